From an optimization exercise on the open Yosys and OpenROAD flow, aimed at small area; shortcuts taken in it are not production practice.
Where RTL was checked, it was by simulation tests only, not by an equivalence proof against the original.
The runs stand in the order in which they began. Some may have run side by side, so a run need not build on the results above it, and the first need not be the original design.
Some runs may be left out. An edit can pass the tests and still lose a function that they never use.
Only the layout flow was run in run 3; the RTL was not checked for function there.
The clock cells of runs 19 and 20 come from the design's own scripts or RTL, not from TritonCTS.
The clock input has no modelled driver; a real chip could not lean on it and would need a root buffer or a full tree.
No activity file was given, so power comes from the tool's default toggle rates.

==> config.mk <==
export PLATFORM = sky130hd
export DESIGN_NAME = pll_d
export DESIGN_NICKNAME = pll_d
export VERILOG_FILES = /design/flow/design.v
export SDC_FILE = /design/flow/constraint.sdc
export NUM_CORES = 4
export LEC_CHECK = 0
export CAP_MARGIN = 20
export CORE_MARGIN = 2
export CORE_UTILIZATION = 40
export SLEW_MARGIN = 20
==> constraint.sdc <==
create_clock -name core_clock -period 6.0 [get_ports {Clock}]
set_input_delay 1.2000 -clock core_clock [delete_from_list [all_inputs] [get_ports {Clock}]]
set_output_delay 1.2000 -clock core_clock [all_outputs]
set_load 0.01 [all_outputs]
==> design.v <==
module pfd (
	output logic first_second, timeout, ready,
	output logic [16-1:0] diff_1, diff_2, f_out,
	input f_1, f_2,
	input Clock, nReset
);
logic [16-1:0] counter_1, counter_2, f_count;
logic [1:0] state, state2;
logic [16:0] timeout_counter;
always_ff @(posedge Clock, negedge nReset)
	if(~nReset)
	begin
		first_second <= 0;
		counter_1 <= 0;
		counter_2 <= 0;
		f_out <= 0;
		f_count <= 0;
		ready <= 0;
		diff_1 <= 0;
		diff_2 <= 0;
		state <= 0;
		state2 <= 0;
		timeout_counter <= 0;
	end
	else
	begin
		case(state2)
		0: if(f_1)
			begin
			f_count <= 0;
			state2 <= 1;
			end
		1: if(f_1 == 0) begin
			f_out <= f_count;
			state2 <= 0;
			end
			else
			if(f_count < 2**16-2)
				f_count <= f_count + 1;
		default: state2 <= 0;
		endcase
		case(state)
		0: begin
			if(f_1 ^ f_2)
				begin
				if(f_1)
					first_second <= 0;
				else
					first_second <= 1;
				ready <= 0;
				state <= 1;
				counter_1 <= 0;
				counter_2 <= 0;
				timeout_counter <= 0;
				end
			end
		1: begin
			timeout_counter <= timeout_counter + 1;
			if(f_1 & ~f_2)
				if(counter_1 < 2**16-2)
					counter_1 <= counter_1 + 1;
			if(f_2 & ~f_1)
				if(counter_2 < 2**16-2)
					counter_2 <= counter_2 + 1;
			if(f_1 == 0 & f_2 == 0)
				begin
				diff_1 <= counter_1;
				diff_2 <= counter_2;
				ready <= 1;
				state <= 0;
				end
			if(timeout_counter >= (2**16-2))
				state <= 2;
			end
		2: begin
			if(f_1 == 0 & f_2 == 0)
				begin
				diff_1 <= counter_1;
				diff_2 <= counter_2;
				ready <= 0;
				state <= 0;
				end
			end
		default: state <= 0;
		endcase
	end
assign timeout = (state == 2);
endmodule
module freq_gen(
	output logic f_out,
	input first_second, timeout, ready,
	input [16-1:0] diff_1, diff_2, f_in,
	input Clock, nReset
	);
logic [1:0] state;
logic skip;
logic [16:0] counter, difference;
always_ff @(posedge Clock, negedge nReset)
	if(~nReset)
	begin
		counter <= 0;
		difference <= 0;
		skip <= 0;
		state <= 0;
	end
	else
	begin
		if(timeout) begin
			difference <= 0;
			counter <= 0;
		end
		if(ready)
			skip <= !skip;
		if(ready) begin
			if(diff_1 + diff_2 > 0)
				if(skip)
					if(first_second)
						difference <= diff_1+1;
					else
						difference <= -diff_1-1;
				else
					if(first_second)
						difference <= diff_1;
					else
						difference <= -diff_1;
			else
				difference <= 0;
			end
		case(state)
		0: begin
				if(counter >= f_in)
					begin
					counter <= 0;
					state <= 1;
					end
				else
					counter <= counter + 1;
			end
		1: begin
				if(counter >= f_in + difference)
					begin
					counter <= 0;
					state <= 0;
					end
				else
					counter <= counter + 1;
			end
		default: state <= 0;
		endcase
	end
always_comb
begin
f_out = (state == 0);
end
endmodule
module pll_d(
	output logic freq_synced,
	input freq_in,
	input Clock, nReset
	);
wire first_second, timeout, ready;
wire [16-1:0] diff_1, diff_2, f_out;
pfd p0(
	.first_second, .timeout, .ready,
	.diff_1, .diff_2, .f_out,
	.f_1(freq_in), .f_2(freq_synced),
	.Clock, .nReset
);
freq_gen f0(.f_out(freq_synced),
	.first_second, .timeout, .ready,
	.diff_1, .diff_2, .f_in(f_out),
	.Clock, .nReset
	);
endmodule
==> run.sh <==
#!/bin/bash
# synth_recipe.tcl (not shown) runs the flow's synth.tcl, then flattens the netlist and writes it again
# the make line also repeats each setting of config.mk as NAME=value (left out here)
make -C /OpenROAD-flow-scripts/flow DESIGN_CONFIG=/design/flow/config.mk WORK_HOME=/design/flow/orfs CLKGATE_MAP_FILE= SYNTH_SCRIPT=/design/flow/synth_recipe.tcl finish
==> results of run 1 <==
==> flip-flops by register name (all words and copies together), names as in the netlist, 2 cells and up <==
register,flops
p0.counter_2,16
p0.counter_1,16
f0.counter,17
p0.f_count,16
p0.f_out,16
p0.diff_2,16
p0.timeout_counter,17
p0.state,2
p0.diff_1,16
f0.difference,17
==> area by class of cell <==
class | count | area, sq um | share of cell area (%)
multi-input combinational | 860 | 5810 | 52.9
clock buffer | 17 | 425 | 3.88
inverter | 54 | 203 | 1.85
timing repair buffer | 13 | 106 | 0.969
tap | 330 | 413 | 3.76
sequential | 154 | 3850 | 35.1
clock inverter | 15 | 168 | 1.53
==> layout by cell type (no fill, tap or decap), types with 19 or more instances in the layout <==
cell type | synthesis | layout
inv_1 | 54 | 54
mux2_2 | 32 | 32
nand2_1 | 137 | 137
a21oi_1 | 63 | 63
nand4_1 | 26 | 26
o21ai_0 | 77 | 77
dfrtp_1 | 154 | 154
xor2_1 | 42 | 42
o22ai_1 | 19 | 19
nor3_1 | 19 | 19
nand3_1 | 42 | 42
ha_1 | 82 | 82
nor2_1 | 73 | 71
and3_1 | 19 | 19
xnor2_1 | 41 | 41
==> routing by layer <==
layer	wire length [um]	part of all wire, %
met2	11300	49
met4	441	1.9
met1	11000	47
met3	510	2.2
met5	0	0
==> cell families after synthesis <==
logic type / after synthesis
flip-flops: 154
buffers and inverters: 96
AND/OR/NAND/NOR: 392
XOR/XNOR: 83
AO/OA/AOI/OAI: 268
adder cells (fa/ha/maj): 84
multiplexers: 33
==> power groups by stage <==
stage	sequential [mW]	clock [mW]	combinational (mW)
6_report	1.40	1.07	1.45
5_1_grt	1.43	1.13	1.66
4_1_cts	1.40	1.10	1.45
3_5_place_dp	1.42	0	1.45
3_3_place_gp	1.42	0	1.43
2_1_floorplan	1.31	0	1.21
==> worst max path at each step <==
stage,to,slack (ns)
global placement,p0.counter_2[13],1.91
detailed placement,p0.counter_2[13],1.80
floorplan,f0.counter[1],2.21
global route,f0.counter[0],1.58
finish,f0.counter[0],1.97
CTS,f0.counter[0],1.98
==> tightest hold or removal path, stage by stage, from the launching register on <==
cell and delay (ns):
dfrtp_1 0.35, nand2_1 0.05, o31ai_1 0.05
==> stage by stage <==
step	util, %	hold WS (ns)	power (mW)
CTS	43.9	0.496	3.95
global route	44.0	0.523	4.23
finish	44.0	0.490	3.92
floorplan	-	0.455	2.52
global placement	41.5	0.477	2.84
detailed placement	41.5	0.477	2.86
==> reports/metrics.csv, run 1 <==
stage;metric;value;unit
grt;M2 GR Usage;31.3;%
grt;met3 usage;2.93;%
job;max-cap check violation count;0;
clock_network;Clk Latency, worst-skew pair;0.43;ns
synth;Synth Cell Area;10100;sq um
hold_path;worst min path class;reg -> reg;
worst_setup_path;CP Depth;16;
cells_and_area;final std cells w/o fill;1443;
synth;area fraction of the dominant cell type after synthesis;38.3;%
timing;Max Fclk;248;MHz
synth;Post-synth top flop;dfrtp_1;
placed_design;placed insts;1410;
worst_setup_path;CP Cell Sequence;ha_1 > inv_1 > fa_1 > nor2b_1 > o21ai_0 > a21boi_0 > o211ai_1 > a31oi_1 > nor4b_1 > nor4_1 > ha_1 > a2111o_1 > nor3_1 > a31oi_1 > buf_4 > o32ai_1;
grt;first-pass GRT wire length;39700;um
worst_setup_path;slowest stage delay, CP;0.40;ns
power_and_ir_drop;pwr dens;357;nW/um^2
synth;register area share after synthesis;38.3;%
synth;mux cell area share after synthesis;3.68;%
worst_setup_path;WS Path Type;reg -> reg;
hold_path;Worst Hold Path Cells;2;
worst_setup_path;worst r2r path cells;16;
synth;Simple-Gate Fraction of Synth Area;19.1;%
synth;Synth Warn #;2;
clock_network;CTS tree;built;
clock_network;CTS resizes;0;
synth;Post-Syn Nets;1197;
synth;number of synthesized flops with an enable pin;0;
floorplan;Core Area;25000;sq um
power_and_ir_drop;P_sw;1.56;mW
synth;Synth top cells by count;dfrtp_1 (154), nand2_1 (137), ha_1 (82);
synth;post-synthesis average cell area;9.07;sq um
power_and_ir_drop;VDD IR max;211;uV
floorplan;Die Footprint;26500;sq um
drt;average wire per standard cell;16.1;um
clock_network;Setup Buffers After CTS;0;
placed_design;Area after DPL;10400;sq um
timing;Final Max Slew Viols;0;
hold_path;Hold Crit Start;f0.difference[0];
power_and_ir_drop;Clock power frac;27.3;%
grt;GR Util All Layers;18.5;%
clock_network;clock transition at the registers of the reported paths;0.07;ns
grt;initial antenna violation count;0;
synth;Compound-Gate Fraction of Synth Area;17.1;%
clock_network;cts hold-fix bufs;0;
power_and_ir_drop;Leakage;4.87;nW
hold_path;hold path endpoint;f0.difference[0];
grt;largest net degree at the start of global routing;100;
worst_setup_path;Worst path top cell family by delay;compound AO/OA/AOI/OAI gates;
clock_network;CTS Buffer Depth;2;
timing;Final min period;4.03;ns
placed_design;Detail Placement HPWL;17000;um
worst_setup_path;CP bufs+invs;2;
cells_and_area;Filler cells;2452;
floorplan;width of the die;163;um
power_and_ir_drop;part of the power in registers;35.8;%
power_and_ir_drop;Internal;2.36;mW
timing;Worst Tran Pin Value;1.00;ns
synth;cell taking the most area after synthesis;dfrtp_1;
worst_setup_path;CP Max Fanout;18;
timing;Worst slew margin;33.2;%
placed_design;Placer Congestion;0.844;
timing;TNS Setup;0;ns
synth;register bit total from synthesis;154;
worst_setup_path;reg2reg setup slack;1.97;ns
worst_setup_path;CP Launch Type;flip-flop;
timing;RSZ-0062 raised after global routing;no;
synth;count leader, synth;dfrtp_1;
timing;Tcrit/Tclk final;67.2;%
worst_setup_path;Req. time, crit path;6.33;ns
grt;overflow left after global routing;0;
placed_design;port bufs;3;
timing;final number of setup-violating endpoints;0;
drt;vias per cell;5.53;
floorplan;I/O pins;4;
clock_network;H-tree Lvls;4;
timing;post-route worst setup slack;1.97;ns
drt;total number of vias;7982;
synth;synth top area cells;dfrtp_1 (38%), ha_1 (10%), nand2_1 (5.1%);
clock_network;clk sinks;154;
cells_and_area;layout cells sized above 1;8.36;%
worst_setup_path;CP arrival;4.36;ns
floorplan;Initial Utilization;40.3;%
cells_and_area;Non-Filler Cell Area, Final;11000;sq um
timing;Clock Skew;0.0150;ns
synth;Adder-Cell Fraction of Synth Area;10.6;%
floorplan;Site Rows;58;
clock_network;root buffer cell;clkbuf_16;
worst_setup_path;Worst R2R Start;p0.f_out[0];
worst_setup_path;Crit. End Element;flip-flop;
worst_setup_path;Crit. Startpoint;p0.f_out[0];
synth;Netlist cell types;70;
cells_and_area;final net count;1187;
status;run status;complete, no violations;
cells_and_area;Antenna diodes;0;
floorplan;Die Ht;163;um
worst_setup_path;Worst path slowest cell;fa_1;
clock_network;clock buffer count from CTS;17;
drt;detailed-route DRC error count;0;
synth;Gate Count Post-Synth;1110;
synth;async set-reset flop share out of synthesis;100;%
drt;Post-DRT Antenna Nets;0;
timing;Fin. Hold Viols;0;
cells_and_area;synthesis-to-layout area growth;9.02;%
worst_setup_path;R2R Path End;f0.counter[0];
power_and_ir_drop;combinational fraction of design power;36.9;%
grt;gr busiest metal;met2;
grt;M1 GR Usage;24.6;%
drt;final WL;23300;um
drt;Iteration-0 DRC Markers;456;
synth;combinational family with the most area after synthesis;simple AND/OR/NAND/NOR gates;
placed_design;post-placement setup slack;1.80;ns
drt;First-pass DRT Iterations;5;
grt;vias in the first global route;7911;
synth;XOR/XNOR share of the synthesized area;7.22;%
power_and_ir_drop;Sw Ratio;39.7;%
==> run 2, diff against run 1 <==
==> design.v (replaced) <==
module pfd (
	output logic first_second, timeout, ready, nz, measuring,
	output logic [16-1:0] counter_1, f_out,
	input f_1, f_2,
	input Clock, nReset
);
logic [16-1:0] f_count, tc;
logic state2, st1, st2;
wire both_low = ~f_1 & ~f_2;
wire entry    = ~st1 & ~st2 & (f_1 ^ f_2);
wire hit      = (tc == 16'h0001);
always_ff @(posedge Clock, negedge nReset)
	if(~nReset)
	begin
		state2 <= 0;
		f_out <= 0;
		st1 <= 0;
		st2 <= 0;
		ready <= 0;
	end
	else
	begin
		if(~state2)
		begin
			if(f_1)
				state2 <= 1;
		end
		else if(~f_1)
		begin
			f_out <= f_count;
			state2 <= 0;
		end
		if(st1)
		begin
			st1 <= ~hit & ~both_low;
			st2 <= hit;
			ready <= both_low;
		end
		else if(st2)
		begin
			if(both_low)
			begin
				st2 <= 0;
				ready <= 0;
			end
		end
		else if(f_1 ^ f_2)
		begin
			st1 <= 1;
			ready <= 0;
		end
	end
always_ff @(posedge Clock)
begin
	if(~state2)
		f_count <= 0;
	else if(~&f_count[16-1:1])
		f_count <= f_count + 1;
	if(entry)
	begin
		first_second <= f_2;
		counter_1 <= 0;
		nz <= 0;
	end
	else if(st1)
	begin
		if(f_1 & ~f_2)
			counter_1 <= counter_1 + 1;
		if(f_1 ^ f_2)
			nz <= 1;
	end
	if(st1)
		tc <= {~tc[0], tc[15], tc[14] ^ ~tc[0], tc[13] ^ ~tc[0], tc[12], tc[11] ^ ~tc[0], tc[10:1]};
	else
		tc <= 0;
end
assign timeout = st2;
assign measuring = st1;
endmodule
module freq_gen(
	output logic f_out,
	input first_second, timeout, ready, nz, measuring,
	input [16-1:0] diff_1, f_in,
	input Clock, nReset
	);
logic state, skip, dzero, fsd;
logic [16-1:0] dcopy;
logic [16:0] counter;
wire use_d = state & ~dzero;
wire [16:0] x = {~fsd, dcopy ^ {16{~fsd}}} & {(16+1){use_d}};
wire cin = use_d & (skip ^ fsd);
wire [16:0] threshold = {1'b0, f_in} + x + cin;
wire ge = counter >= threshold;
always_ff @(posedge Clock, negedge nReset)
	if(~nReset)
	begin
		counter <= 0;
		skip <= 0;
		dzero <= 1;
		state <= 0;
	end
	else
	begin
		if(ready)
		begin
			skip <= ~skip;
			dzero <= ~nz;
		end
		else if(timeout)
			dzero <= 1;
		if(ge)
		begin
			counter <= 0;
			state <= ~state;
		end
		else
			counter <= counter + 1;
	end
always_ff @(posedge Clock)
	if(~measuring)
	begin
		dcopy <= diff_1;
		fsd <= first_second;
	end
assign f_out = ~state;
endmodule
module pll_d(
	output logic freq_synced,
	input freq_in,
	input Clock, nReset
	);
wire first_second, timeout, ready, nz, measuring;
wire [16-1:0] counter_1, f_out;
pfd p0(
	.first_second, .timeout, .ready, .nz, .measuring,
	.counter_1, .f_out,
	.f_1(freq_in), .f_2(freq_synced),
	.Clock, .nReset
);
freq_gen f0(.f_out(freq_synced),
	.first_second, .timeout, .ready, .nz, .measuring,
	.diff_1(counter_1), .f_in(f_out),
	.Clock, .nReset
	);
endmodule
==> run 2 against run 1 <==
Effect of this change: still clean; clock power decreased by 41%; non-clock buffer count shrank 9; design area fell by 44%; synthesized cell count shrank 48%; maximum frequency is 12% lower; core utilization rose by 0.57 points; power down 40%; critical path depth is 2 lower; sequential power shrank 28%; largest cell class unchanged.
==> reports/metrics.csv, run 2 <==
stage;metric;value;unit;change
status;run status;complete, no violations;;unchanged
synth;Post-Syn Nets;614;;was 1197
floorplan;width of the die;123;um;was 163 um
timing;Final Max Slew Viols;0;;unchanged
floorplan;Die Ht;123;um;was 163 um
drt;First-pass DRT Iterations;4;;was 5
worst_setup_path;CP bufs+invs;0;;was 2
synth;Netlist cell types;58;;was 70
grt;largest net degree at the start of global routing;41;;was 100
worst_setup_path;Worst path top cell family by delay;adder cells;;was compound AO/OA/AOI/OAI gates
timing;Hold WS;0.399;ns;was 0.490 ns
timing;TNS Setup;0;ns;unchanged
clock_network;clock transition at the registers of the reported paths;0.07;ns;about the same
clock_network;clock buffer count from CTS;9;;was 17
timing;Tcrit/Tclk final;75.9;%;was 67.2%
grt;vias in the first global route;3883;;was 7911
timing;Worst slew margin;39.6;%;was 33.2%
grt;first-pass GRT wire length;18700;um;was 39700 um
cells_and_area;final net count;615;;was 1187
drt;total number of vias;3971;;was 7982
power_and_ir_drop;pwr dens;380;nW/um^2;was 357 nW/um^2
clock_network;CTS resizes;0;;unchanged
clock_network;root buffer cell;clkbuf_16;;unchanged
cells_and_area;multi-input logic area;2980;sq um;was 5810 sq um
timing;final number of setup-violating endpoints;0;;unchanged
synth;number of synthesized flops with an enable pin;18;;was 0
synth;Synth Warn #;2;;unchanged
floorplan;I/O pins;4;;unchanged
synth;Synth Cell Area;5640;sq um;was 10100 sq um
timing;RSZ-0062 raised after global routing;no;;unchanged
synth;mux cell area share after synthesis;3.50;%;was 3.68%
drt;final WL;10800;um;was 23300 um
synth;Post-synth top flop;dfxtp_1;;was dfrtp_1
worst_setup_path;Req. time, crit path;6.20;ns;was 6.33 ns
timing;Clock Skew;0.00697;ns;was 0.0150 ns
clock_network;cts hold-fix bufs;0;;unchanged
cells_and_area;Filler cells;1312;;was 2452
cells_and_area;Antenna diodes;0;;unchanged
cells_and_area;Reg area;2520;sq um;was 3850 sq um
drt;average wire per standard cell;14.2;um;was 16.1 um
clock_network;Setup Buffers After CTS;0;;unchanged
worst_setup_path;CP Max Fanout;20;;was 18
cells_and_area;Reg with most FFs;f0.counter;;
synth;cell taking the most area after synthesis;dfxtp_1;;was dfrtp_1
placed_design;Detail Placement HPWL;8100;um;was 17000 um
cells_and_area;max reg flops;17;;
drt;Post-DRT Antenna Nets;0;;unchanged
worst_setup_path;WS Path Type;reg -> reg;;unchanged
timing;Fin. Hold Viols;0;;unchanged
drt;vias per cell;5.24;;was 5.53
power_and_ir_drop;VDD IR max;233;uV;was 211 uV
synth;async set-reset flop share out of synthesis;37.4;%;was 100%
clock_network;CTS tree;built;;unchanged
job;max-cap check violation count;0;;unchanged
cells_and_area;commonest non-fill, non-tap cells in the layout;nor2_1 (59), dfxtp_1 (49), xor2_1 (39), dfrtp_1 (39);;was dfrtp_1 (154), nand2_1 (137), ha_1 (82), o21ai_0 (77), nor2_1 (71)
synth;synth top area cells;dfxtp_1 (17%), dfrtp_1 (17%), edfxtp_1 (9.6%);;was dfrtp_1 (38%), ha_1 (10%), nand2_1 (5.1%)
synth;count leader, synth;nor2_1;;was dfrtp_1
floorplan;Die Footprint;15100;sq um;was 26500 sq um
drt;detailed-route DRC error count;0;;unchanged
grt;overflow left after global routing;0;;unchanged
worst_setup_path;CP Cell Sequence;xnor2_1 > nand2_1 > fa_1 > fa_1 > nor2b_1 > o2111ai_1 > nand4_1 > a21oi_1 > xor2_1 > ha_1 > and3_1 > nand4_1 > a211oi_4 > nor3_1;;was ha_1 > inv_1 > fa_1 > nor2b_1 > o21ai_0 > a21boi_0 > o211ai_1 > a31oi_1 > nor4b_1 > nor4_1 > ha_1 > a2111o_1 > nor3_1 > a31oi_1 > buf_4 > o32ai_1
placed_design;port bufs;3;;unchanged
placed_design;Placer Congestion;0.873;;was 0.844
worst_setup_path;Crit. End Element;flip-flop;;unchanged
grt;GR Util All Layers;15.8;%;was 18.5%
synth;register area share after synthesis;44.7;%;was 38.3%
worst_setup_path;CP arrival;4.76;ns;was 4.36 ns
worst_setup_path;slowest stage delay, CP;0.93;ns;was 0.40 ns
worst_setup_path;Worst path slowest cell;edfxtp_1;;was fa_1
synth;Adder-Cell Fraction of Synth Area;8.92;%;was 10.6%
floorplan;Initial Utilization;40.8;%;was 40.3%
synth;Gate Count Post-Synth;572;;was 1110
floorplan;Core Area;13800;sq um;was 25000 sq um
clock_network;Clk Latency, worst-skew pair;0.35;ns;was 0.43 ns
synth;Synth top cells by count;nor2_1 (60), dfxtp_1 (49), dfrtp_1 (39), xor2_1 (39);;was dfrtp_1 (154), nand2_1 (137), ha_1 (82)
clock_network;clk sinks;107;;was 154
synth;combinational family with the most area after synthesis;simple AND/OR/NAND/NOR gates;;unchanged
timing;Final min period;4.56;ns;was 4.03 ns
cells_and_area;synthesis-to-layout area growth;9.18;%;was 9.02%
synth;post-synthesis average cell area;9.86;sq um;was 9.07 sq um
grt;initial antenna violation count;0;;unchanged
power_and_ir_drop;Leakage;2.53;nW;was 4.87 nW
floorplan;Site Rows;43;;was 58
clock_network;CTS Buffer Depth;2;;unchanged
synth;register bit total from synthesis;107;;was 154
synth;area fraction of the dominant cell type after synthesis;17.4;%;was 38.3%
drt;Iteration-0 DRC Markers;179;;was 456
timing;Max Fclk;219;MHz;was 248 MHz
synth;XOR/XNOR share of the synthesized area;10.7;%;was 7.22%
hold_path;worst min path class;reg -> reg;;unchanged
cells_and_area;layout cells sized above 1;7.44;%;was 8.36%
cells_and_area;commonest non-fill, non-tap cell in the layout;nor2_1;;was dfrtp_1
timing;Worst Tran Pin Value;0.905;ns;was 1.00 ns
synth;Compound-Gate Fraction of Synth Area;9.65;%;was 17.1%
clock_network;H-tree Lvls;3;;was 4
worst_setup_path;CP Launch Type;flip-flop;;unchanged
synth;Simple-Gate Fraction of Synth Area;19.9;%;was 19.1%
run 2: through the flow:
stage | cells | power [mW] | utilization (%) | setup WS [ns] | cell area [sq um]
2_1_floorplan | 572 | 1.55 | - | 2.01 | 5640
3_3_place_gp | 742 | 1.69 | 42.2 | 1.37 | 5830
3_5_place_dp | 742 | 1.72 | 42.2 | 1.20 | 5840
4_1_cts | 758 | 2.36 | 44.5 | 1.18 | 6150
5_1_grt | 758 | 2.51 | 44.5 | 1.02 | 6160
6_report | 758 | 2.34 | 44.5 | 1.44 | 6160
run 2: area by class of cell:
cell class	count	share of cell area (%)
Sequential cell	107	41.0
Clock inverter	6	1.40
Inverter	22	1.34
Timing Repair Buffer	4	0.528
Tap cell	180	3.66
Clock buffer	10	3.72
Multi-Input combinational cell	429	48.4
run 2: cell families after synthesis:
logic type | after synthesis
and+or+nand+nor | 217
DFF | 107
AOI/OAI and AO/OA | 86
xor gates and xnor gates | 69
adders and majority gates | 39
buffers and inverters | 36
muxes | 18
run 2: metal layers:
| layer | track usage (%) | up-vias | part of all wire, % |
|---|---|---|---|
| met3 | 2.79 | 15 | 2.9 |
| met1 | 21.1 | 1880 | 48 |
| met4 | 7.61 | 0 | 1.9 |
| met2 | 24.8 | 47 | 47 |
| li1 | - | 2029 | - |
| met5 | 0 | - | 0 |
run 2: worst paths after layout:
path	startpoint	to	slack, ns	cells after the start
max in group asynchronous	nReset	p0.f_out[0]	4.46	1
setup / recovery	f0.fsd	f0.counter[5]	1.44	14
hold reg to reg	p0.nz	f0.dzero	0.40	1
setup reg to reg	f0.fsd	f0.counter[5]	1.44	14
hold / removal	p0.nz	f0.dzero	0.40	1
min in group asynchronous	nReset	f0.counter[13]	0.97	1
run 2: power by group:
group	switching, mW	leakage, nW	internal [mW]
logic	0.416	1.26	0.289
clock network	0.261	0.155	0.367
registers	0.127	1.12	0.880
total	0.805	2.53	1.54
==> run 3, diff against run 2 <==
--- a/design.v
+++ b/design.v
@@ -9,6 +9,20 @@
 wire both_low = ~f_1 & ~f_2;
 wire entry    = ~st1 & ~st2 & (f_1 ^ f_2);
 wire hit      = (tc == 16'h0001);
+logic [16-1:0] f_count_inc, counter_1_inc;
+always_comb
+begin
+	logic a, b;
+	a = 1;
+	b = 1;
+	for(int i = 0; i < 16; i++)
+	begin
+		f_count_inc[i] = f_count[i] ^ a;
+		a = a & f_count[i];
+		counter_1_inc[i] = counter_1[i] ^ b;
+		b = b & counter_1[i];
+	end
+end
 always_ff @(posedge Clock, negedge nReset)
 	if(~nReset)
 	begin
@@ -55,7 +69,7 @@
 	if(~state2)
 		f_count <= 0;
 	else if(~&f_count[16-1:1])
-		f_count <= f_count + 1;
+		f_count <= f_count_inc;
 	if(entry)
 	begin
 		first_second <= f_2;
@@ -65,7 +79,7 @@
 	else if(st1)
 	begin
 		if(f_1 & ~f_2)
-			counter_1 <= counter_1 + 1;
+			counter_1 <= counter_1_inc;
 		if(f_1 ^ f_2)
 			nz <= 1;
 	end
@@ -89,8 +103,26 @@
 wire use_d = state & ~dzero;
 wire [16:0] x = {~fsd, dcopy ^ {16{~fsd}}} & {(16+1){use_d}};
 wire cin = use_d & (skip ^ fsd);
-wire [16:0] threshold = {1'b0, f_in} + x + cin;
-wire ge = counter >= threshold;
+logic [16:0] threshold, counter_inc;
+logic ge;
+always_comb
+begin
+	logic c, g, ci;
+	c = cin;
+	g = 1;
+	ci = 1;
+	for(int i = 0; i <= 16; i++)
+	begin
+		logic a;
+		a = (i < 16) ? f_in[i] : 1'b0;
+		threshold[i] = a ^ x[i] ^ c;
+		c = (a & x[i]) | (c & (a ^ x[i]));
+		g = (counter[i] & ~threshold[i]) | (counter[i] & g) | (~threshold[i] & g);
+		counter_inc[i] = counter[i] ^ ci;
+		ci = ci & counter[i];
+	end
+	ge = g;
+end
 always_ff @(posedge Clock, negedge nReset)
 	if(~nReset)
 	begin
@@ -114,7 +146,7 @@
 			state <= ~state;
 		end
 		else
-			counter <= counter + 1;
+			counter <= counter_inc;
 	end
 always_ff @(posedge Clock)
 	if(~measuring)
--- a/config.mk
+++ b/config.mk
@@ -7,5 +7,9 @@
 export LEC_CHECK = 0
 export CAP_MARGIN = 20
 export CORE_MARGIN = 2
-export CORE_UTILIZATION = 40
+export CORE_UTILIZATION = 70
+export CTS_BUF_LIST = sky130_fd_sc_hd__clkbuf_8
+export CTS_CLUSTER_DIAMETER = 100
+export CTS_CLUSTER_SIZE = 40
+export PLACE_DENSITY = 0.85
 export SLEW_MARGIN = 20
==> run 3 against run 2 <==
Effect of this change: design area is 9.5% lower; largest power group unchanged; via count shrank 21%; critical path type unchanged; final cell count shrank 27%; the layout now fails its checks (negative setup slack).
==> reports/metrics.csv, run 3 <==
stage;metric;value;unit;change
status;run status;failed layout checks;;was complete, no violations
status;layout check failures;negative setup slack;;
clock_network;CTS Buffer Depth;2;;unchanged
floorplan;Die Ht;88.8;um;was 123 um
worst_setup_path;reg2reg setup slack;-1.65;ns;was 1.44 ns
synth;Netlist cell types;50;;was 58
floorplan;Initial Utilization;73.3;%;was 40.8%
synth;synth top area cells;dfxtp_1 (19%), dfrtp_1 (19%), ha_1 (11%);;was dfxtp_1 (17%), dfrtp_1 (17%), edfxtp_1 (9.6%)
placed_design;Detail Placement HPWL;6430;um;was 8100 um
drt;total number of vias;3124;;was 3971
floorplan;Core Area;6870;sq um;was 13800 sq um
synth;post-synthesis average cell area;11.7;sq um;was 9.86 sq um
drt;First-pass DRT Iterations;4;;unchanged
clock_network;root buffer cell;clkbuf_8;;was clkbuf_16
grt;initial antenna violation count;0;;unchanged
placed_design;port bufs;3;;unchanged
drt;detailed-route DRC error count;0;;unchanged
worst_setup_path;CP Max Fanout;13;;was 20
grt;overflow left after global routing;0;;unchanged
synth;Synth top cells by count;dfxtp_1 (49), ha_1 (45), dfrtp_1 (39);;was nor2_1 (60), dfxtp_1 (49), dfrtp_1 (39), xor2_1 (39)
timing;post-route worst setup slack;-1.65;ns;was 1.44 ns
floorplan;Site Rows;30;;was 43
clock_network;H-tree Lvls;3;;unchanged
timing;final number of setup-violating endpoints;18;;was 0
cells_and_area;layout cells sized above 1;19.3;%;was 7.44%
drt;average wire per standard cell;16.1;um;was 14.2 um
clock_network;clock transition at the registers of the reported paths;0.10;ns;was 0.07 ns
timing;RSZ-0062 raised after global routing;yes;;was no
timing;Max Fclk;131;MHz;was 219 MHz
synth;number of synthesized flops with an enable pin;18;;unchanged
power_and_ir_drop;pwr dens;382;nW/um^2;was 380 nW/um^2
drt;Iteration-0 DRC Markers;181;;was 179
cells_and_area;final std cells w/o fill;556;;was 758
power_and_ir_drop;combinational fraction of design power;35.0;%;was 30.1%
timing;Final min period;7.65;ns;was 4.56 ns
grt;GR Util All Layers;25.4;%;was 15.8%
job;max-cap check violation count;0;;unchanged
floorplan;I/O pins;4;;unchanged
clock_network;clock buffer count from CTS;9;;unchanged
placed_design;Placer Congestion;0.806;;was 0.873
cells_and_area;Reg area;2520;sq um;unchanged
clock_network;cts hold-fix bufs;0;;unchanged
floorplan;Die Footprint;7890;sq um;was 15100 sq um
cells_and_area;commonest non-fill, non-tap cells in the layout;dfxtp_1 (49), ha_1 (45), dfrtp_1 (39), nand2_1 (37), and2_1 (26);;was nor2_1 (59), dfxtp_1 (49), xor2_1 (39), dfrtp_1 (39)
cells_and_area;Reg with most FFs;f0.counter;;unchanged
timing;Fin. Hold Viols;0;;unchanged
worst_setup_path;Crit. End Element;flip-flop;;unchanged
cells_and_area;max reg flops;17;;unchanged
power_and_ir_drop;Sw Ratio;34.9;%;was 34.4%
synth;Synth Warn #;2;;unchanged
synth;register area share after synthesis;50.1;%;was 44.7%
timing;TNS Setup;-29.22;ns;was 0 ns
power_and_ir_drop;Clock power frac;19.6;%;was 26.8%
grt;largest net degree at the start of global routing;41;;unchanged
synth;cell taking the most area after synthesis;dfxtp_1;;unchanged
power_and_ir_drop;part of the power in registers;45.5;%;was 43.1%
cells_and_area;multi-input logic area;2470;sq um;was 2980 sq um
drt;vias per cell;5.62;;was 5.24
drt;final WL;8940;um;was 10800 um
timing;Worst Tran Pin Value;0.889;ns;was 0.905 ns
cells_and_area;Filler cells;391;;was 1312
worst_setup_path;CP arrival;7.95;ns;was 4.76 ns
timing;Clock Skew;0.0142;ns;was 0.00697 ns
timing;Worst slew margin;40.7;%;was 39.6%
synth;count leader, synth;dfxtp_1;;was nor2_1
worst_setup_path;Req. time, crit path;6.30;ns;was 6.20 ns
power_and_ir_drop;Leakage;2.63;nW;was 2.53 nW
floorplan;width of the die;88.8;um;was 123 um
worst_setup_path;CP Launch Type;flip-flop;;unchanged
synth;Post-synth top flop;dfxtp_1;;unchanged
clock_network;CTS tree;built;;unchanged
grt;first-pass GRT wire length;14700;um;was 18700 um
grt;vias in the first global route;3091;;was 3883
synth;async set-reset flop share out of synthesis;37.4;%;unchanged
synth;Synth Cell Area;5040;sq um;was 5640 sq um
synth;Gate Count Post-Synth;431;;was 572
power_and_ir_drop;P_sw;743;uW;was 805 uW
hold_path;worst min path class;reg -> reg;;unchanged
placed_design;placed insts;538;;was 742
cells_and_area;final net count;519;;was 615
timing;Final Max Slew Viols;0;;unchanged
synth;area fraction of the dominant cell type after synthesis;19.5;%;was 17.4%
clock_network;Clk Latency, worst-skew pair;0.37;ns;was 0.35 ns
synth;Post-Syn Nets;495;;was 614
timing;Tcrit/Tclk final;127;%;was 75.9%
synth;register bit total from synthesis;107;;unchanged
worst_setup_path;WS Path Type;reg -> reg;;unchanged
cells_and_area;synthesis-to-layout area growth;10.7;%;was 9.18%
power_and_ir_drop;Internal;1.39;mW;was 1.54 mW
clock_network;clk sinks;107;;unchanged
cells_and_area;commonest non-fill, non-tap cell in the layout;dfxtp_1;;was nor2_1
power_and_ir_drop;VDD IR max;309;uV;was 233 uV
drt;Post-DRT Antenna Nets;0;;unchanged
cells_and_area;Antenna diodes;0;;unchanged
-- run 3: cell families (layout without fill, tap and decap cells) --
group / Yosys count / count (layout) / synth area share [%]
compound gates: 59 / 59 / 7.98
fa+ha+maj: 63 / 63 / 18.0
flops: 107 / 107 / 50.1
simple gates: 128 / 128 / 13.1
buf+inv: 30 / 59 / 2.38
mux: 17 / 17 / 3.78
xor+xnor: 27 / 27 / 4.70
-- run 3: metrics by stage --
step	power (mW)	cell area (sq um)	hold slack, ns	worst slack [ns]	util [%]
after floorplan	1.45	5100	0.369	-1.37	-
after global placement	1.62	5320	0.391	-1.20	77.5
after detailed placement	1.65	5320	0.397	-1.42	77.5
after CTS	2.11	5550	0.438	-1.47	80.8
after global routing	2.25	5580	0.463	-1.80	81.2
final	2.13	5580	0.454	-1.65	81.2
-- run 3: final timing paths --
check,startpoint,end,cells past startpoint
min in group asynchronous,nReset,f0.counter[11],1
worst max-delay path,f0.fsd,f0.counter[0],27
worst max register to register,f0.fsd,f0.counter[0],27
worst min-delay path,p0.nz,f0.dzero,1
worst min register to register,p0.nz,f0.dzero,1
max in group asynchronous,nReset,p0.f_out[7],1
-- run 3: layout make-up --
class	count	area share, %
clock buffers	9	2.22
clock inverters	7	1.21
inverters	16	1.08
multi-input cells	294	44.3
flip-flops and latches	107	45.3
well taps	96	2.15
repair buffers	27	3.82
-- run 3: power groups by stage --
stage	sequential, mW	clock [mW]	combinational [mW]
after floorplan	0.946	0	0.506
after global placement	0.974	0	0.643
after detailed placement	0.981	0	0.673
after CTS	0.965	0.429	0.712
after global routing	0.985	0.453	0.814
final	0.969	0.417	0.745
-- run 3: layer usage --
metal  vias up  part of all wire (%)  track usage, %
li1       1529                     -               -
met1      1500                    43            30.8
met2        65                    51            43.4
met3        30                   2.6            5.50
met4         0                   3.4            11.6
met5         -                     0               0
-- run 3: timing repair --
item	in CTS	in global routing
buffers inserted	2	0
setup endpoints to repair	18	18
gates resized for setup	7	6
pin swaps	1	1
-- run 3: critical path: stages, from the launching register on --
cell and delay [ns]:
edfxtp_1 0.50, xnor2_2 0.20, nand2_2 0.10, fa_2 0.20
inv_2 0.04, fa_2 0.33, fa_2 0.35, fa_2 0.35
fa_2 0.35, inv_2 0.07, fa_2 0.21, inv_2 0.05
fa_2 0.34, fa_2 0.36, fa_2 0.35, fa_2 0.36
fa_2 0.37, fa_2 0.38, fa_2 0.36, fa_2 0.35
fa_2 0.34, fa_1 0.51, nand2b_1 0.11, a21o_1 0.19
maj3_2 0.33, a31oi_4 0.19, buf_6 0.16, nor2b_1 0.13
==> run 4, diff against run 3 <==
==> design.v (replaced) <==
module pfd (
	output logic first_second, timeout, ready, nz, measuring,
	output logic [16-1:0] counter_1, f_out, f_out_next,
	input f_1, f_2,
	input Clock, nReset
);
logic [16-1:0] f_count, tc;
logic state2, st1, st2;
wire both_low = ~f_1 & ~f_2;
wire entry    = ~st1 & ~st2 & (f_1 ^ f_2);
wire hit      = (tc == 16'h0001);
assign f_out_next = (state2 & ~f_1) ? f_count : f_out;
logic [16-1:0] f_count_inc, counter_1_inc;
always_comb
begin
	logic a, b;
	a = ~&f_count[16-1:1];
	b = f_1 & ~f_2 & ~st2;
	for(int i = 0; i < 16; i++)
	begin
		f_count_inc[i] = f_count[i] ^ a;
		a = a & f_count[i];
		counter_1_inc[i] = counter_1[i] ^ b;
		b = b & counter_1[i];
	end
end
always_ff @(posedge Clock, negedge nReset)
	if(~nReset)
	begin
		state2 <= 0;
		f_out <= 0;
		st1 <= 0;
		st2 <= 0;
		ready <= 0;
	end
	else
	begin
		if(~state2)
		begin
			if(f_1)
				state2 <= 1;
		end
		else if(~f_1)
			state2 <= 0;
		f_out <= f_out_next;
		if(st1)
		begin
			st1 <= ~hit & ~both_low;
			st2 <= hit;
			ready <= both_low;
		end
		else if(st2)
		begin
			if(both_low)
			begin
				st2 <= 0;
				ready <= 0;
			end
		end
		else if(f_1 ^ f_2)
		begin
			st1 <= 1;
			ready <= 0;
		end
	end
always_ff @(posedge Clock)
begin
	if(~state2)
		f_count <= 0;
	else
		f_count <= f_count_inc;
	if(entry)
	begin
		first_second <= f_2;
		counter_1 <= 0;
		nz <= 0;
	end
	else
	begin
		counter_1 <= counter_1_inc;
		if(st1 & (f_1 ^ f_2))
			nz <= 1;
	end
	if(st1)
		tc <= {~tc[0], tc[15], tc[14] ^ ~tc[0], tc[13] ^ ~tc[0], tc[12], tc[11] ^ ~tc[0], tc[10:1]};
	else
		tc <= 0;
end
assign timeout = st2;
assign measuring = st1;
endmodule
module freq_gen(
	output logic f_out,
	input first_second, timeout, ready, nz, measuring,
	input [16-1:0] diff_1, f_in, f_in_next,
	input Clock, nReset
	);
localparam LO = 8;
logic state, skip, dzero, fsd, c_lo;
logic [16-1:0] dcopy;
logic [16:0] counter;
wire use_d = state & ~dzero;
wire [16:0] x = {~fsd, dcopy ^ {16{~fsd}}} & {(16+1){use_d}};
wire cin = use_d & (skip ^ fsd);
wire [16-1:0] dcopy_next = measuring ? dcopy : diff_1;
wire fsd_next = measuring ? fsd : first_second;
wire skip_next = ready ? ~skip : skip;
logic c_lo_next;
always_comb
begin
	logic c;
	c = skip_next ^ fsd_next;
	for(int i = 0; i < LO; i++)
	begin
		logic b;
		b = dcopy_next[i] ^ ~fsd_next;
		c = (f_in_next[i] & b) | (f_in_next[i] & c) | (b & c);
	end
	c_lo_next = c;
end
logic [16:0] threshold, counter_inc;
logic ge;
always_comb
begin
	logic c, g, gt, ge1, ci;
	c = cin;
	g = 1;
	for(int i = 0; i < LO; i++)
	begin
		threshold[i] = f_in[i] ^ x[i] ^ c;
		c = (f_in[i] & x[i]) | (c & (f_in[i] ^ x[i]));
		g = (counter[i] & ~threshold[i]) | (counter[i] & g) | (~threshold[i] & g);
	end
	c = use_d & c_lo;
	gt = 0;
	ge1 = 1;
	for(int i = LO; i <= 16; i++)
	begin
		logic a;
		a = (i < 16) ? f_in[i] : 1'b0;
		threshold[i] = a ^ x[i] ^ c;
		c = (a & x[i]) | (c & (a ^ x[i]));
		gt = (counter[i] & ~threshold[i]) | (counter[i] & gt) | (~threshold[i] & gt);
		ge1 = (counter[i] & ~threshold[i]) | (counter[i] & ge1) | (~threshold[i] & ge1);
	end
	ge = g ? ge1 : gt;
	ci = 1;
	for(int i = 0; i <= 16; i++)
	begin
		counter_inc[i] = counter[i] ^ ci;
		ci = ci & counter[i];
	end
end
always_ff @(posedge Clock, negedge nReset)
	if(~nReset)
	begin
		counter <= 0;
		skip <= 0;
		dzero <= 1;
		state <= 0;
	end
	else
	begin
		skip <= skip_next;
		if(ready)
			dzero <= ~nz;
		else if(timeout)
			dzero <= 1;
		if(ge)
		begin
			counter <= 0;
			state <= ~state;
		end
		else
			counter <= counter_inc;
	end
always_ff @(posedge Clock)
begin
	dcopy <= dcopy_next;
	fsd <= fsd_next;
	c_lo <= c_lo_next;
end
assign f_out = ~state;
endmodule
module pll_d(
	output logic freq_synced,
	input freq_in,
	input Clock, nReset
	);
wire first_second, timeout, ready, nz, measuring;
wire [16-1:0] counter_1, f_out, f_out_next;
pfd p0(
	.first_second, .timeout, .ready, .nz, .measuring,
	.counter_1, .f_out, .f_out_next,
	.f_1(freq_in), .f_2(freq_synced),
	.Clock, .nReset
);
freq_gen f0(.f_out(freq_synced),
	.first_second, .timeout, .ready, .nz, .measuring,
	.diff_1(counter_1), .f_in(f_out), .f_in_next(f_out_next),
	.Clock, .nReset
	);
endmodule
==> config.mk (replaced) <==
export PLATFORM = sky130hd
export DESIGN_NAME = pll_d
export DESIGN_NICKNAME = pll_d
export VERILOG_FILES = /design/flow/design.v
export SDC_FILE = /design/flow/constraint.sdc
export NUM_CORES = 4
export LEC_CHECK = 0
export CAP_MARGIN = 20
export CORE_MARGIN = 2
export CORE_UTILIZATION = 60
export SLEW_MARGIN = 20
==> run 4 against run 3 <==
Effect of this change: now clean on timing, DRC and antenna; critical path depth down 7; count of clock-buffer cells in the layout up 2; register-to-register slack better by 2.0 ns; largest cell class is now multi-input combinational cells; largest power group unchanged.
==> reports/metrics.csv, run 4 <==
stage;metric;value;unit;change
timing;Tcrit/Tclk final;93.4;%;was 127%
floorplan;Die Footprint;9840;sq um;was 7890 sq um
synth;Post-Syn Nets;545;;was 495
placed_design;Area after DPL;5570;sq um;was 5320 sq um
grt;GR Util All Layers;21.6;%;was 25.4%
clock_network;clk sinks;108;;was 107
placed_design;Placer Congestion;0.865;;was 0.806
worst_setup_path;slowest stage delay, CP;0.56;ns;was 0.51 ns
cells_and_area;final net count;550;;was 519
timing;Worst Tran Pin Value;1.01;ns;was 0.889 ns
timing;Worst slew margin;32.9;%;was 40.7%
timing;Fin. Hold Viols;0;;unchanged
floorplan;I/O pins;4;;unchanged
worst_setup_path;reg2reg setup slack;0.40;ns;was -1.65 ns
grt;initial antenna violation count;0;;unchanged
clock_network;clock transition at the registers of the reported paths;0.10;ns;about the same
worst_setup_path;Crit. End Element;flip-flop;;unchanged
drt;Iteration-0 DRC Markers;131;;was 181
timing;RSZ-0062 raised after global routing;no;;was yes
timing;Max Fclk;178;MHz;was 131 MHz
floorplan;width of the die;99.2;um;was 88.8 um
synth;Synth top cells by count;dfxtp_1 (59), ha_1 (47), dfrtp_1 (39);;was dfxtp_1 (49), ha_1 (45), dfrtp_1 (39)
drt;average wire per standard cell;16.2;um;was 16.1 um
worst_setup_path;CP Depth;20;;was 27
timing;TNS Setup;0;ns;was -29.22 ns
floorplan;Core Area;8760;sq um;was 6870 sq um
cells_and_area;Reg with most FFs;f0.counter;;unchanged
grt;overflow left after global routing;0;;unchanged
cells_and_area;commonest non-fill, non-tap cell in the layout;dfxtp_1;;unchanged
worst_setup_path;Worst path slowest cell;dfstp_2;;was fa_1
synth;synth top area cells;dfxtp_1 (22%), dfrtp_1 (18%), ha_1 (11%);;was dfxtp_1 (19%), dfrtp_1 (19%), ha_1 (11%)
grt;largest net degree at the start of global routing;41;;unchanged
power_and_ir_drop;VDD IR max;286;uV;was 309 uV
worst_setup_path;Req. time, crit path;6.21;ns;was 6.30 ns
worst_setup_path;CP Max Fanout;17;;was 13
grt;vias in the first global route;3375;;was 3091
worst_setup_path;Worst R2R Start;f0.dzero;;was f0.fsd
synth;cell taking the most area after synthesis;dfxtp_1;;unchanged
job;max-cap check violation count;0;;unchanged
worst_setup_path;Worst path top cell family by delay;adder cells;;unchanged
cells_and_area;synthesis-to-layout area growth;5.84;%;was 10.7%
clock_network;CTS tree;built;;unchanged
worst_setup_path;CP dominant cell by count;fa_1;;was fa_2
clock_network;clock buffer count from CTS;9;;unchanged
placed_design;Detail Placement HPWL;7500;um;was 6430 um
synth;post-synthesis average cell area;11.3;sq um;was 11.7 sq um
synth;register area share after synthesis;45.1;%;was 50.1%
worst_setup_path;R2R Path End;f0.counter[16];;was f0.counter[0]
synth;area fraction of the dominant cell type after synthesis;21.7;%;was 19.5%
synth;Synth Warn #;2;;unchanged
status;run status;complete, no violations;;was failed layout checks
floorplan;Site Rows;34;;was 30
hold_path;Hold Crit Start;p0.nz;;unchanged
worst_setup_path;Critical Path Sink;f0.counter[16];;was f0.counter[0]
drt;vias per cell;5.56;;was 5.62
worst_setup_path;CP Cell Sequence;nor2_1 > nand2_1 > fa_1 > inv_1 > fa_1 > inv_1 > fa_1 > inv_1 > fa_1 > fa_1 > fa_1 > fa_1 > nor2b_1 > a21oi_1 > nor4b_2 > o32ai_2 > nor4_4 > o21ai_1 > a31oi_4 > mux2i_1;;
synth;count leader, synth;dfxtp_1;;unchanged
drt;detailed-route DRC error count;0;;unchanged
worst_setup_path;worst r2r path cells;20;;was 27
hold_path;worst min path class;reg -> reg;;unchanged
synth;Synth Cell Area;5440;sq um;was 5040 sq um
synth;async set-reset flop share out of synthesis;37.0;%;was 37.4%
floorplan;Initial Utilization;62.1;%;was 73.3%
power_and_ir_drop;Leakage;2.78;nW;was 2.63 nW
synth;Post-synth top flop;dfxtp_1;;unchanged
grt;first-pass GRT wire length;16600;um;was 14700 um
placed_design;port bufs;3;;unchanged
drt;total number of vias;3324;;was 3124
cells_and_area;layout cells sized above 1;12.0;%;was 19.3%
drt;final WL;9700;um;was 8940 um
timing;Final Max Slew Viols;0;;unchanged
clock_network;Clk Latency, worst-skew pair;0.37;ns;about the same
worst_setup_path;CP bufs+invs;3;;was 4
worst_setup_path;CP arrival;5.81;ns;was 7.95 ns
drt;Post-DRT Antenna Nets;0;;unchanged
cells_and_area;max reg flops;17;;unchanged
worst_setup_path;Crit. Startpoint;f0.dzero;;was f0.fsd
timing;Final min period;5.60;ns;was 7.65 ns
synth;number of synthesized flops with an enable pin;9;;was 18
worst_setup_path;CP Launch Type;flip-flop;;unchanged
drt;First-pass DRT Iterations;4;;unchanged
cells_and_area;commonest non-fill, non-tap cells in the layout;dfxtp_1 (59), ha_1 (47), dfrtp_1 (39), nor2_1 (34), and2_1 (30);;was dfxtp_1 (49), ha_1 (45), dfrtp_1 (39), nand2_1 (37), and2_1 (26)
synth;register bit total from synthesis;108;;was 107
clock_network;CTS resizes;0;;was 7
power_and_ir_drop;pwr dens;395;nW/um^2;was 382 nW/um^2
worst_setup_path;WS Path Type;reg -> reg;;unchanged
clock_network;cts hold-fix bufs;0;;unchanged
floorplan;Die Ht;99.2;um;was 88.8 um
synth;Netlist cell types;62;;was 50
cells_and_area;Non-Filler Cell Area, Final;5760;sq um;was 5580 sq um
cells_and_area;Core Util, Final;65.7;%;was 81.2%
clock_network;CTS Buffer Depth;2;;unchanged
cells_and_area;Antenna diodes;0;;unchanged
clock_network;H-tree Lvls;3;;unchanged
clock_network;root buffer cell;clkbuf_8;;unchanged
timing;final number of setup-violating endpoints;0;;was 18
synth;Gate Count Post-Synth;480;;was 431
timing;Clock Skew;0.0189;ns;was 0.0142 ns
clock_network;Setup Buffers After CTS;0;;was 2
==> run 4: final cells by class <==
class | instances | area [sq um]
Sequential cell | 108 | 2450
Inverter | 29 | 109
Tap cell | 108 | 135
Multi-Input combinational cell | 328 | 2810
Fill cell | 719 | 3010
Clock buffer | 11 | 141
Clock inverter | 5 | 43.8
Timing Repair Buffer | 9 | 70.1
==> run 4: worst min path at each step <==
stage | slack, ns | to | depth (start not counted)
finish | 0.43 | f0.dzero | 1
global route | 0.44 | f0.dzero | 1
CTS | 0.43 | f0.dzero | 1
detailed placement | 0.40 | f0.dzero | 1
global placement | 0.41 | f0.dzero | 1
floorplan | 0.37 | f0.dzero | 1
==> run 4: logic make-up after synthesis <==
group | Yosys count | synth area share [%]
AND/OR/NAND/NOR | 141 | 14.5
adder cells (fa/ha/maj) | 68 | 17.5
flip-flops | 108 | 45.1
multiplexers | 29 | 5.86
AO/OA/AOI/OAI | 57 | 8.33
buffers and inverters | 44 | 3.33
XOR/XNOR | 33 | 5.31
==> run 4: power breakdown <==
part	switching, mW	total [mW]	internal [mW]
Clock	0.247	0.416	0.169
Combinational	0.528	0.887	0.359
Sequential	0.114	0.970	0.855
Total	0.889	2.27	1.38
==> run 4: layer usage <==
| metal | track usage, % | vias up | wire length, um |
|---|---|---|---|
| met4 | 5.27 | 0 | 90 |
| met3 | 4.64 | 7 | 275 |
| met2 | 36.2 | 36 | 4720 |
| li1 | - | 1662 | - |
| met5 | 0 | - | 0 |
| met1 | 28.9 | 1619 | 4620 |
==> run 4: metrics by stage <==
| step | hold slack (ns) | total power, mW | setup WS [ns] | cells |
|---|---|---|---|---|
| finish | 0.425 | 2.27 | 0.397 | 598 |
| global route | 0.442 | 2.43 | 0.0213 | 598 |
| detailed placement | 0.400 | 1.88 | 0.383 | 582 |
| global placement | 0.405 | 1.85 | 0.533 | 582 |
| CTS | 0.426 | 2.30 | 0.332 | 598 |
| floorplan | 0.369 | 1.66 | 0.381 | 480 |
==> run 5, diff against run 4 <==
--- a/config.mk
+++ b/config.mk
@@ -7,5 +7,8 @@
 export LEC_CHECK = 0
 export CAP_MARGIN = 20
 export CORE_MARGIN = 2
-export CORE_UTILIZATION = 60
+export CORE_UTILIZATION = 75
+export CTS_CLUSTER_DIAMETER = 150
+export CTS_CLUSTER_SIZE = 30
+export PLACE_DENSITY = 0.85
 export SLEW_MARGIN = 20
==> run 5 against run 4 <==
Effect of this change: still clean on timing, DRC and antenna; global-route usage up 6.2 points; first-iteration DRC count up 120%; via count up 3.9%; maximum frequency down 1.0%; power up 4.8%; area after synthesis unchanged; clock skew down 0.0058 ns; design area up 0.74%; sequential share of layout area down 0.29 points; routed wire length up 4.3%.
==> reports/metrics.csv, run 5 <==
stage;metric;value;unit;change
status;run status;complete, no violations;;unchanged
hold_path;Worst Hold Path Cells;1;;unchanged
drt;Iteration-0 DRC Markers;287;;was 131
clock_network;cts hold-fix bufs;0;;unchanged
cells_and_area;max reg flops;17;;unchanged
drt;detailed-route DRC error count;0;;unchanged
worst_setup_path;CP dominant cell by count;fa_1;;unchanged
clock_network;Clk Latency, worst-skew pair;0.38;ns;was 0.37 ns
placed_design;Area after DPL;5550;sq um;was 5570 sq um
worst_setup_path;WS Path Type;reg -> reg;;unchanged
worst_setup_path;worst r2r path cells;22;;was 20
worst_setup_path;Worst path slowest cell;fa_1;;was dfstp_2
worst_setup_path;Crit. End Element;flip-flop;;unchanged
cells_and_area;synthesis-to-layout area growth;6.62;%;was 5.84%
cells_and_area;Antenna diodes;0;;unchanged
timing;TNS Setup;0;ns;unchanged
synth;register area share after synthesis;45.1;%;unchanged
worst_setup_path;slowest stage delay, CP;0.57;ns;was 0.56 ns
drt;Post-DRT Antenna Nets;0;;unchanged
clock_network;H-tree Lvls;3;;unchanged
clock_network;CTS Buffer Depth;2;;unchanged
synth;Post-Syn Nets;545;;unchanged
grt;initial antenna violation count;0;;unchanged
synth;cell taking the most area after synthesis;dfxtp_1;;unchanged
synth;Synth Warn #;2;;unchanged
grt;first-pass GRT wire length;16300;um;was 16600 um
cells_and_area;commonest non-fill, non-tap cell in the layout;dfxtp_1;;unchanged
hold_path;Hold Crit Start;p0.nz;;unchanged
cells_and_area;commonest non-fill, non-tap cells in the layout;dfxtp_1 (59), ha_1 (47), dfrtp_1 (38), nor2_1 (34), and2_1 (30);;was dfxtp_1 (59), ha_1 (47), dfrtp_1 (39), nor2_1 (34), and2_1 (30)
synth;combinational family with the most area after synthesis;adder cells;;unchanged
cells_and_area;layout cells sized above 1;13.0;%;was 12.0%
drt;total number of vias;3452;;was 3324
timing;Max Fclk;177;MHz;was 178 MHz
timing;Final min period;5.66;ns;was 5.60 ns
floorplan;Initial Utilization;76.2;%;was 62.1%
timing;Clock Skew;0.0131;ns;was 0.0189 ns
worst_setup_path;Worst R2R Start;f0.state;;was f0.dzero
synth;Compound-Gate Fraction of Synth Area;8.33;%;unchanged
worst_setup_path;CP Launch Type;flip-flop;;unchanged
timing;RSZ-0062 raised after global routing;no;;unchanged
worst_setup_path;Crit. Startpoint;f0.state;;was f0.dzero
synth;synth top area cells;dfxtp_1 (22%), dfrtp_1 (18%), ha_1 (11%);;unchanged
drt;vias per cell;5.84;;was 5.56
worst_setup_path;Req. time, crit path;6.30;ns;was 6.21 ns
clock_network;clk sinks;108;;unchanged
worst_setup_path;CP Max Fanout;15;;was 17
grt;GR Util All Layers;27.8;%;was 21.6%
floorplan;Core Area;7140;sq um;was 8760 sq um
synth;post-synthesis average cell area;11.3;sq um;unchanged
placed_design;post-placement setup slack;0.000287;ns;was 0.383 ns
cells_and_area;Filler cells;449;;was 719
floorplan;Die Footprint;7950;sq um;was 9840 sq um
grt;largest net degree at the start of global routing;41;;unchanged
power_and_ir_drop;VDD IR max;359;uV;was 286 uV
synth;register bit total from synthesis;108;;unchanged
floorplan;Site Rows;31;;was 34
synth;Synth Cell Area;5440;sq um;unchanged
synth;count leader, synth;dfxtp_1;;unchanged
clock_network;clock transition at the registers of the reported paths;0.10;ns;about the same
synth;Post-synth top flop;dfxtp_1;;unchanged
synth;async set-reset flop share out of synthesis;37.0;%;unchanged
clock_network;root buffer cell;clkbuf_8;;unchanged
placed_design;Placer Congestion;0.894;;was 0.865
drt;average wire per standard cell;17.1;um;was 16.2 um
worst_setup_path;CP Cell Sequence;inv_1 > nor2_1 > nand2_1 > fa_1 > inv_1 > fa_1 > inv_1 > fa_1 > inv_1 > fa_1 > fa_1 > fa_1 > fa_1 > nor2b_1 > a21oi_1 > nor4b_2 > o32ai_2 > o211a_2 > o31ai_4 > a31oi_4 > buf_4 > a21boi_1;;was nor2_1 > nand2_1 > fa_1 > inv_1 > fa_1 > inv_1 > fa_1 > inv_1 > fa_1 > fa_1 > fa_1 > fa_1 > nor2b_1 > a21oi_1 > nor4b_2 > o32ai_2 > nor4_4 > o21ai_1 > a31oi_4 > mux2i_1
synth;Netlist cell types;62;;unchanged
timing;Final Max Slew Viols;0;;unchanged
timing;final number of setup-violating endpoints;0;;unchanged
power_and_ir_drop;Leakage;2.80;nW;was 2.78 nW
worst_setup_path;CP arrival;5.96;ns;was 5.81 ns
drt;final WL;10100;um;was 9700 um
worst_setup_path;reg2reg setup slack;0.34;ns;was 0.40 ns
job;max-cap check violation count;0;;unchanged
placed_design;port bufs;3;;unchanged
grt;vias in the first global route;3501;;was 3375
clock_network;clock buffer count from CTS;9;;unchanged
synth;number of synthesized flops with an enable pin;9;;unchanged
synth;Simple-Gate Fraction of Synth Area;14.5;%;unchanged
grt;overflow left after global routing;0;;unchanged
timing;Fin. Hold Viols;0;;unchanged
floorplan;I/O pins;4;;unchanged
worst_setup_path;Critical Path Sink;f0.counter[3];;was f0.counter[16]
power_and_ir_drop;pwr dens;410;nW/um^2;was 395 nW/um^2
synth;Gate Count Post-Synth;480;;unchanged
floorplan;width of the die;89.2;um;was 99.2 um
cells_and_area;Non-Filler Cell Area, Final;5800;sq um;was 5760 sq um
synth;XOR/XNOR share of the synthesized area;5.31;%;unchanged
synth;Adder-Cell Fraction of Synth Area;17.5;%;unchanged
cells_and_area;final net count;552;;was 550
floorplan;Die Ht;89.2;um;was 99.2 um
timing;Tcrit/Tclk final;94.3;%;was 93.4%
worst_setup_path;R2R Path End;f0.counter[3];;was f0.counter[16]
cells_and_area;Reg with most FFs;f0.counter;;unchanged
clock_network;CTS tree;built;;unchanged
placed_design;Detail Placement HPWL;7710;um;was 7500 um
synth;Synth top cells by count;dfxtp_1 (59), ha_1 (47), dfrtp_1 (39);;unchanged
drt;First-pass DRT Iterations;4;;unchanged
hold_path;worst min path class;reg -> reg;;unchanged
timing;Worst Tran Pin Value;1.01;ns;about the same
synth;area fraction of the dominant cell type after synthesis;21.7;%;unchanged
timing;post-route worst setup slack;0.339;ns;was 0.397 ns
timing;Worst slew margin;33.0;%;was 32.9%
synth;mux cell area share after synthesis;5.86;%;unchanged
-- run 5: metrics by stage --
step                instances  hold slack (ns)  total power, mW  util (%)
floorplan                 480            0.369             1.66         -
global placement          572            0.417             1.83      77.8
detailed placement        572            0.419             1.88      77.8
CTS                       588            0.436             2.33      80.8
global route              591            0.461             2.53      81.3
finish                    591            0.439             2.38      81.3
-- run 5: cell type report --
type	count	area [sq um]	share of cell area, %
inverters	29	109	1.88
multi-input cells	328	2820	48.6
flip-flops and latches	108	2450	42.3
clock buffers	11	153	2.63
clock inverters	5	53.8	0.928
repair buffers	11	85.1	1.47
well taps	99	124	2.14
-- run 5: worst max-delay path, delay by kind of cell, from the launching register on --
| kind | cells | cell delay (ns) |
|---|---|---|
| adders and majority gates | 7 | 2.62 |
| AOI/OAI and AO/OA | 6 | 1.36 |
| and+or+nand+nor | 4 | 0.60 |
| DFF | 1 | 0.52 |
| buffers and inverters | 5 | 0.50 |
-- run 5: metal layers --
metal  part of all wire (%)  GRT usage [%]
met1                     42           33.3
met2                     50           46.7
met3                    4.8           8.40
met4                    3.0           11.7
met5                      0              0
-- run 5: worst min-delay path by stage --
stage / slack, ns / endpoint
after floorplan: 0.37 / f0.dzero
after global placement: 0.42 / f0.dzero
after detailed placement: 0.42 / f0.dzero
after CTS: 0.44 / f0.dzero
after global routing: 0.46 / f0.dcopy[8]
final: 0.44 / f0.dzero
-- run 5: power breakdown --
group          internal (mW)  switching [mW]
sequential             0.856           0.132
combinational          0.403           0.544
clock                  0.186           0.260
-- run 5: cells by family after synthesis --
group | after synthesis
AND/OR/NAND/NOR | 141
flip-flops | 108
adder cells (fa/ha/maj) | 68
AO/OA/AOI/OAI | 57
buffers and inverters | 44
XOR/XNOR | 33
multiplexers | 29
-- run 5: timing repair --
item | 4_1_cts | 5_1_grt
buffers inserted | 0 | 3
pin swaps | 0 | 2
cloned | 0 | 0
gates resized for setup | 1 | 3
endpoints found under the setup margin | 10 | 17
endpoints found under the hold margin | 0 | 0
==> run 6, diff against run 5 <==
--- a/design.v
+++ b/design.v
@@ -100,9 +100,9 @@
 logic [16-1:0] dcopy;
 logic [16:0] counter;
 wire use_d = state & ~dzero;
-wire [16:0] x = {~fsd, dcopy ^ {16{~fsd}}} & {(16+1){use_d}};
+wire [16:0] x = {~fsd, dcopy} & {(16+1){use_d}};
 wire cin = use_d & (skip ^ fsd);
-wire [16-1:0] dcopy_next = measuring ? dcopy : diff_1;
+wire [16-1:0] dcopy_next = measuring ? dcopy : diff_1 ^ {16{~first_second}};
 wire fsd_next = measuring ? fsd : first_second;
 wire skip_next = ready ? ~skip : skip;
 logic c_lo_next;
@@ -113,7 +113,7 @@
 	for(int i = 0; i < LO; i++)
 	begin
 		logic b;
-		b = dcopy_next[i] ^ ~fsd_next;
+		b = dcopy_next[i];
 		c = (f_in_next[i] & b) | (f_in_next[i] & c) | (b & c);
 	end
 	c_lo_next = c;
--- a/config.mk
+++ b/config.mk
@@ -7,8 +7,5 @@
 export LEC_CHECK = 0
 export CAP_MARGIN = 20
 export CORE_MARGIN = 2
-export CORE_UTILIZATION = 75
-export CTS_CLUSTER_DIAMETER = 150
-export CTS_CLUSTER_SIZE = 30
-export PLACE_DENSITY = 0.85
+export CORE_UTILIZATION = 60
 export SLEW_MARGIN = 20
==> run 6 against run 5 <==
Effect of this change: die area is 18% higher; largest power group unchanged; flip-flop and latch count stayed put; clock power is 7.2% lower; synthesized cell count is 3.3% lower; global-route usage is 7.1 points lower; final cell count is 1.9% lower.
==> reports/metrics.csv, run 6 <==
stage;metric;value;unit;change
timing;Hold WS;0.429;ns;was 0.439 ns
synth;count leader, synth;dfxtp_1;;unchanged
placed_design;Placer Congestion;0.853;;was 0.894
synth;Post-Syn Nets;529;;was 545
cells_and_area;synthesis-to-layout area growth;6.11;%;was 6.62%
drt;First-pass DRT Iterations;4;;unchanged
worst_setup_path;CP Launch Type;flip-flop;;unchanged
synth;Gate Count Post-Synth;464;;was 480
floorplan;width of the die;96.7;um;was 89.2 um
drt;Post-DRT Antenna Nets;0;;unchanged
synth;post-synthesis average cell area;11.1;sq um;was 11.3 sq um
synth;Synth top cells by count;dfxtp_1 (59), ha_1 (47), dfrtp_1 (39);;unchanged
cells_and_area;Antenna diodes;0;;unchanged
status;run status;complete, no violations;;unchanged
floorplan;Initial Utilization;62.5;%;was 76.2%
drt;total number of vias;3145;;was 3452
cells_and_area;final net count;535;;was 552
floorplan;I/O pins;4;;unchanged
drt;average wire per standard cell;15.4;um;was 17.1 um
timing;Clock Skew;0.0102;ns;was 0.0131 ns
timing;final number of setup-violating endpoints;0;;unchanged
cells_and_area;max reg flops;17;;unchanged
power_and_ir_drop;Clock power frac;19.5;%;was 18.7%
drt;vias per cell;5.42;;was 5.84
clock_network;clock transition at the registers of the reported paths;0.10;ns;about the same
power_and_ir_drop;pwr dens;387;nW/um^2;was 410 nW/um^2
timing;RSZ-0062 raised after global routing;no;;unchanged
clock_network;CTS Buffer Depth;2;;unchanged
synth;cell taking the most area after synthesis;dfxtp_1;;unchanged
worst_setup_path;Worst path slowest cell;fa_1;;unchanged
worst_setup_path;WS Path Type;reg -> reg;;unchanged
synth;Synth Cell Area;5160;sq um;was 5440 sq um
floorplan;Die Ht;96.7;um;was 89.2 um
timing;Fin. Hold Viols;0;;unchanged
timing;TNS Setup;0;ns;unchanged
synth;async set-reset flop share out of synthesis;37.0;%;unchanged
clock_network;CTS resizes;0;;was 1
synth;register area share after synthesis;47.5;%;was 45.1%
timing;Max Fclk;178;MHz;was 177 MHz
synth;Post-synth top flop;dfxtp_1;;unchanged
drt;detailed-route DRC error count;0;;unchanged
synth;register bit total from synthesis;108;;unchanged
cells_and_area;final std cells w/o fill;580;;was 591
job;max-cap check violation count;0;;unchanged
drt;final WL;8930;um;was 10100 um
worst_setup_path;CP arrival;5.88;ns;was 5.96 ns
cells_and_area;Non-Filler Cell Area, Final;5480;sq um;was 5800 sq um
clock_network;Clk Latency, worst-skew pair;0.37;ns;was 0.38 ns
timing;Final Max Slew Viols;0;;unchanged
cells_and_area;Reg with most FFs;f0.counter;;unchanged
hold_path;worst min path class;reg -> reg;;unchanged
grt;overflow left after global routing;0;;unchanged
worst_setup_path;slowest stage delay, CP;0.46;ns;was 0.57 ns
timing;Worst Tran Pin Value;0.930;ns;was 1.01 ns
power_and_ir_drop;P_sw;768;uW;was 936 uW
placed_design;Area after DPL;5290;sq um;was 5550 sq um
placed_design;Detail Placement HPWL;6780;um;was 7710 um
grt;initial antenna violation count;0;;unchanged
cells_and_area;commonest non-fill, non-tap cell in the layout;dfxtp_1;;unchanged
synth;Netlist cell types;55;;was 62
floorplan;Die Footprint;9360;sq um;was 7950 sq um
timing;Worst slew margin;38.0;%;was 33.0%
grt;vias in the first global route;3168;;was 3501
timing;Final min period;5.62;ns;was 5.66 ns
timing;Tcrit/Tclk final;93.7;%;was 94.3%
grt;GR Util All Layers;20.7;%;was 27.8%
power_and_ir_drop;Internal;1.35;mW;was 1.45 mW
worst_setup_path;worst r2r path cells;19;;was 22
power_and_ir_drop;combinational fraction of design power;33.3;%;was 39.8%
clock_network;clock buffer count from CTS;9;;unchanged
power_and_ir_drop;Sw Ratio;36.3;%;was 39.3%
power_and_ir_drop;part of the power in registers;47.1;%;was 41.5%
clock_network;clk sinks;108;;unchanged
synth;area fraction of the dominant cell type after synthesis;22.9;%;was 21.7%
worst_setup_path;Req. time, crit path;6.26;ns;was 6.30 ns
grt;largest net degree at the start of global routing;41;;unchanged
grt;first-pass GRT wire length;15500;um;was 16300 um
drt;Iteration-0 DRC Markers;96;;was 287
clock_network;CTS tree;built;;unchanged
floorplan;Site Rows;33;;was 31
synth;synth top area cells;dfxtp_1 (23%), dfrtp_1 (19%), ha_1 (11%);;was dfxtp_1 (22%), dfrtp_1 (18%), ha_1 (11%)
hold_path;Worst Hold Path Cells;1;;unchanged
worst_setup_path;CP Cell Sequence;nor2b_1 > nand2_1 > fa_1 > fa_1 > fa_1 > fa_1 > fa_1 > inv_1 > fa_1 > inv_1 > fa_1 > inv_1 > fa_1 > maj3_1 > nor3_1 > o31ai_1 > o21ai_1 > buf_4 > a21boi_1;;was inv_1 > nor2_1 > nand2_1 > fa_1 > inv_1 > fa_1 > inv_1 > fa_1 > inv_1 > fa_1 > fa_1 > fa_1 > fa_1 > nor2b_1 > a21oi_1 > nor4b_2 > o32ai_2 > o211a_2 > o31ai_4 > a31oi_4 > buf_4 > a21boi_1
synth;number of synthesized flops with an enable pin;9;;unchanged
clock_network;H-tree Lvls;3;;unchanged
worst_setup_path;CP Max Fanout;8;;was 15
placed_design;port bufs;3;;unchanged
clock_network;root buffer cell;clkbuf_8;;unchanged
clock_network;cts hold-fix bufs;0;;unchanged
power_and_ir_drop;Leakage;2.56;nW;was 2.80 nW
worst_setup_path;Crit. End Element;flip-flop;;unchanged
placed_design;placed insts;564;;was 572
synth;Synth Warn #;2;;unchanged
power_and_ir_drop;VDD IR max;290;uV;was 359 uV
clock_network;Setup Buffers After CTS;0;;unchanged
cells_and_area;commonest non-fill, non-tap cells in the layout;dfxtp_1 (59), ha_1 (47), dfrtp_1 (39), nand2_1 (36), and2_1 (34);;was dfxtp_1 (59), ha_1 (47), dfrtp_1 (38), nor2_1 (34), and2_1 (30)
worst_setup_path;CP dominant cell by count;fa_1;;unchanged
cells_and_area;layout cells sized above 1;7.79;%;was 13.0%
floorplan;Core Area;8260;sq um;was 7140 sq um
-- run 6: cell count changes after synthesis, sizes merged, moves of 6 or more --
cell / before / now
o21ai: 6 / 24
mux2: 20 / 5
nand2: 16 / 36
xor2: 23 / 15
mux2i: 9 / 3
nor2: 34 / 10
-- run 6: power by group through the flow --
stage                     registers [mW]  clock network [mW]  logic [mW]
after floorplan                    0.952                   0       0.568
after global placement              1.01                   0       0.694
after detailed placement            1.01                   0       0.709
after CTS                           1.00               0.427       0.714
after global routing                1.02               0.459       0.794
final                              0.999               0.414       0.706
-- run 6: layer usage --
layer | wire, um | vias to the layer above | GRT usage, % | share of wire, %
met3 | 215 | 14 | 3.11 | 2.4
met2 | 4070 | 38 | 31.6 | 46
met5 | 0 | - | 0 | 0
met1 | 4490 | 1503 | 30.1 | 50
met4 | 159 | 0 | 7.26 | 1.8
li1 | - | 1590 | - | -
-- run 6: worst paths after layout --
| path | from | endpoint | slack, ns |
|---|---|---|---|
| min in group asynchronous | nReset | f0.counter[10] | 0.97 |
| worst max-delay path | f0.state | f0.counter[15] | 0.38 |
| worst min-delay path | p0.nz | f0.dzero | 0.43 |
| worst min register to register | p0.nz | f0.dzero | 0.43 |
| max in group asynchronous | nReset | p0.st1 | 4.46 |
| worst max register to register | f0.state | f0.counter[15] | 0.38 |
-- run 6: logic make-up after synthesis --
| logic type | count (synthesis) | share of synthesized area, % |
|---|---|---|
| adder cells (fa/ha/maj) | 70 | 18.9 |
| multiplexers | 8 | 1.75 |
| buffers and inverters | 46 | 3.68 |
| AND/OR/NAND/NOR | 127 | 13.2 |
| flip-flops | 108 | 47.5 |
| XOR/XNOR | 28 | 4.75 |
| AO/OA/AOI/OAI | 77 | 10.3 |
-- run 6: cell type report --
| cell class | instances | area (sq um) |
|---|---|---|
| flip-flops and latches | 108 | 2450 |
| fillers | 693 | 2780 |
| well taps | 105 | 131 |
| clock inverters | 7 | 57.6 |
| repair buffers | 9 | 70.1 |
| multi-input cells | 310 | 2520 |
| clock buffers | 9 | 124 |
| inverters | 32 | 120 |
-- run 6: metrics by stage --
step,utilization (%),total power [mW],setup slack (ns)
finish,66.3,2.12,0.380
floorplan,-,1.52,0.0940
global route,66.3,2.27,0.0657
global placement,64.1,1.71,0.562
CTS,66.3,2.14,0.388
detailed placement,64.1,1.72,0.422
-- run 6: critical path, delay by kind of cell (launching register included) --
family	cells	cell delay, ns
flip-flops	1	0.38
AO/OA/AOI/OAI	3	0.44
AND/OR/NAND/NOR	3	0.83
buffers and inverters	4	0.41
adder cells (fa/ha/maj)	9	3.47
==> run 7, diff against run 6 <==
--- a/design.v
+++ b/design.v
@@ -13,14 +13,16 @@
 logic [16-1:0] f_count_inc, counter_1_inc;
 always_comb
 begin
-	logic a, b;
-	a = ~&f_count[16-1:1];
-	b = f_1 & ~f_2 & ~st2;
+	logic a, b, ea, eb;
+	ea = ~&f_count[16-1:1];
+	eb = f_1 & ~f_2 & ~st2;
+	a = 1;
+	b = 1;
 	for(int i = 0; i < 16; i++)
 	begin
-		f_count_inc[i] = f_count[i] ^ a;
+		f_count_inc[i] = f_count[i] ^ (ea & a);
 		a = a & f_count[i];
-		counter_1_inc[i] = counter_1[i] ^ b;
+		counter_1_inc[i] = counter_1[i] ^ (eb & b);
 		b = b & counter_1[i];
 	end
 end
@@ -154,7 +156,6 @@
 always_ff @(posedge Clock, negedge nReset)
 	if(~nReset)
 	begin
-		counter <= 0;
 		skip <= 0;
 		dzero <= 1;
 		state <= 0;
@@ -167,15 +168,11 @@
 		else if(timeout)
 			dzero <= 1;
 		if(ge)
-		begin
-			counter <= 0;
 			state <= ~state;
-		end
-		else
-			counter <= counter_inc;
 	end
 always_ff @(posedge Clock)
 begin
+	counter <= ge ? '0 : counter_inc;
 	dcopy <= dcopy_next;
 	fsd <= fsd_next;
 	c_lo <= c_lo_next;
==> run 7 against run 6 <==
Effect of this change: non-clock buffer count down 3; final cell count up 3.4%; flip-flop and latch count unchanged; count of clock-buffer cells in the layout unchanged; critical path depth up 1; via count down 1.5%; design area down 2.6%; hold slack better by 0.0086 ns; worst setup slack worse by 0.014 ns; clock power up 5.3%; still clean; sequential power about the same; clock skew up 0.0033 ns.
==> reports/metrics.csv, run 7 <==
stage;metric;value;unit;change
placed_design;port bufs;3;;unchanged
synth;async set-reset flop share out of synthesis;21.3;%;was 37.0%
cells_and_area;commonest non-fill, non-tap cell in the layout;dfxtp_1;;unchanged
timing;TNS Setup;0;ns;unchanged
synth;post-synthesis average cell area;10.4;sq um;was 11.1 sq um
worst_setup_path;CP arrival;5.90;ns;was 5.88 ns
drt;met3 WL;197;um;was 215 um
clock_network;root buffer cell;clkbuf_8;;unchanged
synth;Post-Syn Nets;522;;was 529
drt;top routing layer in use;met4;;unchanged
clock_network;clock transition at the registers of the reported paths;0.11;ns;was 0.10 ns
drt;detailed-route DRC error count;0;;unchanged
placed_design;Detail Placement HPWL;6360;um;was 6780 um
cells_and_area;Reg with most FFs;f0.counter;;unchanged
hold_path;Hold Crit Start;p0.nz;;unchanged
worst_setup_path;WS Path Type;reg -> reg;;unchanged
drt;total number of vias;3097;;was 3145
worst_setup_path;R2R Path End;f0.counter[15];;unchanged
clock_network;clk sinks;108;;unchanged
power_and_ir_drop;Total Power;2.09;mW;was 2.12 mW
synth;Netlist cell types;47;;was 55
clock_network;Clk Latency, worst-skew pair;0.38;ns;was 0.37 ns
drt;Post-DRT Antenna Nets;0;;unchanged
synth;Gate Count Post-Synth;485;;was 464
synth;number of synthesized flops with an enable pin;9;;unchanged
worst_setup_path;CP Launch Type;flip-flop;;unchanged
floorplan;Core Area;8180;sq um;was 8260 sq um
drt;final WL;8470;um;was 8930 um
synth;register bit total from synthesis;108;;unchanged
cells_and_area;final net count;527;;was 535
job;max-cap check violation count;0;;unchanged
cells_and_area;commonest non-fill, non-tap cells in the layout;dfxtp_1 (76), and2_1 (48), nand2_1 (46), inv_1 (41), xor2_1 (28);;was dfxtp_1 (59), ha_1 (47), dfrtp_1 (39), nand2_1 (36), and2_1 (34)
cells_and_area;max reg flops;17;;unchanged
worst_setup_path;Req. time, crit path;6.27;ns;was 6.26 ns
synth;register area share after synthesis;47.2;%;was 47.5%
timing;Final Max Slew Viols;0;;unchanged
synth;synth top area cells;dfxtp_1 (30%), dfrtp_1 (11%), and2_1 (6.0%);;was dfxtp_1 (23%), dfrtp_1 (19%), ha_1 (11%)
cells_and_area;layout cells sized above 1;7.07;%;was 7.79%
status;run status;complete, no violations;;unchanged
synth;Synth Warn #;2;;unchanged
drt;First-pass DRT Iterations;4;;unchanged
clock_network;Setup Buffers After CTS;0;;unchanged
grt;GR Util All Layers;20.9;%;was 20.7%
timing;Worst Tran Pin Value;0.869;ns;was 0.930 ns
timing;Fin. Hold Viols;0;;unchanged
worst_setup_path;Worst R2R Start;f0.state;;unchanged
timing;final number of setup-violating endpoints;0;;unchanged
synth;count leader, synth;dfxtp_1;;unchanged
cells_and_area;Reg area;2370;sq um;was 2450 sq um
drt;Iteration-0 DRC Markers;106;;was 96
synth;Synth top cells by count;dfxtp_1 (76), and2_1 (48), nand2_1 (46);;was dfxtp_1 (59), ha_1 (47), dfrtp_1 (39)
timing;Tcrit/Tclk final;93.9;%;was 93.7%
clock_network;CTS resizes;0;;unchanged
drt;vias per cell;5.16;;was 5.42
timing;RSZ-0062 raised after global routing;no;;unchanged
synth;Synth Cell Area;5020;sq um;was 5160 sq um
floorplan;Die Ht;95.5;um;was 96.7 um
drt;average wire per standard cell;14.1;um;was 15.4 um
cells_and_area;synthesis-to-layout area growth;6.25;%;was 6.11%
power_and_ir_drop;pwr dens;391;nW/um^2;was 387 nW/um^2
cells_and_area;Antenna diodes;0;;unchanged
floorplan;I/O pins;4;;unchanged
worst_setup_path;CP Max Fanout;18;;was 8
worst_setup_path;Critical Path Sink;f0.counter[15];;unchanged
drt;routed wl met2;3920;um;was 4070 um
power_and_ir_drop;VDD IR max;230;uV;was 290 uV
grt;first-pass GRT wire length;14400;um;was 15500 um
clock_network;CTS tree;built;;unchanged
clock_network;CTS Buffer Depth;2;;unchanged
timing;Final min period;5.63;ns;was 5.62 ns
floorplan;width of the die;95.5;um;was 96.7 um
timing;Max Fclk;178;MHz;about the same
timing;Worst slew margin;42.1;%;was 38.0%
clock_network;H-tree Lvls;3;;unchanged
synth;area fraction of the dominant cell type after synthesis;30.3;%;was 22.9%
grt;overflow left after global routing;0;;unchanged
placed_design;Placer Congestion;0.759;;was 0.853
floorplan;Initial Utilization;61.4;%;was 62.5%
clock_network;cts hold-fix bufs;0;;unchanged
grt;initial antenna violation count;0;;unchanged
drt;WL met1;4220;um;was 4490 um
grt;vias in the first global route;3020;;was 3168
grt;largest net degree at the start of global routing;24;;was 41
cells_and_area;Filler cells;711;;was 693
cells_and_area;multi-input logic area;2440;sq um;was 2520 sq um
worst_setup_path;reg2reg setup slack;0.37;ns;was 0.38 ns
power_and_ir_drop;Leakage;2.31;nW;was 2.56 nW
synth;cell taking the most area after synthesis;dfxtp_1;;unchanged
floorplan;Die Footprint;9120;sq um;was 9360 sq um
floorplan;Site Rows;33;;unchanged
worst_setup_path;worst r2r path cells;20;;was 19
worst_setup_path;Crit. End Element;flip-flop;;unchanged
synth;Post-synth top flop;dfxtp_1;;unchanged
worst_setup_path;Crit. Startpoint;f0.state;;unchanged
timing;Clock Skew;0.0136;ns;was 0.0102 ns
hold_path;worst min path class;reg -> reg;;unchanged
clock_network;clock buffer count from CTS;9;;unchanged
## run 7: changes by cell type after synthesis, moves of 13 or more
cell,before,now
ha_1,47,19
nor2_1,10,28
dfrtp_1,39,22
dfxtp_1,59,76
a21boi_1,16,0
and2_1,34,48
xnor2_1,13,27
xor2_1,15,28
## run 7: worst max-delay path, cell delays in order (launching register included)
cell and delay [ns]:
dfrtp_1 0.44, inv_1 0.11, nor2_2 0.16, nand2_1 0.09
fa_1 0.45, fa_1 0.44, fa_1 0.43, fa_1 0.42
fa_1 0.40, inv_1 0.09, fa_1 0.17, inv_1 0.05
fa_1 0.38, inv_1 0.08, fa_1 0.43, nand2b_1 0.16
maj3_1 0.36, and4_1 0.21, a21oi_1 0.25, mux2i_4 0.22
and2_1 0.22
## run 7: final cells by class
class	count	area share, %
multi-input combinational	324	45.7
sequential	108	44.4
inverter	41	2.88
tap	105	2.46
clock buffer	9	2.32
clock inverter	7	1.38
timing repair buffer	6	0.891
## run 7: metal layers
layer	vias up	track usage [%]
met4	0	6.19
met5	-	0
met2	27	33.7
li1	1591	-
met1	1466	28.2
met3	13	4.74
## run 7: where the power goes
part	internal [mW]	switching, mW	total, mW
clock	0.166	0.271	0.436
sequential	0.888	0.124	1.01
combinational	0.295	0.344	0.639
## run 7: cells by family (layout without fill, tap and decap cells)
group / Yosys count / count (layout) / share of synthesized area (%)
AO/OA/AOI/OAI: 42 / 42 / 5.21
multiplexers: 18 / 18 / 4.04
flip-flops: 108 / 108 / 47.2
AND/OR/NAND/NOR: 166 / 166 / 17.0
buffers and inverters: 53 / 63 / 4.36
XOR/XNOR: 55 / 55 / 9.59
adder cells (fa/ha/maj): 43 / 43 / 12.6
## run 7: how the worst min path moves through the flow
stage / slack, ns / to / cells after the start
final: 0.44 / f0.dzero / 1
after global routing: 0.47 / f0.dzero / 1
after CTS: 0.44 / f0.dzero / 1
after detailed placement: 0.42 / f0.dzero / 1
after global placement: 0.41 / f0.dzero / 1
after floorplan: 0.37 / f0.dzero / 1
## run 7: through the flow
| step | instances | util, % | setup WS [ns] | instance area, sq um | hold WS [ns] |
|---|---|---|---|---|---|
| global route | 600 | 65.3 | 0.0736 | 5340 | 0.466 |
| finish | 600 | 65.3 | 0.366 | 5340 | 0.438 |
| floorplan | 485 | - | 0.138 | 5020 | 0.369 |
| detailed placement | 584 | 62.8 | 0.338 | 5140 | 0.418 |
| global placement | 584 | 62.9 | 0.477 | 5140 | 0.406 |
| CTS | 600 | 65.2 | 0.311 | 5330 | 0.441 |
==> run 8, diff against run 7 <==
==> flow/run.sh (new file) <==
#!/bin/bash
# The standard layout, with clock tree synthesis told not to add dummy loads
# (cells that only balance the clock tree's load and drive nothing).
set -euo pipefail
export CTS_ARGS="-sink_clustering_enable -repair_clock_nets -dont_use_dummy_load"
bash standard.sh > standard.log 2>&1
==> standard.sh (new file) <==
#!/bin/bash
# synth_recipe.tcl (not shown) runs the flow's synth.tcl, then flattens the netlist and writes it again
# the make line also repeats each setting of config.mk as NAME=value (left out here)
make -C /OpenROAD-flow-scripts/flow DESIGN_CONFIG=/design/flow/config.mk WORK_HOME=/design/flow/orfs CLKGATE_MAP_FILE= SYNTH_SCRIPT=/design/flow/synth_recipe.tcl "${@:-finish}"
removed: run.sh
==> run 8 against run 7 <==
Effect of this change: critical endpoint unchanged; critical path depth did not move; clock skew rose by 0.022 ns; first-iteration DRC count rose by 8.5%; design area fell by 1.4%; still clean on timing, DRC and antenna; final cell count fell by 1.2%; largest cell class unchanged.
==> reports/metrics.csv, run 8 <==
stage;metric;value;unit;change
timing;Tcrit/Tclk final;94.0;%;was 93.9%
hold_path;worst min path class;reg -> reg;;unchanged
grt;first-pass GRT wire length;14300;um;was 14400 um
grt;initial antenna violation count;0;;unchanged
cells_and_area;Core Util, Final;64.4;%;was 65.3%
synth;async set-reset flop share out of synthesis;21.3;%;unchanged
drt;First-pass DRT Iterations;4;;unchanged
synth;register area share after synthesis;47.2;%;unchanged
timing;Max Fclk;177;MHz;was 178 MHz
floorplan;Site Rows;33;;unchanged
power_and_ir_drop;Leakage;2.27;nW;was 2.31 nW
cells_and_area;layout cells sized above 1;5.74;%;was 7.07%
grt;met3 usage;4.51;%;was 4.74%
floorplan;I/O pins;4;;unchanged
power_and_ir_drop;VDD IR max;230;uV;about the same
worst_setup_path;CP bufs+invs;4;;unchanged
drt;Post-DRT Antenna Nets;0;;unchanged
clock_network;Clk Latency, worst-skew pair;0.37;ns;was 0.38 ns
worst_setup_path;Req. time, crit path;6.23;ns;was 6.27 ns
synth;Post-Syn Nets;522;;unchanged
floorplan;Die Ht;95.5;um;unchanged
timing;Hold WS;0.458;ns;was 0.438 ns
synth;Synth Cell Area;5020;sq um;unchanged
worst_setup_path;Crit. End Element;flip-flop;;unchanged
floorplan;Die Footprint;9120;sq um;unchanged
worst_setup_path;Worst path top cell family by delay;adder cells;;unchanged
placed_design;Placer Congestion;0.759;;unchanged
synth;synth top area cells;dfxtp_1 (30%), dfrtp_1 (11%), and2_1 (6.0%);;unchanged
drt;final WL;8410;um;was 8470 um
grt;M2 GR Usage;33.3;%;was 33.7%
timing;Final min period;5.64;ns;was 5.63 ns
worst_setup_path;CP Launch Type;flip-flop;;unchanged
floorplan;Initial Utilization;61.4;%;unchanged
synth;Gate Count Post-Synth;485;;unchanged
clock_network;clock buffer count from CTS;9;;unchanged
cells_and_area;commonest non-fill, non-tap cells in the layout;dfxtp_1 (76), and2_1 (48), nand2_1 (46), inv_1 (41), xor2_1 (28);;unchanged
timing;RSZ-0062 raised after global routing;no;;unchanged
worst_setup_path;CP dominant cell by count;fa_1;;unchanged
synth;Synth top cells by count;dfxtp_1 (76), and2_1 (48), nand2_1 (46);;unchanged
placed_design;Detail Placement HPWL;6360;um;unchanged
synth;count leader, synth;dfxtp_1;;unchanged
timing;Final Max Slew Viols;0;;unchanged
worst_setup_path;CP Cell Sequence;inv_1 > nor2_2 > nand2_1 > fa_1 > fa_1 > fa_1 > fa_1 > fa_1 > inv_1 > fa_1 > inv_1 > fa_1 > inv_1 > fa_1 > nand2b_1 > maj3_1 > and4_1 > a21oi_1 > mux2i_4 > and2_1;;unchanged
drt;average wire per standard cell;14.2;um;was 14.1 um
synth;cell taking the most area after synthesis;dfxtp_1;;unchanged
worst_setup_path;CP arrival;5.87;ns;was 5.90 ns
timing;Worst slew margin;42.1;%;about the same
cells_and_area;Antenna diodes;0;;unchanged
status;run status;complete, no violations;;unchanged
grt;gr busiest metal;met2;;unchanged
synth;post-synthesis average cell area;10.4;sq um;unchanged
drt;total number of vias;3088;;was 3097
timing;Clock Skew;0.0354;ns;was 0.0136 ns
worst_setup_path;CP Max Fanout;18;;unchanged
cells_and_area;final net count;527;;unchanged
job;max-cap check violation count;0;;unchanged
floorplan;Core Area;8180;sq um;unchanged
floorplan;width of the die;95.5;um;unchanged
cells_and_area;max reg flops;17;;unchanged
drt;Iteration-0 DRC Markers;115;;was 106
timing;Worst Tran Pin Value;0.869;ns;about the same
clock_network;Setup Buffers After CTS;0;;unchanged
synth;area fraction of the dominant cell type after synthesis;30.3;%;unchanged
synth;Synth Warn #;2;;unchanged
cells_and_area;commonest non-fill, non-tap cell in the layout;dfxtp_1;;unchanged
clock_network;CTS Buffer Depth;2;;unchanged
clock_network;root buffer cell;clkbuf_8;;unchanged
worst_setup_path;WS Path Type;reg -> reg;;unchanged
grt;largest net degree at the start of global routing;24;;unchanged
drt;vias per cell;5.21;;was 5.16
timing;final number of setup-violating endpoints;0;;unchanged
placed_design;port bufs;3;;unchanged
timing;Fin. Hold Viols;0;;unchanged
power_and_ir_drop;pwr dens;378;nW/um^2;was 391 nW/um^2
synth;Netlist cell types;47;;unchanged
clock_network;H-tree Lvls;3;;unchanged
clock_network;CTS tree;built;;unchanged
clock_network;clk sinks;108;;unchanged
timing;TNS Setup;0;ns;unchanged
grt;overflow left after global routing;0;;unchanged
worst_setup_path;slowest stage delay, CP;0.45;ns;about the same
clock_network;clock transition at the registers of the reported paths;0.07;ns;was 0.11 ns
synth;register bit total from synthesis;108;;unchanged
synth;number of synthesized flops with an enable pin;9;;unchanged
worst_setup_path;Worst path slowest cell;fa_1;;unchanged
grt;M1 GR Usage;28.2;%;about the same
cells_and_area;Reg with most FFs;f0.counter;;unchanged
drt;detailed-route DRC error count;0;;unchanged
cells_and_area;synthesis-to-layout area growth;4.78;%;was 6.25%
grt;vias in the first global route;2997;;was 3020
synth;Post-synth top flop;dfxtp_1;;unchanged
grt;GR Util All Layers;20.6;%;was 20.9%
==> run 8: path summary, 6_finish.rpt <==
| path | endpoint | slack (ns) | start | depth (start not counted) |
|---|---|---|---|---|
| setup / recovery | f0.counter[15] | 0.36 | f0.state | 20 |
| hold / removal | f0.counter[0] | 0.46 | f0.counter[0] | 1 |
| setup reg to reg | f0.counter[15] | 0.36 | f0.state | 20 |
| hold reg to reg | f0.counter[0] | 0.46 | f0.counter[0] | 1 |
| max in group asynchronous | p0.f_out[8] | 4.75 | nReset | 1 |
| min in group asynchronous | p0.st1 | 0.82 | nReset | 1 |
==> run 8: repair_timing <==
item / CTS / global route
setup endpoints to repair: 0 / 1
endpoints found under the hold margin: 0 / 0
hold buffers: 0 / 0
resized for setup: 0 / 1
==> run 8: worst register-to-register path, stage by stage (launching register included) <==
cell      delay, ns
dfrtp_1        0.43
inv_1          0.11
nor2_2         0.16
nand2_1        0.09
fa_1           0.45
fa_1           0.44
fa_1           0.43
fa_1           0.42
fa_1           0.40
inv_1          0.09
fa_1           0.17
inv_1          0.05
fa_1           0.38
inv_1          0.08
fa_1           0.43
nand2b_1       0.16
maj3_1         0.36
and4_1         0.21
a21oi_1        0.25
mux2i_4        0.22
and2_1         0.22
==> run 8: logic make-up (layout without fill, tap and decap cells) <==
family / count (synthesis) / after routing / share of synthesized area, %
xor+xnor: 55 / 55 / 9.59
flops: 108 / 108 / 47.2
simple gates: 166 / 166 / 17.0
compound gates: 42 / 42 / 5.21
fa+ha+maj: 43 / 43 / 12.6
buf+inv: 53 / 56 / 4.36
mux: 18 / 18 / 4.04
==> run 8: routing by layer <==
metal / vias up / routed length (um)
met5: - / 0
met4: 0 / 114
met3: 9 / 220
met2: 37 / 3860
met1: 1462 / 4210
li1: 1580 / -
==> run 8: report_power, final <==
part / total (mW) / switching, mW / leakage [nW] / internal (mW)
logic: 0.636 / 0.342 / 1.19 / 0.295
registers: 1.01 / 0.124 / 1.01 / 0.889
clock network: 0.343 / 0.208 / 0.0647 / 0.135
total: 1.99 / 0.673 / 2.27 / 1.32
==> run 8: cell type report <==
type | instances | area [sq um]
clock buffers | 9 | 124
fillers | 713 | 2910
inverters | 41 | 154
multi-input cells | 324 | 2440
flip-flops and latches | 108 | 2370
well taps | 105 | 131
repair buffers | 6 | 47.5
==> run 8: through the flow <==
| stage | cell area [sq um] | total power, mW | worst slack [ns] | cells |
|---|---|---|---|---|
| after floorplan | 5020 | 1.52 | 0.138 | 485 |
| after global placement | 5140 | 1.65 | 0.477 | 584 |
| after detailed placement | 5140 | 1.67 | 0.338 | 584 |
| after CTS | 5260 | 2.01 | 0.312 | 593 |
| after global routing | 5260 | 2.14 | 0.0750 | 593 |
| final | 5260 | 1.99 | 0.360 | 593 |
==> run 9, diff against run 8 <==
==> flow/run.sh (replaced) <==
#!/bin/bash
# The standard layout, with clock tree synthesis told not to add dummy loads
# (cells that only balance the clock tree's load and drive nothing) and to
# use larger sink clusters.
set -euo pipefail
export CTS_ARGS="-sink_clustering_enable -repair_clock_nets -dont_use_dummy_load -sink_clustering_size 60 -sink_clustering_max_diameter 300 -buf_list sky130_fd_sc_hd__clkbuf_16 -root_buf sky130_fd_sc_hd__clkbuf_16"
bash standard.sh > standard.log 2>&1
==> run 9 against run 8 <==
Effect of this change: maximum frequency down 0.67%; sequential power barely moved; global-route usage is 0.51 points higher; non-clock buffer count unchanged; worst setup slack got worse by 0.038 ns; die area is the same; power is 7.6% higher; combinational power about the same; register-to-register slack got worse by 0.04 ns; sequential share of layout area shrank 0.85 points; core utilization up 1.2 points; critical path type unchanged; critical endpoint unchanged; largest cell class unchanged; largest power group unchanged; highest routed layer unchanged.
==> reports/metrics.csv, run 9 <==
stage;metric;value;unit;change
clock_network;H-tree Lvls;3;;unchanged
clock_network;CTS Buffer Depth;2;;unchanged
clock_network;Clk Latency, worst-skew pair;0.34;ns;was 0.37 ns
floorplan;Die Footprint;9120;sq um;unchanged
synth;Netlist cell types;47;;unchanged
floorplan;Core Area;8180;sq um;unchanged
status;run status;complete, no violations;;unchanged
worst_setup_path;CP Max Fanout;18;;unchanged
cells_and_area;Non-Filler Cell Area, Final;5360;sq um;was 5260 sq um
grt;gr busiest metal;met2;;unchanged
worst_setup_path;Worst path slowest cell;fa_1;;unchanged
worst_setup_path;WS Path Type;reg -> reg;;unchanged
timing;Clock Skew;0.0237;ns;was 0.0354 ns
worst_setup_path;worst r2r path cells;20;;unchanged
cells_and_area;Antenna diodes;0;;unchanged
clock_network;clk sinks;108;;unchanged
synth;count leader, synth;dfxtp_1;;unchanged
drt;Post-DRT Antenna Nets;0;;unchanged
synth;Post-Syn Nets;522;;unchanged
floorplan;I/O pins;4;;unchanged
power_and_ir_drop;VDD IR max;307;uV;was 230 uV
synth;area fraction of the dominant cell type after synthesis;30.3;%;unchanged
cells_and_area;layout cells sized above 1;5.74;%;unchanged
timing;Max Fclk;176;MHz;was 177 MHz
synth;Synth Cell Area;5020;sq um;unchanged
job;max-cap check violation count;0;;unchanged
timing;final number of setup-violating endpoints;0;;unchanged
hold_path;Worst Hold Path Cells;1;;unchanged
timing;post-route worst setup slack;0.322;ns;was 0.360 ns
worst_setup_path;CP arrival;5.89;ns;was 5.87 ns
floorplan;width of the die;95.5;um;unchanged
clock_network;CTS tree;built;;unchanged
placed_design;Detail Placement HPWL;6360;um;unchanged
floorplan;Site Rows;33;;unchanged
floorplan;Initial Utilization;61.4;%;unchanged
synth;Synth top cells by count;dfxtp_1 (76), and2_1 (48), nand2_1 (46);;unchanged
grt;overflow left after global routing;0;;unchanged
drt;final WL;8530;um;was 8410 um
grt;M2 GR Usage;33.9;%;was 33.3%
timing;RSZ-0062 raised after global routing;no;;unchanged
placed_design;Placer Congestion;0.759;;unchanged
placed_design;Area after DPL;5140;sq um;unchanged
timing;Tcrit/Tclk final;94.6;%;was 94.0%
synth;register bit total from synthesis;108;;unchanged
synth;Synth Warn #;2;;unchanged
placed_design;port bufs;3;;unchanged
synth;async set-reset flop share out of synthesis;21.3;%;unchanged
power_and_ir_drop;Leakage;2.32;nW;was 2.27 nW
hold_path;worst min path class;reg -> reg;;unchanged
drt;detailed-route DRC error count;0;;unchanged
synth;Post-synth top flop;dfxtp_1;;unchanged
cells_and_area;final std cells w/o fill;593;;unchanged
hold_path;Hold Crit Start;p0.nz;;was f0.counter[0]
timing;Worst Tran Pin Value;0.849;ns;was 0.869 ns
grt;initial antenna violation count;0;;unchanged
grt;vias in the first global route;3007;;was 2997
drt;average wire per standard cell;14.4;um;was 14.2 um
drt;Iteration-0 DRC Markers;90;;was 115
clock_network;cts hold-fix bufs;0;;unchanged
worst_setup_path;Req. time, crit path;6.21;ns;was 6.23 ns
cells_and_area;final net count;527;;unchanged
worst_setup_path;CP dominant cell by count;fa_1;;unchanged
synth;post-synthesis average cell area;10.4;sq um;unchanged
worst_setup_path;reg2reg setup slack;0.32;ns;was 0.36 ns
grt;first-pass GRT wire length;14500;um;was 14300 um
grt;met3 usage;4.98;%;was 4.51%
synth;register area share after synthesis;47.2;%;unchanged
clock_network;root buffer cell;clkbuf_16;;was clkbuf_8
grt;GR Util All Layers;21.1;%;was 20.6%
worst_setup_path;CP Cell Sequence;inv_1 > nor2_2 > nand2_1 > fa_1 > fa_1 > fa_1 > fa_1 > fa_1 > inv_1 > fa_1 > inv_1 > fa_1 > inv_1 > fa_1 > nand2b_1 > maj3_1 > and4_1 > a21oi_1 > mux2i_4 > and2_1;;unchanged
synth;synth top area cells;dfxtp_1 (30%), dfrtp_1 (11%), and2_1 (6.0%);;unchanged
synth;number of synthesized flops with an enable pin;9;;unchanged
cells_and_area;synthesis-to-layout area growth;6.80;%;was 4.78%
worst_setup_path;Crit. End Element;flip-flop;;unchanged
floorplan;Die Ht;95.5;um;unchanged
timing;Fin. Hold Viols;0;;unchanged
grt;largest net degree at the start of global routing;24;;unchanged
timing;Final Max Slew Viols;0;;unchanged
placed_design;post-placement setup slack;0.338;ns;unchanged
worst_setup_path;Worst R2R Start;f0.state;;unchanged
cells_and_area;commonest non-fill, non-tap cell in the layout;dfxtp_1;;unchanged
cells_and_area;Core Util, Final;65.6;%;was 64.4%
timing;Worst slew margin;43.4;%;was 42.1%
clock_network;clock buffer count from CTS;9;;unchanged
drt;First-pass DRT Iterations;4;;unchanged
worst_setup_path;slowest stage delay, CP;0.45;ns;about the same
synth;Gate Count Post-Synth;485;;unchanged
drt;vias per cell;5.22;;was 5.21
grt;M1 GR Usage;28.6;%;was 28.2%
timing;Final min period;5.68;ns;was 5.64 ns
worst_setup_path;R2R Path End;f0.counter[15];;unchanged
synth;cell taking the most area after synthesis;dfxtp_1;;unchanged
hold_path;hold path endpoint;f0.dzero;;was f0.counter[0]
cells_and_area;commonest non-fill, non-tap cells in the layout;dfxtp_1 (76), and2_1 (48), nand2_1 (46), inv_1 (41), xor2_1 (28);;unchanged
power_and_ir_drop;pwr dens;400;nW/um^2;was 378 nW/um^2
timing;TNS Setup;0;ns;unchanged
cells_and_area;max reg flops;17;;unchanged
drt;total number of vias;3095;;was 3088
worst_setup_path;CP Launch Type;flip-flop;;unchanged
clock_network;clock transition at the registers of the reported paths;0.08;ns;was 0.07 ns
placed_design;placed insts;584;;unchanged
cells_and_area;Reg with most FFs;f0.counter;;unchanged
run 9: cell counts after synthesis:
No cell type changed its count.
run 9: worst max-delay path: cells and delay by family (launching register included):
family,cells,cell delay (ns)
adders and majority gates,9,3.48
AOI/OAI and AO/OA,1,0.25
and+or+nand+nor,5,0.86
muxes,1,0.22
DFF,1,0.43
buffers and inverters,4,0.34
run 9: kinds of logic (layout without fill, tap and decap cells):
kind of cell             after synthesis  in the layout  synth area share, %
AND/OR/NAND/NOR                      166            166                 17.0
flip-flops                           108            108                 47.2
XOR/XNOR                              55             55                 9.59
buffers and inverters                 53             56                 4.36
adder cells (fa/ha/maj)               43             43                 12.6
AO/OA/AOI/OAI                         42             42                 5.21
multiplexers                          18             18                 4.04
run 9: repair_timing:
action | CTS | global route
setup endpoints to repair | 0 | 4
endpoints found under the hold margin | 0 | 0
buffers inserted | 0 | 0
gates resized for setup | 0 | 1
run 9: layout make-up:
class | instances | area, sq um
Inverter | 41 | 154
Multi-Input combinational cell | 324 | 2440
Sequential cell | 108 | 2370
Timing Repair Buffer | 6 | 47.5
Tap cell | 105 | 131
Fill cell | 687 | 2810
Clock buffer | 9 | 225
run 9: worst max path at each step:
stage	start	end	slack [ns]	cells after the start
after floorplan	f0.state	f0.counter[10]	0.14	22
after global placement	f0.state	f0.counter[1]	0.48	20
after detailed placement	f0.state	f0.counter[15]	0.34	20
after CTS	f0.state	f0.counter[15]	0.28	20
after global routing	f0.state	f0.counter[15]	0.06	20
final	f0.state	f0.counter[15]	0.32	20
run 9: stage by stage:
stage,hold slack (ns),total power [mW]
floorplan,0.369,1.52
detailed placement,0.418,1.67
finish,0.443,2.14
CTS,0.446,2.17
global route,0.479,2.29
global placement,0.406,1.65
run 9: per-layer routing:
layer	part of all wire [%]	vias up	routed length, um
met2	47	22	4020
met3	1.8	6	154
met1	50	1485	4240
li1	-	1582	-
met4	1.4	0	116
met5	0	-	0
run 9: power by group:
part,internal (mW),switching (mW)
logic,0.295,0.343
clock network,0.265,0.227
registers,0.890,0.124
==> run 10, diff against run 9 <==
==> flow/run.sh (replaced) <==
#!/bin/bash
# The standard layout, with clock tree synthesis told not to add dummy loads
# (cells that only balance the clock tree's load and drive nothing) and to
# use larger sink clusters.
set -euo pipefail
export CTS_ARGS="-sink_clustering_enable -repair_clock_nets -dont_use_dummy_load -sink_clustering_size 30 -sink_clustering_max_diameter 200 -buf_list sky130_fd_sc_hd__clkbuf_8"
bash standard.sh > standard.log 2>&1
==> run 10 against run 9 <==
Effect of this change: core utilization fell by 1.2 points; final cell count is the same; clock power fell by about 30%; area after synthesis is the same; design area fell by 1.9%; routed wire length fell by 1.4%; combinational power hardly changed; critical path depth unchanged; register-to-register slack better by 0.04 ns; sequential share of layout area is 0.85 points higher; flip-flop and latch count did not move; count of clock-buffer cells in the layout stayed put; critical endpoint unchanged.
==> reports/metrics.csv, run 10 <==
stage;metric;value;unit;change
status;run status;complete, no violations;;unchanged
clock_network;CTS Buffer Depth;2;;unchanged
clock_network;clk sinks;108;;unchanged
power_and_ir_drop;Internal;1.32;mW;was 1.45 mW
placed_design;Detail Placement HPWL;6360;um;unchanged
timing;TNS Setup;0;ns;unchanged
worst_setup_path;Worst R2R Start;f0.state;;unchanged
worst_setup_path;Crit. Startpoint;f0.state;;unchanged
timing;Max Fclk;177;MHz;was 176 MHz
grt;initial antenna violation count;0;;unchanged
worst_setup_path;CP Cell Sequence;inv_1 > nor2_2 > nand2_1 > fa_1 > fa_1 > fa_1 > fa_1 > fa_1 > inv_1 > fa_1 > inv_1 > fa_1 > inv_1 > fa_1 > nand2b_1 > maj3_1 > and4_1 > a21oi_1 > mux2i_4 > and2_1;;unchanged
grt;largest net degree at the start of global routing;24;;unchanged
power_and_ir_drop;VDD IR max;230;uV;was 307 uV
placed_design;placed insts;584;;unchanged
placed_design;Placer Congestion;0.759;;unchanged
cells_and_area;commonest non-fill, non-tap cell in the layout;dfxtp_1;;unchanged
worst_setup_path;Crit. End Element;flip-flop;;unchanged
cells_and_area;final std cells w/o fill;593;;unchanged
worst_setup_path;CP Launch Type;flip-flop;;unchanged
grt;first-pass GRT wire length;14300;um;was 14500 um
drt;final WL;8410;um;was 8530 um
power_and_ir_drop;P_sw;673;uW;was 694 uW
floorplan;Core Area;8180;sq um;unchanged
cells_and_area;synthesis-to-layout area growth;4.78;%;was 6.80%
timing;Fin. Hold Viols;0;;unchanged
grt;overflow left after global routing;0;;unchanged
job;max-cap check violation count;0;;unchanged
synth;area fraction of the dominant cell type after synthesis;30.3;%;unchanged
worst_setup_path;CP Max Fanout;18;;unchanged
clock_network;clock buffer count from CTS;9;;unchanged
synth;Synth top cells by count;dfxtp_1 (76), and2_1 (48), nand2_1 (46);;unchanged
synth;count leader, synth;dfxtp_1;;unchanged
floorplan;Initial Utilization;61.4;%;unchanged
drt;total number of vias;3088;;was 3095
synth;Post-synth top flop;dfxtp_1;;unchanged
placed_design;post-placement setup slack;0.338;ns;unchanged
worst_setup_path;WS Path Type;reg -> reg;;unchanged
cells_and_area;commonest non-fill, non-tap cells in the layout;dfxtp_1 (76), and2_1 (48), nand2_1 (46), inv_1 (41), xor2_1 (28);;unchanged
synth;synth top area cells;dfxtp_1 (30%), dfrtp_1 (11%), and2_1 (6.0%);;unchanged
cells_and_area;Reg with most FFs;f0.counter;;unchanged
clock_network;H-tree Lvls;3;;unchanged
cells_and_area;final net count;527;;unchanged
worst_setup_path;Req. time, crit path;6.23;ns;was 6.21 ns
timing;post-route worst setup slack;0.360;ns;was 0.322 ns
floorplan;Site Rows;33;;unchanged
timing;Final Max Slew Viols;0;;unchanged
cells_and_area;max reg flops;17;;unchanged
grt;vias in the first global route;2997;;was 3007
clock_network;root buffer cell;clkbuf_8;;was clkbuf_16
grt;GR Util All Layers;20.6;%;was 21.1%
floorplan;Die Footprint;9120;sq um;unchanged
timing;Final min period;5.64;ns;was 5.68 ns
synth;register bit total from synthesis;108;;unchanged
power_and_ir_drop;part of the power in registers;50.8;%;was 47.3%
worst_setup_path;CP dominant cell by count;fa_1;;unchanged
power_and_ir_drop;combinational fraction of design power;31.9;%;was 29.8%
power_and_ir_drop;Total Power;1.99;mW;was 2.14 mW
power_and_ir_drop;Leakage;2.27;nW;was 2.32 nW
timing;Hold WS;0.458;ns;was 0.443 ns
drt;vias per cell;5.21;;was 5.22
placed_design;port bufs;3;;unchanged
synth;register area share after synthesis;47.2;%;unchanged
power_and_ir_drop;Sw Ratio;33.8;%;was 32.4%
worst_setup_path;Worst path slowest cell;fa_1;;unchanged
synth;Netlist cell types;47;;unchanged
synth;number of synthesized flops with an enable pin;9;;unchanged
clock_network;CTS tree;built;;unchanged
hold_path;Hold Crit Start;f0.counter[0];;was p0.nz
synth;Post-Syn Nets;522;;unchanged
cells_and_area;Antenna diodes;0;;unchanged
worst_setup_path;slowest stage delay, CP;0.45;ns;about the same
synth;post-synthesis average cell area;10.4;sq um;unchanged
worst_setup_path;Worst path top cell family by delay;adder cells;;unchanged
clock_network;clock transition at the registers of the reported paths;0.07;ns;was 0.08 ns
synth;async set-reset flop share out of synthesis;21.3;%;unchanged
drt;detailed-route DRC error count;0;;unchanged
synth;Synth Cell Area;5020;sq um;unchanged
hold_path;worst min path class;reg -> reg;;unchanged
drt;average wire per standard cell;14.2;um;was 14.4 um
synth;Synth Warn #;2;;unchanged
timing;Clock Skew;0.0354;ns;was 0.0237 ns
timing;final number of setup-violating endpoints;0;;unchanged
worst_setup_path;CP arrival;5.87;ns;was 5.89 ns
cells_and_area;layout cells sized above 1;5.74;%;unchanged
synth;cell taking the most area after synthesis;dfxtp_1;;unchanged
worst_setup_path;CP bufs+invs;4;;unchanged
clock_network;Clk Latency, worst-skew pair;0.37;ns;was 0.34 ns
timing;RSZ-0062 raised after global routing;no;;unchanged
floorplan;Die Ht;95.5;um;unchanged
timing;Tcrit/Tclk final;94.0;%;was 94.6%
floorplan;I/O pins;4;;unchanged
floorplan;width of the die;95.5;um;unchanged
synth;Gate Count Post-Synth;485;;unchanged
power_and_ir_drop;Clock power frac;17.2;%;was 22.9%
drt;Iteration-0 DRC Markers;115;;was 90
timing;Worst Tran Pin Value;0.869;ns;was 0.849 ns
drt;First-pass DRT Iterations;4;;unchanged
power_and_ir_drop;pwr dens;378;nW/um^2;was 400 nW/um^2
clock_network;Setup Buffers After CTS;0;;unchanged
drt;Post-DRT Antenna Nets;0;;unchanged
timing;Worst slew margin;42.1;%;was 43.4%
[run 10: cell counts after synthesis]
Identical to the previous run, type by type.
[run 10: per-layer routing]
| metal | up-vias | GRT usage [%] | routed length [um] |
|---|---|---|---|
| met3 | 9 | 4.51 | 220 |
| met1 | 1462 | 28.2 | 4210 |
| met2 | 37 | 33.3 | 3860 |
| met4 | 0 | 5.48 | 114 |
| met5 | - | 0 | 0 |
| li1 | 1580 | - | - |
[run 10: logic make-up after synthesis]
family          after synthesis  synth area share, %
xor+xnor                     55                 9.59
fa+ha+maj                    43                 12.6
simple gates                166                 17.0
mux                          18                 4.04
buf+inv                      53                 4.36
compound gates               42                 5.21
flops                       108                 47.2
[run 10: what timing repair did]
action,in CTS,in global routing
hold endpoints to repair,0,0
resized for setup,0,1
setup endpoints to repair,0,1
hold buffers,0,0
[run 10: worst register-to-register path: cells and delay by family, from the launching register on]
family | cells | cell delay, ns
multiplexers | 1 | 0.22
flip-flops | 1 | 0.43
buffers and inverters | 4 | 0.33
AND/OR/NAND/NOR | 5 | 0.84
adder cells (fa/ha/maj) | 9 | 3.48
AO/OA/AOI/OAI | 1 | 0.25
[run 10: path summary, 6_finish.rpt]
path	slack (ns)	depth (start not counted)	endpoint
worst min-delay path	0.46	1	f0.counter[0]
worst max-delay path	0.36	20	f0.counter[15]
worst min register to register	0.46	1	f0.counter[0]
max in group asynchronous	4.75	1	p0.f_out[8]
worst max register to register	0.36	20	f0.counter[15]
min in group asynchronous	0.82	1	p0.st1
[run 10: cell type report]
type	instances	area, sq um
clock buffers	9	124
well taps	105	131
flip-flops and latches	108	2370
repair buffers	6	47.5
inverters	41	154
fillers	713	2910
multi-input cells	324	2440
[run 10: power by group through the flow]
stage / registers (mW) / logic, mW / clock network, mW
finish: 1.01 / 0.636 / 0.343
global route: 1.03 / 0.719 / 0.387
CTS: 1.01 / 0.642 / 0.360
detailed placement: 1.03 / 0.640 / 0
global placement: 1.03 / 0.626 / 0
floorplan: 0.964 / 0.555 / 0
[run 10: through the flow]
| step | area, sq um | utilization [%] |
|---|---|---|
| finish | 5260 | 64.4 |
| global route | 5260 | 64.4 |
| CTS | 5260 | 64.3 |
| detailed placement | 5140 | 62.8 |
| global placement | 5140 | 62.9 |
| floorplan | 5020 | - |
==> run 11, diff against run 10 <==
==> flow/run.sh (replaced) <==
#!/bin/bash
# The standard layout, with clock tree synthesis told not to add dummy loads
# (cells that only balance the clock tree's load and drive nothing).
set -euo pipefail
export CTS_ARGS="-sink_clustering_enable -repair_clock_nets -dont_use_dummy_load"
bash standard.sh > standard.log 2>&1
--- a/config.mk
+++ b/config.mk
@@ -7,5 +7,6 @@
 export LEC_CHECK = 0
 export CAP_MARGIN = 20
 export CORE_MARGIN = 2
-export CORE_UTILIZATION = 60
+export CORE_UTILIZATION = 80
+export PLACE_DENSITY = 0.9
 export SLEW_MARGIN = 20
==> run 11 against run 10 <==
Effect of this change: sequential power barely moved; synthesized cell count did not move; non-clock buffer count fell by 1; largest power group unchanged; clock skew fell by 0.0024 ns; maximum frequency fell by 2.3%; global-route usage rose by 7.3 points; routed wire length rose by 5.8%; via count rose by 4.6%; largest cell class unchanged; still clean; combinational power rose by 0.9%; critical path depth did not move; design area fell by 0.86%.
==> reports/metrics.csv, run 11 <==
stage;metric;value;unit;change
status;run status;complete, no violations;;unchanged
timing;Max Fclk;173;MHz;was 177 MHz
cells_and_area;multi-input logic area;2440;sq um;unchanged
synth;Synth top cells by count;dfxtp_1 (76), and2_1 (48), nand2_1 (46);;unchanged
cells_and_area;Reg with most FFs;f0.counter;;unchanged
grt;largest net degree at the start of global routing;24;;unchanged
grt;initial antenna violation count;0;;unchanged
clock_network;Clk Latency, worst-skew pair;0.37;ns;about the same
timing;RSZ-0062 raised after global routing;no;;unchanged
power_and_ir_drop;Leakage;2.27;nW;about the same
worst_setup_path;CP dominant cell by count;fa_1;;unchanged
synth;Gate Count Post-Synth;485;;unchanged
cells_and_area;layout cells sized above 1;5.54;%;was 5.74%
worst_setup_path;Critical Path Sink;f0.counter[4];;was f0.counter[15]
cells_and_area;Core Util, Final;87.1;%;was 64.4%
clock_network;Setup Buffers After CTS;0;;unchanged
synth;Netlist cell types;47;;unchanged
power_and_ir_drop;Total Power;2.02;mW;was 1.99 mW
floorplan;width of the die;83.2;um;was 95.5 um
drt;average wire per standard cell;15.8;um;was 14.2 um
placed_design;placed insts;553;;was 584
cells_and_area;commonest non-fill, non-tap cell in the layout;dfxtp_1;;unchanged
worst_setup_path;CP Max Fanout;18;;unchanged
worst_setup_path;slowest stage delay, CP;0.46;ns;was 0.45 ns
worst_setup_path;Req. time, crit path;6.23;ns;about the same
clock_network;cts hold-fix bufs;0;;unchanged
synth;register bit total from synthesis;108;;unchanged
cells_and_area;commonest non-fill, non-tap cells in the layout;dfxtp_1 (76), and2_1 (48), nand2_1 (46), inv_1 (41), xor2_1 (28);;unchanged
floorplan;I/O pins;4;;unchanged
worst_setup_path;CP arrival;6.00;ns;was 5.87 ns
clock_network;clock transition at the registers of the reported paths;0.08;ns;was 0.07 ns
synth;Synth Cell Area;5020;sq um;unchanged
cells_and_area;final std cells w/o fill;562;;was 593
worst_setup_path;CP Launch Type;flip-flop;;unchanged
clock_network;clk sinks;108;;unchanged
synth;async set-reset flop share out of synthesis;21.3;%;unchanged
timing;Worst slew margin;41.5;%;was 42.1%
cells_and_area;max reg flops;17;;unchanged
hold_path;Hold Crit Start;p0.nz;;was f0.counter[0]
timing;Worst Tran Pin Value;0.877;ns;was 0.869 ns
synth;Synth Warn #;2;;unchanged
clock_network;clock buffer count from CTS;9;;unchanged
hold_path;worst min path class;reg -> reg;;unchanged
worst_setup_path;worst r2r path cells;20;;unchanged
floorplan;Die Footprint;6930;sq um;was 9120 sq um
synth;post-synthesis average cell area;10.4;sq um;unchanged
cells_and_area;synthesis-to-layout area growth;3.89;%;was 4.78%
cells_and_area;final net count;526;;was 527
clock_network;CTS tree;built;;unchanged
synth;cell taking the most area after synthesis;dfxtp_1;;unchanged
timing;TNS Setup;0;ns;unchanged
timing;final number of setup-violating endpoints;0;;unchanged
timing;Final Max Slew Viols;0;;unchanged
drt;total number of vias;3231;;was 3088
timing;Hold WS;0.424;ns;was 0.458 ns
floorplan;Core Area;5990;sq um;was 8180 sq um
drt;final WL;8900;um;was 8410 um
cells_and_area;Antenna diodes;0;;unchanged
worst_setup_path;Worst path slowest cell;fa_1;;unchanged
grt;vias in the first global route;3303;;was 2997
synth;area fraction of the dominant cell type after synthesis;30.3;%;unchanged
drt;First-pass DRT Iterations;5;;was 4
worst_setup_path;CP Cell Sequence;inv_1 > nor2_1 > nand2_1 > fa_1 > fa_1 > fa_1 > fa_1 > fa_1 > inv_1 > fa_1 > inv_1 > fa_1 > inv_1 > fa_1 > nand2b_1 > maj3_1 > and4_1 > a21oi_1 > mux2i_4 > and2_1;;was inv_1 > nor2_2 > nand2_1 > fa_1 > fa_1 > fa_1 > fa_1 > fa_1 > inv_1 > fa_1 > inv_1 > fa_1 > inv_1 > fa_1 > nand2b_1 > maj3_1 > and4_1 > a21oi_1 > mux2i_4 > and2_1
drt;Post-DRT Antenna Nets;0;;unchanged
grt;overflow left after global routing;0;;unchanged
synth;Post-synth top flop;dfxtp_1;;unchanged
placed_design;Detail Placement HPWL;6670;um;was 6360 um
timing;Final min period;5.77;ns;was 5.64 ns
worst_setup_path;Crit. Startpoint;f0.state;;unchanged
placed_design;Placer Congestion;0.901;;was 0.759
power_and_ir_drop;VDD IR max;372;uV;was 230 uV
floorplan;Initial Utilization;83.8;%;was 61.4%
drt;detailed-route DRC error count;0;;unchanged
worst_setup_path;WS Path Type;reg -> reg;;unchanged
job;max-cap check violation count;0;;unchanged
clock_network;CTS resizes;0;;unchanged
worst_setup_path;Crit. End Element;flip-flop;;unchanged
drt;Iteration-0 DRC Markers;288;;was 115
placed_design;port bufs;3;;unchanged
timing;Fin. Hold Viols;0;;unchanged
worst_setup_path;R2R Path End;f0.counter[4];;was f0.counter[15]
clock_network;H-tree Lvls;3;;unchanged
drt;vias per cell;5.75;;was 5.21
synth;number of synthesized flops with an enable pin;9;;unchanged
timing;Tcrit/Tclk final;96.2;%;was 94.0%
worst_setup_path;Worst R2R Start;f0.state;;unchanged
floorplan;Die Ht;83.2;um;was 95.5 um
floorplan;Site Rows;28;;was 33
power_and_ir_drop;pwr dens;386;nW/um^2;was 378 nW/um^2
synth;Post-Syn Nets;522;;unchanged
grt;GR Util All Layers;27.9;%;was 20.6%
synth;synth top area cells;dfxtp_1 (30%), dfrtp_1 (11%), and2_1 (6.0%);;unchanged
clock_network;CTS Buffer Depth;2;;unchanged
worst_setup_path;reg2reg setup slack;0.23;ns;was 0.36 ns
grt;first-pass GRT wire length;15500;um;was 14300 um
cells_and_area;Reg area;2370;sq um;unchanged
cells_and_area;Filler cells;302;;was 713
synth;register area share after synthesis;47.2;%;unchanged
clock_network;root buffer cell;clkbuf_8;;unchanged
synth;count leader, synth;dfxtp_1;;unchanged
timing;Clock Skew;0.0330;ns;was 0.0354 ns
[run 11: cell families (layout without fill, tap and decap cells)]
kind of cell | count (synthesis) | after routing | synth area share [%]
flip-flops | 108 | 108 | 47.2
AO/OA/AOI/OAI | 42 | 42 | 5.21
XOR/XNOR | 55 | 55 | 9.59
AND/OR/NAND/NOR | 166 | 166 | 17.0
multiplexers | 18 | 18 | 4.04
adder cells (fa/ha/maj) | 43 | 43 | 12.6
buffers and inverters | 53 | 55 | 4.36
[run 11: worst min path at each step]
stage,endpoint,slack [ns],cells after the start
6_report,f0.dzero,0.42,1
5_1_grt,f0.dzero,0.47,1
4_1_cts,f0.dzero,0.42,1
3_5_place_dp,f0.dzero,0.40,1
3_3_place_gp,f0.dzero,0.39,1
2_1_floorplan,f0.dzero,0.37,1
[run 11: report_power, final]
| group | internal, mW | switching, mW | leakage, nW | total (mW) |
|---|---|---|---|---|
| clock network | 0.135 | 0.210 | 0.0647 | 0.345 |
| logic | 0.291 | 0.352 | 1.19 | 0.642 |
| registers | 0.890 | 0.139 | 1.01 | 1.03 |
| total | 1.32 | 0.701 | 2.27 | 2.02 |
[run 11: critical path: cells and delay by family, from the launching register on]
| family | cells | cell delay, ns |
|---|---|---|
| AND/OR/NAND/NOR | 5 | 0.99 |
| adder cells (fa/ha/maj) | 9 | 3.48 |
| AO/OA/AOI/OAI | 1 | 0.23 |
| buffers and inverters | 4 | 0.33 |
| flip-flops | 1 | 0.44 |
| multiplexers | 1 | 0.20 |
[run 11: metrics by stage]
| step | cell area (sq um) | setup slack (ns) |
|---|---|---|
| 2_1_floorplan | 5020 | 0.138 |
| 3_3_place_gp | 5100 | 0.472 |
| 3_5_place_dp | 5100 | 0.280 |
| 4_1_cts | 5220 | 0.257 |
| 5_1_grt | 5220 | 0.0140 |
| 6_report | 5220 | 0.226 |
[run 11: layout make-up]
| class | count | area share (%) |
|---|---|---|
| Clock buffer | 9 | 2.37 |
| Multi-Input combinational cell | 324 | 46.7 |
| Tap cell | 75 | 1.80 |
| Inverter | 41 | 2.95 |
| Sequential cell | 108 | 45.4 |
| Timing Repair Buffer | 5 | 0.767 |
[run 11: metal layers]
layer / wire [um] / share of wire, % / track usage [%] / up-vias
met5: 0 / 0 / 0 / -
met4: 204 / 2.3 / 8.05 / 0
met3: 367 / 4.1 / 6.16 / 17
met2: 4340 / 49 / 46.9 / 75
met1: 3980 / 45 / 36.5 / 1558
li1: - / - / - / 1581
==> run 12, diff against run 11 <==
--- a/config.mk
+++ b/config.mk
@@ -7,6 +7,6 @@
 export LEC_CHECK = 0
 export CAP_MARGIN = 20
 export CORE_MARGIN = 2
-export CORE_UTILIZATION = 80
-export PLACE_DENSITY = 0.9
+export CORE_UTILIZATION = 70
+export PLACE_DENSITY = 0.8
 export SLEW_MARGIN = 20
==> run 12 against run 11 <==
Effect of this change: synthesized cell count did not move; hold slack improved by 0.0027 ns; design area increased by 0.79%; register-to-register slack gained 0.23 ns; area after synthesis stayed put; clock power about the same; power down 0.50%; critical endpoint is now f0.counter[11].
==> reports/metrics.csv, run 12 <==
stage;metric;value;unit;change
status;run status;complete, no violations;;unchanged
cells_and_area;layout cells sized above 1;5.93;%;was 5.54%
worst_setup_path;Crit. Startpoint;f0.state;;unchanged
placed_design;placed insts;576;;was 553
synth;cell taking the most area after synthesis;dfxtp_1;;unchanged
clock_network;root buffer cell;clkbuf_8;;unchanged
worst_setup_path;slowest stage delay, CP;0.45;ns;was 0.46 ns
floorplan;Site Rows;30;;was 28
hold_path;Hold Crit Start;p0.nz;;unchanged
worst_setup_path;CP Cell Sequence;inv_1 > nor2_1 > nand2_1 > fa_1 > fa_1 > fa_1 > fa_1 > fa_1 > inv_1 > fa_1 > inv_1 > fa_1 > inv_1 > fa_1 > nand2b_1 > maj3_1 > and4_1 > a21oi_1 > mux2i_4 > and2_1;;unchanged
synth;register area share after synthesis;47.2;%;unchanged
floorplan;I/O pins;4;;unchanged
cells_and_area;final std cells w/o fill;585;;was 562
worst_setup_path;Worst R2R Start;f0.state;;unchanged
timing;final number of setup-violating endpoints;0;;unchanged
timing;Fin. Hold Viols;0;;unchanged
clock_network;clk sinks;108;;unchanged
timing;RSZ-0062 raised after global routing;no;;unchanged
synth;area fraction of the dominant cell type after synthesis;30.3;%;unchanged
placed_design;Placer Congestion;0.820;;was 0.901
timing;Final min period;5.55;ns;was 5.77 ns
drt;Iteration-0 DRC Markers;141;;was 288
clock_network;CTS Buffer Depth;2;;unchanged
drt;First-pass DRT Iterations;6;;was 5
floorplan;Core Area;6870;sq um;was 5990 sq um
grt;first-pass GRT wire length;14000;um;was 15500 um
clock_network;Clk Latency, worst-skew pair;0.37;ns;about the same
clock_network;Setup Buffers After CTS;0;;unchanged
synth;Post-synth top flop;dfxtp_1;;unchanged
floorplan;Die Footprint;7870;sq um;was 6930 sq um
timing;Worst Tran Pin Value;0.930;ns;was 0.877 ns
synth;Post-Syn Nets;522;;unchanged
grt;initial antenna violation count;0;;unchanged
hold_path;worst min path class;reg -> reg;;unchanged
timing;post-route worst setup slack;0.455;ns;was 0.226 ns
power_and_ir_drop;VDD IR max;246;uV;was 372 uV
drt;Post-DRT Antenna Nets;0;;unchanged
synth;async set-reset flop share out of synthesis;21.3;%;unchanged
power_and_ir_drop;Leakage;2.28;nW;was 2.27 nW
clock_network;cts hold-fix bufs;0;;unchanged
floorplan;width of the die;88.7;um;was 83.2 um
worst_setup_path;CP arrival;5.78;ns;was 6.00 ns
synth;count leader, synth;dfxtp_1;;unchanged
worst_setup_path;CP dominant cell by count;fa_1;;unchanged
worst_setup_path;Crit. End Element;flip-flop;;unchanged
cells_and_area;commonest non-fill, non-tap cells in the layout;dfxtp_1 (76), and2_1 (48), nand2_1 (46), inv_1 (41), xor2_1 (28);;unchanged
synth;post-synthesis average cell area;10.4;sq um;unchanged
synth;Gate Count Post-Synth;485;;unchanged
synth;Synth top cells by count;dfxtp_1 (76), and2_1 (48), nand2_1 (46);;unchanged
cells_and_area;final net count;528;;was 526
worst_setup_path;Worst path slowest cell;fa_1;;unchanged
cells_and_area;Reg with most FFs;f0.counter;;unchanged
timing;Final Max Slew Viols;0;;unchanged
cells_and_area;max reg flops;17;;unchanged
drt;total number of vias;3145;;was 3231
cells_and_area;commonest non-fill, non-tap cell in the layout;dfxtp_1;;unchanged
clock_network;CTS tree;built;;unchanged
placed_design;Area after DPL;5140;sq um;was 5100 sq um
drt;vias per cell;5.38;;was 5.75
worst_setup_path;CP Launch Type;flip-flop;;unchanged
clock_network;CTS resizes;0;;unchanged
worst_setup_path;Req. time, crit path;6.24;ns;was 6.23 ns
placed_design;port bufs;3;;unchanged
drt;detailed-route DRC error count;0;;unchanged
placed_design;Detail Placement HPWL;6270;um;was 6670 um
grt;vias in the first global route;2986;;was 3303
worst_setup_path;WS Path Type;reg -> reg;;unchanged
cells_and_area;Non-Filler Cell Area, Final;5260;sq um;was 5220 sq um
clock_network;H-tree Lvls;3;;unchanged
timing;Worst slew margin;38.0;%;was 41.5%
timing;Clock Skew;0.0422;ns;was 0.0330 ns
grt;overflow left after global routing;0;;unchanged
synth;register bit total from synthesis;108;;unchanged
placed_design;post-placement setup slack;0.398;ns;was 0.280 ns
synth;synth top area cells;dfxtp_1 (30%), dfrtp_1 (11%), and2_1 (6.0%);;unchanged
timing;Tcrit/Tclk final;92.4;%;was 96.2%
synth;number of synthesized flops with an enable pin;9;;unchanged
cells_and_area;synthesis-to-layout area growth;4.71;%;was 3.89%
power_and_ir_drop;pwr dens;382;nW/um^2;was 386 nW/um^2
synth;Synth Warn #;2;;unchanged
clock_network;clock buffer count from CTS;9;;unchanged
timing;TNS Setup;0;ns;unchanged
cells_and_area;Antenna diodes;0;;unchanged
drt;final WL;8390;um;was 8900 um
synth;Synth Cell Area;5020;sq um;unchanged
floorplan;Initial Utilization;73.1;%;was 83.8%
timing;Max Fclk;180;MHz;was 173 MHz
drt;average wire per standard cell;14.3;um;was 15.8 um
grt;GR Util All Layers;23.5;%;was 27.9%
floorplan;Die Ht;88.7;um;was 83.2 um
cells_and_area;Filler cells;493;;was 302
job;max-cap check violation count;0;;unchanged
worst_setup_path;CP Max Fanout;18;;unchanged
clock_network;clock transition at the registers of the reported paths;0.09;ns;was 0.08 ns
grt;largest net degree at the start of global routing;24;;unchanged
synth;Netlist cell types;47;;unchanged
## run 12: cell count changes in the layout (fill, tap and decap cells not counted), sizes merged
cell  change
buf       +2
## run 12: area by class of cell
cell class	instances	area (sq um)	area share (%)
sequential	108	2370	45.0
tap	96	120	2.28
multi-input combinational	324	2440	46.3
clock buffer	9	124	2.36
inverter	41	154	2.93
timing repair buffer	7	55.1	1.05
## run 12: power by group
| part | total [mW] | internal [mW] | switching (mW) |
|---|---|---|---|
| Combinational | 0.651 | 0.297 | 0.353 |
| Clock | 0.343 | 0.135 | 0.208 |
| Sequential | 1.01 | 0.888 | 0.124 |
## run 12: cell families (layout without fill, tap and decap cells)
kind of cell             count (synthesis)  in the layout  synth area share [%]
XOR/XNOR                                55             55                  9.59
buffers and inverters                   53             57                  4.36
multiplexers                            18             18                  4.04
adder cells (fa/ha/maj)                 43             43                  12.6
AND/OR/NAND/NOR                        166            166                  17.0
flip-flops                             108            108                  47.2
AO/OA/AOI/OAI                           42             42                  5.21
## run 12: per-stage QoR
stage                     hold slack (ns)  utilization, %  total power [mW]
after global placement              0.391            74.8              1.64
after global routing                0.433            76.6              2.14
after floorplan                     0.369               -              1.52
final                               0.427            76.6              2.01
after CTS                           0.426            76.6              2.02
after detailed placement            0.408            74.8              1.67
## run 12: path summary, 6_finish.rpt
| path | endpoint | slack, ns | cells past startpoint |
|---|---|---|---|
| worst max-delay path | f0.counter[11] | 0.45 | 20 |
| worst min-delay path | f0.dzero | 0.43 | 1 |
| worst max register to register | f0.counter[11] | 0.45 | 20 |
| worst min register to register | f0.dzero | 0.43 | 1 |
| max in group asynchronous | f0.state | 4.77 | 1 |
| min in group asynchronous | p0.st2 | 0.81 | 1 |
## run 12: critical path, delay by kind of cell, from the launching register on
| kind | cells | cell delay (ns) |
|---|---|---|
| adders and majority gates | 9 | 3.45 |
| and+or+nand+nor | 5 | 0.93 |
| DFF | 1 | 0.35 |
| buffers and inverters | 4 | 0.28 |
| AOI/OAI and AO/OA | 1 | 0.23 |
| muxes | 1 | 0.20 |
## run 12: per-layer routing
metal | vias up | global-route usage (%) | share of wire, %
met1 | 1501 | 32.8 | 49
met4 | 0 | 5.51 | 1.5
met3 | 13 | 6.44 | 3.5
met2 | 44 | 37.0 | 46
met5 | - | 0 | 0
li1 | 1587 | - | -
==> run 13, diff against run 12 <==
==> flow/run.sh (replaced) <==
#!/bin/bash
# The standard layout with two changes:
#  - after the standard synthesis, the combinational logic between its
#    flip-flops is mapped again by ABC for area (flow/reabc.tcl); every
#    flip-flop keeps its name and cell;
#  - clock tree synthesis adds no dummy loads (cells that only balance the
#    clock tree's load and drive nothing).
set -euo pipefail
export CTS_ARGS="-sink_clustering_enable -repair_clock_nets -dont_use_dummy_load"
RES=orfs/results/$FLOW_PLATFORM/pll_d/base
LIB=$FLOW_HOME/platforms/$FLOW_PLATFORM/lib/sky130_fd_sc_hd__tt_025C_1v80.lib
YOSYS=$(command -v yosys || echo "$FLOW_HOME/../tools/install/yosys/bin/yosys")

bash standard.sh synth > synth.log 2>&1
cp $RES/1_2_yosys.v standard_synth.v
python3 flow/mklib.py "$LIB" comb.lib > mklib.log 2>&1
LIB=$LIB RES=$RES COMBLIB=comb.lib TOP=$FLOW_TOP "$YOSYS" -c flow/reabc.tcl > reabc.log 2>&1
rm -f $RES/1_synth.odb $RES/1_synth.sdc
bash standard.sh > standard.log 2>&1
==> flow/mklib.py (new file) <==
#!/usr/bin/env python3
"""Write a copy of a Liberty file that keeps only its single-purpose
combinational cells: no flip-flops, latches or clock gates, and no full or
half adders (those stay as the standard synthesis placed them).
usage: mklib.py IN.lib OUT.lib"""
import re
import sys

src, dst = sys.argv[1], sys.argv[2]
s = open(src).read()
first = s.index('cell (')
head = s[:s.rfind('\n', 0, first) + 1]
cells = []
pos = first
while True:
    j = s.find('cell (', pos)
    if j < 0:
        break
    j = s.rfind('\n', 0, j) + 1
    k = s.index('{', j)
    depth, m = 1, k + 1
    while depth:
        c = s[m]
        if c == '{':
            depth += 1
        elif c == '}':
            depth -= 1
        m += 1
    cells.append(s[j:m])
    pos = m


def keep(cell):
    name = re.search(r'cell \("([^"]+)"', cell).group(1)
    if re.search(r'\b(ff|latch|statetable|clock_gating_integrated_cell)\b', cell):
        return False
    if re.search(r'__(fa|ha)_\d', name):
        return False
    return True


with open(dst, 'w') as f:
    f.write(head)
    for c in cells:
        if keep(c):
            f.write(c + '\n')
    f.write('}\n')
==> flow/reabc.tcl (new file) <==
# Re-map the combinational logic of the standard synthesis for area.
# Flip-flops (and the full/half adders) are left exactly as they are: only the
# logic between them is read as gates and mapped again by ABC.
yosys -import
set lib $::env(LIB)
set res $::env(RES)
read_verilog $res/1_2_yosys.v
read_liberty -lib $lib
read_liberty -overwrite -ignore_miss_func $::env(COMBLIB)
hierarchy -check -top $::env(TOP)
flatten
opt_clean
abc -liberty $lib -dont_use *lpflow* -dont_use *probe* -script "+strash;dc2;dch;amap;strash;dch;amap;"
opt_clean -purge
setundef -zero
hilomap -singleton -hicell sky130_fd_sc_hd__conb_1 HI -locell sky130_fd_sc_hd__conb_1 LO
splitnets
opt_clean -purge
insbuf -buf sky130_fd_sc_hd__buf_4 A X
yosys rename -enumerate -pattern reabc_%
read_liberty -lib -overwrite $lib
hierarchy -check -top $::env(TOP)
check -assert -mapped
stat -liberty $lib
write_verilog -noattr -nohex -nodec $res/1_2_yosys.v
==> run 13 against run 12 <==
Effect of this change: clock skew down 0.0082 ns; routed wire length up 6.2%; critical path depth up 11; combinational power up 9.8%; sequential share of layout area up 2.8 points; sequential power about the same; largest cell class is now registers.
==> reports/metrics.csv, run 13 <==
stage;metric;value;unit;change
cells_and_area;Reg with most FFs;f0.counter;;unchanged
worst_setup_path;CP Launch Type;flip-flop;;unchanged
drt;total number of vias;3360;;was 3145
floorplan;Die Footprint;7270;sq um;was 7870 sq um
worst_setup_path;R2R Path End;f0.counter[7];;was f0.counter[11]
clock_network;root buffer cell;clkbuf_8;;unchanged
synth;post-synthesis average cell area;9.59;sq um;was 10.4 sq um
drt;Iteration-0 DRC Markers;253;;was 141
timing;final number of setup-violating endpoints;0;;unchanged
clock_network;CTS Buffer Depth;2;;unchanged
grt;overflow left after global routing;0;;unchanged
hold_path;Hold Crit Start;p0.tc[2];;was p0.nz
drt;detailed-route DRC error count;0;;unchanged
floorplan;width of the die;85.2;um;was 88.7 um
drt;average wire per standard cell;15.4;um;was 14.3 um
clock_network;Clk Latency, worst-skew pair;0.36;ns;was 0.37 ns
placed_design;port bufs;3;;unchanged
worst_setup_path;Worst path slowest cell;fa_1;;unchanged
grt;GR Util All Layers;26.7;%;was 23.5%
cells_and_area;Filler cells;458;;was 493
power_and_ir_drop;Leakage;1.93;nW;was 2.28 nW
placed_design;Detail Placement HPWL;6860;um;was 6270 um
worst_setup_path;Req. time, crit path;6.27;ns;was 6.24 ns
timing;Final Max Slew Viols;0;;unchanged
clock_network;clk sinks;108;;unchanged
timing;Worst slew margin;37.3;%;was 38.0%
worst_setup_path;slowest stage delay, CP;0.40;ns;was 0.45 ns
power_and_ir_drop;VDD IR max;276;uV;was 246 uV
timing;Fin. Hold Viols;0;;unchanged
floorplan;Die Ht;85.2;um;was 88.7 um
worst_setup_path;Worst path top cell family by delay;adder cells;;unchanged
cells_and_area;commonest non-fill, non-tap cells in the layout;dfxtp_1 (76), nor2_1 (67), clkinv_1 (64), nand2_1 (38), a21oi_1 (30);;was dfxtp_1 (76), and2_1 (48), nand2_1 (46), inv_1 (41), xor2_1 (28)
worst_setup_path;WS Path Type;reg -> reg;;unchanged
worst_setup_path;Crit. End Element;flip-flop;;unchanged
synth;Post-Syn Nets;519;;was 522
clock_network;clock transition at the registers of the reported paths;0.11;ns;was 0.09 ns
floorplan;Site Rows;29;;was 30
worst_setup_path;reg2reg setup slack;0.51;ns;was 0.45 ns
drt;Post-DRT Antenna Nets;0;;unchanged
cells_and_area;synthesis-to-layout area growth;7.09;%;was 4.71%
hold_path;hold path endpoint;p0.tc[1];;was f0.dzero
drt;final WL;8910;um;was 8390 um
worst_setup_path;CP bufs+invs;7;;was 4
timing;Worst Tran Pin Value;0.934;ns;was 0.930 ns
worst_setup_path;CP Max Fanout;13;;was 18
cells_and_area;commonest non-fill, non-tap cell in the layout;dfxtp_1;;unchanged
cells_and_area;final net count;540;;was 528
timing;RSZ-0062 raised after global routing;no;;unchanged
floorplan;I/O pins;4;;unchanged
grt;largest net degree at the start of global routing;35;;was 24
timing;Tcrit/Tclk final;91.6;%;was 92.4%
grt;initial antenna violation count;0;;unchanged
synth;Gate Count Post-Synth;482;;was 485
cells_and_area;Antenna diodes;0;;unchanged
job;max-cap check violation count;0;;unchanged
floorplan;Initial Utilization;72.8;%;was 73.1%
timing;Max Fclk;182;MHz;was 180 MHz
timing;Final min period;5.49;ns;was 5.55 ns
clock_network;clock buffer count from CTS;9;;unchanged
placed_design;Placer Congestion;0.874;;was 0.820
grt;vias in the first global route;3273;;was 2986
timing;Hold WS;0.421;ns;was 0.427 ns
timing;post-route worst setup slack;0.506;ns;was 0.455 ns
timing;Clock Skew;0.0339;ns;was 0.0422 ns
worst_setup_path;CP arrival;5.76;ns;was 5.78 ns
worst_setup_path;worst r2r path cells;31;;was 20
timing;TNS Setup;0;ns;unchanged
cells_and_area;Core Util, Final;77.9;%;was 76.6%
worst_setup_path;Crit. Startpoint;f0.state;;unchanged
floorplan;Core Area;6350;sq um;was 6870 sq um
clock_network;CTS tree;built;;unchanged
hold_path;worst min path class;reg -> reg;;unchanged
clock_network;H-tree Lvls;3;;unchanged
cells_and_area;layout cells sized above 1;5.39;%;was 5.93%
power_and_ir_drop;pwr dens;421;nW/um^2;was 382 nW/um^2
hold_path;Worst Hold Path Cells;2;;was 1
status;run status;complete, no violations;;unchanged
grt;first-pass GRT wire length;15100;um;was 14000 um
drt;vias per cell;5.81;;was 5.38
synth;Synth Cell Area;4620;sq um;was 5020 sq um
synth;Synth Warn #;2;;unchanged
cells_and_area;Non-Filler Cell Area, Final;4950;sq um;was 5260 sq um
placed_design;Area after DPL;4810;sq um;was 5140 sq um
cells_and_area;max reg flops;17;;unchanged
drt;First-pass DRT Iterations;5;;was 6
worst_setup_path;Worst R2R Start;f0.state;;unchanged
placed_design;post-placement setup slack;0.102;ns;was 0.398 ns
run 13: area by class of cell:
class | count | area [sq um] | area share [%]
sequential | 108 | 2370 | 47.9
multi-input combinational | 308 | 2030 | 41.0
timing repair buffer | 10 | 81.3 | 1.64
tap | 77 | 96.3 | 1.95
inverter | 66 | 248 | 5.01
clock buffer | 9 | 124 | 2.50
run 13: where the power goes:
group          internal, mW  leakage [nW]  switching, mW
Combinational         0.300         0.862          0.415
Sequential            0.904          1.00          0.123
Clock                 0.135        0.0647          0.207
Total                  1.34          1.93          0.744
run 13: stage by stage:
step,instances,power (mW)
3_3_place_gp,569,1.69
2_1_floorplan,482,1.52
5_1_grt,578,2.23
3_5_place_dp,569,1.74
6_report,578,2.08
4_1_cts,578,2.07
run 13: worst max path at each step:
| stage | end | cells after the start | slack, ns |
|---|---|---|---|
| 3_5_place_dp | f0.counter[3] | 31 | 0.10 |
| 6_report | f0.counter[7] | 31 | 0.51 |
| 3_3_place_gp | f0.counter[2] | 31 | 0.36 |
| 2_1_floorplan | f0.counter[16] | 30 | 0.05 |
| 5_1_grt | f0.counter[7] | 31 | 0.05 |
| 4_1_cts | f0.counter[7] | 31 | 0.06 |
run 13: metal layers:
metal  track usage [%]  part of all wire, %
met2              42.5                   47
met1              35.4                   47
met4              11.8                  3.2
met3              6.03                  3.4
met5                 0                    0
run 13: timing repair:
action / CTS / global route
buffers inserted: 0 / 0
resized for setup: 0 / 11
endpoints found under the setup margin: 0 / 18
hold buffers: 0 / 0
run 13: worst register-to-register path, delay by kind of cell (launching register included):
family	cells	cell delay, ns
adder cells (fa/ha/maj)	7	2.27
flip-flops	1	0.37
AO/OA/AOI/OAI	9	1.23
AND/OR/NAND/NOR	8	0.87
buffers and inverters	7	0.64
==> run 14, diff against run 13 <==
--- a/design.v
+++ b/design.v
@@ -4,7 +4,9 @@
 	input f_1, f_2,
 	input Clock, nReset
 );
-logic [16-1:0] f_count, tc;
+logic [16-1:0] f_count, tc_q;
+localparam [16-1:0] TC_POL = 16'h5555;
+wire [16-1:0] tc = tc_q ^ TC_POL;
 logic state2, st1, st2;
 wire both_low = ~f_1 & ~f_2;
 wire entry    = ~st1 & ~st2 & (f_1 ^ f_2);
@@ -84,9 +86,9 @@
 			nz <= 1;
 	end
 	if(st1)
-		tc <= {~tc[0], tc[15], tc[14] ^ ~tc[0], tc[13] ^ ~tc[0], tc[12], tc[11] ^ ~tc[0], tc[10:1]};
-	else
-		tc <= 0;
+		tc_q <= {~tc[0], tc[15], tc[14] ^ ~tc[0], tc[13] ^ ~tc[0], tc[12], tc[11] ^ ~tc[0], tc[10:1]} ^ TC_POL;
+	else
+		tc_q <= TC_POL;
 end
 assign timeout = st2;
 assign measuring = st1;
--- a/flow/run.sh
+++ b/flow/run.sh
@@ -4,8 +4,10 @@
 #    flip-flops is mapped again by ABC for area (flow/reabc.tcl); every
 #    flip-flop keeps its name and cell;
 #  - clock tree synthesis adds no dummy loads (cells that only balance the
-#    clock tree's load and drive nothing).
+#    clock tree's load and drive nothing);
+#  - the ports are buffered with buf_2 rather than a delay buffer.
 set -euo pipefail
+export BUFFER_PORTS_ARGS="-buffer_cell sky130_fd_sc_hd__buf_2"
 export CTS_ARGS="-sink_clustering_enable -repair_clock_nets -dont_use_dummy_load"
 RES=orfs/results/$FLOW_PLATFORM/pll_d/base
 LIB=$FLOW_HOME/platforms/$FLOW_PLATFORM/lib/sky130_fd_sc_hd__tt_025C_1v80.lib
--- a/flow/mklib.py
+++ b/flow/mklib.py
@@ -1,7 +1,7 @@
 #!/usr/bin/env python3
 """Write a copy of a Liberty file that keeps only its single-purpose
-combinational cells: no flip-flops, latches or clock gates, and no full or
-half adders (those stay as the standard synthesis placed them).
+combinational cells: no flip-flops, latches or clock gates, and no full
+adders (those stay as the standard synthesis placed them).
 usage: mklib.py IN.lib OUT.lib"""
 import re
 import sys
@@ -34,7 +34,7 @@
     name = re.search(r'cell \("([^"]+)"', cell).group(1)
     if re.search(r'\b(ff|latch|statetable|clock_gating_integrated_cell)\b', cell):
         return False
-    if re.search(r'__(fa|ha)_\d', name):
+    if re.search(r'__fa_\d', name):
         return False
     return True
 
--- a/flow/reabc.tcl
+++ b/flow/reabc.tcl
@@ -1,5 +1,5 @@
 # Re-map the combinational logic of the standard synthesis for area.
-# Flip-flops (and the full/half adders) are left exactly as they are: only the
+# Flip-flops (and the full adders) are left exactly as they are: only the
 # logic between them is read as gates and mapped again by ABC.
 yosys -import
 set lib $::env(LIB)
--- a/config.mk
+++ b/config.mk
@@ -8,5 +8,6 @@
 export CAP_MARGIN = 20
 export CORE_MARGIN = 2
 export CORE_UTILIZATION = 70
+export GPL_TIMING_DRIVEN = 0
 export PLACE_DENSITY = 0.8
 export SLEW_MARGIN = 20
==> run 14 against run 13 <==
Effect of this change: largest power group unchanged; hold slack worse by 0.025 ns; count of clock-buffer cells in the layout did not move; clock skew decreased by 0.0092 ns.
==> reports/metrics.csv, run 14 <==
stage;metric;value;unit;change
power_and_ir_drop;Total Power;2.29;mW;was 2.08 mW
grt;largest net degree at the start of global routing;30;;was 35
drt;vias per cell;6.00;;was 5.81
placed_design;Detail Placement HPWL;6710;um;was 6860 um
clock_network;root buffer cell;clkbuf_8;;unchanged
clock_network;CTS Buffer Depth;2;;unchanged
grt;overflow left after global routing;0;;unchanged
grt;vias in the first global route;3344;;was 3273
floorplan;Initial Utilization;71.9;%;was 72.8%
clock_network;cts hold-fix bufs;0;;unchanged
floorplan;I/O pins;4;;unchanged
worst_setup_path;Req. time, crit path;6.25;ns;was 6.27 ns
cells_and_area;layout cells sized above 1;4.92;%;was 5.39%
clock_network;Clk Latency, worst-skew pair;0.36;ns;about the same
timing;Max Fclk;175;MHz;was 182 MHz
floorplan;Die Ht;84.3;um;was 85.2 um
clock_network;clock transition at the registers of the reported paths;0.09;ns;was 0.11 ns
clock_network;clock buffer count from CTS;9;;unchanged
synth;Synth Warn #;2;;unchanged
timing;Worst slew margin;36.8;%;was 37.3%
synth;post-synthesis average cell area;9.21;sq um;was 9.59 sq um
placed_design;Placer Congestion;0.888;;was 0.874
floorplan;Core Area;6280;sq um;was 6350 sq um
drt;First-pass DRT Iterations;6;;was 5
power_and_ir_drop;Leakage;1.72;nW;was 1.93 nW
synth;Post-Syn Nets;508;;was 519
timing;Final Max Slew Viols;0;;unchanged
synth;Gate Count Post-Synth;490;;was 482
drt;Iteration-0 DRC Markers;213;;was 253
cells_and_area;final net count;528;;was 540
floorplan;Die Footprint;7100;sq um;was 7270 sq um
clock_network;clk sinks;108;;unchanged
cells_and_area;Antenna diodes;0;;unchanged
timing;Clock Skew;0.0247;ns;was 0.0339 ns
timing;Tcrit/Tclk final;95.1;%;was 91.6%
worst_setup_path;CP Max Fanout;15;;was 13
grt;GR Util All Layers;27.4;%;was 26.7%
cells_and_area;synthesis-to-layout area growth;7.13;%;was 7.09%
timing;Fin. Hold Viols;0;;unchanged
clock_network;CTS tree;built;;unchanged
hold_path;worst min path class;reg -> reg;;unchanged
cells_and_area;max reg flops;17;;unchanged
grt;initial antenna violation count;0;;unchanged
clock_network;H-tree Lvls;3;;unchanged
cells_and_area;Reg with most FFs;f0.counter;;unchanged
cells_and_area;commonest non-fill, non-tap cell in the layout;nor2_1;;was dfxtp_1
drt;average wire per standard cell;16.1;um;was 15.4 um
floorplan;width of the die;84.3;um;was 85.2 um
power_and_ir_drop;pwr dens;474;nW/um^2;was 421 nW/um^2
floorplan;Site Rows;29;;unchanged
placed_design;post-placement setup slack;-0.611;ns;was 0.102 ns
placed_design;port bufs;3;;unchanged
worst_setup_path;CP arrival;5.96;ns;was 5.76 ns
timing;Final min period;5.71;ns;was 5.49 ns
grt;first-pass GRT wire length;15500;um;was 15100 um
drt;final WL;9440;um;was 8910 um
cells_and_area;commonest non-fill, non-tap cells in the layout;nor2_1 (81), dfxtp_1 (76), clkinv_1 (63), nand2_1 (53), a21oi_1 (27);;was dfxtp_1 (76), nor2_1 (67), clkinv_1 (64), nand2_1 (38), a21oi_1 (30)
timing;post-route worst setup slack;0.292;ns;was 0.506 ns
timing;Worst Tran Pin Value;0.948;ns;was 0.934 ns
worst_setup_path;WS Path Type;reg -> reg;;unchanged
synth;Synth Cell Area;4510;sq um;was 4620 sq um
status;run status;complete, no violations;;unchanged
worst_setup_path;CP Launch Type;flip-flop;;unchanged
job;max-cap check violation count;0;;unchanged
worst_setup_path;Crit. End Element;flip-flop;;unchanged
drt;detailed-route DRC error count;0;;unchanged
drt;Post-DRT Antenna Nets;0;;unchanged
drt;total number of vias;3512;;was 3360
timing;final number of setup-violating endpoints;0;;unchanged
power_and_ir_drop;VDD IR max;582;uV;was 276 uV
==> run 14: through the flow <==
step           util (%)  hold WS (ns)  instance area (sq um)  instances  TNS [ns]
6_report           77.0         0.396                   4830        585         0
5_1_grt            77.0         0.409                   4830        585   -0.0192
4_1_cts            75.8         0.394                   4760        579         0
2_1_floorplan         -         0.361                   4510        490         0
3_3_place_gp       73.6         0.367                   4620        570    -14.38
3_5_place_dp       73.7         0.374                   4620        570     -9.76
==> run 14: path summary, 6_finish.rpt <==
| path | startpoint | endpoint | slack (ns) | depth (start not counted) |
|---|---|---|---|---|
| max | f0.state | f0.counter[5] | 0.29 | 20 |
| min | p0.tc_q[5] | p0.tc_q[4] | 0.40 | 1 |
| max reg2reg | f0.state | f0.counter[5] | 0.29 | 20 |
| min reg2reg | p0.tc_q[5] | p0.tc_q[4] | 0.40 | 1 |
| max in group asynchronous | nReset | f0.state | 4.76 | 1 |
| min in group asynchronous | nReset | p0.f_out[14] | 0.83 | 1 |
==> run 14: layer usage <==
metal	share of wire [%]	vias up	track usage (%)
met3	3.5	12	5.41
li1	-	1750	-
met4	1.3	0	6.60
met2	51	77	46.5
met1	45	1673	36.6
met5	0	-	0
==> run 14: report_power, final <==
group | total (mW) | internal, mW | switching, mW
clock network | 0.344 | 0.135 | 0.209
logic | 0.875 | 0.361 | 0.514
registers | 1.07 | 0.925 | 0.146
==> run 14: cell type report <==
| cell class | instances | area (sq um) |
|---|---|---|
| clock buffer | 9 | 124 |
| fill | 449 | 1450 |
| inverter | 64 | 244 |
| multi-input combinational | 319 | 1930 |
| sequential | 108 | 2370 |
| tap | 77 | 96.3 |
| timing repair buffer | 8 | 65.1 |
==> run 14: worst max-delay path: stages, from the launching register on <==
cell	delay [ns]
dfrtp_2	0.42
clkinvlp_4	0.22
nor2_4	0.25
nand2_1	0.13
fa_1	0.45
fa_1	0.43
fa_1	0.45
fa_1	0.43
fa_1	0.41
clkinv_1	0.08
fa_1	0.17
clkinv_1	0.08
fa_1	0.47
and2_0	0.20
a211oi_1	0.17
o21ai_0	0.20
o21a_1	0.24
o32ai_2	0.33
nor2_4	0.09
buf_12	0.16
a211oi_1	0.22
==> run 14: repair_timing <==
item / 4_1_cts / 5_1_grt
pin swaps: 0 / 2
setup buffers: 0 / 5
gates cloned: 0 / 1
endpoints found under the setup margin: 18 / 18
gates resized for setup: 3 / 3
==> run 15, diff against run 14 <==
--- a/flow/run.sh
+++ b/flow/run.sh
@@ -4,10 +4,8 @@
 #    flip-flops is mapped again by ABC for area (flow/reabc.tcl); every
 #    flip-flop keeps its name and cell;
 #  - clock tree synthesis adds no dummy loads (cells that only balance the
-#    clock tree's load and drive nothing);
-#  - the ports are buffered with buf_2 rather than a delay buffer.
+#    clock tree's load and drive nothing).
 set -euo pipefail
-export BUFFER_PORTS_ARGS="-buffer_cell sky130_fd_sc_hd__buf_2"
 export CTS_ARGS="-sink_clustering_enable -repair_clock_nets -dont_use_dummy_load"
 RES=orfs/results/$FLOW_PLATFORM/pll_d/base
 LIB=$FLOW_HOME/platforms/$FLOW_PLATFORM/lib/sky130_fd_sc_hd__tt_025C_1v80.lib
--- a/config.mk
+++ b/config.mk
@@ -8,6 +8,5 @@
 export CAP_MARGIN = 20
 export CORE_MARGIN = 2
 export CORE_UTILIZATION = 70
-export GPL_TIMING_DRIVEN = 0
 export PLACE_DENSITY = 0.8
 export SLEW_MARGIN = 20
==> run 15 against run 14 <==
Effect of this change: sequential power barely moved; largest power group unchanged; worst setup slack improved by 0.26 ns; synthesized cell count unchanged; non-clock buffer count up 1; highest routed layer unchanged; design area decreased by 0.54%; largest cell class unchanged.
==> reports/metrics.csv, run 15 <==
stage;metric;value;unit;change
status;run status;complete, no violations;;unchanged
placed_design;post-placement setup slack;0.519;ns;was -0.611 ns
cells_and_area;synthesis-to-layout area growth;6.55;%;was 7.13%
power_and_ir_drop;VDD IR max;363;uV;was 582 uV
floorplan;I/O pins;4;;unchanged
timing;TNS Setup;0;ns;unchanged
placed_design;Placer Congestion;0.884;;was 0.888
worst_setup_path;CP arrival;5.67;ns;was 5.96 ns
cells_and_area;final net count;528;;unchanged
drt;vias per cell;5.94;;was 6.00
worst_setup_path;CP Max Fanout;16;;was 15
floorplan;Die Footprint;7100;sq um;unchanged
cells_and_area;Antenna diodes;0;;unchanged
power_and_ir_drop;part of the power in registers;47.9;%;was 46.8%
timing;Final Max Slew Viols;0;;unchanged
drt;Post-DRT Antenna Nets;0;;unchanged
clock_network;Clk Latency, worst-skew pair;0.37;ns;was 0.36 ns
worst_setup_path;Req. time, crit path;6.22;ns;was 6.25 ns
timing;Fin. Hold Viols;0;;unchanged
drt;top routing layer in use;met4;;unchanged
drt;average wire per standard cell;15.2;um;was 16.1 um
worst_setup_path;Critical Path Sink;f0.counter[6];;was f0.counter[5]
clock_network;H-tree Lvls;3;;unchanged
power_and_ir_drop;combinational fraction of design power;36.6;%;was 38.2%
drt;WL met1;3860;um;was 4210 um
clock_network;Setup Buffers After CTS;0;;unchanged
drt;detailed-route DRC error count;0;;unchanged
grt;largest net degree at the start of global routing;30;;unchanged
worst_setup_path;Worst R2R Start;f0.state;;unchanged
worst_setup_path;Crit. End Element;flip-flop;;unchanged
clock_network;cts hold-fix bufs;0;;unchanged
floorplan;Core Area;6280;sq um;unchanged
placed_design;Detail Placement HPWL;6720;um;was 6710 um
power_and_ir_drop;pwr dens;457;nW/um^2;was 474 nW/um^2
worst_setup_path;Crit. Startpoint;f0.state;;unchanged
timing;Clock Skew;0.0361;ns;was 0.0247 ns
grt;vias in the first global route;3316;;was 3344
clock_network;CTS tree;built;;unchanged
timing;Max Fclk;183;MHz;was 175 MHz
worst_setup_path;WS Path Type;reg -> reg;;unchanged
floorplan;width of the die;84.3;um;unchanged
power_and_ir_drop;Leakage;1.72;nW;about the same
drt;Iteration-0 DRC Markers;290;;was 213
clock_network;CTS Buffer Depth;2;;unchanged
timing;Final min period;5.45;ns;was 5.71 ns
floorplan;Die Ht;84.3;um;unchanged
floorplan;Site Rows;29;;unchanged
cells_and_area;Filler cells;452;;was 449
job;max-cap check violation count;0;;unchanged
power_and_ir_drop;P_sw;825;uW;was 870 uW
power_and_ir_drop;Clock power frac;15.5;%;was 15.0%
power_and_ir_drop;Internal;1.37;mW;was 1.42 mW
timing;Tcrit/Tclk final;90.9;%;was 95.1%
cells_and_area;max reg flops;17;;unchanged
placed_design;port bufs;3;;unchanged
cells_and_area;Reg with most FFs;f0.counter;;unchanged
worst_setup_path;R2R Path End;f0.counter[6];;was f0.counter[5]
grt;GR Util All Layers;27.2;%;was 27.4%
cells_and_area;commonest non-fill, non-tap cell in the layout;nor2_1;;unchanged
drt;First-pass DRT Iterations;5;;was 6
clock_network;root buffer cell;clkbuf_8;;unchanged
drt;routed wl met2;4440;um;was 4770 um
synth;Post-Syn Nets;508;;unchanged
grt;first-pass GRT wire length;15300;um;was 15500 um
synth;post-synthesis average cell area;9.21;sq um;unchanged
worst_setup_path;worst r2r path cells;21;;was 20
cells_and_area;commonest non-fill, non-tap cells in the layout;nor2_1 (84), dfxtp_1 (76), clkinv_1 (64), nand2_1 (53), a21oi_1 (27);;was nor2_1 (81), dfxtp_1 (76), clkinv_1 (63), nand2_1 (53), a21oi_1 (27)
clock_network;clock buffer count from CTS;9;;unchanged
timing;Worst Tran Pin Value;0.981;ns;was 0.948 ns
floorplan;Initial Utilization;71.9;%;unchanged
worst_setup_path;reg2reg setup slack;0.55;ns;was 0.29 ns
synth;Synth Warn #;2;;unchanged
power_and_ir_drop;Sw Ratio;37.6;%;was 38.0%
hold_path;worst min path class;reg -> reg;;unchanged
timing;Worst slew margin;34.4;%;was 36.8%
drt;final WL;8920;um;was 9440 um
drt;met3 WL;498;um;was 332 um
timing;final number of setup-violating endpoints;0;;unchanged
clock_network;CTS resizes;0;;was 3
synth;Gate Count Post-Synth;490;;unchanged
clock_network;clk sinks;108;;unchanged
timing;post-route worst setup slack;0.548;ns;was 0.292 ns
drt;total number of vias;3477;;was 3512
synth;Synth Cell Area;4510;sq um;unchanged
grt;overflow left after global routing;0;;unchanged
grt;initial antenna violation count;0;;unchanged
timing;RSZ-0062 raised after global routing;no;;
worst_setup_path;CP Launch Type;flip-flop;;unchanged
cells_and_area;layout cells sized above 1;3.15;%;was 4.92%
clock_network;clock transition at the registers of the reported paths;0.10;ns;was 0.09 ns
[run 15: critical path, cell delays in order (launching register included)]
cell and delay [ns]:
dfrtp_1 0.39, clkinv_1 0.10, nor2_1 0.24, nand2_1 0.13, fa_1 0.45, fa_1 0.42, fa_1 0.43, fa_1 0.43
fa_1 0.40, clkinv_1 0.07, fa_1 0.17, clkinv_1 0.09, fa_1 0.40, clkinv_1 0.07, fa_1 0.42, a211oi_1 0.29
o21ai_0 0.13, nand2_1 0.08, nor2_1 0.04, nor2_1 0.25, buf_4 0.27, nor3_1 0.07
[run 15: how the worst min path moves through the flow]
stage	to	cells past startpoint	slack, ns	startpoint
after floorplan	p0.tc_q[8]	1	0.36	p0.tc_q[9]
after global placement	p0.tc_q[8]	1	0.37	p0.tc_q[9]
after detailed placement	p0.tc_q[8]	1	0.38	p0.tc_q[9]
after CTS	p0.tc_q[8]	1	0.40	p0.tc_q[9]
after global routing	p0.tc_q[2]	1	0.42	p0.tc_q[3]
final	p0.tc_q[8]	1	0.40	p0.tc_q[9]
[run 15: stage by stage]
stage	cell area [sq um]	hold WS [ns]	cells	util, %	power (mW)
4_1_cts	4810	0.401	585	76.6	2.20
3_5_place_dp	4680	0.375	576	74.6	1.86
6_report	4810	0.397	585	76.6	2.20
3_3_place_gp	4680	0.372	576	74.6	1.82
2_1_floorplan	4510	0.361	490	-	1.61
5_1_grt	4810	0.419	585	76.6	2.35
[run 15: layer usage]
layer	GRT usage, %	vias up
met5	0	-
met4	6.60	0
met3	7.37	10
met2	46.6	94
met1	34.5	1618
li1	-	1755
[run 15: cell type report]
class | instances | area [sq um] | share of cell area (%)
multi-input combinational | 318 | 1900 | 39.6
clock buffer | 9 | 124 | 2.58
timing repair buffer | 9 | 75.1 | 1.56
sequential | 108 | 2370 | 49.3
tap | 77 | 96.3 | 2.00
inverter | 64 | 240 | 5.00
[run 15: power groups by stage]
stage / Clock, mW / Sequential [mW] / Combinational [mW]
2_1_floorplan: 0 / 1.04 / 0.573
3_3_place_gp: 0 / 1.06 / 0.762
3_5_place_dp: 0 / 1.07 / 0.791
4_1_cts: 0.351 / 1.05 / 0.800
5_1_grt: 0.374 / 1.07 / 0.905
6_report: 0.341 / 1.05 / 0.804
==> run 16, diff against run 15 <==
--- a/flow/run.sh
+++ b/flow/run.sh
@@ -1,11 +1,13 @@
 #!/bin/bash
-# The standard layout with two changes:
+# The standard layout with three changes:
 #  - after the standard synthesis, the combinational logic between its
 #    flip-flops is mapped again by ABC for area (flow/reabc.tcl); every
 #    flip-flop keeps its name and cell;
 #  - clock tree synthesis adds no dummy loads (cells that only balance the
-#    clock tree's load and drive nothing).
+#    clock tree's load and drive nothing);
+#  - the ports are buffered with buf_2 rather than a delay buffer.
 set -euo pipefail
+export BUFFER_PORTS_ARGS="-buffer_cell sky130_fd_sc_hd__buf_2"
 export CTS_ARGS="-sink_clustering_enable -repair_clock_nets -dont_use_dummy_load"
 RES=orfs/results/$FLOW_PLATFORM/pll_d/base
 LIB=$FLOW_HOME/platforms/$FLOW_PLATFORM/lib/sky130_fd_sc_hd__tt_025C_1v80.lib
--- a/config.mk
+++ b/config.mk
@@ -5,8 +5,8 @@
 export SDC_FILE = /design/flow/constraint.sdc
 export NUM_CORES = 4
 export LEC_CHECK = 0
-export CAP_MARGIN = 20
+export CAP_MARGIN = 5
 export CORE_MARGIN = 2
 export CORE_UTILIZATION = 70
 export PLACE_DENSITY = 0.8
-export SLEW_MARGIN = 20
+export SLEW_MARGIN = 5
==> run 16 against run 15 <==
Effect of this change: routed wire length increased by 0.86%; hold slack about the same; sequential share of layout area grew 0.15 points; first-iteration DRC count is 2.8% higher; power about the same; via count rose by 0.55%; non-clock buffer count stayed put; die area is the same.
==> reports/metrics.csv, run 16 <==
stage;metric;value;unit;change
synth;post-synthesis average cell area;9.21;sq um;unchanged
power_and_ir_drop;pwr dens;459;nW/um^2;was 457 nW/um^2
synth;Synth Cell Area;4510;sq um;unchanged
cells_and_area;layout cells sized above 1;3.74;%;was 3.15%
grt;overflow left after global routing;0;;unchanged
cells_and_area;final std cells w/o fill;585;;unchanged
clock_network;cts hold-fix bufs;0;;unchanged
worst_setup_path;Worst path top cell family by delay;adder cells;;unchanged
floorplan;Die Footprint;7100;sq um;unchanged
grt;largest net degree at the start of global routing;30;;unchanged
clock_network;CTS tree;built;;unchanged
floorplan;Core Area;6280;sq um;unchanged
synth;Gate Count Post-Synth;490;;unchanged
cells_and_area;synthesis-to-layout area growth;6.21;%;was 6.55%
clock_network;CTS resizes;0;;unchanged
floorplan;I/O pins;4;;unchanged
grt;vias in the first global route;3306;;was 3316
cells_and_area;multi-input logic area;1900;sq um;unchanged
drt;First-pass DRT Iterations;5;;unchanged
drt;vias per cell;5.98;;was 5.94
grt;initial antenna violation count;0;;unchanged
clock_network;Setup Buffers After CTS;0;;unchanged
status;run status;complete, no violations;;unchanged
placed_design;Detail Placement HPWL;6770;um;was 6720 um
cells_and_area;Filler cells;457;;was 452
cells_and_area;Reg area;2370;sq um;unchanged
clock_network;root buffer cell;clkbuf_8;;unchanged
placed_design;placed insts;576;;unchanged
floorplan;width of the die;84.3;um;unchanged
cells_and_area;Antenna diodes;0;;unchanged
placed_design;Placer Congestion;0.828;;was 0.884
timing;TNS Setup;0;ns;unchanged
job;max-cap check violation count;0;;unchanged
synth;Synth Warn #;2;;unchanged
cells_and_area;commonest non-fill, non-tap cells in the layout;nor2_1 (84), dfxtp_1 (76), clkinv_1 (64), nand2_1 (53), a21oi_1 (27);;unchanged
clock_network;CTS Buffer Depth;2;;unchanged
worst_setup_path;CP Cell Sequence;clkinv_1 > nor2_1 > nand2_1 > fa_1 > fa_1 > fa_1 > fa_1 > fa_1 > clkinv_1 > fa_1 > clkinv_1 > fa_1 > clkinv_1 > fa_1 > a211oi_1 > o21ai_0 > nand2_1 > nor2_1 > nor2_1 > buf_4 > nor3_1;;unchanged
grt;first-pass GRT wire length;15300;um;about the same
floorplan;Die Ht;84.3;um;unchanged
timing;Final min period;5.56;ns;was 5.45 ns
worst_setup_path;WS Path Type;reg -> reg;;unchanged
worst_setup_path;CP dominant cell by count;fa_1;;unchanged
clock_network;H-tree Lvls;3;;unchanged
power_and_ir_drop;VDD IR max;409;uV;was 363 uV
worst_setup_path;CP Launch Type;flip-flop;;unchanged
clock_network;clk sinks;108;;unchanged
placed_design;port bufs;3;;unchanged
timing;Tcrit/Tclk final;92.7;%;was 90.9%
hold_path;worst min path class;reg -> reg;;unchanged
worst_setup_path;CP Max Fanout;16;;unchanged
synth;Post-Syn Nets;508;;unchanged
clock_network;clock transition at the registers of the reported paths;0.10;ns;about the same
power_and_ir_drop;Leakage;1.72;nW;about the same
floorplan;Site Rows;29;;unchanged
timing;RSZ-0062 raised after global routing;no;;unchanged
drt;final WL;8990;um;was 8920 um
floorplan;Initial Utilization;71.9;%;unchanged
timing;Clock Skew;0.0288;ns;was 0.0361 ns
worst_setup_path;Req. time, crit path;6.22;ns;about the same
clock_network;Clk Latency, worst-skew pair;0.37;ns;about the same
timing;Final Max Slew Viols;0;;unchanged
timing;Worst Tran Pin Value;0.751;ns;was 0.981 ns
worst_setup_path;Worst path slowest cell;fa_1;;unchanged
clock_network;clock buffer count from CTS;9;;unchanged
cells_and_area;Reg with most FFs;f0.counter;;unchanged
drt;detailed-route DRC error count;0;;unchanged
grt;GR Util All Layers;27.2;%;about the same
worst_setup_path;slowest stage delay, CP;0.46;ns;was 0.45 ns
drt;Post-DRT Antenna Nets;0;;unchanged
cells_and_area;final net count;528;;unchanged
timing;final number of setup-violating endpoints;0;;unchanged
worst_setup_path;reg2reg setup slack;0.44;ns;was 0.55 ns
drt;total number of vias;3496;;was 3477
worst_setup_path;Crit. End Element;flip-flop;;unchanged
timing;Max Fclk;180;MHz;was 183 MHz
cells_and_area;max reg flops;17;;unchanged
cells_and_area;Core Util, Final;76.3;%;was 76.6%
worst_setup_path;CP bufs+invs;5;;unchanged
timing;Worst slew margin;49.7;%;was 34.4%
worst_setup_path;CP arrival;5.78;ns;was 5.67 ns
timing;Fin. Hold Viols;0;;unchanged
drt;Iteration-0 DRC Markers;298;;was 290
cells_and_area;commonest non-fill, non-tap cell in the layout;nor2_1;;unchanged
drt;average wire per standard cell;15.4;um;was 15.2 um
[run 16: changes by cell type in the layout (fill, tap and decap cells not counted), sizes merged]
cell / previous run / this run
buf: 6 / 9
clkdlybuf4s50: 3 / 0
[run 16: where the power goes]
group	internal, mW	switching, mW	leakage, nW
clock network	0.135	0.210	0.0647
registers	0.925	0.127	1.00
logic	0.308	0.493	0.660
total	1.37	0.830	1.72
[run 16: cell type report]
| class | instances | share of cell area, % |
|---|---|---|
| tap | 77 | 2.01 |
| timing repair buffer | 9 | 1.25 |
| multi-input combinational | 318 | 39.7 |
| inverter | 64 | 5.01 |
| clock buffer | 9 | 2.59 |
| sequential | 108 | 49.4 |
[run 16: final timing paths]
check,start,to,cells after the start
setup reg to reg,f0.state,f0.counter[6],21
setup / recovery,f0.state,f0.counter[6],21
max in group asynchronous,nReset,f0.dzero,1
min in group asynchronous,nReset,p0.f_out[3],1
hold reg to reg,p0.tc_q[9],p0.tc_q[8],1
hold / removal,p0.tc_q[9],p0.tc_q[8],1
[run 16: stage by stage]
step           hold WS (ns)  total power, mW  instance area, sq um  worst slack, ns
2_1_floorplan         0.361             1.61                  4510           0.0582
3_3_place_gp          0.371             1.82                  4670            0.720
3_5_place_dp          0.376             1.86                  4670            0.437
4_1_cts               0.402             2.20                  4790            0.422
5_1_grt               0.411             2.34                  4790           0.0973
6_report              0.397             2.20                  4790            0.441
[run 16: routing by layer]
metal | routed length, um | vias to the layer above | global-route usage [%]
met5 | 0 | - | 0
met3 | 459 | 20 | 7.18
met2 | 4270 | 94 | 44.2
met4 | 178 | 0 | 8.50
met1 | 4090 | 1629 | 36.0
li1 | - | 1753 | -
==> run 17, diff against run 16 <==
--- a/config.mk
+++ b/config.mk
@@ -5,8 +5,8 @@
 export SDC_FILE = /design/flow/constraint.sdc
 export NUM_CORES = 4
 export LEC_CHECK = 0
-export CAP_MARGIN = 5
+export CAP_MARGIN = 20
 export CORE_MARGIN = 2
 export CORE_UTILIZATION = 70
 export PLACE_DENSITY = 0.8
-export SLEW_MARGIN = 5
+export SLEW_MARGIN = 20
==> run 17 against run 16 <==
Effect of this change: count of clock-buffer cells in the layout stayed put; global-route usage unchanged; clock power barely moved; still clean on timing, DRC and antenna; via count unchanged; largest power group unchanged; highest routed layer unchanged; core utilization did not move; critical path type unchanged; area after synthesis unchanged; critical path depth unchanged; die area stayed put; synthesized cell count unchanged; register-to-register slack about the same.
==> reports/metrics.csv, run 17 <==
stage;metric;value;unit;change
worst_setup_path;Crit. End Element;flip-flop;;unchanged
power_and_ir_drop;part of the power in registers;47.9;%;about the same
floorplan;Core Area;6280;sq um;unchanged
floorplan;Site Rows;29;;unchanged
synth;Synth Warn #;2;;unchanged
cells_and_area;commonest non-fill, non-tap cells in the layout;nor2_1 (84), dfxtp_1 (76), clkinv_1 (64), nand2_1 (53), a21oi_1 (27);;unchanged
drt;average wire per standard cell;15.4;um;unchanged
cells_and_area;Core Util, Final;76.3;%;unchanged
cells_and_area;Reg with most FFs;f0.counter;;unchanged
timing;final number of setup-violating endpoints;0;;unchanged
cells_and_area;commonest non-fill, non-tap cell in the layout;nor2_1;;unchanged
clock_network;cts hold-fix bufs;0;;unchanged
clock_network;Clk Latency, worst-skew pair;0.37;ns;about the same
drt;vias per cell;5.98;;unchanged
timing;Worst Tran Pin Value;0.751;ns;unchanged
job;max-cap check violation count;0;;unchanged
timing;Clock Skew;0.0288;ns;unchanged
worst_setup_path;CP Max Fanout;16;;unchanged
placed_design;Placer Congestion;0.828;;unchanged
cells_and_area;final net count;528;;unchanged
hold_path;worst min path class;reg -> reg;;unchanged
synth;Post-Syn Nets;508;;unchanged
placed_design;Detail Placement HPWL;6770;um;unchanged
worst_setup_path;WS Path Type;reg -> reg;;unchanged
cells_and_area;layout cells sized above 1;3.74;%;unchanged
power_and_ir_drop;VDD IR max;409;uV;unchanged
cells_and_area;max reg flops;17;;unchanged
clock_network;CTS Buffer Depth;2;;unchanged
timing;RSZ-0062 raised after global routing;no;;unchanged
grt;vias in the first global route;3306;;unchanged
hold_path;Hold Crit Start;p0.tc_q[9];;unchanged
floorplan;Die Footprint;7100;sq um;unchanged
power_and_ir_drop;Clock power frac;15.7;%;about the same
floorplan;I/O pins;4;;unchanged
timing;Tcrit/Tclk final;92.7;%;unchanged
worst_setup_path;Worst R2R Start;f0.state;;unchanged
grt;initial antenna violation count;0;;unchanged
timing;Fin. Hold Viols;0;;unchanged
worst_setup_path;Req. time, crit path;6.22;ns;about the same
grt;first-pass GRT wire length;15300;um;unchanged
worst_setup_path;R2R Path End;f0.counter[6];;unchanged
grt;overflow left after global routing;0;;unchanged
clock_network;Setup Buffers After CTS;0;;unchanged
clock_network;H-tree Lvls;3;;unchanged
floorplan;width of the die;84.3;um;unchanged
worst_setup_path;Crit. Startpoint;f0.state;;unchanged
timing;Final Max Slew Viols;0;;unchanged
placed_design;port bufs;3;;unchanged
worst_setup_path;CP arrival;5.78;ns;about the same
drt;final WL;8990;um;unchanged
worst_setup_path;reg2reg setup slack;0.44;ns;about the same
cells_and_area;synthesis-to-layout area growth;6.21;%;unchanged
drt;Post-DRT Antenna Nets;0;;unchanged
clock_network;root buffer cell;clkbuf_8;;unchanged
floorplan;Die Ht;84.3;um;unchanged
clock_network;clock transition at the registers of the reported paths;0.10;ns;about the same
clock_network;clock buffer count from CTS;9;;unchanged
hold_path;hold path endpoint;p0.tc_q[8];;unchanged
power_and_ir_drop;Leakage;1.72;nW;unchanged
power_and_ir_drop;Internal;1.37;mW;unchanged
worst_setup_path;worst r2r path cells;21;;unchanged
clock_network;clk sinks;108;;unchanged
status;run status;complete, no violations;;unchanged
power_and_ir_drop;P_sw;830;uW;unchanged
worst_setup_path;CP Launch Type;flip-flop;;unchanged
clock_network;CTS resizes;0;;unchanged
clock_network;CTS tree;built;;unchanged
synth;post-synthesis average cell area;9.21;sq um;unchanged
power_and_ir_drop;Sw Ratio;37.7;%;unchanged
hold_path;Worst Hold Path Cells;1;;unchanged
power_and_ir_drop;pwr dens;459;nW/um^2;unchanged
drt;total number of vias;3496;;unchanged
drt;Iteration-0 DRC Markers;298;;unchanged
synth;Gate Count Post-Synth;490;;unchanged
timing;Worst slew margin;49.7;%;unchanged
drt;First-pass DRT Iterations;5;;unchanged
cells_and_area;Antenna diodes;0;;unchanged
timing;Final min period;5.56;ns;unchanged
floorplan;Initial Utilization;71.9;%;unchanged
timing;TNS Setup;0;ns;unchanged
timing;Max Fclk;180;MHz;unchanged
drt;detailed-route DRC error count;0;;unchanged
power_and_ir_drop;combinational fraction of design power;36.4;%;about the same
grt;GR Util All Layers;27.2;%;unchanged
synth;Synth Cell Area;4510;sq um;unchanged
grt;largest net degree at the start of global routing;30;;unchanged
==> run 17: cell counts in the layout (fill, tap and decap cells not counted) <==
Identical to the previous run, type by type.
==> run 17: routing by layer <==
layer  track usage, %  wire length [um]
met1             36.0              4090
met2             44.2              4270
met3             7.18               459
met4             8.50               178
met5                0                 0
==> run 17: area by class of cell <==
cell class	count	area, sq um
clock buffers	9	124
inverters	64	240
well taps	77	96.3
multi-input cells	318	1900
repair buffers	9	60.1
flip-flops and latches	108	2370
fillers	457	1490
==> run 17: worst max-delay path by stage <==
stage	depth (start not counted)	to
2_1_floorplan	20	f0.state
3_3_place_gp	21	f0.counter[6]
3_5_place_dp	21	f0.counter[6]
4_1_cts	21	f0.counter[6]
5_1_grt	24	f0.counter[6]
6_report	21	f0.counter[6]
==> run 17: metrics by stage <==
step	hold WS [ns]	cells	setup slack, ns	area (sq um)	power (mW)
floorplan	0.361	490	0.0582	4510	1.61
global placement	0.371	576	0.720	4670	1.82
detailed placement	0.376	576	0.437	4670	1.86
CTS	0.402	585	0.422	4790	2.20
global route	0.411	585	0.0973	4790	2.34
finish	0.397	585	0.441	4790	2.20
==> run 17: critical path, cell delays in order, from the launching register on <==
cell and delay, ns:
dfrtp_1 0.38, clkinv_1 0.09, nor2_1 0.26, nand2_1 0.14
fa_1 0.46, fa_1 0.44, fa_1 0.44, fa_1 0.44
fa_1 0.40, clkinv_1 0.07, fa_1 0.17, clkinv_1 0.08
fa_1 0.40, clkinv_1 0.07, fa_1 0.43, a211oi_1 0.29
o21ai_0 0.14, nand2_1 0.09, nor2_1 0.04, nor2_1 0.26
buf_4 0.27, nor3_1 0.09
==> run 17: power by group through the flow <==
stage	logic [mW]	clock network (mW)	registers [mW]
6_report	0.801	0.345	1.05
5_1_grt	0.893	0.377	1.07
4_1_cts	0.797	0.351	1.05
3_5_place_dp	0.793	0	1.07
3_3_place_gp	0.759	0	1.06
2_1_floorplan	0.573	0	1.04
==> run 18, diff against run 17 <==
--- a/flow/reabc.tcl
+++ b/flow/reabc.tcl
@@ -10,7 +10,7 @@
 hierarchy -check -top $::env(TOP)
 flatten
 opt_clean
-abc -liberty $lib -dont_use *lpflow* -dont_use *probe* -script "+strash;dc2;dch;amap;strash;dch;amap;"
+abc -liberty $lib -dont_use *lpflow* -dont_use *probe* -script "+strash;if,-K,6;mfs2,-W,10;strash;dc2;dch;amap;strash;dch;amap;"
 opt_clean -purge
 setundef -zero
 hilomap -singleton -hicell sky130_fd_sc_hd__conb_1 HI -locell sky130_fd_sc_hd__conb_1 LO
==> run 18 against run 17 <==
Effect of this change: first-iteration DRC count fell by 36%; design area rose by 0.50%; non-clock buffer count is the same; synthesized cell count fell by 0.41%; via count decreased by 1.8%; count of clock-buffer cells in the layout is the same; combinational power fell by about 20%; core utilization up 0.38 points; hold slack lost 0.0059 ns; critical path depth grew 8; die area is 0.58% lower; largest power group unchanged.
==> reports/metrics.csv, run 18 <==
stage;metric;value;unit;change
clock_network;Clk Latency, worst-skew pair;0.37;ns;about the same
timing;Tcrit/Tclk final;95.8;%;was 92.7%
clock_network;CTS Buffer Depth;2;;unchanged
grt;first-pass GRT wire length;15200;um;was 15300 um
grt;overflow left after global routing;0;;unchanged
worst_setup_path;WS Path Type;reg -> reg;;unchanged
floorplan;Site Rows;29;;unchanged
clock_network;cts hold-fix bufs;0;;unchanged
synth;post-synthesis average cell area;9.19;sq um;was 9.21 sq um
placed_design;Area after DPL;4640;sq um;was 4670 sq um
timing;Fin. Hold Viols;0;;unchanged
cells_and_area;commonest non-fill, non-tap cells in the layout;nor2_1 (90), dfxtp_1 (76), clkinv_1 (67), nand2_1 (45), dfrtp_1 (22);;was nor2_1 (84), dfxtp_1 (76), clkinv_1 (64), nand2_1 (53), a21oi_1 (27)
worst_setup_path;Req. time, crit path;6.30;ns;was 6.22 ns
worst_setup_path;Worst path slowest cell;fa_1;;unchanged
synth;Synth Cell Area;4480;sq um;was 4510 sq um
timing;Final Max Slew Viols;0;;unchanged
drt;detailed-route DRC error count;0;;unchanged
worst_setup_path;CP arrival;6.05;ns;was 5.78 ns
placed_design;port bufs;3;;unchanged
grt;initial antenna violation count;0;;unchanged
drt;average wire per standard cell;15.2;um;was 15.4 um
drt;vias per cell;5.89;;was 5.98
drt;Post-DRT Antenna Nets;0;;unchanged
cells_and_area;commonest non-fill, non-tap cell in the layout;nor2_1;;unchanged
timing;Max Fclk;174;MHz;was 180 MHz
clock_network;clock transition at the registers of the reported paths;0.08;ns;was 0.10 ns
placed_design;Placer Congestion;0.841;;was 0.828
grt;GR Util All Layers;27.2;%;about the same
floorplan;width of the die;84.0;um;was 84.3 um
worst_setup_path;Crit. End Element;flip-flop;;unchanged
timing;final number of setup-violating endpoints;0;;unchanged
floorplan;Die Ht;84.0;um;was 84.3 um
cells_and_area;synthesis-to-layout area growth;7.40;%;was 6.21%
clock_network;CTS tree;built;;unchanged
timing;Worst Tran Pin Value;0.943;ns;was 0.751 ns
drt;final WL;8870;um;was 8990 um
cells_and_area;Antenna diodes;0;;unchanged
cells_and_area;final std cells w/o fill;583;;was 585
cells_and_area;final net count;526;;was 528
floorplan;Core Area;6280;sq um;unchanged
cells_and_area;Reg with most FFs;f0.counter;;unchanged
clock_network;root buffer cell;clkbuf_8;;unchanged
worst_setup_path;CP Max Fanout;19;;was 16
worst_setup_path;Worst path top cell family by delay;adder cells;;unchanged
timing;Clock Skew;0.0284;ns;was 0.0288 ns
worst_setup_path;CP Launch Type;flip-flop;;unchanged
grt;vias in the first global route;3300;;was 3306
drt;First-pass DRT Iterations;5;;unchanged
floorplan;I/O pins;4;;unchanged
drt;Iteration-0 DRC Markers;192;;was 298
hold_path;worst min path class;reg -> reg;;unchanged
clock_network;clock buffer count from CTS;9;;unchanged
worst_setup_path;CP dominant cell by count;fa_1;;unchanged
synth;Gate Count Post-Synth;488;;was 490
worst_setup_path;slowest stage delay, CP;0.46;ns;about the same
power_and_ir_drop;VDD IR max;356;uV;was 409 uV
status;run status;complete, no violations;;unchanged
synth;Post-Syn Nets;506;;was 508
cells_and_area;max reg flops;17;;unchanged
power_and_ir_drop;pwr dens;415;nW/um^2;was 459 nW/um^2
clock_network;clk sinks;108;;unchanged
cells_and_area;layout cells sized above 1;5.93;%;was 3.74%
worst_setup_path;CP bufs+invs;6;;was 5
cells_and_area;Non-Filler Cell Area, Final;4810;sq um;was 4790 sq um
drt;total number of vias;3432;;was 3496
job;max-cap check violation count;0;;unchanged
clock_network;H-tree Lvls;3;;unchanged
placed_design;Detail Placement HPWL;6730;um;was 6770 um
floorplan;Die Footprint;7060;sq um;was 7100 sq um
power_and_ir_drop;Leakage;1.75;nW;was 1.72 nW
synth;Synth Warn #;2;;unchanged
grt;largest net degree at the start of global routing;27;;was 30
floorplan;Initial Utilization;71.4;%;was 71.9%
placed_design;placed insts;573;;was 576
timing;Worst slew margin;36.9;%;was 49.7%
timing;Final min period;5.75;ns;was 5.56 ns
## run 18: cell types whose count changed in the layout (fill, tap and decap cells not counted), moves of 3 or more
| cell | before | now |
|---|---|---|
| o22ai_1 | 21 | 16 |
| a211oi_2 | 0 | 3 |
| o22a_1 | 5 | 1 |
| a21oi_1 | 27 | 21 |
| a222oi_1 | 0 | 5 |
| a211oi_1 | 24 | 18 |
| nor2_1 | 84 | 90 |
| o21a_1 | 5 | 2 |
| nor3_1 | 16 | 20 |
| nand2_1 | 53 | 45 |
| and3_1 | 2 | 5 |
| clkinv_1 | 64 | 67 |
## run 18: layout make-up
cell class | count | area, sq um
fillers | 479 | 1460
repair buffers | 9 | 63.8
clock buffers | 9 | 124
well taps | 77 | 96.3
flip-flops and latches | 108 | 2370
multi-input cells | 312 | 1910
inverters | 68 | 255
## run 18: path summary, 6_finish.rpt
| check | start | end | slack [ns] | cells after the start |
|---|---|---|---|---|
| max | f0.state | f0.counter[0] | 0.25 | 29 |
| min | p0.tc_q[5] | p0.tc_q[4] | 0.39 | 1 |
| max reg2reg | f0.state | f0.counter[0] | 0.25 | 29 |
| min reg2reg | p0.tc_q[5] | p0.tc_q[4] | 0.39 | 1 |
| max in group asynchronous | nReset | p0.f_out[12] | 4.80 | 1 |
| min in group asynchronous | nReset | p0.f_out[3] | 0.80 | 1 |
## run 18: per-layer routing
metal	global-route usage [%]	up-vias	part of all wire (%)
met1	36.1	1621	44
met3	6.63	13	4.0
li1	-	1732	-
met4	7.92	0	1.8
met2	44.7	66	50
met5	0	-	0
## run 18: power breakdown
part | total (mW) | internal (mW) | leakage [nW] | switching, mW
clock network | 0.335 | 0.135 | 0.0647 | 0.200
logic | 0.644 | 0.255 | 0.696 | 0.389
registers | 1.02 | 0.903 | 0.994 | 0.116
total | 2.00 | 1.29 | 1.75 | 0.705
## run 18: repair_timing
| action | in CTS | in global routing |
|---|---|---|
| setup buffers | 0 | 1 |
| gates resized for setup | 0 | 12 |
| setup endpoints to repair | 0 | 18 |
## run 18: stage by stage
step / power, mW / util, % / hold WS, ns / setup slack [ns] / TNS, ns
final: 2.00 / 76.7 / 0.391 / 0.254 / 0
after global routing: 2.14 / 76.7 / 0.411 / -0.0588 / -0.450
after CTS: 1.98 / 75.9 / 0.397 / 0.153 / 0
after detailed placement: 1.64 / 73.9 / 0.375 / 0.181 / 0
after global placement: 1.61 / 73.9 / 0.372 / 0.434 / 0
after floorplan: 1.45 / - / 0.361 / 0.172 / 0
## run 18: worst reg2reg max path, delay by kind of cell (launching register included)
kind / cells / cell delay, ns
and+or+nand+nor: 10 / 1.37
AOI/OAI and AO/OA: 6 / 0.79
buffers and inverters: 6 / 0.69
adders and majority gates: 7 / 2.47
DFF: 1 / 0.37
==> run 19, diff against run 18 <==
--- a/flow/run.sh
+++ b/flow/run.sh
@@ -3,12 +3,13 @@
 #  - after the standard synthesis, the combinational logic between its
 #    flip-flops is mapped again by ABC for area (flow/reabc.tcl); every
 #    flip-flop keeps its name and cell;
-#  - clock tree synthesis adds no dummy loads (cells that only balance the
-#    clock tree's load and drive nothing);
+#  - the clock tree is one level of four clkbuf_16 driven by the clock port,
+#    one per group of nearby flip-flops (flow/manual_cts.tcl), in place of
+#    TritonCTS;
 #  - the ports are buffered with buf_2 rather than a delay buffer.
 set -euo pipefail
 export BUFFER_PORTS_ARGS="-buffer_cell sky130_fd_sc_hd__buf_2"
-export CTS_ARGS="-sink_clustering_enable -repair_clock_nets -dont_use_dummy_load"
+export PRE_CTS_TCL=$PWD/flow/manual_cts.tcl
 RES=orfs/results/$FLOW_PLATFORM/pll_d/base
 LIB=$FLOW_HOME/platforms/$FLOW_PLATFORM/lib/sky130_fd_sc_hd__tt_025C_1v80.lib
 YOSYS=$(command -v yosys || echo "$FLOW_HOME/../tools/install/yosys/bin/yosys")
==> flow/manual_cts.tcl (new file) <==
rename clock_tree_synthesis __tritoncts_unused
proc clock_tree_synthesis { args } {
  set nleaf 4
  set bufname sky130_fd_sc_hd__clkbuf_16
  set block [ord::get_db_block]
  set clknet [$block findNet Clock]
  set sinks {}
  foreach it [$clknet getITerms] {
    set bb [[$it getInst] getBBox]
    lappend sinks [list $it [expr {([$bb xMin] + [$bb xMax]) / 2}] \
                     [expr {([$bb yMin] + [$bb yMax]) / 2}]]
  }
  set n [llength $sinks]
  # k-means on the sink positions, seeded along x
  set sorted [lsort -real -index 1 $sinks]
  set cent {}
  for {set k 0} {$k < $nleaf} {incr k} {
    set e [lindex $sorted [expr {int(($k + 0.5) * $n / $nleaf)}]]
    lappend cent [list [lindex $e 1] [lindex $e 2]]
  }
  for {set iter 0} {$iter < 30} {incr iter} {
    set sx [lrepeat $nleaf 0.0]
    set sy [lrepeat $nleaf 0.0]
    set cnt [lrepeat $nleaf 0]
    set assign {}
    foreach s $sinks {
      set best 0
      set bd 1e30
      for {set k 0} {$k < $nleaf} {incr k} {
        set c [lindex $cent $k]
        set d [expr {abs([lindex $s 1] - [lindex $c 0]) + abs([lindex $s 2] - [lindex $c 1])}]
        if {$d < $bd} {
          set bd $d
          set best $k
        }
      }
      lappend assign $best
      lset sx $best [expr {[lindex $sx $best] + [lindex $s 1]}]
      lset sy $best [expr {[lindex $sy $best] + [lindex $s 2]}]
      lset cnt $best [expr {[lindex $cnt $best] + 1}]
    }
    set cent {}
    for {set k 0} {$k < $nleaf} {incr k} {
      set c [expr {max(1, [lindex $cnt $k])}]
      lappend cent [list [expr {[lindex $sx $k] / $c}] [expr {[lindex $sy $k] / $c}]]
    }
  }
  puts "manual clock tree: $nleaf x $bufname, group sizes $cnt"
  set master [[ord::get_db] findMaster $bufname]
  set nets {}
  for {set k 0} {$k < $nleaf} {incr k} {
    set inst [odb::dbInst_create $block $master clkbuf_leaf_$k]
    set net [odb::dbNet_create $block clknet_leaf_$k]
    $net setSigType CLOCK
    [$inst findITerm A] connect $clknet
    [$inst findITerm X] connect $net
    set c [lindex $cent $k]
    $inst setLocation [expr {int([lindex $c 0])}] [expr {int([lindex $c 1])}]
    $inst setPlacementStatus PLACED
    lappend nets $net
  }
  set i 0
  foreach s $sinks {
    set it [lindex $s 0]
    $it disconnect
    $it connect [lindex $nets [lindex $assign $i]]
    incr i
  }
  $clknet setSigType CLOCK
  set_propagated_clock [all_clocks]
}
--- a/flow/reabc.tcl
+++ b/flow/reabc.tcl
@@ -10,7 +10,7 @@
 hierarchy -check -top $::env(TOP)
 flatten
 opt_clean
-abc -liberty $lib -dont_use *lpflow* -dont_use *probe* -script "+strash;if,-K,6;mfs2,-W,10;strash;dc2;dch;amap;strash;dch;amap;"
+abc -liberty $lib -dont_use *lpflow* -dont_use *probe* -script "+strash;dc2;dch;amap;strash;dch;amap;"
 opt_clean -purge
 setundef -zero
 hilomap -singleton -hicell sky130_fd_sc_hd__conb_1 HI -locell sky130_fd_sc_hd__conb_1 LO
==> run 19 against run 18 <==
Effect of this change: largest cell class unchanged; clock skew down 0.0024 ns; design area shrank 0.99%; via count is 0.87% lower; sequential share of layout area increased by 0.49 points; first-iteration DRC count increased by 17%; critical path depth decreased by 8; area after synthesis is 0.61% higher.
==> reports/metrics.csv, run 19 <==
stage;metric;value;unit;change
status;run status;complete, no violations;;unchanged
timing;Fin. Hold Viols;0;;unchanged
worst_setup_path;Req. time, crit path;6.03;ns;was 6.30 ns
hold_path;Hold Crit Start;p0.tc_q[7];;was p0.tc_q[5]
drt;Post-DRT Antenna Nets;0;;unchanged
cells_and_area;Core Util, Final;75.9;%;was 76.7%
grt;initial antenna violation count;0;;unchanged
power_and_ir_drop;Leakage;1.71;nW;was 1.75 nW
placed_design;placed insts;576;;was 573
cells_and_area;Filler cells;453;;was 479
synth;Synth Cell Area;4510;sq um;was 4480 sq um
drt;final WL;8800;um;was 8870 um
clock_network;CTS resizes;0;;unchanged
floorplan;Core Area;6280;sq um;unchanged
worst_setup_path;CP Max Fanout;16;;was 19
floorplan;Die Ht;84.3;um;was 84.0 um
cells_and_area;layout cells sized above 1;2.78;%;was 5.93%
cells_and_area;max reg flops;17;;unchanged
cells_and_area;commonest non-fill, non-tap cells in the layout;nor2_1 (84), dfxtp_1 (76), clkinv_1 (64), nand2_1 (53), a21oi_1 (27);;was nor2_1 (90), dfxtp_1 (76), clkinv_1 (67), nand2_1 (45), dfrtp_1 (22)
timing;Tcrit/Tclk final;93.3;%;was 95.8%
worst_setup_path;CP Launch Type;flip-flop;;unchanged
worst_setup_path;R2R Path End;f0.counter[6];;was f0.counter[0]
grt;vias in the first global route;3217;;was 3300
drt;First-pass DRT Iterations;5;;unchanged
drt;Iteration-0 DRC Markers;224;;was 192
timing;Clock Skew;0.0260;ns;was 0.0284 ns
drt;average wire per standard cell;15.2;um;about the same
floorplan;Die Footprint;7100;sq um;was 7060 sq um
placed_design;port bufs;3;;unchanged
timing;Final min period;5.60;ns;was 5.75 ns
grt;largest net degree at the start of global routing;31;;was 27
timing;Final Max Slew Viols;0;;unchanged
grt;first-pass GRT wire length;15000;um;was 15200 um
clock_network;clock transition at the registers of the reported paths;0.11;ns;was 0.08 ns
timing;Worst slew margin;49.5;%;was 36.9%
hold_path;Worst Hold Path Cells;1;;unchanged
cells_and_area;final net count;523;;was 526
grt;GR Util All Layers;25.4;%;was 27.2%
timing;Max Fclk;179;MHz;was 174 MHz
worst_setup_path;WS Path Type;reg -> reg;;unchanged
cells_and_area;Antenna diodes;0;;unchanged
floorplan;width of the die;84.3;um;was 84.0 um
cells_and_area;Reg with most FFs;f0.counter;;unchanged
floorplan;Initial Utilization;71.9;%;was 71.4%
clock_network;Setup Buffers After CTS;0;;unchanged
worst_setup_path;CP arrival;5.63;ns;was 6.05 ns
power_and_ir_drop;Total Power;2.14;mW;was 2.00 mW
placed_design;Placer Congestion;0.828;;was 0.841
power_and_ir_drop;pwr dens;450;nW/um^2;was 415 nW/um^2
clock_network;cts hold-fix bufs;0;;unchanged
clock_network;Clk Latency, worst-skew pair;0.17;ns;was 0.37 ns
hold_path;worst min path class;reg -> reg;;unchanged
synth;Gate Count Post-Synth;490;;was 488
drt;detailed-route DRC error count;0;;unchanged
floorplan;I/O pins;4;;unchanged
power_and_ir_drop;VDD IR max;341;uV;was 356 uV
synth;Synth Warn #;2;;unchanged
cells_and_area;final std cells w/o fill;580;;was 583
hold_path;hold path endpoint;p0.tc_q[6];;was p0.tc_q[4]
cells_and_area;commonest non-fill, non-tap cell in the layout;nor2_1;;unchanged
timing;RSZ-0062 raised after global routing;no;;
floorplan;Site Rows;29;;unchanged
placed_design;Detail Placement HPWL;6770;um;was 6730 um
timing;TNS Setup;0;ns;unchanged
worst_setup_path;Crit. End Element;flip-flop;;unchanged
drt;total number of vias;3402;;was 3432
synth;post-synthesis average cell area;9.21;sq um;was 9.19 sq um
job;max-cap check violation count;0;;unchanged
worst_setup_path;worst r2r path cells;21;;was 29
cells_and_area;synthesis-to-layout area growth;5.69;%;was 7.40%
timing;final number of setup-violating endpoints;0;;unchanged
drt;vias per cell;5.87;;was 5.89
synth;Post-Syn Nets;508;;was 506
timing;Worst Tran Pin Value;0.755;ns;was 0.943 ns
worst_setup_path;Worst R2R Start;f0.state;;unchanged
worst_setup_path;reg2reg setup slack;0.40;ns;was 0.25 ns
grt;overflow left after global routing;0;;unchanged
-- run 19: metal layers --
layer	up-vias	part of all wire, %	track usage (%)
li1	1739	-	-
met1	1596	46	36.9
met2	55	48	43.2
met3	12	3.9	1.97
met4	0	1.6	3.52
met5	-	0	0
-- run 19: layout make-up --
class,instances,area (sq um),share of cell area [%]
buffer,4,100,2.10
inverter,64,240,5.04
multi-input combinational,318,1900,39.9
sequential,108,2370,49.7
tap,77,96.3,2.02
timing repair buffer,9,60.1,1.26
-- run 19: per-stage QoR --
step                      hold slack [ns]  setup WS, ns  instance area [sq um]
after floorplan                     0.361        0.0582                   4510
after global placement              0.371         0.720                   4670
after detailed placement            0.376         0.437                   4670
after CTS                           0.403         0.377                   4770
after global routing                0.417        0.0487                   4770
final                               0.402         0.401                   4770
-- run 19: critical path: stages (launching register included) --
cell	delay (ns)
dfrtp_1	0.40
clkinv_1	0.09
nor2_1	0.26
nand2_1	0.14
fa_1	0.46
fa_1	0.44
fa_1	0.44
fa_1	0.44
fa_1	0.40
clkinv_1	0.07
fa_1	0.17
clkinv_1	0.08
fa_1	0.40
clkinv_1	0.07
fa_1	0.42
a211oi_1	0.31
o21ai_0	0.15
nand2_1	0.09
nor2_1	0.04
nor2_1	0.25
buf_4	0.27
nor3_1	0.08
-- run 19: where the power goes --
| part | internal [mW] | switching, mW |
|---|---|---|
| clock network | 0.123 | 0.172 |
| logic | 0.308 | 0.492 |
| registers | 0.925 | 0.125 |
-- run 19: worst max-delay path by stage --
stage / to / start / cells after the start
global placement: f0.counter[6] / f0.state / 21
global route: f0.counter[10] / f0.state / 24
floorplan: f0.state / f0.state / 20
finish: f0.counter[6] / f0.state / 21
CTS: f0.counter[6] / f0.state / 21
detailed placement: f0.counter[6] / f0.state / 21
==> run 20, diff against run 19 <==
--- a/config.mk
+++ b/config.mk
@@ -7,6 +7,6 @@
 export LEC_CHECK = 0
 export CAP_MARGIN = 20
 export CORE_MARGIN = 2
-export CORE_UTILIZATION = 70
-export PLACE_DENSITY = 0.8
+export CORE_UTILIZATION = 76
+export PLACE_DENSITY = 0.84
 export SLEW_MARGIN = 20
==> run 20 against run 19 <==
Effect of this change: register-to-register slack better by 0.04 ns; via count is 3.4% higher; sequential share of layout area is 0.052 points lower; synthesized cell count stayed put; routed wire length is 7.6% higher; combinational power is 4.5% higher; design area is 0.11% higher; area after synthesis stayed put; worst setup slack better by 0.037 ns; clock power hardly changed; critical endpoint is now f0.counter[2]; largest power group unchanged.
==> reports/metrics.csv, run 20 <==
stage;metric;value;unit;change
synth;Synth Warn #;2;;unchanged
worst_setup_path;CP arrival;5.63;ns;about the same
cells_and_area;Non-Filler Cell Area, Final;4770;sq um;about the same
grt;overflow left after global routing;0;;unchanged
cells_and_area;commonest non-fill, non-tap cells in the layout;nor2_1 (84), dfxtp_1 (76), clkinv_1 (64), nand2_1 (53), a21oi_1 (27);;unchanged
cells_and_area;Antenna diodes;0;;unchanged
worst_setup_path;Req. time, crit path;6.07;ns;was 6.03 ns
drt;detailed-route DRC error count;0;;unchanged
timing;Final min period;5.56;ns;was 5.60 ns
cells_and_area;commonest non-fill, non-tap cell in the layout;nor2_1;;unchanged
floorplan;Die Footprint;6570;sq um;was 7100 sq um
placed_design;Detail Placement HPWL;7110;um;was 6770 um
floorplan;Initial Utilization;77.6;%;was 71.9%
hold_path;Worst Hold Path Cells;1;;unchanged
status;run status;complete, no violations;;unchanged
worst_setup_path;Crit. Startpoint;f0.state;;unchanged
power_and_ir_drop;combinational fraction of design power;38.2;%;was 37.3%
hold_path;worst min path class;reg -> reg;;unchanged
drt;total number of vias;3516;;was 3402
timing;Final Max Slew Viols;0;;unchanged
timing;Hold WS;0.397;ns;was 0.402 ns
cells_and_area;Reg with most FFs;f0.counter;;unchanged
worst_setup_path;Crit. End Element;flip-flop;;unchanged
worst_setup_path;CP dominant cell by count;fa_1;;unchanged
job;max-cap check violation count;0;;unchanged
floorplan;width of the die;81.0;um;was 84.3 um
timing;Fin. Hold Viols;0;;unchanged
worst_setup_path;Worst R2R Start;f0.state;;unchanged
timing;Clock Skew;0.0258;ns;was 0.0260 ns
worst_setup_path;CP Launch Type;flip-flop;;unchanged
placed_design;port bufs;3;;unchanged
drt;First-pass DRT Iterations;4;;was 5
grt;initial antenna violation count;0;;unchanged
timing;final number of setup-violating endpoints;0;;unchanged
clock_network;Setup Buffers After CTS;0;;unchanged
cells_and_area;layout cells sized above 1;2.98;%;was 2.78%
hold_path;Hold Crit Start;p0.tc_q[3];;was p0.tc_q[7]
drt;Post-DRT Antenna Nets;0;;unchanged
power_and_ir_drop;part of the power in registers;48.3;%;was 49.0%
worst_setup_path;Worst path top cell family by delay;adder cells;;unchanged
floorplan;Site Rows;28;;was 29
synth;Post-Syn Nets;508;;unchanged
cells_and_area;final std cells w/o fill;579;;was 580
cells_and_area;Reg area;2370;sq um;unchanged
hold_path;hold path endpoint;p0.tc_q[2];;was p0.tc_q[6]
cells_and_area;max reg flops;17;;unchanged
synth;post-synthesis average cell area;9.21;sq um;unchanged
clock_network;cts hold-fix bufs;0;;unchanged
timing;Worst slew margin;42.9;%;was 49.5%
grt;vias in the first global route;3388;;was 3217
cells_and_area;final net count;524;;was 523
floorplan;Core Area;5820;sq um;was 6280 sq um
worst_setup_path;worst r2r path cells;21;;unchanged
timing;TNS Setup;0;ns;unchanged
grt;largest net degree at the start of global routing;34;;was 31
timing;Tcrit/Tclk final;92.7;%;was 93.3%
power_and_ir_drop;Clock power frac;13.5;%;was 13.8%
floorplan;I/O pins;4;;unchanged
cells_and_area;synthesis-to-layout area growth;5.80;%;was 5.69%
clock_network;CTS resizes;0;;unchanged
placed_design;Placer Congestion;0.939;;was 0.828
grt;GR Util All Layers;30.3;%;was 25.4%
cells_and_area;Filler cells;358;;was 453
worst_setup_path;CP Max Fanout;13;;was 16
clock_network;clock transition at the registers of the reported paths;0.09;ns;was 0.11 ns
worst_setup_path;CP bufs+invs;5;;unchanged
placed_design;placed insts;575;;was 576
floorplan;Die Ht;81.0;um;was 84.3 um
worst_setup_path;CP Cell Sequence;clkinv_1 > nor2_1 > buf_4 > nand2_1 > fa_1 > fa_1 > fa_1 > fa_1 > fa_1 > clkinv_1 > fa_1 > clkinv_1 > fa_1 > and2_0 > a211oi_1 > o21ai_0 > o21a_1 > o32ai_1 > nor2_1 > buf_4 > a211oi_1;;was clkinv_1 > nor2_1 > nand2_1 > fa_1 > fa_1 > fa_1 > fa_1 > fa_1 > clkinv_1 > fa_1 > clkinv_1 > fa_1 > clkinv_1 > fa_1 > a211oi_1 > o21ai_0 > nand2_1 > nor2_1 > nor2_1 > buf_4 > nor3_1
drt;Iteration-0 DRC Markers;225;;was 224
timing;Worst Tran Pin Value;0.853;ns;was 0.755 ns
power_and_ir_drop;Sw Ratio;37.5;%;was 36.8%
drt;average wire per standard cell;16.4;um;was 15.2 um
clock_network;Clk Latency, worst-skew pair;0.18;ns;was 0.17 ns
worst_setup_path;slowest stage delay, CP;0.47;ns;was 0.46 ns
timing;Max Fclk;180;MHz;was 179 MHz
drt;vias per cell;6.07;;was 5.87
power_and_ir_drop;pwr dens;458;nW/um^2;was 450 nW/um^2
worst_setup_path;Worst path slowest cell;fa_1;;unchanged
power_and_ir_drop;P_sw;820;uW;was 789 uW
power_and_ir_drop;VDD IR max;405;uV;was 341 uV
synth;Synth Cell Area;4510;sq um;unchanged
power_and_ir_drop;Leakage;1.71;nW;about the same
worst_setup_path;WS Path Type;reg -> reg;;unchanged
synth;Gate Count Post-Synth;490;;unchanged
cells_and_area;multi-input logic area;1900;sq um;unchanged
power_and_ir_drop;Total Power;2.19;mW;was 2.14 mW
placed_design;Area after DPL;4670;sq um;about the same
drt;final WL;9470;um;was 8800 um
timing;RSZ-0062 raised after global routing;no;;unchanged
power_and_ir_drop;Internal;1.37;mW;was 1.36 mW
worst_setup_path;reg2reg setup slack;0.44;ns;was 0.40 ns
grt;first-pass GRT wire length;15600;um;was 15000 um
worst_setup_path;R2R Path End;f0.counter[2];;was f0.counter[6]
-- run 20: area by class of cell --
type,count,share of cell area [%]
Tap cell,75,1.97
Buffer,4,2.10
Timing Repair Buffer,10,1.42
Inverter,64,5.03
Multi-Input combinational cell,318,39.9
Sequential cell,108,49.6
-- run 20: worst max path at each step --
stage | end | slack (ns) | cells after the start
global placement | f0.state | 0.67 | 23
finish | f0.counter[2] | 0.44 | 21
floorplan | f0.state | 0.06 | 20
CTS | f0.counter[2] | 0.44 | 21
global route | f0.counter[2] | 0.07 | 25
detailed placement | f0.counter[2] | 0.50 | 21
-- run 20: power groups by stage --
stage                     logic, mW  clock network [mW]  registers [mW]
final                         0.836               0.296            1.06
after global routing          0.927               0.316            1.08
after CTS                     0.828               0.296            1.05
after detailed placement      0.820                   0            1.07
after global placement        0.774                   0            1.06
after floorplan               0.573                   0            1.04
-- run 20: routing by layer --
metal | vias to the layer above | track usage, % | wire [um]
li1 | 1739 | - | -
met2 | 96 | 56.2 | 4860
met4 | 0 | 5.93 | 141
met1 | 1664 | 38.9 | 4060
met3 | 17 | 2.89 | 411
met5 | - | 0 | 0
-- run 20: through the flow --
| step | worst slack [ns] | utilization, % |
|---|---|---|
| floorplan | 0.0582 | - |
| global placement | 0.669 | 80.3 |
| detailed placement | 0.499 | 80.3 |
| CTS | 0.443 | 82.1 |
| global route | 0.0717 | 82.1 |
| finish | 0.438 | 82.1 |

[static timing again, ports no longer ideal]
The flow's constraints put no driver on any port. The routed layouts listed below were extracted and timed again, unchanged, in two steps. Step 1: set_driving_cell puts a clkbuf_16 on Clock and a buf_2 on each other input, an assumption about the parent block. Step 2 also shifts input and output timing later by t, the mid clock arrival at the registers, as if the neighbouring blocks saw the same clock. a / b / c = ideal ports / drivers / drivers and shift; a / b = the first two.
| run | t (ns) | setup slack, ns | slew at the worst register clock pin (ns) |
|---|---|---|---|
| run 1 | 0.469 | 1.971 / 1.971 / 1.770 | 0.08 / 0.08 |
| run 2 | 0.389 | 1.443 / 1.443 / 1.443 | 0.07 / 0.07 |
| run 3 | 0.398 | -1.647 / -1.647 / -1.647 | 0.11 / 0.11 |
| run 4 | 0.391 | 0.397 / 0.397 / 0.397 | 0.11 / 0.11 |
| run 5 | 0.405 | 0.339 / 0.339 / 0.339 | 0.11 / 0.11 |
| run 6 | 0.395 | 0.380 / 0.380 / 0.380 | 0.11 / 0.11 |
| run 7 | 0.403 | 0.366 / 0.366 / 0.366 | 0.11 / 0.11 |
| run 8 | 0.383 | 0.360 / 0.360 / 0.360 | 0.11 / 0.11 |
| run 9 | 0.372 | 0.322 / 0.322 / 0.322 | 0.08 / 0.08 |
| run 10 | 0.383 | 0.360 / 0.360 / 0.360 | 0.11 / 0.11 |
| run 11 | 0.379 | 0.226 / 0.226 / 0.226 | 0.11 / 0.11 |
| run 12 | 0.383 | 0.455 / 0.455 / 0.455 | 0.12 / 0.12 |
| run 13 | 0.376 | 0.506 / 0.506 / 0.506 | 0.11 / 0.11 |
| run 14 | 0.378 | 0.292 / 0.292 / 0.292 | 0.10 / 0.10 |
| run 15 | 0.382 | 0.548 / 0.548 / 0.548 | 0.10 / 0.10 |
| run 16 | 0.387 | 0.441 / 0.441 / 0.441 | 0.10 / 0.10 |
| run 17 | 0.387 | 0.441 / 0.441 / 0.441 | 0.10 / 0.10 |
| run 18 | 0.388 | 0.254 / 0.254 / 0.254 | 0.10 / 0.10 |
| run 19 | 0.234 | 0.401 / 0.401 / 0.401 | 0.11 / 0.11 |
| run 20 | 0.241 | 0.438 / 0.438 / 0.438 | 0.12 / 0.12 |
For run 1, which loses most, drivers alone change the setup slack by 0.000 ns; drivers and shift together by -0.201 ns.
